What follows belongs to an exercise in optimizing a design on an open flow for small area; a production flow would make more cautious choices. At most, simulation tests tie the RTL to the original design; equivalence was not proved. Runs are listed by start time; runs that overlapped did not see each other's results, and the first one shown may already differ from the original design. Some runs may be left out. An edit can pass the tests and still lose a function that they never use. Function not checked in run 4: the RTL went through the layout flow alone. In run 12 the design's own scripts or RTL, not TritonCTS, make the clock network. The clock port is modelled as an ideal driver, which makes a skipped or thinned clock tree look cheaper than it is; a real chip needs a root buffer or a tree. No activity file was given, so power comes from the tool's default toggle rates.

## flow/config.mk

```make
export PLATFORM = sky130hd
export DESIGN_NAME = vga_core
export DESIGN_NICKNAME = vga_core
export VERILOG_FILES = /design/flow/design.v
export SDC_FILE = /design/flow/constraint.sdc
export NUM_CORES = 4
export LEC_CHECK = 0
export CAP_MARGIN = 20
export CORE_MARGIN = 2
export CORE_UTILIZATION = 40
export SLEW_MARGIN = 20
```

## flow/constraint.sdc

```tcl
create_clock -name core_clock -period 10.0 [get_ports {clk_dot}]
set_input_delay 2.0000 -clock core_clock [delete_from_list [all_inputs] [get_ports {clk_dot}]]
set_output_delay 2.0000 -clock core_clock [all_outputs]
set_load 0.01 [all_outputs]
```

## flow/design.v

```verilog
`default_nettype none  
module vga_timing
 (
   input  wire         reset,
   input  wire         clk_dot,
   output reg          vid_new_frame,
   output reg          vid_new_line,
   output reg          vid_active,  
   output reg          vga_hsync,
   output reg          vga_vsync
 ); 
 reg  [15:0]   cnt_h;
 reg  [15:0]   cnt_v;
 reg  [1:0]    fsm_h;
 reg  [1:0]    fsm_v;
 reg           hsync_loc;
 reg           vsync_loc;
 reg           vsync_loc_p1;
 reg           h_rollover;
always @ (posedge clk_dot  or posedge reset ) begin : proc_dout
 if ( reset == 1 ) begin
   vga_hsync    <= 1'b0;
   vga_vsync    <= 1'b0;
   vsync_loc_p1 <= 1'b0;
 end else begin
   vga_hsync    <= hsync_loc;
   vga_vsync    <= vsync_loc;
   vsync_loc_p1 <= vsync_loc;
 end
end
always @ (posedge clk_dot  or posedge reset ) begin : proc_vga_h
 if ( reset == 1 ) begin
   hsync_loc     <= 1'b0;
   vid_new_line  <= 1'b0;
   vid_new_frame <= 1'b0;
   vid_active    <= 1'b0;
   cnt_h         <= 16'd1;
   fsm_h         <= 2'd0;
   h_rollover    <= 1'b1;
 end else begin
   h_rollover    <= 1'b0;
   vid_new_line  <= 1'b0;
   vid_new_frame <= 1'b0;
   vid_active    <= 1'b0;
   hsync_loc     <= 1'b0;           
   cnt_h         <= cnt_h + 16'd1;  
   if ( fsm_h == 2'd0 ) begin
     hsync_loc  <= 1'b1;
   end
   if ( fsm_h == 2'd2 && fsm_v == 2'd2 ) begin
     vid_active   <= 1'b1;
   end
   if ( fsm_h == 2'd0 && cnt_h == 16'd128 ) begin
     cnt_h        <= 16'd1;
     fsm_h        <= fsm_h + 2'd1;
   end
   if ( fsm_h == 2'd1   && cnt_h == 16'd88   ) begin
     cnt_h        <= 16'd1;
     fsm_h        <= fsm_h + 2'd1;
     vid_new_line <= 1'b1;
     if ( fsm_v == 2'd2 && cnt_v == 16'd2 ) begin
       vid_new_frame <= 1'b1;
     end
   end
   if ( fsm_h == 2'd2   && cnt_h == 16'd800 ) begin
     cnt_h        <= 16'd1;
     fsm_h        <= fsm_h + 2'd1;
   end
   if ( fsm_h == 2'd3     && cnt_h == 16'd40   ) begin
     cnt_h        <= 16'd1;
     fsm_h        <= fsm_h + 2'd1;
     h_rollover   <= 1'b1;
   end
 end
end  
always @ (posedge clk_dot  or posedge reset ) begin : proc_vga_v
 if ( reset == 1 ) begin
   cnt_v      <= 16'd1;
   vsync_loc  <= 1'b0;
   fsm_v      <= 2'd3;
 end else begin
   if ( h_rollover == 1'b1 ) begin
     cnt_v     <= cnt_v + 16'd1;  
     vsync_loc <= 1'b0;           
     if ( fsm_v == 2'd0 && cnt_v == 16'd4 ) begin
       cnt_v <= 16'd1;
       fsm_v <= fsm_v + 2'd1;
     end
     if ( fsm_v == 2'd1   && cnt_v == 16'd23   ) begin
       cnt_v <= 16'd1;
       fsm_v <= fsm_v + 2'd1;
     end
     if ( fsm_v == 2'd2 && cnt_v == 16'd600 ) begin
       cnt_v <= 16'd1;
       fsm_v <= fsm_v + 2'd1;
     end
     if ( fsm_v == 2'd3   && cnt_v == 16'd1 ) begin
       cnt_v      <= 16'd1;
       fsm_v      <= fsm_v + 2'd1;
       vsync_loc  <= 1'b1;
     end
     if ( fsm_v == 2'd0 && cnt_v != 16'd4 ) begin
       vsync_loc  <= 1'b1;
     end
   end
 end
end  
endmodule  
`default_nettype none  
module vga_core
(
  input  wire         reset,
  input  wire         color_3b,       
  input  wire         mode_bit,       
  input  wire         clk_dot,        
  input  wire  [31:0] random_num,     
  output wire  [23:0] vga_pixel_rgb,  
  output wire         vga_active,     
  output wire         vga_hsync,      
  output wire         vga_vsync       
);
  reg  [15:0]   u0_pel_x;
  reg  [15:0]   u0_pel_y;
  reg  [23:0]   vga_rgb_tp;
  reg  [23:0]   vga_rgb_ball;
  reg  [23:0]   vga_rgb_line;
  reg  [23:0]   vga_rgb;
  wire [7:0]    ramp;
  reg  [15:0]   ball_x_dir;
  reg  [15:0]   ball_y_dir;
  reg  [23:0]   ball_x_pos;
  reg  [23:0]   ball_y_pos;
  reg  [3:0]    dir_chg_sr;
  reg  [23:0]   ball_rgb;
  reg  [3:0]    demo_mode;
  reg           mode_bit_p1;
  reg  [15:0]   line_x_pos;
  reg  [15:0]   line_y_pos;
  reg  [23:0]   line_rgb;
  wire          u0_vid_new_frame;
  wire          u0_vid_new_line;
  wire          u0_vid_active;
  wire          u0_vga_hsync;
  wire          u0_vga_vsync;
  assign vga_active    = u0_vid_active;
  assign vga_hsync     = u0_vga_hsync;
  assign vga_vsync     = u0_vga_vsync;
  assign vga_pixel_rgb = vga_rgb[23:0];
  assign ramp          = { u0_pel_x[6:0], 1'b0 };
always @ ( posedge clk_dot or posedge reset ) begin : proc_out_mux 
 if ( reset == 1 ) begin
  mode_bit_p1 <= 1'b0;
  demo_mode   <= 4'd0;
  vga_rgb     <= 24'd0;
 end else begin
  mode_bit_p1 <= mode_bit;
  if ( color_3b == 0 ) begin
    if ( mode_bit == 0 ) begin
      vga_rgb <= vga_rgb_tp[23:0];
    end else begin
      if ( mode_bit_p1 == 0 ) begin
        demo_mode <= ~demo_mode[3:0];
      end
        if ( demo_mode[0] == 0 ) begin
        vga_rgb <= vga_rgb_ball[23:0];
      end else begin
        vga_rgb <= vga_rgb_line[23:0];
      end 
    end 
  end else begin
    if ( mode_bit == 0 ) begin
      vga_rgb[23:16] <= ( vga_rgb_tp[23:16] >= 8'd128 ) ? 8'hFF : 8'h00;
      vga_rgb[15:8 ] <= ( vga_rgb_tp[15:8 ] >= 8'd128 ) ? 8'hFF : 8'h00;
      vga_rgb[7:0  ] <= ( vga_rgb_tp[7:0  ] >= 8'd128 ) ? 8'hFF : 8'h00;
    end else begin
      if ( mode_bit_p1 == 0 ) begin
        demo_mode <= ~demo_mode[3:0];
      end
        if ( demo_mode[0] == 0 ) begin
        vga_rgb[23:16] <= ( vga_rgb_ball[23:16] >= 8'd128 ) ? 8'hFF : 8'h00;
        vga_rgb[15:8 ] <= ( vga_rgb_ball[15:8 ] >= 8'd128 ) ? 8'hFF : 8'h00;
        vga_rgb[7:0  ] <= ( vga_rgb_ball[7:0  ] >= 8'd128 ) ? 8'hFF : 8'h00;
      end else begin
        vga_rgb[23:16] <= ( vga_rgb_line[23:16] >= 8'd128 ) ? 8'hFF : 8'h00;
        vga_rgb[15:8 ] <= ( vga_rgb_line[15:8 ] >= 8'd128 ) ? 8'hFF : 8'h00;
        vga_rgb[7:0  ] <= ( vga_rgb_line[7:0  ] >= 8'd128 ) ? 8'hFF : 8'h00;
      end 
    end 
  end
 end
end  
always @ ( posedge clk_dot or posedge reset ) begin : proc_line
 if ( reset == 1 ) begin
  line_x_pos   <= 16'd400;
  line_y_pos   <= 16'd300;
  line_rgb     <= 24'd0;
  vga_rgb_line <= 24'd0;
 end else begin
  if ( mode_bit == 0 ) begin
    line_x_pos <= 16'd400;
    line_y_pos <= 16'd300;
    line_rgb   <= random_num[23:0]; 
  end else begin
    if ( u0_vid_new_frame == 1 ) begin
      line_x_pos <= line_x_pos - 1;
      line_y_pos <= line_y_pos - 1;
      if ( line_x_pos == 16'd0 || line_y_pos == 16'd0 ) begin
        line_x_pos <= 16'd400;
        line_y_pos <= 16'd300;
        line_rgb   <= random_num[23:0]; 
      end
    end
    vga_rgb_line[23:0] <= { 8'd0, 8'd0, 8'd0 };
    if ( u0_pel_x == 16'd400 - line_x_pos[15:0] ||
         u0_pel_x == 16'd400 + line_x_pos[15:0] ||
         u0_pel_y == 16'd300 - line_y_pos[15:0] ||
         u0_pel_y == 16'd300 + line_y_pos[15:0]    ) begin
      vga_rgb_line[23:0] <= { 1'b1, line_rgb[22:0] };
    end
  end
 end  
end  
always @ ( posedge clk_dot or posedge reset ) begin : proc_ball
 if ( reset == 1 ) begin
  ball_x_pos   <= {8'd0, 8'd400, 8'd0 };
  ball_y_pos   <= {8'd0, 8'd300, 8'd0 };
  ball_rgb     <= 24'd0;
  ball_x_dir   <= { 2'b01, 10'd0 };
  ball_y_dir   <= { 2'b01, 10'd0 };
  dir_chg_sr   <= 4'd0;
  vga_rgb_ball <= 24'd0;
 end else begin
  if ( mode_bit == 0 ) begin
    ball_x_pos <= {8'd0, 8'd400, 8'd0 };        
    ball_y_pos <= {8'd0, 8'd300, 8'd0 };
    ball_rgb   <= random_num[23:0];             
    ball_x_dir <= { 2'b01, random_num[11:2]  }; 
    ball_y_dir <= { 2'b01, random_num[23:14] }; 
  end else begin
    if ( u0_vid_new_frame == 1 ) begin
      dir_chg_sr <= { dir_chg_sr[2:0], 1'b0 };
      ball_x_pos <= ball_x_pos + { {12{ball_x_dir[11]}}, ball_x_dir[11:0] };
      ball_y_pos <= ball_y_pos + { {12{ball_y_dir[11]}}, ball_y_dir[11:0] };
      if          ( ball_x_pos[23:8] <  32 && dir_chg_sr == 4'd0 ) begin
        ball_x_dir    <= ~ ball_x_dir[11:0];
        dir_chg_sr[0] <= 1;
      end else if ( ball_x_pos[23:8] > 768 && dir_chg_sr == 4'd0 ) begin
        ball_x_dir    <= ~ ball_x_dir[11:0];
        dir_chg_sr[0] <= 1;
      end
      if          ( ball_y_pos[23:8] <  32 && dir_chg_sr == 4'd0 ) begin
        ball_y_dir    <= ~ ball_y_dir[11:0];
        dir_chg_sr[0] <= 1;
      end else if ( ball_y_pos[23:8] > 550 && dir_chg_sr == 4'd0 ) begin
        ball_y_dir    <= ~ ball_y_dir[11:0];
        dir_chg_sr[0] <= 1;
      end
      if ( dir_chg_sr[0] == 1 ) begin
        ball_rgb   <= random_num[23:0]; 
      end
    end
    vga_rgb_ball[23:0] <= { 8'h00, 8'h00, 8'h00 };
    if ( u0_pel_x > ball_x_pos[23:8] - 16'd8  &&
         u0_pel_x < ball_x_pos[23:8] + 16'd8  &&
         u0_pel_y > ball_y_pos[23:8] - 16'd8  &&
         u0_pel_y < ball_y_pos[23:8] + 16'd8     ) begin
      vga_rgb_ball[23:0] <= { 1'b1, ball_rgb[22:0] };
    end
  end
 end  
end  
always @ ( posedge clk_dot or posedge reset ) begin : proc_test_pattern 
 if ( reset == 1 ) begin
  vga_rgb_tp <= 24'd0;
 end else begin
  if          ( u0_pel_x[9:7] == 3'd6 ) begin
    vga_rgb_tp <= { ramp, ramp, ramp }; 
  end else if ( u0_pel_x[9:7] == 3'd5 ) begin
    vga_rgb_tp <= { ramp, ramp, 8'd0 }; 
  end else if ( u0_pel_x[9:7] == 3'd4 ) begin
    vga_rgb_tp <= { 8'd0, ramp, ramp }; 
  end else if ( u0_pel_x[9:7] == 3'd3 ) begin
    vga_rgb_tp <= { 8'd0, ramp, 8'd0 }; 
  end else if ( u0_pel_x[9:7] == 3'd2 ) begin
    vga_rgb_tp <= { ramp, 8'd0, ramp }; 
  end else if ( u0_pel_x[9:7] == 3'd1 ) begin
    vga_rgb_tp <= { ramp, 8'd0, 8'd0 }; 
  end else if ( u0_pel_x[9:7] == 3'd0 ) begin
    vga_rgb_tp <= { 8'd0, 8'd0, ramp }; 
  end
 end  
end  
always @ ( posedge clk_dot or posedge reset ) begin : proc_u0_raster_cnt
 if ( reset == 1 ) begin
  u0_pel_x <= 16'd0;
  u0_pel_y <= 16'd0;
 end else begin
  if ( u0_vid_new_frame == 1 ) begin
    u0_pel_y <= 16'd0;
  end else if ( u0_vid_new_line == 1 ) begin
    if ( u0_pel_y == 16'hFFFF ) begin
      u0_pel_y <= 16'hFFFF; 
    end else begin
      u0_pel_y <= u0_pel_y + 1;
    end
  end  
  if ( u0_vid_new_line == 1 ) begin
    u0_pel_x <= 16'd0;
  end else begin
    if ( u0_pel_x == 16'hFFFF ) begin
      u0_pel_x <= 16'hFFFF; 
    end else begin
      u0_pel_x <= u0_pel_x + 1;
    end
  end   
 end  
end  
vga_timing u0_vga_timing
(
  .reset                           ( reset             ),
  .clk_dot                         ( clk_dot           ),
  .vid_new_frame                   ( u0_vid_new_frame  ),
  .vid_new_line                    ( u0_vid_new_line   ),
  .vid_active                      ( u0_vid_active     ),
  .vga_hsync                       ( u0_vga_hsync      ),
  .vga_vsync                       ( u0_vga_vsync      )
);
endmodule  
```

## flow/run.sh

```bash
#!/bin/bash
# synth_recipe.tcl (not shown) runs the flow's synth.tcl, then flattens the netlist and writes it again
# the make line also repeats each setting of config.mk as NAME=value (left out here)
make -C /OpenROAD-flow-scripts/flow DESIGN_CONFIG=/design/flow/config.mk WORK_HOME=/design/flow/orfs CLKGATE_MAP_FILE= SYNTH_SCRIPT=/design/flow/synth_recipe.tcl finish
```

==> results of run 1 <==
area by class of cell:
type	count	share of cell area (%)
clock buffers	59	5.09
clock inverters	15	0.813
inverters	117	1.96
multi-input cells	1618	49.4
flip-flops and latches	325	36.0
well taps	672	3.71
repair buffers	72	2.97
layer usage:
metal / share of wire, % / wire [um] / GRT usage, %
met1: 47 / 23900 / 26.5
met2: 47 / 23600 / 31.5
met3: 4.2 / 2120 / 2.95
met4: 2.2 / 1120 / 5.42
met5: 0 / 0 / 0
Yosys cell counts, types with 11 or more instances:
master and count:
nor2_1 220, xor2_1 83, a211oi_1 29, and3_1 19
and2_1 11, nor3_1 54, nand3_1 69, o32ai_1 25
nand4_1 34, inv_1 116, dfrtp_1 306, a21oi_1 138
a21o_1 33, or3_1 15, o211ai_1 12, a31oi_1 18
mux2_2 52, o21a_1 16, ha_1 130, nand2_1 133
o21ai_0 121, or4_1 11, nor2b_1 18, nor4_1 15
clkbuf_1 101, mux2i_1 73, a22o_1 16, dfstp_2 19
xnor2_1 123, nand2b_1 15
registers in the layout, summed over array words and instances (netlist names), 21 cells and up:
name and count:
ball_x_pos 24, vga_rgb 24, vga_rgb_line 24, vga_rgb_ball 24
ball_y_pos 24, vga_rgb_tp 21, ball_rgb 23, line_rgb 23
per-stage QoR:
step	power [uW]	instances	cell area, um^2	hold slack, ns
detailed placement	1710	2804	21300	0.344
global placement	1700	2804	21300	0.336
global route	3270	2878	22600	0.368
finish	3140	2878	22600	0.352
CTS	3180	2878	22600	0.357
floorplan	1610	2185	20300	0.331
path summary, 6_finish.rpt:
check / startpoint / endpoint / depth (start not counted)
setup / recovery: ball_x_pos[13]$_DFFE_PP0P_ / vga_rgb_ball[6]$_DFFE_PP0P_ / 16
hold reg to reg: u0_vga_timing.hsync_loc$_DFF_PP0_ / u0_vga_timing.vga_hsync$_DFF_PP0_ / 0
min in group asynchronous: reset / ball_rgb[12]$_DFFE_PP0P_ / 2
setup reg to reg: ball_x_pos[13]$_DFFE_PP0P_ / vga_rgb_ball[6]$_DFFE_PP0P_ / 16
hold / removal: u0_vga_timing.hsync_loc$_DFF_PP0_ / u0_vga_timing.vga_hsync$_DFF_PP0_ / 0
max in group asynchronous: reset / line_y_pos[13]$_DFFE_PP0P_ / 4
power breakdown:
group,total [uW],switching (uW),internal [uW]
clock,1460,617,840
sequential,1400,36.6,1370
combinational,275,156,120
total,3140,810,2330
critical path: cells and delay by family, from the launching register on:
family	cells	cell delay, ns
xor gates and xnor gates	1	0.16
DFF	1	0.50
AOI/OAI and AO/OA	7	1.13
buffers and inverters	1	0.28
and+or+nand+nor	6	1.66
adders and majority gates	1	0.36
cells by family (layout without fill, tap and decap cells):
logic type,count (synthesis),in the layout,share of synthesized area (%)
simple gates,656,656,15.5
compound gates,499,499,15.9
flops,325,325,40.2
buf+inv,242,263,4.73
xor+xnor,206,206,8.90
fa+ha+maj,132,132,8.22
mux,125,125,6.49
==> impl_metrics.ini, run 1 <==
[cts]
clock_tree.buffer_depth = 3
clock_tree_from_tritoncts = yes
path_clk_slew_ns = 0.06
clkSinkCount = 325
cts-buffers-inserted = 40
cts_root_buffer = clkbuf_16
htreeDepth = 2
ctsHoldBuffers = 0
count_of_buffers_added_by_post_cts_timing_repair_for_setup = 0
worst_skew_pair.late_latency_ns = 0.59
ctsResizeCount = 0

[floorplan]
chipWidth_um = 229
initial_core_util_pct = 40.5
top_level_ports = 63
rows = 82
fp.coreArea_um2 = 50100
die_area_um2 = 52500
die_height_um = 229

[synth]
yosysWarningCount = 6
synthesis.instances = 2185
synth-async-reset-ratio_pct = 100
ys_types = 78
synthTopCellsByArea = dfrtp_1 38%, ha_1 8.0%, xnor2_1 5.3%, nor2_1 4.1%, mux2i_1 3.6%
syn_nets = 2353
post_synth.cell_area_avg_um2 = 9.28
synth_top_cell_by_area = dfrtp_1
synth_top_area_share_pct = 37.8
synth_seq_area_share_pct = 40.2
combined_area_of_all_synthesized_cells_um2 = 20300
synth_edf_count = 0
most_used_dff_post_synth = dfrtp_1
number_of_synthesized_register_bits = 325

[worst_setup_path]
cp_slowest_stage_delay_ns = 0.50
crit_path_cell_trace = or3_1 -> or3_1 -> nor3_1 -> nor3b_1 -> nand2_1 -> xor2_1 -> ha_1 -> o21a_1 -> o211ai_1 -> a21oi_1 -> nand4_1 -> o21bai_1 -> a31oi_1 -> o221ai_2 -> buf_4 -> o32ai_1
timing.critical_path.from_type = flop
cp_max_fo = 24
regToRegSetupSlack_ns = 5.80
crit_type = flop to flop
critical_path.endpoint_type = flop
cp_data_arrival_time_ns = 4.68
critPathSlowestCell = dfrtp_1
cp.required_ns = 10.49
most_prevalent_standard_cell_on_the_critical_path = or3_1

[drt]
drc_errors = 0
finalWirelength_um = 50700
detail_route.iter0.violations = 1169
detail-route-antenna-nets = 0
routed-via-count = 16000
drt_first_pass_iters = 5
wl_per_cell_um = 17.6
vias_per_std_cell = 5.55

[global_route]
grt_pass1_vias = 15600
pin_count_of_the_biggest_net_entering_global_routing = 89
grt.overflow.total = 0
grtUsageTotal_pct = 19.2
antenna_found_initial = 0
grt_first_pass_wirelength_um = 82900

[layout]
area.growth.synth_to_final_pct = 11.7
layout_commonest_cell = dfrtp_1
num-nets-final = 2342
finish.utilization_pct = 45.2
layout.cells.most_common_list = 305 x dfrtp_1, 219 x nor2_1, 137 x a21oi_1
multiInputGateArea_um2 = 11200
antennaDiodeCount = 0
fraction_of_final_layout_cells_sized_beyond_drive_strength_1_pct = 7.93
final.fill_count = 4844
seqCellArea_um2 = 8160

[sta]
slew_headroom_pct = 29.8
fmax_mhz = 238
final.setup.tns_ns = 0
timing_hold_violations_final = 0
drv_slew = 0
setup_viol = 0
finClkSkew_ns = 0.0465
worst_pin_slew_ns = 1.05
layout_min_cycle_time_ns = 4.20
grt_setup_unrepaired = false
postLayoutSetupSlackWorst_ns = 5.80
timing.final.crit_share_pct = 42.0

[place]
hpwl_um = 34800
pre_cts_slack_ns = 5.31
finalWeightedCongestion = 0.870
number_of_i_o_port_buffers = 54

[pwr]
vdd_drop_max_v = 0.000172
pwr_density_cell_nw_per_um2 = 139
power.leakage_uw = 0.00989

[job]
count_of_maximum_capacitance_violations = 0

[outcome]
status = complete, no violations

[hold_path]
worstHoldPathType = flop to flop
==> run 2, diff against run 1 <==
==> flow/design.v (replaced) <==
`default_nettype none
module vga_timing
 (
   input  wire         reset,
   input  wire         clk_dot,
   output wire [10:0]  h,
   output wire [9:0]   v,
   output wire [10:0]  hn,
   output wire [9:0]   vn,
   output wire         new_frame,    
   output wire         vid_active,
   output wire         vga_hsync,
   output wire         vga_vsync
 );
 reg  [10:0] h_r;
 reg  [9:0]  v_r;
 wire h_end = ( h_r == 11'd1055 );
 wire v_end = ( v_r == 10'd627 );
 assign hn = h_end ? 11'd0 : h_r + 11'd1;
 assign vn = h_end ? ( v_end ? 10'd0 : v_r + 10'd1 ) : v_r;
 assign h  = h_r;
 assign v  = v_r;
 always @ ( posedge clk_dot or posedge reset ) begin
   if ( reset == 1 ) begin
     h_r <= 11'd837;
     v_r <= 10'd599;
   end else begin
     h_r <= hn;
     v_r <= vn;
   end
 end
 assign new_frame  = ( v_r == 10'd627 ) && ( h_r == 11'd1053 );
 wire h_act  = ( h_r <= 11'd797 ) || ( h_r >= 11'd1054 );
 wire v_act  = ( h_r >= 11'd1054 ) ? ( v_r <= 10'd597 || v_r >= 10'd626 )
                                   : ( v_r <= 10'd598 || v_r == 10'd627 );
 assign vid_active = h_act && v_act;
 assign vga_hsync  = ( h_r >= 11'd839 ) && ( h_r <= 11'd966 );
 wire   p_2_218    = ( h_r >= 11'd839 );
 assign vga_vsync  = ( v_r >= 10'd600 && v_r <= 10'd602 ) ||
                     ( v_r == 10'd599 &&  p_2_218 ) ||
                     ( v_r == 10'd603 && !p_2_218 );
endmodule
`default_nettype none
module vga_core
(
  input  wire         reset,
  input  wire         color_3b,       
  input  wire         mode_bit,       
  input  wire         clk_dot,        
  input  wire  [31:0] random_num,     
  output wire  [23:0] vga_pixel_rgb,  
  output wire         vga_active,     
  output wire         vga_hsync,      
  output wire         vga_vsync       
);
  wire [10:0] h, hn;
  wire [9:0]  v, vn;
  wire        new_frame;
  vga_timing u0_vga_timing
  (
    .reset      ( reset      ),
    .clk_dot    ( clk_dot    ),
    .h          ( h          ),
    .v          ( v          ),
    .hn         ( hn         ),
    .vn         ( vn         ),
    .new_frame  ( new_frame  ),
    .vid_active ( vga_active ),
    .vga_hsync  ( vga_hsync  ),
    .vga_vsync  ( vga_vsync  )
  );
  reg          mode_p1;      
  reg          c3_p1;        
  reg          demo;         
  reg          first;        
  reg  [8:0]   line_d;       
  reg  [22:0]  line_rgb;
  reg  [23:0]  bx;           
  reg  [23:0]  by;           
  reg          x_neg, y_neg;
  reg  [9:0]   x_frac, y_frac;
  reg  [3:0]   dir_chg_sr;
  reg  [22:0]  ball_rgb;
  reg          pix_hit;      
  reg  [22:0]  pix_rgb;
  wire rise = mode_bit & ~mode_p1;
  wire line_wrap = ( line_d == 9'd300 );
  always @ ( posedge clk_dot or posedge reset ) begin
    if ( reset == 1 ) begin
      line_d   <= 9'd0;
      line_rgb <= 23'd0;
    end else if ( mode_bit == 0 ) begin
      line_d   <= 9'd0;
      line_rgb <= random_num[22:0];
    end else if ( new_frame == 1 ) begin
      if ( line_wrap ) begin
        line_d   <= 9'd0;
        line_rgb <= random_num[22:0];
      end else begin
        line_d   <= line_d + 9'd1;
      end
    end
  end
  wire [11:0] x_dir = x_neg ? { 2'b10, ~x_frac } : { 2'b01, x_frac };
  wire [11:0] y_dir = y_neg ? { 2'b10, ~y_frac } : { 2'b01, y_frac };
  wire [15:0] bxi = bx[23:8];
  wire [15:0] byi = by[23:8];
  wire x_out = ( bxi < 16'd24 ) || ( bxi > 16'd760 );
  wire y_out = ( byi < 16'd24 ) || ( byi > 16'd542 );
  wire unlocked = ( dir_chg_sr == 4'd0 );
  wire x_bounce = unlocked && x_out;
  wire y_bounce = unlocked && y_out;
  always @ ( posedge clk_dot or posedge reset ) begin
    if ( reset == 1 ) begin
      bx         <= 24'h008800;    
      by         <= 24'h002400;    
      x_neg      <= 1'b0;
      y_neg      <= 1'b0;
      x_frac     <= 10'd0;
      y_frac     <= 10'd0;
      dir_chg_sr <= 4'd0;
      ball_rgb   <= 23'd0;
    end else if ( mode_bit == 0 ) begin
      bx         <= 24'h008800;
      by         <= 24'h002400;
      x_neg      <= 1'b0;
      y_neg      <= 1'b0;
      x_frac     <= random_num[11:2];
      y_frac     <= random_num[23:14];
      ball_rgb   <= random_num[22:0];
    end else if ( new_frame == 1 ) begin
      bx         <= bx + { {12{x_dir[11]}}, x_dir };
      by         <= by + { {12{y_dir[11]}}, y_dir };
      if ( x_bounce ) x_neg <= ~x_neg;
      if ( y_bounce ) y_neg <= ~y_neg;
      dir_chg_sr <= { dir_chg_sr[2:0], x_bounce | y_bounce };
      if ( dir_chg_sr[0] == 1 ) ball_rgb <= random_num[22:0];
    end
  end
  wire [11:0] dxh = { 1'b0, hn } - { 1'b0, bxi[10:0] };
  wire [10:0] dyv = { 1'b0, vn } - { 1'b0, byi[9:0] };
  wire ball_hit = ( bxi[15:11] == 5'd0 ) && ( dxh[11:4] == 8'd0 ) && ( dxh[3:0] != 4'd0 ) &&
                  ( byi[15:10] == 6'd0 ) && ( dyv[10:4] == 7'd0 ) && ( dyv[3:0] != 4'd0 );
  wire [10:0] ld = { 2'd0, line_d };
  wire line_hit = ( hn == ld ) || ( hn + ld == 11'd800 ) ||
                  ( { 1'b0, vn } == ld ) || ( { 1'b0, vn } + ld + first == 11'd600 );
  always @ ( posedge clk_dot or posedge reset ) begin
    if ( reset == 1 ) begin
      mode_p1 <= 1'b0;
      demo    <= 1'b0;
      first   <= 1'b1;
      pix_hit <= 1'b0;
      pix_rgb <= 23'd0;
    end else begin
      mode_p1 <= mode_bit;
      if ( rise ) demo <= ~demo;
      if ( new_frame ) first <= 1'b0;
      if ( mode_p1 ) begin
        pix_hit <= demo ? line_hit : ball_hit;
        pix_rgb <= demo ? line_rgb : ball_rgb;
      end
    end
  end
  always @ ( posedge clk_dot ) c3_p1 <= color_3b;
  wire [2:0] bar = h[9:7];
  wire r_en = bar[0] ^ bar[1];
  wire g_en = bar[2] | ( bar[1] & bar[0] );
  wire b_en = ~bar[0];
  wire [7:0] ramp = { h[6:0], 1'b0 };
  wire [23:0] tp  = { r_en ? ramp : 8'd0, g_en ? ramp : 8'd0, b_en ? ramp : 8'd0 };
  wire [23:0] dp  = pix_hit ? { 1'b1, pix_rgb } : 24'd0;
  wire [23:0] raw = mode_p1 ? dp : tp;
  assign vga_pixel_rgb = c3_p1 ? { {8{raw[23]}}, {8{raw[15]}}, {8{raw[7]}} } : raw;
endmodule
==> run 2 against run 1 <==
Routed wire length decreased by 38%. Die area shrank 38%. Critical path depth fell by 9. Synthesized cell count decreased by 40%. Sequential power down 42%. Worst hold slack improved by 0.13 ns. Flip-flop and latch count fell by 147. Clock-buffer cell count shrank 41. Non-clock buffer count shrank 4. Area after synthesis is 39% lower. Cell area down 39%. Critical endpoint is now vga_active.
==> impl_metrics.ini, run 2 <==
[layout]
layout.cells.most_common_list = 160 x dfrtp_1, 102 x a21oi_1, 102 x nand2_1
area.growth.synth_to_final_pct = 12.2
num-nets-final = 1491
final_std_cells_w_o_fill = 1759
antennaDiodeCount = 0
finish.utilization_pct = 45.5
fraction_of_final_layout_cells_sized_beyond_drive_strength_1_pct = 8.36
layout_commonest_cell = dfrtp_1
largest_registers = bx (24), by (24)

[worst_setup_path]
crit_family = simple AND/OR/NAND/NOR gates
critPathSlowestCell = dfstp_2
timing.critical_path.from_type = flop
critical_path.endpoint_type = output pin
cp.required_ns = 8.00
critical_path.n_buffers_inverters = 1
cp_data_arrival_time_ns = 3.08
regToRegStartpoint = u0_vga_timing.h_r[5]$_DFF_PP0_
crit_type = flop to output pin
crit_path_cell_trace = nor4bb_1 -> nand2_1 -> nor4b_1 -> nand2b_1 -> a221oi_1 -> o32ai_1 -> clkdlybuf4s50_1
cp_slowest_stage_delay_ns = 0.58
startpoint = u0_vga_timing.v_r[6]$_DFF_PP1_
reg2reg_depth = 14
worst-path-stages = 7
cp_max_fo = 7

[synth]
synth_top_area_share_pct = 32.6
number_of_synthesized_register_bits = 178
post_synth.cell_area_avg_um2 = 9.39
most_used_dff_post_synth = dfrtp_1
combined_area_of_all_synthesized_cells_um2 = 12400
syn_nets = 1459
synth_commonest_cells = 161 x dfrtp_1, 102 x a21oi_1, 102 x nand2_1, 98 x ha_1, 90 x nor2_1
yosys.cell_count.top_type = dfrtp_1
ys_types = 85
synthTopCellsByArea = dfrtp_1 33%, ha_1 9.9%, mux2_1 4.4%, a21oi_1 4.1%, dfstp_2 3.4%
synth_edf_count = 0
synth_top_cell_by_area = dfrtp_1
yosysWarningCount = 2
synth_seq_area_share_pct = 36.1
synthesis.instances = 1318
synth-async-reset-ratio_pct = 99.4

[floorplan]
chipWidth_um = 180
die_area_um2 = 32400
top_level_ports = 63
rows = 64
initial_core_util_pct = 40.6
fp.coreArea_um2 = 30500
die_height_um = 180

[cts]
clkSinkCount = 178
count_of_buffers_added_by_post_cts_timing_repair_for_setup = 0
worst_skew_pair.late_latency_ns = 0.44
ctsResizeCount = 0
clock_tree_from_tritoncts = yes
htreeDepth = 4
cts_root_buffer = clkbuf_16
path_clk_slew_ns = 0.08
ctsHoldBuffers = 0
clock_tree.buffer_depth = 2
cts-buffers-inserted = 17

[sta]
setup_viol = 0
layout_min_cycle_time_ns = 5.08
finClkSkew_ns = 0.0185
grt_setup_unrepaired = false
worst_pin_slew_ns = 1.03
slew_headroom_pct = 31.3
holdWs_ns = 0.484
timing_hold_violations_final = 0
drv_slew = 0
timing.final.crit_share_pct = 50.8
final.setup.tns_ns = 0
fmax_mhz = 197

[drt]
drc_errors = 0
detail-route-antenna-nets = 0
routed-via-count = 9965
detail_route.iter0.violations = 679
finalWirelength_um = 31300
wl_per_cell_um = 17.8
drt_first_pass_iters = 5
vias_per_std_cell = 5.67

[global_route]
grt_util_met3_pct = 2.39
global_route.usage.met1_pct = 28.1
grt_pass1_vias = 9653
antenna_found_initial = 0
grt_first_pass_wirelength_um = 51200
groute.layer.met2.usage_pct = 31.7
pin_count_of_the_biggest_net_entering_global_routing = 69
grt.overflow.total = 0
gr-max-usage-layer = met2
grtUsageTotal_pct = 19.5

[hold_path]
timing.hold.worst.start = ball_rgb[7]$_DFFE_PP0P_
min_path_cells = 1
worstHoldPathType = flop to flop

[place]
placed_cells_incl_taps = 1727
finalWeightedCongestion = 0.898
number_of_i_o_port_buffers = 54
hpwl_um = 22700

[pwr]
pwr_density_cell_nw_per_um2 = 129
power.leakage_uw = 0.00604
vdd_drop_max_v = 0.000122

[outcome]
status = complete, no violations

[job]
count_of_maximum_capacitance_violations = 0
run 2: cell count changes in the layout (fill, tap and decap cells not counted), moves of 43 or more:
cell     delta
inv_1      -56
o21ai_0    -83
nor2_1    -129
mux2i_1    -43
xnor2_1    -86
dfrtp_1   -145
mux2_1     +48
run 2: metrics by stage:
step	cell area [um^2]	power, uW	worst slack [ns]
floorplan	12400	1020	3.22
global placement	13300	1140	5.14
detailed placement	13300	1140	5.13
CTS	13900	1820	4.84
global route	13900	1880	4.63
finish	13900	1790	4.92
run 2: worst paths after layout:
| check | to | slack [ns] |
|---|---|---|
| min in group asynchronous | by[0]$_DFFE_PP0P_ | 1.97 |
| worst max register to register | pix_hit$_DFFE_PP0P_ | 5.07 |
| worst max-delay path | vga_active | 4.92 |
| max in group asynchronous | pix_rgb[13]$_DFFE_PP0P_ | 6.78 |
| worst min-delay path | ball_rgb[7]$_DFFE_PP0P_ | 0.48 |
| worst min register to register | ball_rgb[7]$_DFFE_PP0P_ | 0.48 |
run 2: cell type report:
type,count,area [um^2]
Multi-Input combinational cell,1022,7440
Clock buffer,18,429
Tap cell,396,495
Timing Repair Buffer,68,641
Sequential cell,178,4470
Clock inverter,14,160
Inverter,63,241
Fill cell,2869,16600
run 2: layer usage:
layer,up-vias,share of wire (%),wire (um)
li1,4901,-,-
met1,4869,49,15500
met2,174,47,14600
met3,21,3.2,989
met4,0,0.82,255
met5,-,0,0
run 2: cell families after synthesis:
kind of cell | count (synthesis) | synth area share [%]
buffers and inverters | 118 | 3.79
DFF | 178 | 36.1
xor gates and xnor gates | 82 | 5.80
muxes | 100 | 8.80
adders and majority gates | 105 | 11.0
and+or+nand+nor | 399 | 16.3
AOI/OAI and AO/OA | 336 | 18.1
run 2: power by group:
part           internal, uW  leakage [uW]  switching, uW  total [uW]
logic                   152       0.00357            161         312
registers               777       0.00219           37.0         814
clock network           337      0.000286            332         668
total                  1270       0.00604            529        1790
==> run 3, diff against run 2 <==
--- a/flow/design.v
+++ b/flow/design.v
@@ -78,5 +78,5 @@
   reg  [23:0]  bx;           
   reg  [23:0]  by;           
-  reg          x_neg, y_neg;
+  reg          x_neg, y_neg;      
   reg  [9:0]   x_frac, y_frac;
   reg  [3:0]   dir_chg_sr;
@@ -102,6 +102,4 @@
     end
   end
-  wire [11:0] x_dir = x_neg ? { 2'b10, ~x_frac } : { 2'b01, x_frac };
-  wire [11:0] y_dir = y_neg ? { 2'b10, ~y_frac } : { 2'b01, y_frac };
   wire [15:0] bxi = bx[23:8];
   wire [15:0] byi = by[23:8];
@@ -111,4 +109,14 @@
   wire x_bounce = unlocked && x_out;
   wire y_bounce = unlocked && y_out;
+  reg        busy, x_flip, y_flip, x_c, y_c;
+  wire [4:0] bit_i = h[4:0];
+  wire       shift = busy & ~h[10];              
+  wire       last  = busy & ( h[4:0] == 5'd23 ) & ~h[10];
+  wire       x_g   = ( bit_i < 5'd10 ) ? x_frac[bit_i[3:0]] : ( bit_i == 5'd10 );
+  wire       y_g   = ( bit_i < 5'd10 ) ? y_frac[bit_i[3:0]] : ( bit_i == 5'd10 );
+  wire       x_d   = x_neg ^ x_g;
+  wire       y_d   = y_neg ^ y_g;
+  wire       x_s   = bx[0] ^ x_d ^ x_c;
+  wire       y_s   = by[0] ^ y_d ^ y_c;
   always @ ( posedge clk_dot or posedge reset ) begin
     if ( reset == 1 ) begin
@@ -121,4 +129,9 @@
       dir_chg_sr <= 4'd0;
       ball_rgb   <= 23'd0;
+      busy       <= 1'b0;
+      x_flip     <= 1'b0;
+      y_flip     <= 1'b0;
+      x_c        <= 1'b0;
+      y_c        <= 1'b0;
     end else if ( mode_bit == 0 ) begin
       bx         <= 24'h008800;
@@ -129,11 +142,32 @@
       y_frac     <= random_num[23:14];
       ball_rgb   <= random_num[22:0];
-    end else if ( new_frame == 1 ) begin
-      bx         <= bx + { {12{x_dir[11]}}, x_dir };
-      by         <= by + { {12{y_dir[11]}}, y_dir };
-      if ( x_bounce ) x_neg <= ~x_neg;
-      if ( y_bounce ) y_neg <= ~y_neg;
-      dir_chg_sr <= { dir_chg_sr[2:0], x_bounce | y_bounce };
-      if ( dir_chg_sr[0] == 1 ) ball_rgb <= random_num[22:0];
+      busy       <= 1'b0;
+      x_flip     <= 1'b0;
+      y_flip     <= 1'b0;
+      x_c        <= 1'b0;
+      y_c        <= 1'b0;
+    end else begin
+      if ( new_frame == 1 ) begin
+        busy       <= 1'b1;
+        x_flip     <= x_bounce;
+        y_flip     <= y_bounce;
+        dir_chg_sr <= { dir_chg_sr[2:0], x_bounce | y_bounce };
+        if ( dir_chg_sr[0] == 1 ) ball_rgb <= random_num[22:0];
+      end
+      if ( shift ) begin
+        bx  <= { x_s, bx[23:1] };
+        by  <= { y_s, by[23:1] };
+        x_c <= ( bx[0] & x_d ) | ( bx[0] & x_c ) | ( x_d & x_c );
+        y_c <= ( by[0] & y_d ) | ( by[0] & y_c ) | ( y_d & y_c );
+      end
+      if ( last ) begin
+        busy   <= 1'b0;
+        x_c    <= 1'b0;
+        y_c    <= 1'b0;
+        x_neg  <= x_neg ^ x_flip;
+        y_neg  <= y_neg ^ y_flip;
+        x_flip <= 1'b0;
+        y_flip <= 1'b0;
+      end
     end
   end
==> run 3 against run 2 <==
Still clean on timing, DRC and antenna. Routed wire length fell by 17%. Global-route usage shrank 0.33 points. Critical path depth unchanged. Clock-buffer cell count down 1. Die area down 13%. Sequential power grew 3.1%. Register-to-register slack improved by 0.09 ns. Clock power rose by 3.0%. Critical endpoint is now vga_hsync. Largest cell class unchanged. Largest power group unchanged. Highest routed layer unchanged.
==> impl_metrics.ini, run 3 <==
[worst_setup_path]
cp_max_fo = 13
startpoint = u0_vga_timing.h_r[0]$_DFF_PP1_
regToRegSetupSlack_ns = 5.16
worst-path-stages = 7
reg2reg_to = pix_hit$_DFFE_PP0P_
critPathSlowestCell = dfstp_2
timing.critical_path.from_type = flop
regToRegStartpoint = u0_vga_timing.h_r[0]$_DFF_PP1_
crit_path_cell_trace = ha_1 -> nand4_1 -> nor2_1 -> a221oi_1 -> buf_4 -> a311oi_1 -> clkdlybuf4s50_1
crit_type = flop to output pin
cp.required_ns = 8.00
critical_path.n_buffers_inverters = 2
critical_path.endpoint_type = output pin
cp_data_arrival_time_ns = 3.17
cp_slowest_stage_delay_ns = 0.77
reg2reg_depth = 15
crit_family = buffers and inverters

[cts]
clock_tree_from_tritoncts = yes
clkSinkCount = 183
clock_tree.buffer_depth = 2
count_of_buffers_added_by_post_cts_timing_repair_for_setup = 0
cts-buffers-inserted = 17
ctsHoldBuffers = 0
path_clk_slew_ns = 0.07
ctsResizeCount = 0
htreeDepth = 4
worst_skew_pair.late_latency_ns = 0.44
cts_root_buffer = clkbuf_16

[global_route]
grt_pass1_vias = 7879
gr-max-usage-layer = met2
grt.overflow.total = 0
groute.layer.met2.usage_pct = 30.2
antenna_found_initial = 0
grtUsageTotal_pct = 19.2
pin_count_of_the_biggest_net_entering_global_routing = 100
global_route.usage.met1_pct = 27.2
grt_util_met3_pct = 3.10
grt_first_pass_wirelength_um = 42900

[floorplan]
chipWidth_um = 167
initial_core_util_pct = 40.9
top_level_ports = 63
fp.coreArea_um2 = 26100
die_area_um2 = 28000
die_height_um = 167
rows = 59

[drt]
vias_per_std_cell = 5.57
routed-via-count = 8161
drc_errors = 0
wl_per_cell_um = 17.7
detail_route.iter0.violations = 635
drt_first_pass_iters = 6
finalWirelength_um = 25900
detail-route-antenna-nets = 0

[layout]
area.growth.synth_to_final_pct = 13.3
num-nets-final = 1210
layout_commonest_cell = dfrtp_1
largest_registers = bx (24), by (24)
finish.utilization_pct = 46.3
layout.cells.most_common_list = 165 x dfrtp_1, 151 x nand2_1, 80 x nor2_1
fraction_of_final_layout_cells_sized_beyond_drive_strength_1_pct = 13.8
final.fill_count = 2506
antennaDiodeCount = 0

[hold_path]
timing.hold.worst.start = y_frac[3]$_DFFE_PP0N_
min_path_cells = 1
worstHoldPathType = flop to flop
min_delay_worst_endpoint = y_frac[3]$_DFFE_PP0N_

[synth]
yosysWarningCount = 2
synth-async-reset-ratio_pct = 99.5
synthTopCellsByArea = dfrtp_1 39%, mux2_2 7.4%, ha_1 5.9%, nand2_1 5.3%, dfstp_2 3.9%
synth_commonest_cells = 166 x dfrtp_1, 151 x nand2_1, 80 x nor2_1, 70 x mux2_2, 51 x inv_1
synth_seq_area_share_pct = 43.0
most_used_dff_post_synth = dfrtp_1
synthesis.instances = 1090
ys_types = 76
yosys.cell_count.top_type = dfrtp_1
synth_edf_count = 0
syn_nets = 1183
combined_area_of_all_synthesized_cells_um2 = 10700
number_of_synthesized_register_bits = 183
synth_top_cell_by_area = dfrtp_1
synth_top_area_share_pct = 38.9
post_synth.cell_area_avg_um2 = 9.79

[sta]
finClkSkew_ns = 0.0151
drv_slew = 0
setup_viol = 0
slew_headroom_pct = 29.0
timing_hold_violations_final = 0
fmax_mhz = 193
worst_pin_slew_ns = 1.06
timing.final.crit_share_pct = 51.7
grt_setup_unrepaired = false
final.setup.tns_ns = 0
layout_min_cycle_time_ns = 5.17

[pwr]
vdd_drop_max_v = 0.0000937
totalPowerFinal_uw = 1830
power.combinational.fraction_pct = 16.5
total_switching_power_uw = 533
cell_int_power_uw = 1300
pwr_density_cell_nw_per_um2 = 151
p_clk_share_pct = 37.6
netSwitchingFraction_pct = 29.2
power.leakage_uw = 0.00507
pwr-share-seq_pct = 45.9

[job]
count_of_maximum_capacitance_violations = 0

[place]
hpwl_um = 17800
finalWeightedCongestion = 0.942
number_of_i_o_port_buffers = 54

[outcome]
status = complete, no violations
==> run 3: worst register-to-register path, stage by stage (launching register included) <==
cell     delay [ns]
dfstp_2        0.77
ha_1           0.29
nand2_1        0.16
or4_1          0.74
nand2_1        0.15
o21a_1         0.19
inv_1          0.11
fa_1           0.44
fa_1           0.48
a21o_1         0.22
a31o_2         0.24
nor4_1         0.49
a31oi_1        0.15
o21ai_0        0.17
a32oi_1        0.08
o21ai_1        0.10
==> run 3: how the worst max path moves through the flow <==
stage                                   end  slack (ns)
finish                            vga_hsync        4.83
global route                      vga_hsync        4.62
CTS                               vga_hsync        4.85
detailed placement      pix_hit$_DFFE_PP0P_        5.20
global placement        pix_hit$_DFFE_PP0P_        5.21
floorplan           ball_rgb[0]$_DFFE_PP0P_        3.08
==> run 3: routing by layer <==
metal	part of all wire [%]	up-vias
met4	1.9	0
met5	0	-
met1	48	4024
li1	-	3941
met2	47	164
met3	3.6	32
==> run 3: cell type report <==
type | instances | area (um^2) | area share [%]
Multi-Input combinational cell | 799 | 5660 | 46.8
Sequential cell | 183 | 4600 | 38.0
Timing Repair Buffer | 64 | 614 | 5.08
Clock buffer | 17 | 425 | 3.52
Tap cell | 335 | 419 | 3.47
Inverter | 52 | 203 | 1.68
Clock inverter | 15 | 175 | 1.45
==> run 3: cells by family after synthesis <==
kind of cell,Yosys count,synth area share (%)
AND/OR/NAND/NOR,362,16.1
AO/OA/AOI/OAI,241,15.7
flip-flops,183,43.0
buffers and inverters,108,4.04
multiplexers,102,10.9
adder cells (fa/ha/maj),60,7.47
XOR/XNOR,34,2.79
==> run 3: power groups by stage <==
stage,logic [uW],registers (uW),clock network (uW)
2_1_floorplan,198,839,0
3_3_place_gp,302,850,0
3_5_place_dp,304,852,0
4_1_cts,306,838,703
5_1_grt,329,846,733
6_report,302,839,688
==> run 3: metrics by stage <==
stage / cell area, um^2 / hold WS, ns / setup slack, ns / instances
2_1_floorplan: 10700 / 0.471 / 3.08 / 1090
3_5_place_dp: 11500 / 0.492 / 5.20 / 1433
5_1_grt: 12100 / 0.515 / 4.62 / 1465
4_1_cts: 12100 / 0.508 / 4.85 / 1465
6_report: 12100 / 0.504 / 4.83 / 1465
3_3_place_gp: 11500 / 0.483 / 5.21 / 1433
==> run 4, diff against run 3 <==
--- a/flow/design.v
+++ b/flow/design.v
@@ -15,6 +15,7 @@
  reg  [10:0] h_r;
  reg  [9:0]  v_r;
- wire h_end = ( h_r == 11'd1055 );
- wire v_end = ( v_r == 10'd627 );
+ wire h_end = h_r[10] & ( &h_r[4:0] );                                
+ wire v_end = v_r[9] & v_r[6] & v_r[5] & v_r[4] & v_r[1] & v_r[0];    
+ wire h_hi  = h_r[10] & h_r[4] & h_r[3] & h_r[2] & h_r[1];            
  assign hn = h_end ? 11'd0 : h_r + 11'd1;
  assign vn = h_end ? ( v_end ? 10'd0 : v_r + 10'd1 ) : v_r;
@@ -30,11 +31,11 @@
    end
  end
- assign new_frame  = ( v_r == 10'd627 ) && ( h_r == 11'd1053 );
- wire h_act  = ( h_r <= 11'd797 ) || ( h_r >= 11'd1054 );
- wire v_act  = ( h_r >= 11'd1054 ) ? ( v_r <= 10'd597 || v_r >= 10'd626 )
-                                   : ( v_r <= 10'd598 || v_r == 10'd627 );
+ assign new_frame  = v_end & h_r[10] & h_r[4] & h_r[3] & h_r[2] & ~h_r[1] & h_r[0];
+ wire h_act  = ( !h_r[10] && h_r[9:0] <= 10'd797 ) || h_hi;
+ wire v_act  = h_hi ? ( v_r <= 10'd597 || v_r >= 10'd626 )
+                    : ( v_r <= 10'd598 || v_end );
  assign vid_active = h_act && v_act;
- assign vga_hsync  = ( h_r >= 11'd839 ) && ( h_r <= 11'd966 );
- wire   p_2_218    = ( h_r >= 11'd839 );
+ assign vga_hsync  = !h_r[10] && ( h_r[9:0] >= 10'd839 ) && ( h_r[9:0] <= 10'd966 );
+ wire   p_2_218    = h_r[10] || ( h_r[9:0] >= 10'd839 );
  assign vga_vsync  = ( v_r >= 10'd600 && v_r <= 10'd602 ) ||
                      ( v_r == 10'd599 &&  p_2_218 ) ||
@@ -113,6 +114,7 @@
   wire       shift = busy & ~h[10];              
   wire       last  = busy & ( h[4:0] == 5'd23 ) & ~h[10];
-  wire       x_g   = ( bit_i < 5'd10 ) ? x_frac[bit_i[3:0]] : ( bit_i == 5'd10 );
-  wire       y_g   = ( bit_i < 5'd10 ) ? y_frac[bit_i[3:0]] : ( bit_i == 5'd10 );
+  wire       lo10  = ( bit_i < 5'd10 );
+  wire       x_g   = lo10 ? x_frac[0] : ( bit_i == 5'd10 );
+  wire       y_g   = lo10 ? y_frac[0] : ( bit_i == 5'd10 );
   wire       x_d   = x_neg ^ x_g;
   wire       y_d   = y_neg ^ y_g;
@@ -130,6 +132,4 @@
       ball_rgb   <= 23'd0;
       busy       <= 1'b0;
-      x_flip     <= 1'b0;
-      y_flip     <= 1'b0;
       x_c        <= 1'b0;
       y_c        <= 1'b0;
@@ -143,6 +143,4 @@
       ball_rgb   <= random_num[22:0];
       busy       <= 1'b0;
-      x_flip     <= 1'b0;
-      y_flip     <= 1'b0;
       x_c        <= 1'b0;
       y_c        <= 1'b0;
@@ -150,8 +148,10 @@
       if ( new_frame == 1 ) begin
         busy       <= 1'b1;
-        x_flip     <= x_bounce;
-        y_flip     <= y_bounce;
         dir_chg_sr <= { dir_chg_sr[2:0], x_bounce | y_bounce };
         if ( dir_chg_sr[0] == 1 ) ball_rgb <= random_num[22:0];
+      end
+      if ( shift & lo10 ) begin
+        x_frac <= { x_frac[0], x_frac[9:1] };
+        y_frac <= { y_frac[0], y_frac[9:1] };
       end
       if ( shift ) begin
@@ -167,7 +167,11 @@
         x_neg  <= x_neg ^ x_flip;
         y_neg  <= y_neg ^ y_flip;
-        x_flip <= 1'b0;
-        y_flip <= 1'b0;
-      end
+      end
+    end
+  end
+  always @ ( posedge clk_dot ) begin
+    if ( new_frame ) begin
+      x_flip <= x_bounce;
+      y_flip <= y_bounce;
     end
   end
@@ -177,6 +181,17 @@
                   ( byi[15:10] == 6'd0 ) && ( dyv[10:4] == 7'd0 ) && ( dyv[3:0] != 4'd0 );
   wire [10:0] ld = { 2'd0, line_d };
-  wire line_hit = ( hn == ld ) || ( hn + ld == 11'd800 ) ||
-                  ( { 1'b0, vn } == ld ) || ( { 1'b0, vn } + ld + first == 11'd600 );
+  function sum_is;
+    input [10:0] a, b, k;
+    input        cin;
+    reg   [11:0] c;
+    reg   [10:0] co;
+    begin
+      c  = { 1'b0, a ^ b ^ k };
+      co = ( k & a & b ) | ( ~k & ( a | b ) );
+      sum_is = ( c[0] == cin ) && ( c[11:1] == co );
+    end
+  endfunction
+  wire line_hit = ( hn == ld ) || sum_is( hn, ld, 11'd800, 1'b0 ) ||
+                  ( { 1'b0, vn } == ld ) || sum_is( { 1'b0, vn }, ld, 11'd600, first );
   always @ ( posedge clk_dot or posedge reset ) begin
     if ( reset == 1 ) begin
@@ -185,14 +200,13 @@
       first   <= 1'b1;
       pix_hit <= 1'b0;
-      pix_rgb <= 23'd0;
     end else begin
       mode_p1 <= mode_bit;
       if ( rise ) demo <= ~demo;
       if ( new_frame ) first <= 1'b0;
-      if ( mode_p1 ) begin
-        pix_hit <= demo ? line_hit : ball_hit;
-        pix_rgb <= demo ? line_rgb : ball_rgb;
-      end
-    end
+      if ( mode_p1 ) pix_hit <= demo ? line_hit : ball_hit;
+    end
+  end
+  always @ ( posedge clk_dot ) begin
+    if ( mode_p1 ) pix_rgb <= demo ? line_rgb : ball_rgb;
   end
   always @ ( posedge clk_dot ) c3_p1 <= color_3b;
==> flow/flow/run.sh (new file) <==
#!/bin/bash
# Own flow: the standard layout (standard.sh, unchanged synthesis), with
# the smallest buffer on the ports and a clock tree of small buffers without
# dummy loads.  Each tool's output is in orfs/logs; make's own output is in
# flow_make.log here.
set -euo pipefail
CTS="-sink_clustering_enable -repair_clock_nets -sink_clustering_size 30 -sink_clustering_max_diameter 100 -buf_list {sky130_fd_sc_hd__clkbuf_4 sky130_fd_sc_hd__clkbuf_8} -dont_use_dummy_load"
bash standard.sh "BUFFER_PORTS_ARGS=-buffer_cell sky130_fd_sc_hd__buf_1" "CTS_ARGS=$CTS" finish > flow_make.log 2>&1
==> flow/standard.sh (new file) <==
#!/bin/bash
# synth_recipe.tcl (not shown) runs the flow's synth.tcl, then flattens the netlist and writes it again
# the make line also repeats each setting of config.mk as NAME=value (left out here)
make -C /OpenROAD-flow-scripts/flow DESIGN_CONFIG=/design/flow/config.mk WORK_HOME=/design/flow/orfs CLKGATE_MAP_FILE= SYNTH_SCRIPT=/design/flow/synth_recipe.tcl "${@:-finish}"
removed: flow/run.sh
==> run 4 against run 3 <==
Still clean on timing, DRC and antenna. Routed wire length decreased by 8.0%. Synthesized cell count decreased by 6.0%. Flip-flop and latch count unchanged. Global-route usage decreased by 0.47 points. Worst setup slack improved by 0.61 ns. First-iteration DRC count decreased by 9.9%. Clock-buffer cell count unchanged. Sequential power increased by 2%. Utilization decreased by 3.1 points. Die area decreased by 2.5%. Combinational power decreased by 24%. Critical endpoint is now vga_active.
==> impl_metrics.ini, run 4 <==
[synth]
largest_family_of_logic_cells_by_synthesized_area = simple AND/OR/NAND/NOR gates
combined_area_of_all_synthesized_cells_um2 = 10400
synth_top_cell_by_area = dfrtp_1
synth_commonest_cells = 145 x nand2_1, 141 x dfrtp_1, 63 x inv_1, 58 x nor2_1
yosysWarningCount = 2
most_used_dff_post_synth = dfrtp_1
synth_top_area_share_pct = 33.9
ys_types = 76
syn_nets = 1117
synth_compound_gate_area_share_pct = 13.6
yosys.cell_count.top_type = nand2_1
post_synth.cell_area_avg_um2 = 10.1
synth-simple-area-share_pct = 15.2
synth_adder_area_share_pct = 7.03
synth_seq_area_share_pct = 45.4
synthTopCellsByArea = dfrtp_1 34%, edfxtp_1 7.2%, ha_1 6.3%, mux2_2 5.6%, nand2_1 5.2%
synthesis.instances = 1025
synth_edf_count = 25
mux_contribution_to_synthesized_area_pct = 10.9
number_of_synthesized_register_bits = 183
synth-async-reset-ratio_pct = 85.8
synth-xor-area-share_pct = 3.45

[worst_setup_path]
regToRegSetupSlack_ns = 5.59
cp_data_arrival_time_ns = 2.56
reg2reg_to = pix_hit$_DFFE_PP0P_
timing.critical_path.from_type = flop
crit_type = flop to output pin
cp_max_fo = 5
regToRegStartpoint = u0_vga_timing.h_r[0]$_DFF_PP1_
cp.required_ns = 8.00
critical_path.endpoint_type = output pin
reg2reg_depth = 16

[place]
finalWeightedCongestion = 0.865
number_of_i_o_port_buffers = 54
hpwl_um = 16600

[cts]
count_of_buffers_added_by_post_cts_timing_repair_for_setup = 0
ctsResizeCount = 0
cts_root_buffer = clkbuf_8
ctsHoldBuffers = 0
clock_tree.buffer_depth = 2
clkSinkCount = 183
htreeDepth = 4
worst_skew_pair.late_latency_ns = 0.49
clock_tree_from_tritoncts = yes
path_clk_slew_ns = 0.07
cts-buffers-inserted = 17

[drt]
finalWirelength_um = 23900
drc_errors = 0
detail_route.iter0.violations = 572
wl_per_cell_um = 17.2
drt_first_pass_iters = 7
detail-route-antenna-nets = 0
routed-via-count = 7425
vias_per_std_cell = 5.34

[layout]
fraction_of_final_layout_cells_sized_beyond_drive_strength_1_pct = 13.4
final.fill_count = 2511
layout_commonest_cell = nand2_1
finish.utilization_pct = 43.2
largest_registers = bx (24), by (24)
num-nets-final = 1150
seqCellArea_um2 = 4720
layout.cells.most_common_list = 145 x nand2_1, 141 x dfrtp_1, 62 x inv_1
area.growth.synth_to_final_pct = 6.99
multiInputGateArea_um2 = 5230
antennaDiodeCount = 0

[sta]
setup_viol = 0
final.setup.tns_ns = 0
holdWs_ns = 0.493
worst_pin_slew_ns = 1.08
drv_slew = 0
layout_min_cycle_time_ns = 4.56
grt_setup_unrepaired = false
slew_headroom_pct = 27.1
timing.final.crit_share_pct = 45.6
finClkSkew_ns = 0.0492
fmax_mhz = 219
timing_hold_violations_final = 0

[hold_path]
min_delay_worst_endpoint = first$_DFFE_PP1P_
timing.hold.worst.start = first$_DFFE_PP1P_
worstHoldPathType = flop to flop
min_path_cells = 1

[floorplan]
initial_core_util_pct = 40.4
chipWidth_um = 165
rows = 59
top_level_ports = 63
fp.coreArea_um2 = 25800
die_area_um2 = 27300
die_height_um = 165

[global_route]
antenna_found_initial = 0
grt_first_pass_wirelength_um = 39700
grt.overflow.total = 0
grt_pass1_vias = 7344
pin_count_of_the_biggest_net_entering_global_routing = 89
grtUsageTotal_pct = 18.7

[pwr]
pwr_density_cell_nw_per_um2 = 133
vdd_drop_max_v = 0.0000972
power.leakage_uw = 0.00468

[outcome]
status = complete, no violations

[job]
count_of_maximum_capacitance_violations = 0
## run 4: layer usage
layer,GRT usage [%],vias to the layer above,routed length [um]
met1,26.3,3625,11500
li1,-,3648,-
met4,4.19,0,297
met2,29.1,134,11000
met5,0,-,0
met3,4.52,18,1140
## run 4: worst max-delay path by stage
stage	start	endpoint	slack [ns]	cells after the start
after CTS	u0_vga_timing.v_r[9]$_DFF_PP1_	vga_active	5.41	7
after global placement	u0_vga_timing.h_r[0]$_DFF_PP1_	pix_hit$_DFFE_PP0P_	5.66	13
after floorplan	reset	ball_rgb[0]$_DFFE_PP0P_	3.79	1
after global routing	u0_vga_timing.v_r[4]$_DFF_PP1_	vga_active	5.22	7
after detailed placement	u0_vga_timing.h_r[0]$_DFF_PP1_	pix_hit$_DFFE_PP0P_	5.62	13
final	u0_vga_timing.v_r[9]$_DFF_PP1_	vga_active	5.44	7
## run 4: kinds of logic (layout without fill, tap and decap cells)
kind of cell	count (synthesis)	in the layout
AO/OA/AOI/OAI	201	201
XOR/XNOR	41	41
adder cells (fa/ha/maj)	56	56
buffers and inverters	113	144
flip-flops	183	183
multiplexers	96	96
AND/OR/NAND/NOR	335	335
## run 4: cell type report
cell class	count	share of cell area, %
Timing Repair Buffer	64	2.51
Clock buffer	17	2.10
Inverter	63	2.17
Sequential cell	183	42.4
Tap cell	335	3.77
Multi-Input combinational cell	729	47.0
## run 4: worst max-delay path, stage by stage (launching register included)
cell and delay, ns:
dfstp_2 0.57, nand3_1 0.18, or4_1 0.49, nor3_2 0.19, nand2b_1 0.08, a222oi_1 0.34
o31ai_1 0.12, buf_1 0.14
## run 4: stage by stage
stage	total power, uW	setup WS, ns	instance area (um^2)	cells
2_1_floorplan	1030	3.79	10400	1025
3_3_place_gp	1100	5.66	10900	1374
3_5_place_dp	1100	5.62	10900	1374
4_1_cts	1490	5.41	11100	1391
5_1_grt	1550	5.22	11100	1391
6_report	1480	5.44	11100	1391
## run 4: power by group
part,leakage (uW),internal (uW),switching (uW)
clock network,0.000122,151,241
registers,0.00221,824,32.1
logic,0.00235,112,118
total,0.00468,1090,390
==> run 5, diff against run 4 <==
==> flow/design.v (replaced) <==
`default_nettype none
module vga_timing
 (
   input  wire         reset,
   input  wire         clk_dot,
   output wire [10:0]  h,
   output wire [9:0]   v,
   output wire [10:0]  hn,
   output wire [9:0]   vn,
   output wire         new_frame,    
   output wire         vid_active,
   output wire         vga_hsync,
   output wire         vga_vsync
 );
 reg  [10:0] h_r;
 reg  [9:0]  v_r;
 wire h_end = h_r[10] & ( &h_r[4:0] );                                
 wire v_end = v_r[9] & v_r[6] & v_r[5] & v_r[4] & v_r[1] & v_r[0];    
 wire h_hi  = h_r[10] & h_r[4] & h_r[3] & h_r[2] & h_r[1];            
 assign hn = h_end ? 11'd0 : h_r + 11'd1;
 assign vn = h_end ? ( v_end ? 10'd0 : v_r + 10'd1 ) : v_r;
 assign h  = h_r;
 assign v  = v_r;
 always @ ( posedge clk_dot or posedge reset ) begin
   if ( reset == 1 ) begin
     h_r <= 11'd837;
     v_r <= 10'd599;
   end else begin
     h_r <= hn;
     v_r <= vn;
   end
 end
 reg act_r;
 wire h_1053 = h_r[10] & h_r[4] & h_r[3] & h_r[2] & ~h_r[1] & h_r[0];
 wire h_797  = ( h_r == 11'd797 );
 always @ ( posedge clk_dot or posedge reset ) begin
   if ( reset == 1 )   act_r <= 1'b0;
   else if ( h_1053 )  act_r <= ( v_r <= 10'd597 ) || ( v_r >= 10'd626 );
   else if ( h_797 )   act_r <= 1'b0;
 end
 assign vid_active = act_r;
 assign new_frame  = v_end & h_1053;
 assign vga_hsync  = !h_r[10] && ( h_r[9:0] >= 10'd839 ) && ( h_r[9:0] <= 10'd966 );
 wire   p_2_218    = h_r[10] || ( h_r[9:0] >= 10'd839 );
 assign vga_vsync  = ( v_r >= 10'd600 && v_r <= 10'd602 ) ||
                     ( v_r == 10'd599 &&  p_2_218 ) ||
                     ( v_r == 10'd603 && !p_2_218 );
endmodule
`default_nettype none
module vga_core
(
  input  wire         reset,
  input  wire         color_3b,       
  input  wire         mode_bit,       
  input  wire         clk_dot,        
  input  wire  [31:0] random_num,     
  output wire  [23:0] vga_pixel_rgb,  
  output wire         vga_active,     
  output wire         vga_hsync,      
  output wire         vga_vsync       
);
  wire [10:0] h, hn;
  wire [9:0]  v, vn;
  wire        new_frame;
  vga_timing u0_vga_timing
  (
    .reset      ( reset      ),
    .clk_dot    ( clk_dot    ),
    .h          ( h          ),
    .v          ( v          ),
    .hn         ( hn         ),
    .vn         ( vn         ),
    .new_frame  ( new_frame  ),
    .vid_active ( vga_active ),
    .vga_hsync  ( vga_hsync  ),
    .vga_vsync  ( vga_vsync  )
  );
  reg          init;         
  reg          mode_p1;      
  reg          c3_p1;        
  reg          demo;         
  reg          first;        
  reg  [8:0]   line_d;       
  reg  [22:0]  line_rgb;
  reg  [23:0]  bx;           
  reg  [23:0]  by;           
  reg          x_neg, y_neg;      
  reg  [9:0]   x_frac, y_frac;    
  reg  [2:0]   lock;         
  reg  [22:0]  ball_rgb;
  reg          line_v, ball_v, dir_v;   
  reg          pix_hit;      
  reg  [22:0]  pix_rgb;
  always @ ( posedge clk_dot or posedge reset ) begin
    if ( reset == 1 ) init <= 1'b1;
    else              init <= 1'b0;
  end
  wire start = init | ~mode_bit;    
  wire rise  = mode_bit & ( ~mode_p1 | init );
  wire line_wrap = ( line_d == 9'd300 );
  wire line_load = ~mode_bit | ( new_frame & line_wrap );
  always @ ( posedge clk_dot ) begin
    if ( start ) begin
      line_d <= 9'd0;
    end else if ( new_frame == 1 ) begin
      line_d <= line_wrap ? 9'd0 : line_d + 9'd1;
    end
    line_v <= line_load | ( line_v & ~init );
    if ( line_load ) line_rgb <= random_num[22:0];
  end
  wire [15:0] bxi = bx[23:8];
  wire [15:0] byi = by[23:8];
  wire x_out = ( bxi < 16'd24 ) || ( bxi > 16'd760 );
  wire y_out = ( byi < 16'd24 ) || ( byi > 16'd542 );
  wire unlocked = ( lock == 3'd0 );
  wire sr0      = lock[0] & ~lock[1];
  wire x_bounce = unlocked && x_out;
  wire y_bounce = unlocked && y_out;
  reg        busy, x_flip, y_flip, x_c, y_c;
  wire [4:0] bit_i = h[4:0];
  wire       shift = busy & ~h[10];              
  wire       last  = shift & ( bit_i == 5'd23 );
  wire       lo10  = ( bit_i < 5'd10 );
  wire       x_g   = lo10 ? ( dir_v & x_frac[0] ) : ( bit_i == 5'd10 );
  wire       y_g   = lo10 ? ( dir_v & y_frac[0] ) : ( bit_i == 5'd10 );
  wire       x_d   = x_neg ^ x_g;
  wire       y_d   = y_neg ^ y_g;
  wire       x_s   = bx[0] ^ x_d ^ x_c;
  wire       y_s   = by[0] ^ y_d ^ y_c;
  always @ ( posedge clk_dot ) begin
    if ( start ) begin
      bx     <= 24'h008800;    
      by     <= 24'h002400;    
      x_neg  <= 1'b0;
      y_neg  <= 1'b0;
      busy   <= 1'b0;
    end else begin
      if ( new_frame ) busy <= 1'b1;
      if ( shift ) begin
        bx <= { x_s, bx[23:1] };
        by <= { y_s, by[23:1] };
      end
      if ( last ) begin
        busy  <= 1'b0;
        x_neg <= x_neg ^ x_flip;
        y_neg <= y_neg ^ y_flip;
      end
    end
    x_c <= shift & ~last & ( ( bx[0] & x_d ) | ( bx[0] & x_c ) | ( x_d & x_c ) );
    y_c <= shift & ~last & ( ( by[0] & y_d ) | ( by[0] & y_c ) | ( y_d & y_c ) );
    if ( new_frame ) begin
      x_flip <= x_bounce;
      y_flip <= y_bounce;
    end
    if ( init ) begin
      lock <= 3'd0;
    end else if ( mode_bit & new_frame ) begin
      lock <= { lock[1:0], x_bounce | y_bounce | sr0 };
    end
  end
  wire ball_load = ~mode_bit | ( new_frame & sr0 );
  always @ ( posedge clk_dot ) begin
    ball_v <= ball_load | ( ball_v & ~init );
    dir_v  <= ~mode_bit | ( dir_v & ~init );
    if ( ball_load ) ball_rgb <= random_num[22:0];
    if ( mode_bit == 0 ) begin
      x_frac <= random_num[11:2];
      y_frac <= random_num[23:14];
    end else if ( shift & lo10 ) begin
      x_frac <= { x_frac[0], x_frac[9:1] };
      y_frac <= { y_frac[0], y_frac[9:1] };
    end
  end
  function inc_eq;   
    input [6:0] a, c;
    reg   [7:0] t;
    integer i;
    begin
      t[0] = 1'b1;
      for ( i = 0; i < 7; i = i + 1 ) t[i+1] = t[i] & c[i];
      inc_eq = ( a == ( c ^ t[6:0] ) ) && !t[7];
    end
  endfunction
  function win;
    input [6:0] a, c;
    input [3:0] b, e;
    begin
      win = ( ( a == c ) && ( b > e ) ) || ( inc_eq( a, c ) && ( b < e ) );
    end
  endfunction
  wire ball_hit = ( bxi[15:11] == 5'd0 ) && win( hn[10:4], bxi[10:4], hn[3:0], bxi[3:0] ) &&
                  ( byi[15:10] == 6'd0 ) && win( { 1'b0, vn[9:4] }, { 1'b0, byi[9:4] }, vn[3:0], byi[3:0] );
  wire [10:0] ld = { 2'd0, line_d };
  function sum_is;
    input [10:0] a, b, k;
    input        cin;
    reg   [11:0] c;
    reg   [10:0] co;
    begin
      c  = { 1'b0, a ^ b ^ k };
      co = ( k & a & b ) | ( ~k & ( a | b ) );
      sum_is = ( c[0] == cin ) && ( c[11:1] == co );
    end
  endfunction
  wire line_hit = ( hn == ld ) || sum_is( hn, ld, 11'd800, 1'b0 ) ||
                  ( { 1'b0, vn } == ld ) || sum_is( { 1'b0, vn }, ld, 11'd600, first );
  always @ ( posedge clk_dot or posedge reset ) begin
    if ( reset == 1 ) begin
      demo <= 1'b0;
    end else begin
      if ( rise ) demo <= ~demo;
    end
  end
  always @ ( posedge clk_dot ) begin
    mode_p1 <= mode_bit;
    c3_p1   <= color_3b;
    first   <= init | ( first & ~new_frame );
    if ( init )         pix_hit <= 1'b0;
    else if ( mode_p1 ) pix_hit <= demo ? line_hit : ball_hit;
    if ( mode_p1 ) pix_rgb <= demo ? ( line_v ? line_rgb : 23'd0 ) : ( ball_v ? ball_rgb : 23'd0 );
  end
  wire [2:0] bar = h[9:7];
  wire r_en = bar[0] ^ bar[1];
  wire g_en = bar[2] | ( bar[1] & bar[0] );
  wire b_en = ~bar[0];
  wire [7:0] ramp = { h[6:0], 1'b0 };
  wire [23:0] tp  = { r_en ? ramp : 8'd0, g_en ? ramp : 8'd0, b_en ? ramp : 8'd0 };
  wire [23:0] dp  = pix_hit ? { 1'b1, pix_rgb } : 24'd0;
  wire [23:0] raw = mode_p1 ? dp : tp;
  assign vga_pixel_rgb = c3_p1 ? { {8{raw[23]}}, {8{raw[15]}}, {8{raw[7]}} } : raw;
endmodule
--- a/flow/flow/run.sh
+++ b/flow/flow/run.sh
@@ -6,3 +6,3 @@
 set -euo pipefail
 CTS="-sink_clustering_enable -repair_clock_nets -sink_clustering_size 30 -sink_clustering_max_diameter 100 -buf_list {sky130_fd_sc_hd__clkbuf_4 sky130_fd_sc_hd__clkbuf_8} -dont_use_dummy_load"
-bash standard.sh "BUFFER_PORTS_ARGS=-buffer_cell sky130_fd_sc_hd__buf_1" "CTS_ARGS=$CTS" finish > flow_make.log 2>&1
+bash standard.sh "BUFFER_PORTS_ARGS=-buffer_cell sky130_fd_sc_hd__buf_1" "CTS_ARGS=$CTS"  finish > flow_make.log 2>&1
--- a/flow/config.mk
+++ b/flow/config.mk
@@ -8,4 +8,4 @@
 export CAP_MARGIN = 20
 export CORE_MARGIN = 2
-export CORE_UTILIZATION = 40
+export CORE_UTILIZATION = 65
 export SLEW_MARGIN = 20
==> run 5 against run 4 <==
Die area fell by 44%. Synthesized cell count fell by 12%. Cell count fell by 20%. Total power fell by 6.1%. Clock-buffer cell count did not move. First-iteration DRC count rose by 4.4%.
==> impl_metrics.ini, run 5 <==
[job]
count_of_maximum_capacitance_violations = 0

[hold_path]
timing.hold.worst.start = by[1]$_SDFFE_PP0P_
worstHoldPathType = flop to flop

[place]
finalWeightedCongestion = 0.899
placement.cell_area_um2 = 9640
pre_cts_slack_ns = 5.66
hpwl_um = 14800
number_of_i_o_port_buffers = 54

[sta]
timing.final.crit_share_pct = 48.4
slew_headroom_pct = 30.3
drv_slew = 0
worst_pin_slew_ns = 1.04
grt_setup_unrepaired = false
setup_viol = 0
layout_min_cycle_time_ns = 4.84
holdWs_ns = 0.455
postLayoutSetupSlackWorst_ns = 5.16
timing_hold_violations_final = 0
fmax_mhz = 207
finClkSkew_ns = 0.0399
final.setup.tns_ns = 0

[floorplan]
fp.coreArea_um2 = 14000
chipWidth_um = 124
die_height_um = 124
rows = 43
die_area_um2 = 15400
top_level_ports = 63
initial_core_util_pct = 66.9

[synth]
combined_area_of_all_synthesized_cells_um2 = 9350
synth_seq_area_share_pct = 51.2
number_of_synthesized_register_bits = 187
synth_top_area_share_pct = 29.2
synthesis.instances = 900
synth-async-reset-ratio_pct = 12.8
ys_types = 79
synth_edf_count = 91
synth_top_cell_by_area = edfxtp_1
post_synth.cell_area_avg_um2 = 10.4
synthTopCellsByArea = edfxtp_1 29%, dfxtp_1 15%, ha_1 6.3%, nand2_1 5.3%, a21oi_1 3.5%
yosys.cell_count.top_type = nand2_1
most_used_dff_post_synth = edfxtp_1
synth_commonest_cells = 133 x nand2_1, 91 x edfxtp_1, 72 x dfxtp_1, 66 x a21oi_1, 50 x inv_1
syn_nets = 985
yosysWarningCount = 2

[layout]
layout_commonest_cell = nand2_1
fraction_of_final_layout_cells_sized_beyond_drive_strength_1_pct = 9.42
num-nets-final = 1021
seqCellArea_um2 = 4790
largest_registers = bx (24), by (24)
final.fill_count = 1049
antennaDiodeCount = 0
area.growth.synth_to_final_pct = 5.83
layout.cells.most_common_list = 132 x nand2_1, 91 x edfxtp_1, 72 x dfxtp_1
finish.instance_area_um2 = 9900
multiInputGateArea_um2 = 4180

[global_route]
grt_first_pass_wirelength_um = 32400
grt.overflow.total = 0
grtUsageTotal_pct = 27.9
antenna_found_initial = 0
pin_count_of_the_biggest_net_entering_global_routing = 52
grt_pass1_vias = 6472

[worst_setup_path]
regToRegSetupSlack_ns = 6.04
crit_family = simple AND/OR/NAND/NOR gates
cp.required_ns = 8.00
critical_path.n_buffers_inverters = 1
critPathSlowestCell = dfstp_2
regToRegStartpoint = u0_vga_timing.h_r[0]$_DFF_PP1_
critical_path.endpoint_type = output pin
startpoint = u0_vga_timing.h_r[0]$_DFF_PP1_
cp_slowest_stage_delay_ns = 0.59
cp_max_fo = 5
cp_data_arrival_time_ns = 2.84
timing.critical_path.from_type = flop
crit_path_cell_trace = ha_1 -> nand2_2 -> nand2_1 -> a21oi_1 -> nor2b_1 -> nor2_1 -> or3b_2 -> a211oi_1 -> buf_1
crit_type = flop to output pin

[cts]
clock_tree_from_tritoncts = yes
ctsResizeCount = 0
clock_tree.buffer_depth = 2
count_of_buffers_added_by_post_cts_timing_repair_for_setup = 0
path_clk_slew_ns = 0.09
htreeDepth = 4
worst_skew_pair.late_latency_ns = 0.47
clkSinkCount = 187
ctsHoldBuffers = 0
cts_root_buffer = clkbuf_8
cts-buffers-inserted = 17

[drt]
routed-via-count = 6879
finalWirelength_um = 20500
wl_per_cell_um = 18.4
drt_first_pass_iters = 5
detail_route.iter0.violations = 597
detail-route-antenna-nets = 0
vias_per_std_cell = 6.18
drc_errors = 0

[pwr]
power.leakage_uw = 0.00361
vdd_drop_max_v = 0.000188
pwr_density_cell_nw_per_um2 = 140
totalPowerFinal_uw = 1390

[outcome]
status = complete, no violations
## run 5: changes by cell type after synthesis, sizes merged, moves of 23 or more
cell,delta
dfrtp,-129
a21boi,-43
a21oi,+28
edfxtp,+66
a22o,+23
dfxtp,+71
mux2,-54
## run 5: worst paths after layout
kind                                             endpoint  cells past startpoint
setup / recovery                                vga_vsync                      9
hold / removal                         by[0]$_SDFFE_PP0P_                      2
setup reg to reg                     pix_hit$_SDFFE_PP0P_                     13
hold reg to reg                        by[0]$_SDFFE_PP0P_                      2
max in group asynchronous  u0_vga_timing.h_r[5]$_DFF_PP0_                      2
min in group asynchronous  u0_vga_timing.h_r[3]$_DFF_PP0_                      2
## run 5: through the flow
stage               util [%]  std cells
CTS                     70.6       1113
detailed placement      68.9       1096
finish                  70.8       1114
global placement        68.9       1096
floorplan                  -        900
global route            70.8       1114
## run 5: layer usage
metal / track usage [%] / share of wire [%] / wire [um] / vias up
met5: 0 / 0 / 0 / -
met4: 10.0 / 2.0 / 404 / 0
met3: 5.91 / 7.1 / 1450 / 32
met2: 42.1 / 46 / 9430 / 251
met1: 40.1 / 45 / 9190 / 3321
li1: - / - / - / 3275
## run 5: worst min-delay path, delay by kind of cell, from the launching register on
| family | cells | cell delay, ns |
|---|---|---|
| AND/OR/NAND/NOR | 1 | 0.05 |
| flip-flops | 1 | 0.32 |
| AO/OA/AOI/OAI | 1 | 0.05 |
## run 5: cell families (layout without fill, tap and decap cells)
logic type | Yosys count | after routing | synth area share [%]
XOR/XNOR | 52 | 52 | 4.87
multiplexers | 25 | 25 | 2.98
AO/OA/AOI/OAI | 179 | 179 | 13.2
AND/OR/NAND/NOR | 311 | 311 | 16.8
buffers and inverters | 96 | 130 | 4.20
adder cells (fa/ha/maj) | 49 | 49 | 6.71
other | 1 | 1 | 0.0401
flip-flops | 187 | 187 | 51.2
## run 5: cell type report
class                      count  area share, %
timing repair buffer          62           2.78
tap                          180           2.28
clock buffer                  17           2.36
sequential                   187           48.4
multi-input combinational    617           42.3
inverter                      51           1.93
## run 5: report_power, final
part / total [uW] / internal [uW] / leakage, uW / switching (uW)
clock: 374 / 150 / 0.000122 / 223
combinational: 133 / 53.8 / 0.00173 / 79.2
sequential: 880 / 857 / 0.00176 / 23.1
==> run 6, diff against run 5 <==
==> flow/flow/run.sh (replaced) <==
#!/bin/bash
# Own flow: the standard layout (standard.sh, unchanged synthesis), with
# the smallest buffer on the ports and a clock tree of small buffers without
# dummy loads.  Each tool's output is in orfs/logs; make's own output is in
# flow_make.log here.
set -euo pipefail
CTS="-sink_clustering_enable -repair_clock_nets -sink_clustering_size 50 -sink_clustering_max_diameter 300 -buf_list {sky130_fd_sc_hd__clkbuf_16} -dont_use_dummy_load"
bash standard.sh "BUFFER_PORTS_ARGS=-buffer_cell sky130_fd_sc_hd__buf_1" "CTS_ARGS=$CTS"  finish > flow_make.log 2>&1
--- a/flow/config.mk
+++ b/flow/config.mk
@@ -8,4 +8,4 @@
 export CAP_MARGIN = 20
 export CORE_MARGIN = 2
-export CORE_UTILIZATION = 65
+export CORE_UTILIZATION = 40
 export SLEW_MARGIN = 20
==> run 6 against run 5 <==
Still clean. Clock-buffer cell count stayed put. Critical path depth is the same. Cell count is 12% higher. Non-clock buffer count decreased by 3. Clock skew is 0.0019 ns lower. Clock power increased by 46%. Cell area is 3.4% higher. Synthesized cell count is the same.
==> impl_metrics.ini, run 6 <==
[outcome]
status = complete, no violations

[sta]
timing.final.crit_share_pct = 48.4
fmax_mhz = 207
final.setup.tns_ns = 0
worst_pin_slew_ns = 0.963
layout_min_cycle_time_ns = 4.84
drv_slew = 0
slew_headroom_pct = 35.8
finClkSkew_ns = 0.0380
grt_setup_unrepaired = false
setup_viol = 0
postLayoutSetupSlackWorst_ns = 5.16
timing_hold_violations_final = 0

[layout]
largest_registers = bx (24), by (24)
multiInputGateArea_um2 = 4190
antennaDiodeCount = 0
seqCellArea_um2 = 4790
num-nets-final = 1018
layout.cells.most_common_list = 132 x nand2_1, 91 x edfxtp_1, 72 x dfxtp_1
final.fill_count = 2179
area.growth.synth_to_final_pct = 9.43
layout_commonest_cell = nand2_1
fraction_of_final_layout_cells_sized_beyond_drive_strength_1_pct = 9.45

[floorplan]
top_level_ports = 63
die_area_um2 = 24600
chipWidth_um = 157
die_height_um = 157
initial_core_util_pct = 41.1
rows = 55
fp.coreArea_um2 = 22800

[cts]
cts_root_buffer = clkbuf_16
ctsResizeCount = 0
path_clk_slew_ns = 0.06
clkSinkCount = 187
htreeDepth = 4
clock_tree.buffer_depth = 2
count_of_buffers_added_by_post_cts_timing_repair_for_setup = 0
ctsHoldBuffers = 0
cts-buffers-inserted = 17
worst_skew_pair.late_latency_ns = 0.45
clock_tree_from_tritoncts = yes

[drt]
drt_first_pass_iters = 5
finalWirelength_um = 21000
drc_errors = 0
wl_per_cell_um = 16.9
detail_route.iter0.violations = 527
routed-via-count = 6638
vias_per_std_cell = 5.34
detail-route-antenna-nets = 0

[synth]
synth_top_area_share_pct = 29.2
synth_edf_count = 91
synthesis.instances = 900
synth_top_cell_by_area = edfxtp_1
synth_seq_area_share_pct = 51.2
number_of_synthesized_register_bits = 187
most_used_dff_post_synth = edfxtp_1
ys_types = 79
post_synth.cell_area_avg_um2 = 10.4
synth-async-reset-ratio_pct = 12.8
combined_area_of_all_synthesized_cells_um2 = 9350
synth_commonest_cells = 133 x nand2_1, 91 x edfxtp_1, 72 x dfxtp_1, 66 x a21oi_1, 50 x inv_1
syn_nets = 985
yosysWarningCount = 2
synthTopCellsByArea = edfxtp_1 29%, dfxtp_1 15%, ha_1 6.3%, nand2_1 5.3%, a21oi_1 3.5%
yosys.cell_count.top_type = nand2_1

[global_route]
antenna_found_initial = 0
grt.overflow.total = 0
pin_count_of_the_biggest_net_entering_global_routing = 52
grtUsageTotal_pct = 17.7
grt_first_pass_wirelength_um = 33700
grt_pass1_vias = 6287

[worst_setup_path]
regToRegSetupSlack_ns = 5.95
cp_max_fo = 5
regToRegStartpoint = u0_vga_timing.h_r[0]$_DFF_PP1_
critical_path.endpoint_type = output pin
crit_type = flop to output pin
cp_data_arrival_time_ns = 2.84
reg2reg_to = pix_hit$_SDFFE_PP0P_
timing.critical_path.from_type = flop
cp.required_ns = 8.00
reg2reg_depth = 14

[pwr]
vdd_drop_max_v = 0.0000879
pwr_density_cell_nw_per_um2 = 153
power.leakage_uw = 0.00368

[hold_path]
min_path_cells = 2
worstHoldPathType = flop to flop
timing.hold.worst.start = bx[1]$_SDFFE_PP0P_
min_delay_worst_endpoint = bx[0]$_SDFFE_PP0P_

[place]
pre_cts_slack_ns = 5.55
finalWeightedCongestion = 0.812
hpwl_um = 14800
number_of_i_o_port_buffers = 54

[job]
count_of_maximum_capacitance_violations = 0
## run 6: critical path, stage by stage (launching register included)
cell and delay, ns:
dfstp_2 0.58, ha_1 0.27, nand2_2 0.15, nand2_1 0.09, a21oi_1 0.06, nor2b_1 0.25
nor2_1 0.10, or3b_2 0.49, a211oi_1 0.24, buf_1 0.19
## run 6: layout make-up
| type | count | share of cell area (%) |
|---|---|---|
| sequential | 187 | 46.8 |
| multi-input combinational | 617 | 40.9 |
| clock buffer | 17 | 4.16 |
| tap | 313 | 3.83 |
| timing repair buffer | 59 | 2.43 |
| inverter | 51 | 1.87 |
## run 6: logic make-up (layout without fill, tap and decap cells)
| group | count (synthesis) | in the layout | share of synthesized area, % |
|---|---|---|---|
| AO/OA/AOI/OAI | 179 | 179 | 13.2 |
| XOR/XNOR | 52 | 52 | 4.87 |
| adder cells (fa/ha/maj) | 49 | 49 | 6.71 |
| buffers and inverters | 96 | 127 | 4.20 |
| flip-flops | 187 | 187 | 51.2 |
| multiplexers | 25 | 25 | 2.98 |
| other | 1 | 1 | 0.0401 |
| AND/OR/NAND/NOR | 311 | 311 | 16.8 |
## run 6: per-layer routing
metal	track usage [%]	vias to the layer above	part of all wire, %
met5	0	-	0
met4	4.81	0	1.6
met3	3.25	24	4.1
met2	28.5	129	46
met1	24.6	3207	48
li1	-	3278	-
## run 6: worst max path at each step
stage / start / to / slack (ns) / cells past startpoint
floorplan: mode_p1$_DFF_P_ / vga_pixel_rgb[10] / 5.87 / 5
detailed placement: u0_vga_timing.h_r[0]$_DFF_PP1_ / vga_vsync / 5.55 / 9
finish: u0_vga_timing.h_r[0]$_DFF_PP1_ / vga_vsync / 5.16 / 9
CTS: u0_vga_timing.h_r[0]$_DFF_PP1_ / vga_vsync / 5.09 / 9
global route: u0_vga_timing.h_r[0]$_DFF_PP1_ / vga_vsync / 4.97 / 9
global placement: u0_vga_timing.h_r[0]$_DFF_PP1_ / vga_vsync / 5.55 / 9
## run 6: where the power goes
part / internal, uW / switching [uW]
Clock: 296 / 251
Sequential: 858 / 24.1
Combinational: 54.0 / 81.7
## run 6: metrics by stage
step	instances	util (%)	hold WS, ns	cell area, um^2	power (uW)
final	1244	44.9	0.448	10200	1570
after detailed placement	1226	43.0	0.446	9790	1030
after global routing	1244	44.9	0.468	10200	1620
after CTS	1243	44.9	0.454	10200	1580
after floorplan	900	-	0.432	9350	975
after global placement	1226	43.0	0.441	9790	1030
==> run 7, diff against run 6 <==
--- a/flow/flow/run.sh
+++ b/flow/flow/run.sh
@@ -5,4 +5,4 @@
 # flow_make.log here.
 set -euo pipefail
-CTS="-sink_clustering_enable -repair_clock_nets -sink_clustering_size 50 -sink_clustering_max_diameter 300 -buf_list {sky130_fd_sc_hd__clkbuf_16} -dont_use_dummy_load"
+CTS="-sink_clustering_enable -repair_clock_nets -sink_clustering_size 20 -sink_clustering_max_diameter 60 -buf_list {sky130_fd_sc_hd__clkbuf_8 sky130_fd_sc_hd__clkbuf_16} -dont_use_dummy_load"
 bash standard.sh "BUFFER_PORTS_ARGS=-buffer_cell sky130_fd_sc_hd__buf_1" "CTS_ARGS=$CTS"  finish > flow_make.log 2>&1
==> run 7 against run 6 <==
Register-to-register slack is essentially flat. First-iteration DRC count unchanged. Routed wire length unchanged. Sequential share of layout area unchanged. Cell count did not move. Utilization did not move. Sequential power hardly changed. Combinational power about the same. Fmax unchanged. Cell area did not move. Synthesized cell count unchanged. Area after synthesis unchanged. Critical path type unchanged. Largest cell class unchanged. Highest routed layer unchanged.
==> impl_metrics.ini, run 7 <==
[synth]
mux_contribution_to_synthesized_area_pct = 2.98
combined_area_of_all_synthesized_cells_um2 = 9350
most_used_dff_post_synth = edfxtp_1
synth-simple-area-share_pct = 16.8
synth-async-reset-ratio_pct = 12.8
yosys.cell_count.top_type = nand2_1
synth_commonest_cells = 133 x nand2_1, 91 x edfxtp_1, 72 x dfxtp_1, 66 x a21oi_1, 50 x inv_1
synth_top_area_share_pct = 29.2
synth_adder_area_share_pct = 6.71
synth_edf_count = 91
largest_family_of_logic_cells_by_synthesized_area = simple AND/OR/NAND/NOR gates
synth_compound_gate_area_share_pct = 13.2
syn_nets = 985
synth_seq_area_share_pct = 51.2
synthTopCellsByArea = edfxtp_1 29%, dfxtp_1 15%, ha_1 6.3%, nand2_1 5.3%, a21oi_1 3.5%
synth-xor-area-share_pct = 4.87
post_synth.cell_area_avg_um2 = 10.4
number_of_synthesized_register_bits = 187
synth_top_cell_by_area = edfxtp_1
ys_types = 79
yosysWarningCount = 2
synthesis.instances = 900

[layout]
seqCellArea_um2 = 4790
finish.utilization_pct = 44.9
layout.cells.most_common_list = 132 x nand2_1, 91 x edfxtp_1, 72 x dfxtp_1
final.fill_count = 2179
num-nets-final = 1018
antennaDiodeCount = 0
area.growth.synth_to_final_pct = 9.43
layout_commonest_cell = nand2_1
finish.instance_area_um2 = 10200
fraction_of_final_layout_cells_sized_beyond_drive_strength_1_pct = 9.45
final_std_cells_w_o_fill = 1244
multiInputGateArea_um2 = 4190
largest_registers = bx (24), by (24)

[sta]
final.setup.tns_ns = 0
layout_min_cycle_time_ns = 4.84
worst_pin_slew_ns = 0.963
drv_slew = 0
slew_headroom_pct = 35.8
timing_hold_violations_final = 0
fmax_mhz = 207
setup_viol = 0
timing.final.crit_share_pct = 48.4
grt_setup_unrepaired = false
finClkSkew_ns = 0.0380

[drt]
drc_errors = 0
detail-route-antenna-nets = 0
vias_per_std_cell = 5.34
routed-via-count = 6638
finalWirelength_um = 21000
detail_route.iter0.violations = 527
drt_first_pass_iters = 5
wl_per_cell_um = 16.9

[worst_setup_path]
timing.critical_path.from_type = flop
regToRegStartpoint = u0_vga_timing.h_r[0]$_DFF_PP1_
cp_max_fo = 5
critical_path.endpoint_type = output pin
cp_data_arrival_time_ns = 2.84
startpoint = u0_vga_timing.h_r[0]$_DFF_PP1_
cp.required_ns = 8.00
crit_type = flop to output pin

[floorplan]
initial_core_util_pct = 41.1
rows = 55
top_level_ports = 63
fp.coreArea_um2 = 22800
chipWidth_um = 157
die_height_um = 157
die_area_um2 = 24600

[hold_path]
timing.hold.worst.start = bx[1]$_SDFFE_PP0P_
worstHoldPathType = flop to flop

[global_route]
grt_pass1_vias = 6287
pin_count_of_the_biggest_net_entering_global_routing = 52
grt_first_pass_wirelength_um = 33700
grtUsageTotal_pct = 17.7
antenna_found_initial = 0
grt.overflow.total = 0

[job]
count_of_maximum_capacitance_violations = 0

[cts]
clock_tree_from_tritoncts = yes
htreeDepth = 4
worst_skew_pair.late_latency_ns = 0.45
clock_tree.buffer_depth = 2
cts_root_buffer = clkbuf_16
ctsHoldBuffers = 0
path_clk_slew_ns = 0.06
clkSinkCount = 187
count_of_buffers_added_by_post_cts_timing_repair_for_setup = 0
ctsResizeCount = 0
cts-buffers-inserted = 17

[pwr]
p_clk_share_pct = 35.0
pwr-share-seq_pct = 56.4
power.combinational.fraction_pct = 8.7
vdd_drop_max_v = 0.0000879
pwr_density_cell_nw_per_um2 = 153
totalPowerFinal_uw = 1570
cell_int_power_uw = 1210
netSwitchingFraction_pct = 22.8
power.leakage_uw = 0.00368
total_switching_power_uw = 357

[outcome]
status = complete, no violations

[place]
placed_cells_incl_taps = 1226
number_of_i_o_port_buffers = 54
finalWeightedCongestion = 0.812
placement.cell_area_um2 = 9790
hpwl_um = 14800
run 7: cell counts after synthesis:
No cell type changed its count.
run 7: layer usage:
layer | up-vias | part of all wire [%] | GRT usage (%)
met5 | - | 0 | 0
met4 | 0 | 1.6 | 4.81
met3 | 24 | 4.1 | 3.25
met2 | 129 | 46 | 28.5
met1 | 3207 | 48 | 24.6
li1 | 3278 | - | -
run 7: final timing paths:
path                                              endpoint  slack, ns  cells past startpoint
max                                              vga_vsync       5.16                      9
min                                     bx[0]$_SDFFE_PP0P_       0.45                      2
max reg2reg                           pix_hit$_SDFFE_PP0P_       5.95                     14
min reg2reg                             bx[0]$_SDFFE_PP0P_       0.45                      2
max in group asynchronous   u0_vga_timing.h_r[1]$_DFF_PP0_       7.92                      2
min in group asynchronous  u0_vga_timing.act_r$_DFFE_PP0P_       1.65                      2
run 7: layout make-up:
type,count,share of cell area (%)
clock buffer,17,4.16
inverter,51,1.87
multi-input combinational,617,40.9
sequential,187,46.8
tap,313,3.83
timing repair buffer,59,2.43
run 7: worst max-delay path, stage by stage (launching register included):
cell,delay (ns)
dfstp_2,0.58
ha_1,0.27
nand2_2,0.15
nand2_1,0.09
a21oi_1,0.06
nor2b_1,0.25
nor2_1,0.10
or3b_2,0.49
a211oi_1,0.24
buf_1,0.19
run 7: kinds of logic after synthesis:
logic type      after synthesis
simple gates                311
flops                       187
compound gates              179
buf+inv                      96
xor+xnor                     52
fa+ha+maj                    49
mux                          25
other cells                   1
run 7: per-stage QoR:
stage,worst slack (ns),hold WS [ns]
5_1_grt,4.97,0.468
6_report,5.16,0.448
4_1_cts,5.09,0.454
3_5_place_dp,5.55,0.446
2_1_floorplan,5.87,0.432
3_3_place_gp,5.55,0.441
run 7: power by group through the flow:
stage	clock, uW	sequential, uW	combinational [uW]
6_report	547	882	136
5_1_grt	588	885	149
4_1_cts	563	883	136
3_5_place_dp	0	899	136
3_3_place_gp	0	898	134
2_1_floorplan	0	885	90.5
==> run 8, diff against run 7 <==
==> flow/flow/run.sh (replaced) <==
#!/bin/bash
# Own flow: the standard layout (standard.sh, unchanged synthesis), with
# the smallest buffer on the ports and a clock tree of small buffers without
# dummy loads.  Each tool's output is in orfs/logs; make's own output is in
# flow_make.log here.
set -euo pipefail
CTS="-sink_clustering_enable -repair_clock_nets -sink_clustering_size 30 -sink_clustering_max_diameter 100 -buf_list {sky130_fd_sc_hd__clkbuf_8} -dont_use_dummy_load"
bash standard.sh "BUFFER_PORTS_ARGS=-buffer_cell sky130_fd_sc_hd__buf_1" "CTS_ARGS=$CTS"  finish > flow_make.log 2>&1
--- a/flow/config.mk
+++ b/flow/config.mk
@@ -8,4 +8,4 @@
 export CAP_MARGIN = 20
 export CORE_MARGIN = 2
-export CORE_UTILIZATION = 40
+export CORE_UTILIZATION = 80
 export SLEW_MARGIN = 20
==> run 8 against run 7 <==
Area after synthesis stayed put. Via count is 8.1% higher. Global-route usage grew 19 points. Flip-flop and latch count is the same. First-iteration DRC count increased by 100%. Highest routed layer unchanged. Non-clock buffer count grew 1. Fmax grew 1.7%. Worst hold slack improved by 0.0020 ns. Critical path depth unchanged. Clock-buffer cell count unchanged. Largest cell class unchanged.
==> impl_metrics.ini, run 8 <==
[worst_setup_path]
cp.required_ns = 8.00
critical_path.endpoint_type = output pin
cp_max_fo = 5
regToRegStartpoint = u0_vga_timing.h_r[0]$_DFF_PP1_
critPathSlowestCell = dfstp_2
cp_data_arrival_time_ns = 2.76
startpoint = u0_vga_timing.h_r[0]$_DFF_PP1_
timing.critical_path.from_type = flop
crit_path_cell_trace = ha_1 -> nand2_2 -> nand2_1 -> a21oi_1 -> nor2b_1 -> nor2_1 -> or3b_2 -> a211oi_1 -> buf_1
reg2reg_depth = 13
reg2reg_to = pix_hit$_SDFFE_PP0P_
crit_type = flop to output pin
cp_slowest_stage_delay_ns = 0.59
regToRegSetupSlack_ns = 5.79

[layout]
layout_commonest_cell = nand2_1
area.growth.synth_to_final_pct = 4.99
final_std_cells_w_o_fill = 1075
antennaDiodeCount = 0
num-nets-final = 1019
finish.utilization_pct = 86.0
finish.instance_area_um2 = 9820
fraction_of_final_layout_cells_sized_beyond_drive_strength_1_pct = 9.01
layout.cells.most_common_list = 133 x nand2_1, 91 x edfxtp_1, 72 x dfxtp_1
largest_registers = bx (24), by (24)
final.fill_count = 605

[synth]
synth_commonest_cells = 133 x nand2_1, 91 x edfxtp_1, 72 x dfxtp_1, 66 x a21oi_1, 50 x inv_1
ys_types = 79
synth_edf_count = 91
synthTopCellsByArea = edfxtp_1 29%, dfxtp_1 15%, ha_1 6.3%, nand2_1 5.3%, a21oi_1 3.5%
synth_seq_area_share_pct = 51.2
synth_top_area_share_pct = 29.2
synthesis.instances = 900
most_used_dff_post_synth = edfxtp_1
synth-async-reset-ratio_pct = 12.8
synth_top_cell_by_area = edfxtp_1
syn_nets = 985
post_synth.cell_area_avg_um2 = 10.4
combined_area_of_all_synthesized_cells_um2 = 9350
yosysWarningCount = 2
number_of_synthesized_register_bits = 187
yosys.cell_count.top_type = nand2_1

[global_route]
grt_first_pass_wirelength_um = 35600
grtUsageTotal_pct = 36.5
antenna_found_initial = 0
grt.overflow.total = 0
grt_pass1_vias = 6914
pin_count_of_the_biggest_net_entering_global_routing = 52

[job]
count_of_maximum_capacitance_violations = 0

[sta]
timing_hold_violations_final = 0
layout_min_cycle_time_ns = 4.76
fmax_mhz = 210
grt_setup_unrepaired = false
setup_viol = 0
finClkSkew_ns = 0.0445
final.setup.tns_ns = 0
holdWs_ns = 0.450
timing.final.crit_share_pct = 47.6
drv_slew = 0
worst_pin_slew_ns = 1.10
slew_headroom_pct = 26.6

[drt]
wl_per_cell_um = 20.8
drc_errors = 0
drt_first_pass_iters = 5
finalWirelength_um = 22400
detail-route-antenna-nets = 0
vias_per_std_cell = 6.67
routed-via-count = 7175
detail_route.iter0.violations = 1058

[hold_path]
worstHoldPathType = flop to flop
min_delay_worst_endpoint = by[20]$_SDFFE_PP0P_
timing.hold.worst.start = by[21]$_SDFFE_PP0P_
min_path_cells = 2

[cts]
clock_tree.buffer_depth = 2
cts_root_buffer = clkbuf_8
worst_skew_pair.late_latency_ns = 0.47
ctsResizeCount = 0
clkSinkCount = 187
cts-buffers-inserted = 17
path_clk_slew_ns = 0.10
htreeDepth = 4
clock_tree_from_tritoncts = yes
ctsHoldBuffers = 0
count_of_buffers_added_by_post_cts_timing_repair_for_setup = 0

[pwr]
cell_int_power_uw = 1060
pwr_density_cell_nw_per_um2 = 142
power.leakage_uw = 0.00360
vdd_drop_max_v = 0.000204
p_clk_share_pct = 26.7
total_switching_power_uw = 337
netSwitchingFraction_pct = 24.1
power.combinational.fraction_pct = 10.4
pwr-share-seq_pct = 62.9

[floorplan]
initial_core_util_pct = 81.9
top_level_ports = 63
fp.coreArea_um2 = 11400
chipWidth_um = 112
die_area_um2 = 12600
rows = 39
die_height_um = 112

[place]
finalWeightedCongestion = 0.901
hpwl_um = 15900
placed_cells_incl_taps = 1058
number_of_i_o_port_buffers = 54
placement.cell_area_um2 = 9590

[outcome]
status = complete, no violations
[run 8: cell type report]
type	instances	area (um^2)	share of cell area [%]
sequential	187	4790	48.8
multi-input combinational	617	4180	42.6
timing repair buffer	60	248	2.52
clock buffer	17	234	2.38
inverter	51	191	1.95
tap	143	179	1.82
[run 8: through the flow]
step           total power (uW)  worst slack (ns)
2_1_floorplan               975              5.87
5_1_grt                    1440              5.08
6_report                   1400              5.24
3_5_place_dp               1040              5.71
3_3_place_gp               1030              5.79
4_1_cts                    1400              5.23
[run 8: worst max path at each step]
stage | endpoint | slack [ns] | depth (start not counted)
floorplan | vga_pixel_rgb[10] | 5.87 | 5
global placement | vga_vsync | 5.79 | 9
detailed placement | vga_vsync | 5.71 | 9
CTS | vga_vsync | 5.23 | 9
global route | vga_vsync | 5.08 | 9
finish | vga_vsync | 5.24 | 9
[run 8: cells by family (layout without fill, tap and decap cells)]
| family | count (synthesis) | after routing | synth area share (%) |
|---|---|---|---|
| xor gates and xnor gates | 52 | 52 | 4.87 |
| other | 1 | 1 | 0.0401 |
| AOI/OAI and AO/OA | 179 | 179 | 13.2 |
| DFF | 187 | 187 | 51.2 |
| adders and majority gates | 49 | 49 | 6.71 |
| muxes | 25 | 25 | 2.98 |
| buffers and inverters | 96 | 128 | 4.20 |
| and+or+nand+nor | 311 | 311 | 16.8 |
[run 8: worst max-delay path, delay by kind of cell, from the launching register on]
kind                       cells  cell delay (ns)
DFF                            1             0.59
buffers and inverters          1             0.17
and+or+nand+nor                5             0.98
adders and majority gates      1             0.27
AOI/OAI and AO/OA              2             0.31
[run 8: per-layer routing]
layer | up-vias | share of wire (%) | track usage [%]
met5 | - | 0 | 0
met4 | 0 | 3.3 | 13.6
met3 | 73 | 8.2 | 7.34
met2 | 407 | 48 | 59.1
met1 | 3425 | 41 | 49.5
li1 | 3270 | - | -
[run 8: power groups by stage]
stage                     clock network, uW  registers (uW)  logic, uW
after floorplan                           0             885       90.5
after global placement                    0             891        135
after detailed placement                  0             895        141
after CTS                               376             878        142
after global routing                    400             882        154
final                                   374             880        145
==> run 9, diff against run 8 <==
--- a/flow/flow/run.sh
+++ b/flow/flow/run.sh
@@ -6,3 +6,3 @@
 set -euo pipefail
 CTS="-sink_clustering_enable -repair_clock_nets -sink_clustering_size 30 -sink_clustering_max_diameter 100 -buf_list {sky130_fd_sc_hd__clkbuf_8} -dont_use_dummy_load"
-bash standard.sh "BUFFER_PORTS_ARGS=-buffer_cell sky130_fd_sc_hd__buf_1" "CTS_ARGS=$CTS"  finish > flow_make.log 2>&1
+bash standard.sh "BUFFER_PORTS_ARGS=-buffer_cell sky130_fd_sc_hd__buf_1" "CTS_ARGS=$CTS" RECOVER_POWER=100 finish > flow_make.log 2>&1
==> run 9 against run 8 <==
Now fails the layout checks on capacitance limit, slew limit. Cell count unchanged. Area after synthesis did not move. Combinational power about the same. Routed wire length decreased by 0.50%. Critical path type unchanged. Fmax fell by 13%. First-iteration DRC count shrank 8.7%. Flip-flop and latch count stayed put. Cell area is 0.68% lower. Sequential share of layout area rose by 0.33 points. Clock-buffer cell count unchanged.
==> impl_metrics.ini, run 9 <==
[worst_setup_path]
cp_slowest_stage_delay_ns = 1.21
regToRegStartpoint = u0_vga_timing.h_r[0]$_DFF_PP1_
cp_max_fo = 33
timing.critical_path.from_type = flop
crit_type = flop to output pin
startpoint = mode_p1$_DFF_P_
crit_path_cell_trace = clkbuf_1 -> inv_1 -> nand2_1 -> o21ai_0 -> and2_0 -> a221o_1 -> buf_1
cp.required_ns = 8.00
critPathSlowestCell = clkbuf_1
cp_data_arrival_time_ns = 3.46
critical_path.endpoint_type = output pin

[cts]
count_of_buffers_added_by_post_cts_timing_repair_for_setup = 0
path_clk_slew_ns = 0.10
clock_tree_from_tritoncts = yes
clkSinkCount = 187
ctsResizeCount = 0
cts_root_buffer = clkbuf_8
clock_tree.buffer_depth = 2
cts-buffers-inserted = 17
worst_skew_pair.late_latency_ns = 0.47
ctsHoldBuffers = 0
htreeDepth = 4

[sta]
grt_setup_unrepaired = false
fmax_mhz = 183
holdWs_ns = 0.451
finClkSkew_ns = 0.0434
timing_hold_violations_final = 0
setup_viol = 0
drv_slew = 116
slew_headroom_pct = -33.2
timing.final.crit_share_pct = 54.6
final.setup.tns_ns = 0
layout_min_cycle_time_ns = 5.46
worst_pin_slew_ns = 2.00

[floorplan]
top_level_ports = 63
fp.coreArea_um2 = 11400
chipWidth_um = 112
rows = 39
die_area_um2 = 12600
die_height_um = 112
initial_core_util_pct = 81.9

[pwr]
total_switching_power_uw = 337
pwr-share-seq_pct = 62.9
totalPowerFinal_uw = 1400
p_clk_share_pct = 26.8
netSwitchingFraction_pct = 24.1
vdd_drop_max_v = 0.000203
power.combinational.fraction_pct = 10.3
power.leakage_uw = 0.00355
pwr_density_cell_nw_per_um2 = 143
cell_int_power_uw = 1060

[synth]
synth_top_area_share_pct = 29.2
yosysWarningCount = 2
number_of_synthesized_register_bits = 187
largest_family_of_logic_cells_by_synthesized_area = simple AND/OR/NAND/NOR gates
yosys.cell_count.top_type = nand2_1
synth_commonest_cells = 133 x nand2_1, 91 x edfxtp_1, 72 x dfxtp_1, 66 x a21oi_1, 50 x inv_1
synth_adder_area_share_pct = 6.71
mux_contribution_to_synthesized_area_pct = 2.98
synth-simple-area-share_pct = 16.8
synth_compound_gate_area_share_pct = 13.2
ys_types = 79
synth-async-reset-ratio_pct = 12.8
synth_seq_area_share_pct = 51.2
synth_top_cell_by_area = edfxtp_1
synth-xor-area-share_pct = 4.87
synthTopCellsByArea = edfxtp_1 29%, dfxtp_1 15%, ha_1 6.3%, nand2_1 5.3%, a21oi_1 3.5%
combined_area_of_all_synthesized_cells_um2 = 9350
post_synth.cell_area_avg_um2 = 10.4
synth_edf_count = 91
syn_nets = 985
synthesis.instances = 900
most_used_dff_post_synth = edfxtp_1

[place]
number_of_i_o_port_buffers = 54
hpwl_um = 15900
finalWeightedCongestion = 0.901

[layout]
seqCellArea_um2 = 4790
layout.cells.most_common_list = 135 x nand2_1, 91 x edfxtp_1, 72 x dfxtp_1
fraction_of_final_layout_cells_sized_beyond_drive_strength_1_pct = 6.87
layout_commonest_cell = nand2_1
largest_registers = bx (24), by (24)
final.fill_count = 621
antennaDiodeCount = 0
num-nets-final = 1019
area.growth.synth_to_final_pct = 4.28
finish.utilization_pct = 85.4
multiInputGateArea_um2 = 4130

[global_route]
grtUsageTotal_pct = 36.5
global_route.usage.met1_pct = 49.5
grt_first_pass_wirelength_um = 35600
grt.overflow.total = 0
grt_pass1_vias = 6914
antenna_found_initial = 0
groute.layer.met2.usage_pct = 59.1
pin_count_of_the_biggest_net_entering_global_routing = 52
gr-max-usage-layer = met2
grt_util_met3_pct = 7.34

[drt]
wl_per_cell_um = 20.7
finalWirelength_um = 22300
routed-via-count = 7183
drc_errors = 0
vias_per_std_cell = 6.68
drt_first_pass_iters = 6
detail-route-antenna-nets = 0
detail_route.iter0.violations = 966

[outcome]
status = complete, but fails checks
layout.failed_checks = capacitance limit, slew limit

[job]
count_of_maximum_capacitance_violations = 3

[hold_path]
worstHoldPathType = flop to flop
timing.hold.worst.start = by[21]$_SDFFE_PP0P_
## run 9: cell counts after synthesis
Identical to the previous run, type by type.
## run 9: critical path: cells and delay by family, from the launching register on
kind | cells | cell delay, ns
AOI/OAI and AO/OA | 2 | 0.49
buffers and inverters | 3 | 1.62
DFF | 1 | 0.35
and+or+nand+nor | 2 | 0.53
## run 9: area by class of cell
class                      count  area share (%)
multi-input combinational    617            42.3
timing repair buffer          60            2.39
tap                          143            1.83
clock buffer                  17            2.40
sequential                   187            49.1
inverter                      51            1.96
## run 9: logic make-up after synthesis
family                     count (synthesis)
buffers and inverters                     96
xor gates and xnor gates                  52
muxes                                     25
AOI/OAI and AO/OA                        179
adders and majority gates                 49
and+or+nand+nor                          311
DFF                                      187
other                                      1
## run 9: final timing paths
kind	endpoint	slack, ns	depth (start not counted)
worst max-delay path	vga_pixel_rgb[17]	4.54	7
worst min-delay path	by[20]$_SDFFE_PP0P_	0.45	2
worst max register to register	pix_hit$_SDFFE_PP0P_	5.62	13
worst min register to register	by[20]$_SDFFE_PP0P_	0.45	2
max in group asynchronous	u0_vga_timing.v_r[7]$_DFF_PP0_	7.69	2
min in group asynchronous	u0_vga_timing.h_r[4]$_DFF_PP0_	1.70	2
## run 9: power by group through the flow
stage | Combinational, uW | Sequential [uW] | Clock (uW)
global route | 153 | 882 | 400
floorplan | 90.5 | 885 | 0
detailed placement | 141 | 895 | 0
finish | 144 | 880 | 375
CTS | 142 | 878 | 376
global placement | 135 | 891 | 0
## run 9: metrics by stage
step	cell area [um^2]	setup slack (ns)	instances
6_report	9750	4.54	1075
5_1_grt	9750	4.27	1075
4_1_cts	9820	5.23	1075
3_5_place_dp	9590	5.71	1058
3_3_place_gp	9590	5.79	1058
2_1_floorplan	9350	5.87	900
## run 9: routing by layer
layer  vias up  routed length [um]
li1       3268                   -
met1      3439                9010
met2       411               10800
met3        65                1780
met4         0                 714
met5         -                   0
==> run 10, diff against run 9 <==
--- a/flow/design.v
+++ b/flow/design.v
@@ -5,5 +5,4 @@
    input  wire         clk_dot,
    output wire [10:0]  h,
-   output wire [9:0]   v,
    output wire [10:0]  hn,
    output wire [9:0]   vn,
@@ -17,9 +16,7 @@
  wire h_end = h_r[10] & ( &h_r[4:0] );                                
  wire v_end = v_r[9] & v_r[6] & v_r[5] & v_r[4] & v_r[1] & v_r[0];    
- wire h_hi  = h_r[10] & h_r[4] & h_r[3] & h_r[2] & h_r[1];            
  assign hn = h_end ? 11'd0 : h_r + 11'd1;
  assign vn = h_end ? ( v_end ? 10'd0 : v_r + 10'd1 ) : v_r;
  assign h  = h_r;
- assign v  = v_r;
  always @ ( posedge clk_dot or posedge reset ) begin
    if ( reset == 1 ) begin
@@ -61,5 +58,5 @@
 );
   wire [10:0] h, hn;
-  wire [9:0]  v, vn;
+  wire [9:0]  vn;
   wire        new_frame;
   vga_timing u0_vga_timing
@@ -68,5 +65,4 @@
     .clk_dot    ( clk_dot    ),
     .h          ( h          ),
-    .v          ( v          ),
     .hn         ( hn         ),
     .vn         ( vn         ),
--- a/flow/flow/run.sh
+++ b/flow/flow/run.sh
@@ -6,3 +6,3 @@
 set -euo pipefail
 CTS="-sink_clustering_enable -repair_clock_nets -sink_clustering_size 30 -sink_clustering_max_diameter 100 -buf_list {sky130_fd_sc_hd__clkbuf_8} -dont_use_dummy_load"
-bash standard.sh "BUFFER_PORTS_ARGS=-buffer_cell sky130_fd_sc_hd__buf_1" "CTS_ARGS=$CTS" RECOVER_POWER=100 finish > flow_make.log 2>&1
+bash standard.sh "BUFFER_PORTS_ARGS=-buffer_cell sky130_fd_sc_hd__buf_1" "CTS_ARGS=$CTS" "POST_CTS_TCL=$PWD/flow/post_cts.tcl" finish > flow_make.log 2>&1
==> flow/flow/post_cts.tcl (new file) <==
# After CTS: downsize cells off the critical paths (power recovery, which
# here means smaller cells), then repair slew and capacitance again and
# legalise.
estimate_parasitics -placement
repair_timing -recover_power 100 -match_cell_footprint
repair_design -match_cell_footprint
detailed_placement
check_placement -verbose
==> run 10 against run 9 <==
The run now finishes clean. Fmax increased by 13%. Critical path depth increased by 2. Synthesized cell count increased by 0.78%. First-iteration DRC count decreased by 5.3%. Flip-flop and latch count unchanged. Area after synthesis about the same. Register-to-register slack improved by 0.13 ns. Non-clock buffer count unchanged. Largest power group unchanged.
==> impl_metrics.ini, run 10 <==
[synth]
synthTopCellsByArea = edfxtp_1 29%, dfxtp_1 15%, ha_1 6.3%, nand2_1 5.8%, a21oi_1 3.7%
synth_commonest_cells = 144 x nand2_1, 91 x edfxtp_1, 72 x dfxtp_1, 70 x a21oi_1
combined_area_of_all_synthesized_cells_um2 = 9350
post_synth.cell_area_avg_um2 = 10.3
yosys.cell_count.top_type = nand2_1
synth_top_cell_by_area = edfxtp_1
most_used_dff_post_synth = edfxtp_1
synth_top_area_share_pct = 29.2
yosysWarningCount = 2
synth_seq_area_share_pct = 51.2
synth-async-reset-ratio_pct = 12.8
synthesis.instances = 907
number_of_synthesized_register_bits = 187
synth_edf_count = 91
syn_nets = 992
ys_types = 76

[pwr]
p_clk_share_pct = 26.9
total_switching_power_uw = 336
pwr-share-seq_pct = 63.4
power.combinational.fraction_pct = 9.8
netSwitchingFraction_pct = 24.1
power.leakage_uw = 0.00359
cell_int_power_uw = 1060
pwr_density_cell_nw_per_um2 = 143
vdd_drop_max_v = 0.000161

[floorplan]
top_level_ports = 63
fp.coreArea_um2 = 11400
die_area_um2 = 12600
die_height_um = 112
initial_core_util_pct = 81.9
rows = 39
chipWidth_um = 112

[hold_path]
worstHoldPathType = flop to flop

[worst_setup_path]
critical_path.endpoint_type = output pin
crit_type = flop to output pin
cp_max_fo = 12
cp.required_ns = 8.00
timing.critical_path.from_type = flop
cp_data_arrival_time_ns = 2.83

[drt]
vias_per_std_cell = 6.70
detail_route.iter0.violations = 915
drc_errors = 0
wl_per_cell_um = 20.7
drt_first_pass_iters = 5
finalWirelength_um = 22400
routed-via-count = 7225
detail-route-antenna-nets = 0

[place]
finalWeightedCongestion = 0.913
hpwl_um = 15300
number_of_i_o_port_buffers = 54
placed_cells_incl_taps = 1060

[cts]
worst_skew_pair.late_latency_ns = 0.47
path_clk_slew_ns = 0.08
clkSinkCount = 187
clock_tree_from_tritoncts = yes

[job]
count_of_maximum_capacitance_violations = 0

[sta]
fmax_mhz = 207
drv_slew = 0
setup_viol = 0
slew_headroom_pct = 25.3
layout_min_cycle_time_ns = 4.83
grt_setup_unrepaired = false
timing.final.crit_share_pct = 48.3
finClkSkew_ns = 0.0334
timing_hold_violations_final = 0
worst_pin_slew_ns = 1.12
final.setup.tns_ns = 0

[layout]
largest_registers = bx (24), by (24)
layout.cells.most_common_list = 145 x nand2_1, 91 x edfxtp_1, 72 x dfxtp_1
final_std_cells_w_o_fill = 1078
area.growth.synth_to_final_pct = 4.42
finish.utilization_pct = 85.5
layout_commonest_cell = nand2_1
antennaDiodeCount = 0
num-nets-final = 1022
fraction_of_final_layout_cells_sized_beyond_drive_strength_1_pct = 7.17

[global_route]
grt_first_pass_wirelength_um = 35700
grt_pass1_vias = 7072
grt.overflow.total = 0
pin_count_of_the_biggest_net_entering_global_routing = 52
antenna_found_initial = 1
grtUsageTotal_pct = 36.1

[outcome]
status = complete, no violations
==> run 10: kinds of logic (layout without fill, tap and decap cells) <==
family                     Yosys count  after routing  share of synthesized area, %
and+or+nand+nor                    315            315                          16.3
DFF                                187            187                          51.2
AOI/OAI and AO/OA                  175            175                          12.7
buffers and inverters               96            124                          4.36
xor gates and xnor gates            59             59                          5.53
adders and majority gates           49             49                          6.72
muxes                               25             25                          3.12
other                                1              1                        0.0401
==> run 10: cell type report <==
cell class,count,area [um^2]
Clock buffer,17,234
Timing Repair Buffer,60,260
Fill cell,603,1660
Inverter,47,176
Multi-Input combinational cell,624,4120
Sequential cell,187,4790
Tap cell,143,179
==> run 10: worst paths after layout <==
kind                                                start                        endpoint  slack (ns)  cells after the start
min in group asynchronous                           reset  u0_vga_timing.v_r[3]$_DFF_PP0_        1.72                      2
setup / recovery           u0_vga_timing.h_r[1]$_DFF_PP0_                       vga_vsync        5.17                      9
setup reg to reg           u0_vga_timing.h_r[1]$_DFF_PP0_            pix_hit$_SDFFE_PP0P_        5.75                     13
max in group asynchronous                           reset  u0_vga_timing.h_r[4]$_DFF_PP0_        7.69                      2
hold / removal                       lock[2]$_SDFFE_PP0P_            lock[2]$_SDFFE_PP0P_        0.46                      2
hold reg to reg                      lock[2]$_SDFFE_PP0P_            lock[2]$_SDFFE_PP0P_        0.46                      2
==> run 10: stage by stage <==
step | setup WS (ns) | hold slack [ns] | cell area [um^2] | power [uW]
after floorplan | 5.99 | 0.432 | 9350 | 982
after global routing | 5.00 | 0.474 | 9760 | 1430
after detailed placement | 5.71 | 0.444 | 9540 | 1030
final | 5.17 | 0.455 | 9760 | 1400
after global placement | 5.82 | 0.437 | 9540 | 1020
==> run 10: metal layers <==
| layer | routed length, um | global-route usage [%] | up-vias |
|---|---|---|---|
| li1 | - | - | 3271 |
| met1 | 8910 | 49.5 | 3452 |
| met2 | 10700 | 59.3 | 434 |
| met3 | 2090 | 6.10 | 68 |
| met4 | 645 | 12.7 | 0 |
| met5 | 0 | 0 | - |
==> run 10: power groups by stage <==
stage | combinational (uW) | sequential [uW] | clock, uW
6_report | 136 | 885 | 376
5_1_grt | 146 | 887 | 399
3_5_place_dp | 132 | 900 | 0
3_3_place_gp | 126 | 896 | 0
2_1_floorplan | 98.5 | 883 | 0
==> run 10: critical path, cell delays in order, from the launching register on <==
cell	delay (ns)
dfrtp_1	0.55
ha_1	0.32
nand2_1	0.19
a21oi_1	0.09
o211a_1	0.23
nor2_1	0.14
a21oi_1	0.09
o32ai_1	0.24
nor4bb_1	0.32
buf_1	0.19
==> run 11, diff against run 10 <==
--- a/flow/design.v
+++ b/flow/design.v
@@ -5,6 +5,9 @@
    input  wire         clk_dot,
    output wire [10:0]  h,
+   output wire [9:0]   v,
    output wire [10:0]  hn,
    output wire [9:0]   vn,
+   output wire         h_end,        
+   output wire         v_end,        
    output wire         new_frame,    
    output wire         vid_active,
@@ -14,9 +17,10 @@
  reg  [10:0] h_r;
  reg  [9:0]  v_r;
- wire h_end = h_r[10] & ( &h_r[4:0] );                                
- wire v_end = v_r[9] & v_r[6] & v_r[5] & v_r[4] & v_r[1] & v_r[0];    
+ assign h_end = h_r[10] & ( &h_r[4:0] );                              
+ assign v_end = v_r[9] & v_r[6] & v_r[5] & v_r[4] & v_r[1] & v_r[0];  
  assign hn = h_end ? 11'd0 : h_r + 11'd1;
  assign vn = h_end ? ( v_end ? 10'd0 : v_r + 10'd1 ) : v_r;
  assign h  = h_r;
+ assign v  = v_r;
  always @ ( posedge clk_dot or posedge reset ) begin
    if ( reset == 1 ) begin
@@ -58,6 +62,6 @@
 );
   wire [10:0] h, hn;
-  wire [9:0]  vn;
-  wire        new_frame;
+  wire [9:0]  v, vn;
+  wire        h_end, v_end, new_frame;
   vga_timing u0_vga_timing
   (
@@ -65,6 +69,9 @@
     .clk_dot    ( clk_dot    ),
     .h          ( h          ),
+    .v          ( v          ),
     .hn         ( hn         ),
     .vn         ( vn         ),
+    .h_end      ( h_end      ),
+    .v_end      ( v_end      ),
     .new_frame  ( new_frame  ),
     .vid_active ( vga_active ),
@@ -168,23 +175,18 @@
     end
   end
-  function inc_eq;   
-    input [6:0] a, c;
-    reg   [7:0] t;
-    integer i;
-    begin
-      t[0] = 1'b1;
-      for ( i = 0; i < 7; i = i + 1 ) t[i+1] = t[i] & c[i];
-      inc_eq = ( a == ( c ^ t[6:0] ) ) && !t[7];
-    end
-  endfunction
-  function win;
-    input [6:0] a, c;
-    input [3:0] b, e;
-    begin
-      win = ( ( a == c ) && ( b > e ) ) || ( inc_eq( a, c ) && ( b < e ) );
-    end
-  endfunction
-  wire ball_hit = ( bxi[15:11] == 5'd0 ) && win( hn[10:4], bxi[10:4], hn[3:0], bxi[3:0] ) &&
-                  ( byi[15:10] == 6'd0 ) && win( { 1'b0, vn[9:4] }, { 1'b0, byi[9:4] }, vn[3:0], byi[3:0] );
+  reg  ball_hx, ball_hy;
+  wire hx = ~h_end & ( ( h == bxi[10:0] ) | ( ball_hx & ( hn[3:0] != bxi[3:0] ) ) );
+  wire hy = h_end ? ( ~v_end & ( ( v == byi[9:0] ) | ( ball_hy & ( vn[3:0] != byi[3:0] ) ) ) )
+                  : ball_hy;
+  always @ ( posedge clk_dot ) begin
+    if ( start ) begin
+      ball_hx <= ( hn >= 11'd137 ) && ( hn <= 11'd151 );    
+      ball_hy <= ( vn >= 10'd37 ) && ( vn <= 10'd51 );      
+    end else begin
+      ball_hx <= hx;
+      ball_hy <= hy & ~last;
+    end
+  end
+  wire ball_hit = ( bxi[15:11] == 5'd0 ) && hx && ( byi[15:10] == 6'd0 ) && hy;
   wire [10:0] ld = { 2'd0, line_d };
   function sum_is;
==> run 11 against run 10 <==
Critical path type unchanged. Cell area is 1.5% lower. Area after synthesis is 1.8% lower. Fmax is 0.96% lower. Clock power hardly changed. Worst setup slack worse by 0.047 ns. Routed wire length is 1.7% higher. Still clean. Clock skew is 0.0038 ns higher. Worst hold slack worse by 0.0047 ns. Via count is 0.46% lower. Total power is 0.44% higher. Clock-buffer cell count stayed put.
==> impl_metrics.ini, run 11 <==
[outcome]
status = complete, no violations

[place]
pre_cts_slack_ns = 5.84
hpwl_um = 15600
number_of_i_o_port_buffers = 54
finalWeightedCongestion = 1.01

[sta]
worst_pin_slew_ns = 1.06
final.setup.tns_ns = 0
finClkSkew_ns = 0.0371
setup_viol = 0
slew_headroom_pct = 29.1
layout_min_cycle_time_ns = 4.88
timing.final.crit_share_pct = 48.8
grt_setup_unrepaired = false
fmax_mhz = 205
drv_slew = 0
timing_hold_violations_final = 0
postLayoutSetupSlackWorst_ns = 5.12

[floorplan]
initial_core_util_pct = 81.0
rows = 39
fp.coreArea_um2 = 11300
die_area_um2 = 12300
chipWidth_um = 111
top_level_ports = 63
die_height_um = 111

[layout]
antennaDiodeCount = 0
layout_commonest_cell = nand2_1
fraction_of_final_layout_cells_sized_beyond_drive_strength_1_pct = 6.64
multiInputGateArea_um2 = 3950
final.fill_count = 606
seqCellArea_um2 = 4830
num-nets-final = 987
area.growth.synth_to_final_pct = 4.79
layout.cells.most_common_list = 145 x nand2_1, 91 x edfxtp_1, 74 x dfxtp_1
largest_registers = bx (24), by (24)

[global_route]
antenna_found_initial = 0
grtUsageTotal_pct = 37.2
grt_first_pass_wirelength_um = 35800
grt_pass1_vias = 7097
grt.overflow.total = 0
pin_count_of_the_biggest_net_entering_global_routing = 52

[synth]
post_synth.cell_area_avg_um2 = 10.2
synth_commonest_cells = 146 x nand2_1, 91 x edfxtp_1, 74 x dfxtp_1, 61 x a21oi_1, 40 x nor2_1
synth_edf_count = 91
syn_nets = 965
synthTopCellsByArea = edfxtp_1 30%, dfxtp_1 16%, nand2_1 6.0%, ha_1 4.0%, dfstp_2 3.4%
synth_top_cell_by_area = edfxtp_1
synth-async-reset-ratio_pct = 12.7
combined_area_of_all_synthesized_cells_um2 = 9170
synth_seq_area_share_pct = 52.6
number_of_synthesized_register_bits = 189
yosysWarningCount = 2
ys_types = 68
most_used_dff_post_synth = edfxtp_1
synthesis.instances = 898
yosys.cell_count.top_type = nand2_1
synth_top_area_share_pct = 29.8

[worst_setup_path]
critical_path.n_buffers_inverters = 2
crit_path_cell_trace = buf_2 -> nand2_1 -> nor2_1 -> a221o_1 -> buf_1
timing.critical_path.from_type = flop
cp_slowest_stage_delay_ns = 0.82
cp.required_ns = 8.00
cp_data_arrival_time_ns = 2.88
cp_max_fo = 35
critical_path.endpoint_type = output pin
crit_family = simple AND/OR/NAND/NOR gates
critPathSlowestCell = nor2_1
crit_type = flop to output pin

[drt]
detail_route.iter0.violations = 812
finalWirelength_um = 22700
routed-via-count = 7192
vias_per_std_cell = 6.78
wl_per_cell_um = 21.4
drc_errors = 0
drt_first_pass_iters = 7
detail-route-antenna-nets = 0

[pwr]
power.leakage_uw = 0.00351
cell_int_power_uw = 1070
pwr_density_cell_nw_per_um2 = 146
pwr-share-seq_pct = 63.7
p_clk_share_pct = 26.8
netSwitchingFraction_pct = 23.7
vdd_drop_max_v = 0.000168
power.combinational.fraction_pct = 9.5
total_switching_power_uw = 332
totalPowerFinal_uw = 1400

[job]
count_of_maximum_capacitance_violations = 0

[cts]
clkSinkCount = 189
worst_skew_pair.late_latency_ns = 0.46
clock_tree_from_tritoncts = yes
path_clk_slew_ns = 0.10

[hold_path]
worstHoldPathType = flop to flop
## run 11: stage by stage
stage          hold slack (ns)  instances  cell area [um^2]  utilization (%)
3_3_place_gp             0.426       1041              9350             82.6
3_5_place_dp             0.448       1041              9350             82.6
5_1_grt                  0.471       1061              9610             84.9
6_report                 0.451       1061              9610             84.9
2_1_floorplan            0.419        898              9170                -
## run 11: power by group through the flow
stage / Combinational [uW] / Clock (uW) / Sequential [uW]
6_report: 133 / 376 / 894
5_1_grt: 141 / 403 / 896
3_5_place_dp: 129 / 0 / 909
3_3_place_gp: 122 / 0 / 905
2_1_floorplan: 89.1 / 0 / 896
## run 11: cells by family (layout without fill, tap and decap cells)
group | count (synthesis) | in the layout | share of synthesized area (%)
compound gates | 183 | 183 | 13.4
xor+xnor | 60 | 60 | 5.73
fa+ha+maj | 31 | 31 | 4.39
buf+inv | 94 | 114 | 4.17
flops | 189 | 189 | 52.6
mux | 24 | 24 | 2.89
other cells | 1 | 1 | 0.0409
simple gates | 316 | 316 | 16.7
## run 11: area by class of cell
type	count	area share, %
Inverter	34	1.33
Clock buffer	17	2.43
Sequential cell	189	50.2
Multi-Input combinational cell	615	41.1
Timing Repair Buffer	63	3.02
Tap cell	143	1.86
## run 11: worst reg2reg max path, cell delays in order (launching register included)
cell and delay, ns:
dfstp_1 0.79, ha_1 0.30, and3_1 0.17, ha_1 0.31, nand2_1 0.48, or4_1 0.71
nand2_1 0.13, ha_1 0.29, or3_1 0.39, o2111ai_1 0.12, a31oi_1 0.11, a311oi_1 0.34
o2111ai_1 0.22, nand4_1 0.13
## run 11: worst paths after layout
check,endpoint,slack [ns],cells past startpoint,startpoint
worst max-delay path,vga_pixel_rgb[10],5.12,5,mode_p1$_DFF_P_
min in group asynchronous,u0_vga_timing.v_r[5]$_DFF_PP0_,1.48,2,reset
worst min register to register,by[22]$_SDFFE_PN0P_,0.45,2,by[23]$_SDFFE_PN0P_
worst max register to register,pix_hit$_SDFFE_PP0P_,5.44,13,u0_vga_timing.h_r[0]$_DFF_PP1_
max in group asynchronous,u0_vga_timing.h_r[2]$_DFF_PP1_,8.02,3,reset
worst min-delay path,by[22]$_SDFFE_PN0P_,0.45,2,by[23]$_SDFFE_PN0P_
## run 11: layer usage
layer	track usage [%]	wire length (um)	vias to the layer above
met5	0	0	-
met4	14.5	653	0
met3	7.38	2200	69
met2	61.4	11200	440
met1	49.1	8670	3428
li1	-	-	3255
==> run 12, diff against run 11 <==
--- a/flow/flow/run.sh
+++ b/flow/flow/run.sh
@@ -6,3 +6,3 @@
 set -euo pipefail
 CTS="-sink_clustering_enable -repair_clock_nets -sink_clustering_size 30 -sink_clustering_max_diameter 100 -buf_list {sky130_fd_sc_hd__clkbuf_8} -dont_use_dummy_load"
-bash standard.sh "BUFFER_PORTS_ARGS=-buffer_cell sky130_fd_sc_hd__buf_1" "CTS_ARGS=$CTS" "POST_CTS_TCL=$PWD/flow/post_cts.tcl" finish > flow_make.log 2>&1
+bash standard.sh "BUFFER_PORTS_ARGS=-buffer_cell sky130_fd_sc_hd__buf_1" "CTS_ARGS=$CTS" "POST_CTS_TCL=$PWD/flow/post_cts.tcl" MCTS_K=12 MCTS_KX=3 MCTS_LEAF=sky130_fd_sc_hd__clkbuf_8 MCTS_ROOT=sky130_fd_sc_hd__clkbuf_16 finish > flow_make.log 2>&1
==> flow/flow/mcts.tcl (new file) <==
# Clock tree rebuilt after TritonCTS: one root buffer driven by the clock
# port, feeding MCTS_K leaf buffers, each driving the flip-flops of one
# region of the core (flip-flops split by x, then by y, into equal groups).
# The flip-flops keep their places; the new buffers are placed at their
# groups' centres and legalised.
set mcts_block [ord::get_db_block]
set mcts_db    [ord::get_db]
set mcts_k     [expr { [info exists ::env(MCTS_K)] ? $::env(MCTS_K) : 4 }]
set mcts_kx    [expr { [info exists ::env(MCTS_KX)] ? $::env(MCTS_KX) : 2 }]
set mcts_leafm [$mcts_db findMaster $::env(MCTS_LEAF)]
set mcts_rootm [$mcts_db findMaster $::env(MCTS_ROOT)]
set mcts_clk   [$mcts_block findNet clk_dot]

# flip-flop clock pins
set mcts_sinks {}
foreach inst [$mcts_block getInsts] {
  if { [[$inst getMaster] isSequential] } {
    lappend mcts_sinks [$inst findITerm CLK]
  }
}
# remove the clock buffers TritonCTS made, and their nets
set mcts_old_nets {}
foreach inst [$mcts_block getInsts] {
  set name [$inst getName]
  if { [string match "clkbuf_*" $name] || [string match "clkload*" $name] } {
    foreach it [$inst getITerms] {
      set n [$it getNet]
      if { $n != "NULL" && [$n getName] != "clk_dot" && [$n getSigType] == "CLOCK" } {
        lappend mcts_old_nets $n
      }
      $it disconnect
    }
    odb::dbInst_destroy $inst
  }
}
foreach it $mcts_sinks { $it disconnect }
foreach n [lsort -unique $mcts_old_nets] {
  if { [llength [$n getITerms]] == 0 && [llength [$n getBTerms]] == 0 } { odb::dbNet_destroy $n }
}
# group the sinks
proc mcts_xy { it } {
  set inst [$it getInst]
  set loc [$inst getLocation]
  return $loc
}
set mcts_items {}
foreach it $mcts_sinks {
  set loc [mcts_xy $it]
  lappend mcts_items [list [lindex $loc 0] [lindex $loc 1] $it]
}
set mcts_items [lsort -integer -index 0 $mcts_items]
set n [llength $mcts_items]
set ky [expr { $mcts_k / $mcts_kx }]
set groups {}
for { set gx 0 } { $gx < $mcts_kx } { incr gx } {
  set a [expr { $gx * $n / $mcts_kx }]
  set b [expr { ($gx + 1) * $n / $mcts_kx - 1 }]
  set col [lsort -integer -index 1 [lrange $mcts_items $a $b]]
  set m [llength $col]
  for { set gy 0 } { $gy < $ky } { incr gy } {
    set c [expr { $gy * $m / $ky }]
    set d [expr { ($gy + 1) * $m / $ky - 1 }]
    lappend groups [lrange $col $c $d]
  }
}
# root buffer
set rootnet [odb::dbNet_create $mcts_block clknet_root]
$rootnet setSigType CLOCK
set root [odb::dbInst_create $mcts_block $mcts_rootm clkbuf_root]
[$root findITerm A] connect $mcts_clk
[$root findITerm X] connect $rootnet
set sx 0; set sy 0; set ng 0
set i 0
foreach g $groups {
  set net [odb::dbNet_create $mcts_block clknet_leaf_$i]
  $net setSigType CLOCK
  set buf [odb::dbInst_create $mcts_block $mcts_leafm clkbuf_leaf_$i]
  [$buf findITerm A] connect $rootnet
  [$buf findITerm X] connect $net
  set x 0; set y 0
  foreach e $g { incr x [lindex $e 0]; incr y [lindex $e 1]; [lindex $e 2] connect $net }
  set x [expr { $x / [llength $g] }]; set y [expr { $y / [llength $g] }]
  $buf setLocation $x $y
  $buf setPlacementStatus PLACED
  incr sx $x; incr sy $y; incr ng
  incr i
}
$root setLocation [expr { $sx / $ng }] [expr { $sy / $ng }]
$root setPlacementStatus PLACED
puts "mcts: [llength $mcts_sinks] sinks in $ng groups"
detailed_placement
check_placement -verbose
==> flow/flow/post_cts.tcl (replaced) <==
# After CTS: rebuild the clock tree with fewer buffers (mcts.tcl), downsize
# cells off the critical paths (power recovery, which here means smaller
# cells), then repair slew and capacitance again and legalise.
source [file join [file dirname [info script]] mcts.tcl]
estimate_parasitics -placement
repair_timing -recover_power 100 -match_cell_footprint
repair_design -match_cell_footprint
detailed_placement
check_placement -verbose
==> run 12 against run 11 <==
Register-to-register slack improved by 0.04 ns. Worst hold slack improved by 0.012 ns. Flip-flop and latch count unchanged. Sequential power about the same. Clock skew decreased by 0.012 ns. Synthesized cell count unchanged. Combinational power about the same. Critical path type unchanged. Largest cell class unchanged.
==> impl_metrics.ini, run 12 <==
[synth]
post_synth.cell_area_avg_um2 = 10.2
yosysWarningCount = 2
ys_types = 68
yosys.cell_count.top_type = nand2_1
synth_edf_count = 91
synth_top_area_share_pct = 29.8
syn_nets = 965
combined_area_of_all_synthesized_cells_um2 = 9170
synth_top_cell_by_area = edfxtp_1
synthesis.instances = 898
synthTopCellsByArea = edfxtp_1 30%, dfxtp_1 16%, nand2_1 6.0%, ha_1 4.0%, dfstp_2 3.4%
synth-async-reset-ratio_pct = 12.7
most_used_dff_post_synth = edfxtp_1
synth_commonest_cells = 146 x nand2_1, 91 x edfxtp_1, 74 x dfxtp_1, 61 x a21oi_1, 40 x nor2_1
synth_seq_area_share_pct = 52.6
number_of_synthesized_register_bits = 189

[hold_path]
min_path_cells = 2
worstHoldPathType = flop to flop

[global_route]
grt_pass1_vias = 7086
pin_count_of_the_biggest_net_entering_global_routing = 52
grtUsageTotal_pct = 36.8
grt.overflow.total = 0
antenna_found_initial = 0
grt_first_pass_wirelength_um = 36300

[worst_setup_path]
cp_data_arrival_time_ns = 2.79
regToRegSetupSlack_ns = 5.48
crit_path_cell_trace = buf_2 -> nand2_1 -> nor2_1 -> a221o_1 -> buf_1
critical_path.endpoint_type = output pin
crit_family = simple AND/OR/NAND/NOR gates
cp_max_fo = 35
crit_type = flop to output pin
cp.required_ns = 8.00
cp_slowest_stage_delay_ns = 0.83
reg2reg_depth = 13
timing.critical_path.from_type = flop
critPathSlowestCell = nor2_1
worst-path-stages = 5
critical_path.n_buffers_inverters = 2

[cts]
worst_skew_pair.late_latency_ns = 0.39
clkSinkCount = 189
path_clk_slew_ns = 0.09

[drt]
finalWirelength_um = 23200
vias_per_std_cell = 6.91
drc_errors = 0
detail-route-antenna-nets = 0
routed-via-count = 7307
wl_per_cell_um = 21.9
drt_first_pass_iters = 5
detail_route.iter0.violations = 924

[sta]
grt_setup_unrepaired = false
final.setup.tns_ns = 0
timing.final.crit_share_pct = 47.9
finClkSkew_ns = 0.0247
setup_viol = 0
fmax_mhz = 209
worst_pin_slew_ns = 1.09
timing_hold_violations_final = 0
slew_headroom_pct = 27.1
postLayoutSetupSlackWorst_ns = 5.21
layout_min_cycle_time_ns = 4.79
drv_slew = 0

[pwr]
vdd_drop_max_v = 0.000158
pwr_density_cell_nw_per_um2 = 144
power.leakage_uw = 0.00349

[floorplan]
rows = 39
fp.coreArea_um2 = 11300
initial_core_util_pct = 81.0
die_area_um2 = 12300
chipWidth_um = 111
die_height_um = 111
top_level_ports = 63

[outcome]
status = complete, no violations

[place]
finalWeightedCongestion = 1.01
pre_cts_slack_ns = 5.84
placed_cells_incl_taps = 1041
number_of_i_o_port_buffers = 54
hpwl_um = 15600

[layout]
fraction_of_final_layout_cells_sized_beyond_drive_strength_1_pct = 6.23
final_std_cells_w_o_fill = 1058
area.growth.synth_to_final_pct = 4.46
num-nets-final = 984
layout.cells.most_common_list = 145 x nand2_1, 91 x edfxtp_1, 74 x dfxtp_1
antennaDiodeCount = 0
layout_commonest_cell = nand2_1
largest_registers = bx (24), by (24)

[job]
count_of_maximum_capacitance_violations = 0
## run 12: cell counts after synthesis
Identical to the previous run, type by type.
## run 12: layout make-up
| cell class | instances | area, um^2 |
|---|---|---|
| Multi-Input combinational cell | 615 | 3950 |
| Fill cell | 590 | 1740 |
| Timing Repair Buffer | 64 | 304 |
| Inverter | 34 | 128 |
| Buffer | 13 | 190 |
| Tap cell | 143 | 179 |
| Sequential cell | 189 | 4830 |
## run 12: routing by layer
| metal | wire [um] | global-route usage (%) | share of wire, % |
|---|---|---|---|
| met1 | 8720 | 48.8 | 38 |
| met3 | 2290 | 5.25 | 9.9 |
| met2 | 11200 | 63.4 | 49 |
| met5 | 0 | 0 | 0 |
| met4 | 917 | 12.1 | 4.0 |
## run 12: worst register-to-register path: stages, from the launching register on
cell and delay [ns]:
dfstp_1 0.81, ha_1 0.30, and3_1 0.17, ha_1 0.31
nand2_1 0.46, or4_1 0.71, nand2_1 0.14, ha_1 0.28
or3_1 0.38, o2111ai_1 0.12, a31oi_1 0.11, a311oi_1 0.33
o2111ai_1 0.23, nand4_1 0.13
## run 12: per-stage QoR
stage                     total power, uW  util, %  area, um^2  hold WS (ns)
after global routing                 1410     84.6        9580         0.473
after global placement               1030     82.6        9350         0.426
final                                1380     84.6        9580         0.462
after floorplan                       985        -        9170         0.419
after detailed placement             1040     82.6        9350         0.448
## run 12: logic make-up after synthesis
family                   share of synthesized area (%)
AO/OA/AOI/OAI                                     13.4
XOR/XNOR                                          5.73
adder cells (fa/ha/maj)                           4.39
AND/OR/NAND/NOR                                   16.7
multiplexers                                      2.89
other                                           0.0409
flip-flops                                        52.6
buffers and inverters                             4.17
## run 12: final timing paths
check                                               startpoint                             end
worst max register to register  u0_vga_timing.h_r[0]$_DFF_PP1_            pix_hit$_SDFFE_PP0P_
worst max-delay path                           mode_p1$_DFF_P_                vga_pixel_rgb[2]
max in group asynchronous                                reset  u0_vga_timing.h_r[9]$_DFF_PP1_
worst min-delay path                        by[1]$_SDFFE_PN0P_              by[1]$_SDFFE_PN0P_
min in group asynchronous                                reset  u0_vga_timing.v_r[5]$_DFF_PP0_
worst min register to register              by[1]$_SDFFE_PN0P_              by[1]$_SDFFE_PN0P_
## run 12: power breakdown
| part | total, uW | internal (uW) | leakage (uW) | switching, uW |
|---|---|---|---|---|
| logic | 134 | 52.5 | 0.00163 | 81.1 |
| clock network | 353 | 127 | 0.0000986 | 226 |
| registers | 895 | 868 | 0.00177 | 26.4 |
| total | 1380 | 1050 | 0.00349 | 333 |
==> run 13, diff against run 12 <==
--- a/flow/design.v
+++ b/flow/design.v
@@ -85,5 +85,4 @@
   reg          first;        
   reg  [8:0]   line_d;       
-  reg  [22:0]  line_rgb;
   reg  [23:0]  bx;           
   reg  [23:0]  by;           
@@ -91,8 +90,9 @@
   reg  [9:0]   x_frac, y_frac;    
   reg  [2:0]   lock;         
-  reg  [22:0]  ball_rgb;
-  reg          line_v, ball_v, dir_v;   
+  reg  [22:0]  demo_rgb;     
+  reg          rgb_v, dir_v;   
   reg          pix_hit;      
   reg  [22:0]  pix_rgb;
+  reg          pix_cv;       
   always @ ( posedge clk_dot or posedge reset ) begin
     if ( reset == 1 ) init <= 1'b1;
@@ -102,5 +102,4 @@
   wire rise  = mode_bit & ( ~mode_p1 | init );
   wire line_wrap = ( line_d == 9'd300 );
-  wire line_load = ~mode_bit | ( new_frame & line_wrap );
   always @ ( posedge clk_dot ) begin
     if ( start ) begin
@@ -109,6 +108,4 @@
       line_d <= line_wrap ? 9'd0 : line_d + 9'd1;
     end
-    line_v <= line_load | ( line_v & ~init );
-    if ( line_load ) line_rgb <= random_num[22:0];
   end
   wire [15:0] bxi = bx[23:8];
@@ -162,9 +159,10 @@
     end
   end
-  wire ball_load = ~mode_bit | ( new_frame & sr0 );
-  always @ ( posedge clk_dot ) begin
-    ball_v <= ball_load | ( ball_v & ~init );
+  wire demo_next = demo ^ rise;     
+  wire rgb_load  = ~mode_bit | ( new_frame & ( demo_next ? line_wrap : sr0 ) );
+  always @ ( posedge clk_dot ) begin
+    rgb_v  <= rgb_load | ( rgb_v & ~init );
     dir_v  <= ~mode_bit | ( dir_v & ~init );
-    if ( ball_load ) ball_rgb <= random_num[22:0];
+    if ( rgb_load ) demo_rgb <= random_num[22:0];
     if ( mode_bit == 0 ) begin
       x_frac <= random_num[11:2];
@@ -216,5 +214,8 @@
     if ( init )         pix_hit <= 1'b0;
     else if ( mode_p1 ) pix_hit <= demo ? line_hit : ball_hit;
-    if ( mode_p1 ) pix_rgb <= demo ? ( line_v ? line_rgb : 23'd0 ) : ( ball_v ? ball_rgb : 23'd0 );
+    if ( mode_p1 ) begin
+      pix_rgb <= demo_rgb;
+      pix_cv  <= rgb_v;
+    end
   end
   wire [2:0] bar = h[9:7];
@@ -224,5 +225,5 @@
   wire [7:0] ramp = { h[6:0], 1'b0 };
   wire [23:0] tp  = { r_en ? ramp : 8'd0, g_en ? ramp : 8'd0, b_en ? ramp : 8'd0 };
-  wire [23:0] dp  = pix_hit ? { 1'b1, pix_rgb } : 24'd0;
+  wire [23:0] dp  = { pix_hit, ( pix_hit & pix_cv ) ? pix_rgb : 23'd0 };
   wire [23:0] raw = mode_p1 ? dp : tp;
   assign vga_pixel_rgb = c3_p1 ? { {8{raw[23]}}, {8{raw[15]}}, {8{raw[7]}} } : raw;
==> flow/flow/run.sh (replaced) <==
#!/bin/bash
# Own flow: the standard layout (standard.sh, unchanged synthesis), with
# the smallest buffer on the ports and a clock tree of small buffers without
# dummy loads.  Each tool's output is in orfs/logs; make's own output is in
# flow_make.log here.
set -euo pipefail
CTS="-sink_clustering_enable -repair_clock_nets -sink_clustering_size 30 -sink_clustering_max_diameter 100 -buf_list {sky130_fd_sc_hd__clkbuf_8} -dont_use_dummy_load"
bash standard.sh "BUFFER_PORTS_ARGS=-buffer_cell sky130_fd_sc_hd__buf_1" "CTS_ARGS=$CTS" "POST_CTS_TCL=$PWD/flow/post_cts.tcl" finish > flow_make.log 2>&1
==> flow/flow/post_cts.tcl (replaced) <==
# After CTS: downsize cells off the critical paths (power recovery, which
# here means smaller cells), then repair slew and capacitance again and
# legalise.
estimate_parasitics -placement
repair_timing -recover_power 100 -match_cell_footprint
repair_design -match_cell_footprint
detailed_placement
check_placement -verbose
removed: flow/flow/mcts.tcl
==> run 13 against run 12 <==
Flip-flop and latch count down 23. Routed wire length down 9.5%. Worst setup slack better by 0.18 ns. Register-to-register slack improved by 0.38 ns. Cell area shrank 10%. Highest routed layer unchanged.
==> impl_metrics.ini, run 13 <==
[outcome]
status = complete, no violations

[synth]
yosys.cell_count.top_type = nand2_1
synth_top_area_share_pct = 25.4
number_of_synthesized_register_bits = 166
synthesis.instances = 811
synth_commonest_cells = 149 x nand2_1, 73 x dfxtp_1, 69 x edfxtp_1, 58 x a21oi_1, 38 x nor2_1
yosysWarningCount = 2
most_used_dff_post_synth = dfxtp_1
synthTopCellsByArea = edfxtp_1 25%, dfxtp_1 18%, nand2_1 6.9%, ha_1 4.6%, dfstp_2 3.9%
synth-async-reset-ratio_pct = 14.5
ys_types = 69
synth_top_cell_by_area = edfxtp_1
combined_area_of_all_synthesized_cells_um2 = 8150
syn_nets = 879
synth_edf_count = 69
post_synth.cell_area_avg_um2 = 10.1
synth_seq_area_share_pct = 50.9

[layout]
layout_commonest_cell = nand2_1
fraction_of_final_layout_cells_sized_beyond_drive_strength_1_pct = 7.94
num-nets-final = 914
area.growth.synth_to_final_pct = 5.20
largest_registers = bx (24), by (24)
layout.cells.most_common_list = 150 x nand2_1, 73 x dfxtp_1, 69 x edfxtp_1
antennaDiodeCount = 0
final_std_cells_w_o_fill = 977

[cts]
clkSinkCount = 166
clock_tree_from_tritoncts = yes
worst_skew_pair.late_latency_ns = 0.46
path_clk_slew_ns = 0.07

[floorplan]
top_level_ports = 63
initial_core_util_pct = 83.0
die_height_um = 105
rows = 36
die_area_um2 = 11000
fp.coreArea_um2 = 9820
chipWidth_um = 105

[sta]
grt_setup_unrepaired = false
timing_hold_violations_final = 0
worst_pin_slew_ns = 1.06
postLayoutSetupSlackWorst_ns = 5.39
drv_slew = 0
timing.final.crit_share_pct = 46.1
final.setup.tns_ns = 0
holdWs_ns = 0.418
finClkSkew_ns = 0.0208
slew_headroom_pct = 29.0
setup_viol = 0
layout_min_cycle_time_ns = 4.61
fmax_mhz = 217

[worst_setup_path]
crit_type = flop to output pin
cp.required_ns = 8.00
crit_path_cell_trace = ha_1 -> o21ai_0 -> a21boi_0 -> o21bai_1 -> a211oi_1 -> o211a_1 -> buf_1
cp_slowest_stage_delay_ns = 0.76
cp_max_fo = 10
crit_family = compound AO/OA/AOI/OAI gates
critPathSlowestCell = dfstp_1
critical_path.n_buffers_inverters = 1
cp_data_arrival_time_ns = 2.61
critical_path.endpoint_type = output pin
timing.critical_path.from_type = flop

[global_route]
antenna_found_initial = 0
pin_count_of_the_biggest_net_entering_global_routing = 52
grt_first_pass_wirelength_um = 33000
grtUsageTotal_pct = 38.9
grt.overflow.total = 0
grt_pass1_vias = 6447

[place]
number_of_i_o_port_buffers = 54
finalWeightedCongestion = 0.895
placed_cells_incl_taps = 960
hpwl_um = 14000
pre_cts_slack_ns = 5.94

[job]
count_of_maximum_capacitance_violations = 0

[drt]
finalWirelength_um = 21000
drt_first_pass_iters = 5
drc_errors = 0
vias_per_std_cell = 6.75
detail_route.iter0.violations = 730
detail-route-antenna-nets = 0
wl_per_cell_um = 21.5
routed-via-count = 6592

[pwr]
pwr_density_cell_nw_per_um2 = 136
vdd_drop_max_v = 0.000138
power.leakage_uw = 0.00313

[hold_path]
worstHoldPathType = flop to flop
-- run 13: cell types whose count changed after synthesis, sizes merged, moves of 5 or more --
cell and change:
edfxtp -22, buf -5, nand2 +5, a22o -23
or4 +5, o21ai -9, nor2b +6, and3 -5
xor2 +10, nand3 -7, clkbuf -12, xnor2 -6
-- run 13: worst paths after layout --
path / start / end / slack, ns / depth (start not counted)
worst max-delay path: u0_vga_timing.h_r[0]$_DFF_PP1_ / vga_vsync / 5.39 / 7
worst min-delay path: demo_rgb[5]$_DFFE_PP_ / pix_rgb[5]$_DFFE_PP_ / 0.42 / 0
worst max register to register: u0_vga_timing.h_r[0]$_DFF_PP1_ / pix_hit$_SDFFE_PP0P_ / 5.86 / 14
worst min register to register: demo_rgb[5]$_DFFE_PP_ / pix_rgb[5]$_DFFE_PP_ / 0.42 / 0
max in group asynchronous: reset / u0_vga_timing.h_r[3]$_DFF_PP0_ / 7.63 / 2
min in group asynchronous: reset / demo$_DFFE_PP0P_ / 1.75 / 2
-- run 13: cell families after synthesis --
family          share of synthesized area [%]
compound gates                           10.8
other cells                            0.0460
simple gates                             18.7
fa+ha+maj                                5.09
xor+xnor                                 6.87
mux                                      3.51
flops                                    50.9
buf+inv                                  4.10
-- run 13: per-layer routing --
metal | GRT usage, % | vias up | share of wire [%]
met5 | 0 | - | 0
met4 | 17.0 | 0 | 4.1
met3 | 9.05 | 91 | 11
met2 | 62.7 | 489 | 48
met1 | 50.5 | 3109 | 38
li1 | - | 2903 | -
-- run 13: layout make-up --
cell class / instances / area (um^2)
Clock buffer: 17 / 234
Fill cell: 487 / 1240
Inverter: 35 / 133
Multi-Input combinational cell: 567 / 3670
Sequential cell: 166 / 4150
Tap cell: 133 / 166
Timing Repair Buffer: 59 / 230
-- run 13: stage by stage --
| step | area, um^2 | utilization, % | power [uW] |
|---|---|---|---|
| detailed placement | 8380 | 85.3 | 822 |
| global route | 8580 | 87.4 | 1190 |
| global placement | 8380 | 85.3 | 816 |
| floorplan | 8150 | - | 796 |
| finish | 8580 | 87.4 | 1170 |
-- run 13: power breakdown --
group          switching (uW)  leakage [uW]  total [uW]  internal (uW)
combinational            36.8       0.00147        57.6           20.8
sequential               14.7       0.00154         752            738
clock                     206      0.000122         356            150
total                     257       0.00313        1170            908
==> run 14, diff against run 13 <==
--- a/flow/design.v
+++ b/flow/design.v
@@ -34,5 +34,5 @@
  reg act_r;
  wire h_1053 = h_r[10] & h_r[4] & h_r[3] & h_r[2] & ~h_r[1] & h_r[0];
- wire h_797  = ( h_r == 11'd797 );
+ wire h_797  = ( h_r[9:0] == 10'd797 );                         
  always @ ( posedge clk_dot or posedge reset ) begin
    if ( reset == 1 )   act_r <= 1'b0;
@@ -101,5 +101,5 @@
   wire start = init | ~mode_bit;    
   wire rise  = mode_bit & ( ~mode_p1 | init );
-  wire line_wrap = ( line_d == 9'd300 );
+  wire line_wrap = line_d[8] & line_d[5] & line_d[3] & line_d[2];
   always @ ( posedge clk_dot ) begin
     if ( start ) begin
==> run 14 against run 13 <==
Synthesized cell count down 1.2%. Global-route usage up 3.1 points. Combinational power up 1%. Fmax down 7.3%. Largest power group unchanged.
==> impl_metrics.ini, run 14 <==
[outcome]
status = complete, no violations

[sta]
timing_hold_violations_final = 0
final.setup.tns_ns = 0
grt_setup_unrepaired = false
slew_headroom_pct = 27.7
fmax_mhz = 201
finClkSkew_ns = 0.0295
layout_min_cycle_time_ns = 4.97
setup_viol = 0
drv_slew = 0
timing.final.crit_share_pct = 49.7
worst_pin_slew_ns = 1.08

[layout]
layout.cells.most_common_list = 146 x nand2_1, 73 x dfxtp_1, 69 x edfxtp_1
seqCellArea_um2 = 4150
fraction_of_final_layout_cells_sized_beyond_drive_strength_1_pct = 7.54
antennaDiodeCount = 0
largest_registers = bx (24), by (24)
area.growth.synth_to_final_pct = 5.77
finish.utilization_pct = 86.9
final_std_cells_w_o_fill = 969
layout_commonest_cell = nand2_1
num-nets-final = 903
multiInputGateArea_um2 = 3550
final.fill_count = 443

[global_route]
grtUsageTotal_pct = 42.0
grt_util_met3_pct = 10.3
grt_first_pass_wirelength_um = 34800
groute.layer.met2.usage_pct = 69.0
grt.overflow.total = 0
grt_pass1_vias = 6505
gr-max-usage-layer = met2
global_route.usage.met1_pct = 51.1
antenna_found_initial = 0
pin_count_of_the_biggest_net_entering_global_routing = 50

[floorplan]
top_level_ports = 63
rows = 36
die_area_um2 = 10900
initial_core_util_pct = 82.1
chipWidth_um = 104
fp.coreArea_um2 = 9770
die_height_um = 104

[drt]
drt_first_pass_iters = 9
detail-route-antenna-nets = 0
routed-via-count = 6638
finalWirelength_um = 21900
wl_per_cell_um = 22.6
vias_per_std_cell = 6.85
drc_errors = 0
detail_route.iter0.violations = 874

[place]
number_of_i_o_port_buffers = 54
finalWeightedCongestion = 0.969
hpwl_um = 14400
placed_cells_incl_taps = 951

[cts]
worst_skew_pair.late_latency_ns = 0.47
clkSinkCount = 166
path_clk_slew_ns = 0.08
clock_tree_from_tritoncts = yes

[synth]
combined_area_of_all_synthesized_cells_um2 = 8030
synthTopCellsByArea = edfxtp_1 26%, dfxtp_1 18%, nand2_1 6.8%, ha_1 4.2%, dfstp_2 3.9%
yosysWarningCount = 2
synth_seq_area_share_pct = 51.7
syn_nets = 866
ys_types = 67
post_synth.cell_area_avg_um2 = 10.0
yosys.cell_count.top_type = nand2_1
synth_edf_count = 69
synth_top_area_share_pct = 25.8
synth_top_cell_by_area = edfxtp_1
synthesis.instances = 801
synth_commonest_cells = 146 x nand2_1, 73 x dfxtp_1, 69 x edfxtp_1, 57 x a21oi_1, 45 x nor2_1
most_used_dff_post_synth = dfxtp_1
synth-async-reset-ratio_pct = 14.5
number_of_synthesized_register_bits = 166

[hold_path]
min_path_cells = 0
worstHoldPathType = flop to flop
timing.hold.worst.start = demo_rgb[10]$_DFFE_PP_
min_delay_worst_endpoint = pix_rgb[10]$_DFFE_PP_

[pwr]
total_switching_power_uw = 269
pwr-share-seq_pct = 63.6
cell_int_power_uw = 904
power.leakage_uw = 0.00307
p_clk_share_pct = 31.4
power.combinational.fraction_pct = 5.0
netSwitchingFraction_pct = 22.9
pwr_density_cell_nw_per_um2 = 138
vdd_drop_max_v = 0.000132

[worst_setup_path]
reg2reg_to = pix_hit$_SDFFE_PP0P_
cp.required_ns = 10.37
crit_family = simple AND/OR/NAND/NOR gates
crit_path_cell_trace = ha_1 -> nand2_1 -> nor2_1 -> ha_1 -> and2_0 -> nor2_1 -> inv_1 -> ha_1 -> xor2_1 -> nand4_1 -> or4_1 -> o21ai_0 -> nor2_1 -> o311a_1 -> o31ai_1
critPathSlowestCell = and2_0
timing.critical_path.from_type = flop
regToRegSetupSlack_ns = 5.03
regToRegStartpoint = u0_vga_timing.h_r[0]$_DFF_PP1_
critical_path.n_buffers_inverters = 1
cp_slowest_stage_delay_ns = 0.88
cp_max_fo = 18
cp_data_arrival_time_ns = 5.35
critical_path.endpoint_type = flop
reg2reg_depth = 15
crit_type = flop to flop

[job]
count_of_maximum_capacitance_violations = 0
run 14: cell count changes after synthesis, moves of 6 or more:
cell    change
nor2_1      +7
buf_2       -6
buf_1       +6
nor4_1      +6
run 14: logic make-up (layout without fill, tap and decap cells):
logic type               Yosys count  in the layout  share of synthesized area (%)
AO/OA/AOI/OAI                    140            140                           11.6
adder cells (fa/ha/maj)           29             29                           4.71
AND/OR/NAND/NOR                  303            303                           17.8
multiplexers                      22             22                           3.07
other                              1              1                         0.0467
XOR/XNOR                          63             63                           6.87
flip-flops                       166            166                           51.7
buffers and inverters             77            112                           4.24
run 14: worst max path at each step:
stage	start	endpoint	slack, ns	cells after the start
after floorplan	mode_bit	demo_rgb[0]$_DFFE_PP_	4.93	5
after detailed placement	u0_vga_timing.h_r[0]$_DFF_PP1_	pix_hit$_SDFFE_PP0P_	5.62	15
after global placement	mode_bit	demo_rgb[21]$_DFFE_PP_	5.63	6
after global routing	u0_vga_timing.h_r[0]$_DFF_PP1_	pix_hit$_SDFFE_PP0P_	4.85	15
final	u0_vga_timing.h_r[0]$_DFF_PP1_	pix_hit$_SDFFE_PP0P_	5.03	15
run 14: metrics by stage:
stage	setup slack, ns	hold WS (ns)	power, uW	area, um^2
after global routing	4.85	0.440	1190	8490
final	5.03	0.413	1170	8490
after floorplan	4.93	0.400	789	8030
after global placement	5.63	0.401	806	8240
after detailed placement	5.62	0.405	812	8250
run 14: worst register-to-register path, cell delays in order (launching register included):
cell and delay, ns:
dfstp_1 0.69, ha_1 0.27, nand2_1 0.20, nor2_1 0.15
ha_1 0.30, and2_0 0.88, nor2_1 0.30, inv_1 0.19
ha_1 0.27, xor2_1 0.17, nand4_1 0.09, or4_1 0.49
o21ai_0 0.19, nor2_1 0.06, o311a_1 0.39, o31ai_1 0.26
run 14: area by class of cell:
cell class	instances	area share, %
Clock buffer	17	2.76
Inverter	35	1.55
Multi-Input combinational cell	558	41.8
Sequential cell	166	48.9
Tap cell	133	1.96
Timing Repair Buffer	60	3.07
run 14: layer usage:
layer  vias up  routed length [um]
met2       555               10700
met4         0                1300
li1       2897                   -
met5         -                   0
met3       136                2400
met1      3050                7580
run 14: power groups by stage:
stage,clock [uW],sequential [uW],combinational (uW)
floorplan,0,755,34.7
global placement,0,756,50.3
detailed placement,0,758,54.0
global route,386,747,61.9
finish,369,745,58.4
==> run 15, diff against run 14 <==
--- a/flow/config.mk
+++ b/flow/config.mk
@@ -8,4 +8,4 @@
 export CAP_MARGIN = 20
 export CORE_MARGIN = 2
-export CORE_UTILIZATION = 80
+export CORE_UTILIZATION = 85
 export SLEW_MARGIN = 20
==> run 15 against run 14 <==
Clock power grew 3%. Fmax fell by 2.7%. Clock skew up 0.0078 ns. Worst hold slack got worse by 0.010 ns. First-iteration DRC count grew 62%. Combinational power grew 4.5%.
==> impl_metrics.ini, run 15 <==
[outcome]
status = complete, no violations

[drt]
routed-via-count = 7448
finalWirelength_um = 26500
vias_per_std_cell = 7.85
wl_per_cell_um = 27.9
detail_route.iter0.violations = 1413
drc_errors = 0
detail-route-antenna-nets = 0
drt_first_pass_iters = 11

[synth]
post_synth.cell_area_avg_um2 = 10.0
ys_types = 67
yosys.cell_count.top_type = nand2_1
synth_top_cell_by_area = edfxtp_1
synthTopCellsByArea = edfxtp_1 26%, dfxtp_1 18%, nand2_1 6.8%, ha_1 4.2%, dfstp_2 3.9%
combined_area_of_all_synthesized_cells_um2 = 8030
synth_commonest_cells = 146 x nand2_1, 73 x dfxtp_1, 69 x edfxtp_1, 57 x a21oi_1, 45 x nor2_1
syn_nets = 866
most_used_dff_post_synth = dfxtp_1
synth_edf_count = 69
synth-async-reset-ratio_pct = 14.5
number_of_synthesized_register_bits = 166
synth_seq_area_share_pct = 51.7
synth_top_area_share_pct = 25.8
synthesis.instances = 801
yosysWarningCount = 2

[worst_setup_path]
critical_path.n_buffers_inverters = 1
cp.required_ns = 10.38
critPathSlowestCell = and2_0
cp_max_fo = 18
timing.critical_path.from_type = flop
cp_data_arrival_time_ns = 5.49
cp_slowest_stage_delay_ns = 0.85
crit_path_cell_trace = ha_1 -> nand2_1 -> nor2_1 -> ha_1 -> and2_0 -> nor2_1 -> inv_1 -> ha_1 -> xor2_1 -> nand4_1 -> or4_1 -> o21ai_0 -> nor2_1 -> o311a_1 -> o31ai_1
critical_path.endpoint_type = flop
crit_type = flop to flop
crit_family = simple AND/OR/NAND/NOR gates

[global_route]
pin_count_of_the_biggest_net_entering_global_routing = 51
grt_pass1_vias = 7141
global_route.usage.met1_pct = 63.9
grtUsageTotal_pct = 54.7
gr-max-usage-layer = met2
groute.layer.met2.usage_pct = 80.5
grt_util_met3_pct = 25.0
antenna_found_initial = 1
grt_first_pass_wirelength_um = 40800
grt.overflow.total = 0

[sta]
slew_headroom_pct = 28.6
final.setup.tns_ns = 0
worst_pin_slew_ns = 1.07
drv_slew = 0
setup_viol = 0
layout_min_cycle_time_ns = 5.11
holdWs_ns = 0.403
timing_hold_violations_final = 0
grt_setup_unrepaired = false
finClkSkew_ns = 0.0373
fmax_mhz = 196
timing.final.crit_share_pct = 51.1

[layout]
num-nets-final = 905
finish.instance_area_um2 = 8490
fraction_of_final_layout_cells_sized_beyond_drive_strength_1_pct = 8.11
seqCellArea_um2 = 4150
finish.utilization_pct = 92.3
final.fill_count = 314
layout.cells.most_common_list = 146 x nand2_1, 73 x dfxtp_1, 69 x edfxtp_1
largest_registers = bx (24), by (24)
multiInputGateArea_um2 = 3550
antennaDiodeCount = 0
area.growth.synth_to_final_pct = 5.78
layout_commonest_cell = nand2_1

[floorplan]
initial_core_util_pct = 87.3
fp.coreArea_um2 = 9200
die_area_um2 = 10200
top_level_ports = 63
chipWidth_um = 101
rows = 35
die_height_um = 101

[cts]
clkSinkCount = 166
path_clk_slew_ns = 0.08
worst_skew_pair.late_latency_ns = 0.49
clock_tree_from_tritoncts = yes

[pwr]
vdd_drop_max_v = 0.000161
totalPowerFinal_uw = 1190
power.leakage_uw = 0.00307
pwr_density_cell_nw_per_um2 = 140

[place]
hpwl_um = 14300
finalWeightedCongestion = 1.01
placement.cell_area_um2 = 8210
number_of_i_o_port_buffers = 54

[hold_path]
worstHoldPathType = flop to flop

[job]
count_of_maximum_capacitance_violations = 0
[run 15: cell counts after synthesis]
No cell type changed its count.
[run 15: cells by family (layout without fill, tap and decap cells)]
kind of cell / after synthesis / count (layout) / synth area share (%)
other cells: 1 / 1 / 0.0467
buf+inv: 77 / 114 / 4.24
simple gates: 303 / 303 / 17.8
flops: 166 / 166 / 51.7
mux: 22 / 22 / 3.07
compound gates: 140 / 140 / 11.6
fa+ha+maj: 29 / 29 / 4.71
xor+xnor: 63 / 63 / 6.87
[run 15: final cells by class]
cell class,count,area share [%]
Clock buffer,17,2.76
Inverter,35,1.55
Multi-Input combinational cell,558,41.9
Sequential cell,166,48.9
Tap cell,111,1.64
Timing Repair Buffer,62,3.35
[run 15: path summary, 6_finish.rpt]
kind | start | to | cells past startpoint | slack [ns]
setup / recovery | u0_vga_timing.h_r[0]$_DFF_PP1_ | pix_hit$_SDFFE_PP0P_ | 15 | 4.89
hold / removal | demo_rgb[4]$_DFFE_PP_ | pix_rgb[4]$_DFFE_PP_ | 0 | 0.40
setup reg to reg | u0_vga_timing.h_r[0]$_DFF_PP1_ | pix_hit$_SDFFE_PP0P_ | 15 | 4.89
hold reg to reg | demo_rgb[4]$_DFFE_PP_ | pix_rgb[4]$_DFFE_PP_ | 0 | 0.40
max in group asynchronous | reset | u0_vga_timing.h_r[1]$_DFF_PP0_ | 2 | 7.95
min in group asynchronous | reset | u0_vga_timing.v_r[3]$_DFF_PP0_ | 2 | 1.58
[run 15: per-stage QoR]
stage | std cells | setup WS (ns)
floorplan | 801 | 4.93
global placement | 929 | 5.66
detailed placement | 929 | 5.47
global route | 949 | 4.71
finish | 949 | 4.89
[run 15: routing by layer]
metal	part of all wire (%)	wire length (um)
met4	11	2800
met3	15	3930
met5	0.098	26
met2	43	11500
met1	31	8270
[run 15: power by group]
group / switching, uW / leakage, uW / internal [uW]
Clock: 230 / 0.000122 / 150
Sequential: 16.4 / 0.00154 / 733
Combinational: 39.2 / 0.00141 / 21.8
Total: 286 / 0.00307 / 905
==> run 16, diff against run 15 <==
--- a/flow/config.mk
+++ b/flow/config.mk
@@ -6,6 +6,6 @@
 export NUM_CORES = 4
 export LEC_CHECK = 0
-export CAP_MARGIN = 20
+export CAP_MARGIN = 5
 export CORE_MARGIN = 2
-export CORE_UTILIZATION = 85
-export SLEW_MARGIN = 20
+export CORE_UTILIZATION = 80
+export SLEW_MARGIN = 5
==> run 16 against run 15 <==
Worst hold slack better by 0.0058 ns. Cell area is 0.18% lower. Fmax is 4.0% higher. Clock-buffer cell count stayed put. First-iteration DRC count is 17% lower. Synthesized cell count stayed put. Global-route usage is 11 points lower. Clock skew is 0.011 ns lower. Sequential share of layout area is 0.087 points higher. Critical path depth stayed put. Clock power is 2% lower. Non-clock buffer count is 2 lower. Largest power group unchanged.
==> impl_metrics.ini, run 16 <==
[synth]
yosys.cell_count.top_type = nand2_1
syn_nets = 866
synthTopCellsByArea = edfxtp_1 26%, dfxtp_1 18%, nand2_1 6.8%, ha_1 4.2%, dfstp_2 3.9%
combined_area_of_all_synthesized_cells_um2 = 8030
synth_top_cell_by_area = edfxtp_1
synth_edf_count = 69
synth_commonest_cells = 146 x nand2_1, 73 x dfxtp_1, 69 x edfxtp_1, 57 x a21oi_1, 45 x nor2_1
synthesis.instances = 801
synth-async-reset-ratio_pct = 14.5
yosysWarningCount = 2
number_of_synthesized_register_bits = 166
most_used_dff_post_synth = dfxtp_1
synth_top_area_share_pct = 25.8
synth_seq_area_share_pct = 51.7
ys_types = 67
post_synth.cell_area_avg_um2 = 10.0

[cts]
clock_tree_from_tritoncts = yes
clkSinkCount = 166
path_clk_slew_ns = 0.07
worst_skew_pair.late_latency_ns = 0.47

[worst_setup_path]
cp_data_arrival_time_ns = 5.29
cp_max_fo = 18
crit_type = flop to flop
regToRegSetupSlack_ns = 5.09
critPathSlowestCell = and2_0
cp_slowest_stage_delay_ns = 0.87
cp.required_ns = 10.37
crit_path_cell_trace = ha_1 -> nand2_1 -> nor2_1 -> ha_1 -> and2_0 -> nor2_1 -> inv_1 -> ha_1 -> xor2_1 -> nand4_1 -> or4_1 -> o21ai_0 -> nor2_1 -> o311a_1 -> o31ai_1
critical_path.endpoint_type = flop
timing.critical_path.from_type = flop

[drt]
vias_per_std_cell = 7.04
drc_errors = 0
wl_per_cell_um = 23.7
detail-route-antenna-nets = 0
detail_route.iter0.violations = 1166
finalWirelength_um = 23000
routed-via-count = 6822
drt_first_pass_iters = 9

[global_route]
antenna_found_initial = 1
grt.overflow.total = 0
gr-max-usage-layer = met2
grt_util_met3_pct = 11.0
global_route.usage.met1_pct = 54.0
grtUsageTotal_pct = 43.4
pin_count_of_the_biggest_net_entering_global_routing = 50
grt_pass1_vias = 6630
groute.layer.met2.usage_pct = 70.2
grt_first_pass_wirelength_um = 35900

[layout]
antennaDiodeCount = 0
layout.cells.most_common_list = 146 x nand2_1, 73 x dfxtp_1, 69 x edfxtp_1
num-nets-final = 903
largest_registers = bx (24), by (24)
area.growth.synth_to_final_pct = 5.60
fraction_of_final_layout_cells_sized_beyond_drive_strength_1_pct = 7.66
final.fill_count = 451
layout_commonest_cell = nand2_1
finish.instance_area_um2 = 8480

[pwr]
power.leakage_uw = 0.00305
pwr_density_cell_nw_per_um2 = 139
vdd_drop_max_v = 0.000139

[sta]
grt_setup_unrepaired = false
finClkSkew_ns = 0.0262
timing.final.crit_share_pct = 49.1
layout_min_cycle_time_ns = 4.91
timing_hold_violations_final = 0
holdWs_ns = 0.409
drv_slew = 0
final.setup.tns_ns = 0
slew_headroom_pct = 23.5
setup_viol = 0
fmax_mhz = 204
worst_pin_slew_ns = 1.14

[hold_path]
worstHoldPathType = flop to flop

[floorplan]
initial_core_util_pct = 82.1
die_height_um = 104
rows = 36
fp.coreArea_um2 = 9770
die_area_um2 = 10900
chipWidth_um = 104
top_level_ports = 63

[place]
number_of_i_o_port_buffers = 54
finalWeightedCongestion = 0.969
hpwl_um = 14100
placement.cell_area_um2 = 8240

[job]
count_of_maximum_capacitance_violations = 0

[outcome]
status = complete, no violations
## run 16: cell types whose count changed in the layout (fill, tap and decap cells not counted)
cell / change
and2_1: -3
buf_16: -1
inv_1: +1
buf_2: +2
buf_1: -2
and2_0: +3
mux2_1: +3
clkinv_1: -1
buf_6: -1
mux2_2: -3
nor4_1: +1
nor4_2: -1
## run 16: layout make-up
type / instances / area, um^2 / share of cell area (%)
well taps: 133 / 166 / 1.96
flip-flops and latches: 166 / 4150 / 49.0
inverters: 35 / 131 / 1.55
multi-input cells: 558 / 3550 / 41.9
repair buffers: 60 / 248 / 2.92
clock buffers: 17 / 234 / 2.76
## run 16: where the power goes
part	leakage, uW	switching (uW)	internal [uW]
Combinational	0.00140	37.7	20.2
Sequential	0.00154	12.3	733
Clock	0.000122	224	150
Total	0.00305	274	903
## run 16: cells by family after synthesis
family	after synthesis	share of synthesized area, %
buffers and inverters	77	4.24
xor gates and xnor gates	63	6.87
DFF	166	51.7
muxes	22	3.07
AOI/OAI and AO/OA	140	11.6
and+or+nand+nor	303	17.8
other	1	0.0467
adders and majority gates	29	4.71
## run 16: worst max-delay path: cells and delay by family (launching register included)
kind / cells / cell delay [ns]
AO/OA/AOI/OAI: 3 / 0.80
flip-flops: 1 / 0.68
buffers and inverters: 1 / 0.18
XOR/XNOR: 1 / 0.17
adder cells (fa/ha/maj): 3 / 0.82
AND/OR/NAND/NOR: 7 / 2.19
## run 16: per-stage QoR
step           worst slack, ns  cells  utilization [%]  power (uW)
6_report                  5.09    969             86.7        1180
5_1_grt                   4.90    969             86.7        1200
3_5_place_dp              5.39    951             84.3         813
3_3_place_gp              5.63    951             84.3         806
2_1_floorplan             4.93    801                -         789
## run 16: layer usage
layer,share of wire (%),up-vias
met2,47,618
met1,35,3162
li1,-,2885
met5,0,-
met4,6.3,0
met3,11,157
## run 16: worst paths after layout
check,cells after the start,startpoint,end
worst max-delay path,15,u0_vga_timing.h_r[0]$_DFF_PP1_,pix_hit$_SDFFE_PP0P_
worst min-delay path,0,demo_rgb[1]$_DFFE_PP_,pix_rgb[1]$_DFFE_PP_
worst max register to register,15,u0_vga_timing.h_r[0]$_DFF_PP1_,pix_hit$_SDFFE_PP0P_
worst min register to register,0,demo_rgb[1]$_DFFE_PP_,pix_rgb[1]$_DFFE_PP_
max in group asynchronous,2,reset,u0_vga_timing.h_r[7]$_DFF_PP0_
min in group asynchronous,2,reset,u0_vga_timing.act_r$_DFFE_PP0P_
==> run 17, diff against run 16 <==
==> flow/flow/post_cts.tcl (replaced) <==
# After CTS:
# 2. Downsize cells off the critical paths (power recovery, which here
#    means smaller cells), then repair slew and capacitance again and
#    legalise.
set_propagated_clock [all_clocks]
estimate_parasitics -placement
proc leaf_slew { inst } {
  set w 0
  set out [get_pins [get_full_name $inst]/X]
  foreach p [get_pins -of_objects [get_nets -of_objects $out] -filter "direction==input"] {
    foreach q {slew_max_rise slew_max_fall} {
      set v [get_property $p $q]
      if { $v > $w } { set w $v }
    }
  }
  return $w
}
set small [[ord::get_db] findMaster sky130_fd_sc_hd__clkbuf_4]
foreach inst [[ord::get_db_block] getInsts] {
  set big [$inst getMaster]
  if { [string match "clkbuf_*" [$inst getName]] && [$big getName] == "sky130_fd_sc_hd__clkbuf_8" } {
    set sinks [[$inst findITerm X] getNet]
    set leaf 1
    foreach it [$sinks getITerms] {
      if { [$it isOutputSignal] } { continue }
      if { ![[[$it getInst] getMaster] isSequential] } { set leaf 0 }
    }
    if { !$leaf } { continue }
    $inst swapMaster $small
    estimate_parasitics -placement
    set s [leaf_slew [get_cells [$inst getName]]]
    if { $s > 0.100 } {
      $inst swapMaster $big
      estimate_parasitics -placement
      puts "clock leaf [$inst getName]: kept clkbuf_8 ($s ns with clkbuf_4)"
    } else {
      puts "clock leaf [$inst getName]: clkbuf_4 ($s ns)"
    }
  }
}
repair_timing -recover_power 100 -match_cell_footprint
repair_design -match_cell_footprint
detailed_placement
check_placement -verbose
--- a/flow/config.mk
+++ b/flow/config.mk
@@ -6,6 +6,6 @@
 export NUM_CORES = 4
 export LEC_CHECK = 0
-export CAP_MARGIN = 5
+export CAP_MARGIN = 20
 export CORE_MARGIN = 2
 export CORE_UTILIZATION = 80
-export SLEW_MARGIN = 5
+export SLEW_MARGIN = 20
==> run 17 against run 16 <==
Still clean. Utilization shrank 0.18 points. Total power shrank 2.4%. Global-route usage shrank 1.4 points. Largest cell class unchanged. Highest routed layer unchanged.
==> impl_metrics.ini, run 17 <==
[outcome]
status = complete, no violations

[sta]
postLayoutSetupSlackWorst_ns = 5.09
finClkSkew_ns = 0.0328
worst_pin_slew_ns = 1.05
setup_viol = 0
slew_headroom_pct = 30.1
final.setup.tns_ns = 0
timing.final.crit_share_pct = 49.1
timing_hold_violations_final = 0
fmax_mhz = 203
layout_min_cycle_time_ns = 4.91
drv_slew = 0
grt_setup_unrepaired = false
holdWs_ns = 0.409

[synth]
synth_top_cell_by_area = edfxtp_1
syn_nets = 866
synth_top_area_share_pct = 25.8
yosysWarningCount = 2
most_used_dff_post_synth = dfxtp_1
ys_types = 67
synth_seq_area_share_pct = 51.7
synthTopCellsByArea = edfxtp_1 26%, dfxtp_1 18%, nand2_1 6.8%, ha_1 4.2%, dfstp_2 3.9%
number_of_synthesized_register_bits = 166
yosys.cell_count.top_type = nand2_1
synthesis.instances = 801
combined_area_of_all_synthesized_cells_um2 = 8030
synth_edf_count = 69
synth_commonest_cells = 146 x nand2_1, 73 x dfxtp_1, 69 x edfxtp_1, 57 x a21oi_1, 45 x nor2_1
post_synth.cell_area_avg_um2 = 10.0
synth-async-reset-ratio_pct = 14.5

[floorplan]
rows = 36
die_area_um2 = 10900
chipWidth_um = 104
top_level_ports = 63
fp.coreArea_um2 = 9770
die_height_um = 104
initial_core_util_pct = 82.1

[drt]
met3WireLength_um = 2310
finalWirelength_um = 21900
topRoutingLayerUsed = met4
route.met2.wl_um = 10700
drt_first_pass_iters = 6
detail_route.iter0.violations = 969
detail-route-antenna-nets = 0
route.layer.met1.wl_um = 7550
wl_per_cell_um = 22.6
routed-via-count = 6669
drc_errors = 0
vias_per_std_cell = 6.88

[global_route]
grtUsageTotal_pct = 42.0
grt_pass1_vias = 6509
pin_count_of_the_biggest_net_entering_global_routing = 50
grt_first_pass_wirelength_um = 34800
antenna_found_initial = 0
grt.overflow.total = 0

[pwr]
vdd_drop_max_v = 0.000132
pwr-share-seq_pct = 64.9
netSwitchingFraction_pct = 23.1
pwr_density_cell_nw_per_um2 = 136
power.combinational.fraction_pct = 5.1
power.leakage_uw = 0.00306
total_switching_power_uw = 265
p_clk_share_pct = 30.0
cell_int_power_uw = 883

[place]
finalWeightedCongestion = 0.969
placed_cells_incl_taps = 951
pre_cts_slack_ns = 5.62
number_of_i_o_port_buffers = 54
placement.cell_area_um2 = 8250
hpwl_um = 14400

[job]
count_of_maximum_capacitance_violations = 0

[worst_setup_path]
crit_type = flop to flop
cp.required_ns = 10.35
cp_max_fo = 18
cp_data_arrival_time_ns = 5.27
crit_path_cell_trace = ha_1 -> nand2_1 -> nor2_1 -> ha_1 -> and2_0 -> nor2_1 -> inv_1 -> ha_1 -> xor2_1 -> nand4_1 -> or4_1 -> o21ai_0 -> nor2_1 -> o311a_1 -> o31ai_1
critical_path.endpoint_type = flop
crit_family = simple AND/OR/NAND/NOR gates
critPathSlowestCell = and2_0
cp_slowest_stage_delay_ns = 0.86
regToRegSetupSlack_ns = 5.09
timing.critical_path.from_type = flop
critical_path.n_buffers_inverters = 1

[cts]
clock_tree_from_tritoncts = yes
clkSinkCount = 166
worst_skew_pair.late_latency_ns = 0.46
path_clk_slew_ns = 0.09

[layout]
area.growth.synth_to_final_pct = 5.38
final.fill_count = 452
layout_commonest_cell = nand2_1
largest_registers = bx (24), by (24)
final_std_cells_w_o_fill = 969
finish.instance_area_um2 = 8460
layout.cells.most_common_list = 146 x nand2_1, 73 x dfxtp_1, 69 x edfxtp_1
multiInputGateArea_um2 = 3550
num-nets-final = 903
fraction_of_final_layout_cells_sized_beyond_drive_strength_1_pct = 7.54
antennaDiodeCount = 0
seqCellArea_um2 = 4150

[hold_path]
worstHoldPathType = flop to flop
==> run 17: final timing paths <==
| check | start | depth (start not counted) | endpoint |
|---|---|---|---|
| setup / recovery | u0_vga_timing.h_r[0]$_DFF_PP1_ | 15 | pix_hit$_SDFFE_PP0P_ |
| hold / removal | demo_rgb[14]$_DFFE_PP_ | 0 | pix_rgb[14]$_DFFE_PP_ |
| setup reg to reg | u0_vga_timing.h_r[0]$_DFF_PP1_ | 15 | pix_hit$_SDFFE_PP0P_ |
| hold reg to reg | demo_rgb[14]$_DFFE_PP_ | 0 | pix_rgb[14]$_DFFE_PP_ |
| max in group asynchronous | reset | 2 | u0_vga_timing.h_r[10]$_DFF_PP0_ |
| min in group asynchronous | reset | 2 | u0_vga_timing.h_r[4]$_DFF_PP0_ |
==> run 17: per-layer routing <==
layer	up-vias	global-route usage, %
met5	-	0
met4	0	23.2
met3	148	10.0
met2	551	69.2
met1	3080	51.3
li1	2890	-
==> run 17: power by group through the flow <==
stage | registers, uW | logic [uW] | clock network, uW
finish | 745 | 58.4 | 345
global placement | 756 | 50.3 | 0
detailed placement | 758 | 54.0 | 0
floorplan | 755 | 34.7 | 0
global route | 746 | 62.0 | 362
==> run 17: final cells by class <==
cell class	count	share of cell area (%)
clock buffers	17	2.40
inverters	35	1.55
multi-input cells	558	42.0
flip-flops and latches	166	49.1
well taps	133	1.97
repair buffers	60	3.08
==> run 17: logic make-up (layout without fill, tap and decap cells) <==
family,count (synthesis),after routing,share of synthesized area [%]
adder cells (fa/ha/maj),29,29,4.71
flip-flops,166,166,51.7
multiplexers,22,22,3.07
XOR/XNOR,63,63,6.87
other,1,1,0.0467
AO/OA/AOI/OAI,140,140,11.6
buffers and inverters,77,112,4.24
AND/OR/NAND/NOR,303,303,17.8
==> run 17: metrics by stage <==
step	util (%)	power [uW]
2_1_floorplan	-	789
5_1_grt	86.5	1170
6_report	86.5	1150
3_5_place_dp	84.4	812
3_3_place_gp	84.3	806
==> run 18, diff against run 17 <==
--- a/flow/config.mk
+++ b/flow/config.mk
@@ -6,6 +6,6 @@
 export NUM_CORES = 4
 export LEC_CHECK = 0
-export CAP_MARGIN = 20
+export CAP_MARGIN = 5
 export CORE_MARGIN = 2
 export CORE_UTILIZATION = 80
-export SLEW_MARGIN = 20
+export SLEW_MARGIN = 5
==> run 18 against run 17 <==
Clock power up 3%. Cell area about the same. Highest routed layer unchanged. Sequential power about the same. Largest power group unchanged. Clock skew down 0.0018 ns. Combinational power down 1%.
==> impl_metrics.ini, run 18 <==
[layout]
final.fill_count = 457
layout_commonest_cell = nand2_1
final_std_cells_w_o_fill = 969
layout.cells.most_common_list = 146 x nand2_1, 73 x dfxtp_1, 69 x edfxtp_1
antennaDiodeCount = 0
num-nets-final = 903
area.growth.synth_to_final_pct = 5.28
largest_registers = bx (24), by (24)
fraction_of_final_layout_cells_sized_beyond_drive_strength_1_pct = 7.66
finish.utilization_pct = 86.5

[worst_setup_path]
regToRegSetupSlack_ns = 5.05
crit_path_end = pix_hit$_SDFFE_PP0P_
reg2reg_to = pix_hit$_SDFFE_PP0P_
crit_path_cell_trace = ha_1 -> nand2_1 -> nor2_1 -> ha_1 -> and2_0 -> nor2_1 -> inv_1 -> ha_1 -> xor2_1 -> nand4_1 -> or4_1 -> o21ai_0 -> nor2_1 -> o311a_1 -> o31ai_1
reg2reg_depth = 15
critical_path.n_buffers_inverters = 1
critPathSlowestCell = and2_0
timing.critical_path.from_type = flop
crit_type = flop to flop
critical_path.endpoint_type = flop
cp_data_arrival_time_ns = 5.32
crit_family = simple AND/OR/NAND/NOR gates
startpoint = u0_vga_timing.h_r[0]$_DFF_PP1_
cp_max_fo = 18
regToRegStartpoint = u0_vga_timing.h_r[0]$_DFF_PP1_
cp.required_ns = 10.37
cp_slowest_stage_delay_ns = 0.87
worst-path-stages = 15

[sta]
setup_viol = 0
timing_hold_violations_final = 0
finClkSkew_ns = 0.0310
drv_slew = 0
layout_min_cycle_time_ns = 4.95
slew_headroom_pct = 22.1
final.setup.tns_ns = 0
grt_setup_unrepaired = false
timing.final.crit_share_pct = 49.5
worst_pin_slew_ns = 1.16
holdWs_ns = 0.391
fmax_mhz = 202

[job]
count_of_maximum_capacitance_violations = 0

[synth]
synth_edf_count = 69
synthTopCellsByArea = edfxtp_1 26%, dfxtp_1 18%, nand2_1 6.8%, ha_1 4.2%, dfstp_2 3.9%
number_of_synthesized_register_bits = 166
synth-async-reset-ratio_pct = 14.5
synth_seq_area_share_pct = 51.7
syn_nets = 866
yosysWarningCount = 2
combined_area_of_all_synthesized_cells_um2 = 8030
ys_types = 67
yosys.cell_count.top_type = nand2_1
post_synth.cell_area_avg_um2 = 10.0
synth_commonest_cells = 146 x nand2_1, 73 x dfxtp_1, 69 x edfxtp_1, 57 x a21oi_1, 45 x nor2_1
synthesis.instances = 801
synth_top_area_share_pct = 25.8
synth_top_cell_by_area = edfxtp_1
most_used_dff_post_synth = dfxtp_1

[cts]
clkSinkCount = 166
clock_tree_from_tritoncts = yes
worst_skew_pair.late_latency_ns = 0.48
path_clk_slew_ns = 0.10

[pwr]
pwr_density_cell_nw_per_um2 = 137
vdd_drop_max_v = 0.000139
totalPowerFinal_uw = 1160
power.leakage_uw = 0.00304

[floorplan]
chipWidth_um = 104
die_height_um = 104
top_level_ports = 63
fp.coreArea_um2 = 9770
initial_core_util_pct = 82.1
rows = 36
die_area_um2 = 10900

[hold_path]
timing.hold.worst.start = demo_rgb[8]$_DFFE_PP_
min_path_cells = 0
worstHoldPathType = flop to flop

[drt]
detail-route-antenna-nets = 0
finalWirelength_um = 23000
detail_route.iter0.violations = 1165
drt_first_pass_iters = 12
routed-via-count = 6779
vias_per_std_cell = 7.00
wl_per_cell_um = 23.7
drc_errors = 0

[global_route]
grtUsageTotal_pct = 43.5
antenna_found_initial = 1
pin_count_of_the_biggest_net_entering_global_routing = 50
grt.overflow.total = 0
grt_first_pass_wirelength_um = 35900
grt_pass1_vias = 6622

[place]
number_of_i_o_port_buffers = 54
placed_cells_incl_taps = 951
hpwl_um = 14100
finalWeightedCongestion = 0.969

[outcome]
status = complete, no violations
[run 18: layout make-up]
| type | instances | area, um^2 | area share, % |
|---|---|---|---|
| clock buffers | 17 | 209 | 2.47 |
| inverters | 35 | 131 | 1.55 |
| multi-input cells | 558 | 3550 | 42.0 |
| flip-flops and latches | 166 | 4150 | 49.1 |
| well taps | 133 | 166 | 1.97 |
| repair buffers | 60 | 248 | 2.93 |
[run 18: worst min-delay path by stage]
| stage | end |
|---|---|
| final | pix_rgb[8]$_DFFE_PP_ |
| after global routing | pix_rgb[8]$_DFFE_PP_ |
| after detailed placement | pix_rgb[15]$_DFFE_PP_ |
| after global placement | pix_rgb[0]$_DFFE_PP_ |
| after floorplan | pix_rgb[0]$_DFFE_PP_ |
[run 18: report_power, final]
part           internal, uW  switching [uW]  leakage, uW
Sequential              733            12.3      0.00154
Clock                   134             221     0.000112
Combinational          20.2            37.6      0.00140
Total                   886             271      0.00304
[run 18: per-stage QoR]
step | worst slack (ns) | cell area (um^2)
floorplan | 4.93 | 8030
global placement | 5.63 | 8240
detailed placement | 5.39 | 8240
global route | 4.85 | 8450
finish | 5.05 | 8450
[run 18: routing by layer]
metal / global-route usage, % / vias up / share of wire, %
met5: 0 / - / 0
met4: 23.6 / 0 / 6.3
met3: 11.1 / 160 / 11
met2: 70.2 / 608 / 48
met1: 53.9 / 3131 / 35
li1: - / 2880 / -
[run 18: worst register-to-register path, cell delays in order (launching register included)]
cell and delay [ns]:
dfstp_1 0.69, ha_1 0.27, nand2_1 0.21, nor2_1 0.16, ha_1 0.28, and2_0 0.87
nor2_1 0.30, inv_1 0.18, ha_1 0.27, xor2_1 0.17, nand4_1 0.10, or4_1 0.50
o21ai_0 0.19, nor2_1 0.06, o311a_1 0.38, o31ai_1 0.23
[run 18: cell families (layout without fill, tap and decap cells)]
group / Yosys count / after routing / synth area share (%)
simple gates: 303 / 303 / 17.8
flops: 166 / 166 / 51.7
compound gates: 140 / 140 / 11.6
buf+inv: 77 / 112 / 4.24
xor+xnor: 63 / 63 / 6.87
fa+ha+maj: 29 / 29 / 4.71
mux: 22 / 22 / 3.07
other cells: 1 / 1 / 0.0467

[separate check: timing with driven ports]
Ports are ideal in the flow. The routed layouts listed here were re-timed in OpenROAD. Step 1: set_driving_cell puts a clkbuf_16 on clk_dot and a buf_2 on each other input, an assumption about the parent block. Step 2 also shifts input and output timing later by t, the mid clock arrival at the registers, as if the neighbouring blocks saw the same clock. Slacks: ideal / step 1 / step 2; pairs: ideal / step 1.
| run | t (ns) | slack for setup (ns) | worst setup path after step 2 | worst slew at a driven data input, ns |
|---|---|---|---|---|
| run 1 | 0.621 | 5.802 / 5.802 / 5.319 | input to register | 0.04 |
| run 2 | 0.479 | 4.919 / 4.869 / 5.073 | register to register | 0.06 |
| run 3 | 0.485 | 4.830 / 4.781 / 5.161 | register to register | 0.04 |
| run 4 | 0.509 | 5.438 / 5.394 / 5.588 | register to register | 0.05 |
| run 5 | 0.495 | 5.163 / 5.122 / 5.617 | register to output | 0.06 |
| run 6 | 0.474 | 5.159 / 5.112 / 5.586 | register to output | 0.06 |
| run 7 | 0.474 | 5.159 / 5.112 / 5.586 | register to output | 0.06 |
| run 8 | 0.491 | 5.240 / 5.200 / 5.690 | register to output | 0.07 |
| run 9 | 0.491 | 4.544 / 4.504 / 4.823 | input to register | 0.06 |
| run 10 | 0.485 | 5.170 / 5.136 / 5.620 | register to output | 0.04 |
| run 11 | 0.486 | 5.124 / 5.083 / 5.443 | register to register | 0.04 |
| run 12 | 0.419 | 5.209 / 5.172 / 5.469 | input to register | 0.05 |
| run 13 | 0.485 | 5.391 / 5.354 / 5.601 | input to register | 0.05 |
| run 14 | 0.495 | 5.026 / 5.026 / 5.026 | register to register | 0.05 |
| run 15 | 0.508 | 4.890 / 4.890 / 4.890 | register to register | 0.08 |
| run 16 | 0.495 | 5.089 / 5.089 / 5.089 | register to register | 0.05 |
| run 17 | 0.487 | 5.085 / 5.085 / 5.085 | register to register | 0.05 |
| run 18 | 0.497 | 5.054 / 5.054 / 5.054 | register to register | 0.05 |
For run 1, which loses most, drivers alone change the setup slack by 0.000 ns; drivers and shift together by -0.483 ns.
